This is an optimization exercise on Yosys and OpenROAD, whose aim is small area, not a production implementation.
Function was checked by simulation only, so behaviour that the tests miss may differ from the original.
Order is by start time. A run may have started before the one above it ended, and the first run may already hold edits.
Not every run is shown, and edits may drop behaviour that the tests do not exercise.

File: flow/config.mk
export PLATFORM = sky130hd
export DESIGN_NAME = LCDI
export DESIGN_NICKNAME = LCDI
export VERILOG_FILES = /design/flow/design.v
export SDC_FILE = /design/flow/constraint.sdc
export NUM_CORES = 4
export LEC_CHECK = 0
export CAP_MARGIN = 20
export CORE_MARGIN = 2
export CORE_UTILIZATION = 40
export SLEW_MARGIN = 20
File: flow/constraint.sdc
create_clock -name core_clock -period 10.0 [get_ports {clk}]
set_input_delay 2.0000 -clock core_clock [delete_from_list [all_inputs] [get_ports {clk}]]
set_output_delay 2.0000 -clock core_clock [all_outputs]
set_load 0.01 [all_outputs]
File: flow/design.v
module W_VL1 (
    input  wire        clka,
    input  wire        ena,
    input  wire [6:0]  addra,
    output reg  [31:0] douta
);
reg [31:0] mem [0:80];
initial begin
    $readmemh("W_VL1.hex", mem);
end
always @(posedge clka) begin
    if (ena) begin
        douta <= mem[addra];
    end
end
endmodule
module W_VL2 (
    input  wire        clka,
    input  wire        ena,
    input  wire [6:0]  addra,
    output reg  [31:0] douta
);
reg [31:0] mem [0:80];
initial begin
    $readmemh("W_VL2.hex", mem);
end
always @(posedge clka) begin
    if (ena) begin
        douta <= mem[addra];
    end
end
endmodule
module W_VU1 (
    input  wire        clka,
    input  wire        ena,
    input  wire [6:0]  addra,
    output reg  [31:0] douta
);
reg [31:0] mem [0:80];
initial begin
    $readmemh("W_VU1.hex", mem);
end
always @(posedge clka) begin
    if (ena) begin
        douta <= mem[addra];
    end
end
endmodule
module W_VU2 (
    input  wire        clka,
    input  wire        ena,
    input  wire [6:0]  addra,
    output reg  [31:0] douta
);
reg [31:0] mem [0:80];
initial begin
    $readmemh("W_VU2.hex", mem);
end
always @(posedge clka) begin
    if (ena) begin
        douta <= mem[addra];
    end
end
endmodule
module W_HL1 (
    input  wire        clka,
    input  wire        ena,
    input  wire [6:0]  addra,
    output reg  [31:0] douta
);
reg [31:0] mem [0:80];
initial begin
    $readmemh("W_HL1.hex", mem);
end
always @(posedge clka) begin
    if (ena) begin
        douta <= mem[addra];
    end
end
endmodule
module W_HL2 (
    input  wire        clka,
    input  wire        ena,
    input  wire [6:0]  addra,
    output reg  [31:0] douta
);
reg [31:0] mem [0:80];
initial begin
    $readmemh("W_HL2.hex", mem);
end
always @(posedge clka) begin
    if (ena) begin
        douta <= mem[addra];
    end
end
endmodule
module W_HR1 (
    input  wire        clka,
    input  wire        ena,
    input  wire [6:0]  addra,
    output reg  [31:0] douta
);
reg [31:0] mem [0:80];
initial begin
    $readmemh("W_HR1.hex", mem);
end
always @(posedge clka) begin
    if (ena) begin
        douta <= mem[addra];
    end
end
endmodule
module W_HR2 (
    input  wire        clka,
    input  wire        ena,
    input  wire [6:0]  addra,
    output reg  [31:0] douta
);
reg [31:0] mem [0:80];
initial begin
    $readmemh("W_HR2.hex", mem);
end
always @(posedge clka) begin
    if (ena) begin
        douta <= mem[addra];
    end
end
endmodule
module LCDI_queue
(
    input wire clk,
    input wire rst_n,
    input wire [2:0] LCDI_state,
    input wire write_enable,
    input wire [8-1:0] data0_in,
    input wire [8-1:0] data1_in,
    input wire [8-1:0] data2_in,
    input wire [8-1:0] data3_in,
    output reg [8-1:0] index_data0_out,
    output reg [8-1:0] index_data1_out,
    output reg [8-1:0] index_data2_out,
    output reg [8-1:0] inter_data0_out,
    output reg [8-1:0] inter_data1_out,
    output reg [8-1:0] inter_data2_out
);
reg [1:0] col_index;
reg [8-1:0] tmp_data0_out;
reg [8-1:0] tmp_data1_out;
reg [8-1:0] tmp_data2_out;
reg [8-1:0] tmp_data3_out;
reg [8-1:0] tmp_data0_0, tmp_data0_1, tmp_data0_2, tmp_data0_3;
reg [8-1:0] tmp_data1_0, tmp_data1_1, tmp_data1_2, tmp_data1_3;
reg [8-1:0] tmp_data2_0, tmp_data2_1, tmp_data2_2, tmp_data2_3;
reg [8-1:0] tmp_data3_0, tmp_data3_1, tmp_data3_2, tmp_data3_3;
always @(posedge clk or negedge rst_n) begin
    if(~rst_n) begin
        col_index<=2'd0;
    end
    else begin
        if(write_enable) begin
            col_index<=col_index+2'd1;
        end
    end
end
always @(posedge clk or negedge rst_n) begin
    if(~rst_n) begin
        tmp_data0_0<=8'b0;tmp_data0_1<=8'b0;tmp_data0_2<=8'b0;tmp_data0_3<=8'b0;
        tmp_data1_0<=8'b0;tmp_data1_1<=8'b0;tmp_data1_2<=8'b0;tmp_data1_3<=8'b0;
        tmp_data2_0<=8'b0;tmp_data2_1<=8'b0;tmp_data2_2<=8'b0;tmp_data2_3<=8'b0;
        tmp_data3_0<=8'b0;tmp_data3_1<=8'b0;tmp_data3_2<=8'b0;tmp_data3_3<=8'b0;
    end
    else begin
        if(write_enable) begin
            case(col_index) 
            2'd0:begin
                tmp_data0_0<=data0_in;
                tmp_data1_0<=data1_in;
                tmp_data2_0<=data2_in;
                tmp_data3_0<=data3_in;
            end
            2'd1:begin
                tmp_data0_1<=data0_in;
                tmp_data1_1<=data1_in;
                tmp_data2_1<=data2_in;
                tmp_data3_1<=data3_in;
            end
            2'd2:begin
                tmp_data0_2<=data0_in;
                tmp_data1_2<=data1_in;
                tmp_data2_2<=data2_in;
                tmp_data3_2<=data3_in;
            end
            2'd3:begin
                tmp_data0_3<=data0_in;
                tmp_data1_3<=data1_in;
                tmp_data2_3<=data2_in;
                tmp_data3_3<=data3_in;
            end
            endcase
        end
    end
end
always @(*) begin
    case(LCDI_state)
    3'd1:begin
        tmp_data0_out=tmp_data0_0;
        tmp_data1_out=tmp_data0_1;
        tmp_data2_out=tmp_data0_2;
        tmp_data3_out=tmp_data0_3;
    end
    3'd2:begin
        tmp_data0_out=tmp_data1_0;
        tmp_data1_out=tmp_data1_1;
        tmp_data2_out=tmp_data1_2;
        tmp_data3_out=tmp_data1_3;
    end
    3'd3:begin
        tmp_data0_out=tmp_data2_0;
        tmp_data1_out=tmp_data2_1;
        tmp_data2_out=tmp_data2_2;
        tmp_data3_out=tmp_data2_3;
    end
    3'd4:begin
        tmp_data0_out=tmp_data3_0;
        tmp_data1_out=tmp_data3_1;
        tmp_data2_out=tmp_data3_2;
        tmp_data3_out=tmp_data3_3;
    end
    default:begin
        tmp_data0_out=8'b0;
        tmp_data1_out=8'b0;
        tmp_data2_out=8'b0;
        tmp_data3_out=8'b0;
    end
    endcase
end
always @(posedge clk or negedge rst_n) begin
    if(~rst_n) begin
        index_data0_out<=8'b0;
        index_data1_out<=8'b0;
        index_data2_out<=8'b0;
    end
    else begin
        case(col_index)
        2'd0:begin
            index_data0_out<=tmp_data1_out;
            index_data1_out<=tmp_data2_out;
            index_data2_out<=tmp_data3_out;
        end
        2'd1:begin
            index_data0_out<=tmp_data2_out;
            index_data1_out<=tmp_data3_out;
            index_data2_out<=tmp_data0_out;
        end
        2'd2:begin
            index_data0_out<=tmp_data3_out;
            index_data1_out<=tmp_data0_out;
            index_data2_out<=tmp_data1_out;
        end
        2'd3:begin
            index_data0_out<=tmp_data0_out;
            index_data1_out<=tmp_data1_out;
            index_data2_out<=tmp_data2_out;
        end
        endcase
    end
end
always @(posedge clk or negedge rst_n) begin
    if(~rst_n) begin
        inter_data0_out<=8'b0;
        inter_data1_out<=8'b0;
        inter_data2_out<=8'b0;
    end
    else begin
        case(col_index)
        2'd0:begin
            inter_data0_out<=tmp_data0_out;
            inter_data1_out<=tmp_data1_out;
            inter_data2_out<=tmp_data2_out;
        end
        2'd1:begin
            inter_data0_out<=tmp_data1_out;
            inter_data1_out<=tmp_data2_out;
            inter_data2_out<=tmp_data3_out;
        end
        2'd2:begin
            inter_data0_out<=tmp_data2_out;
            inter_data1_out<=tmp_data3_out;
            inter_data2_out<=tmp_data0_out;
        end
        2'd3:begin
            inter_data0_out<=tmp_data3_out;
            inter_data1_out<=tmp_data0_out;
            inter_data2_out<=tmp_data1_out;
        end
        endcase
    end
end
endmodule
module index1
(
    input wire clk,
    input wire rst_n,
    input wire [2:0] LCDI_state,
    input wire [8-1:0] data0_in,
    input wire [8-1:0] data1_in,
    input wire [8-1:0] data2_in,
    output reg [8-1:0] data0_out,
    output reg [8-1:0] data1_out,
    output reg [8-1:0] data2_out,
    output reg [6:0] index
);
reg [3:0] G0;
reg [3:0] G1;
always @(posedge clk or negedge rst_n) begin
    if(~rst_n) begin
        data0_out<=8'b0;
        data1_out<=8'b0;
        data2_out<=8'b0;
    end
    else begin
        if(LCDI_state==3'd6) begin
            data0_out<=data0_in;
            data1_out<=data1_in;
            data2_out<=data2_in;
        end
    end
end
always @(posedge clk or negedge rst_n) begin
    if(~rst_n) begin
        G0<=4'b0;
        G1<=4'b0;
    end 
    else begin
        G0<=classify(data0_in-data1_in);
        G1<=classify(data2_in-data1_in);
    end
end
always @(posedge clk or negedge rst_n) begin
    if(~rst_n) begin
        index<=7'b0;
    end
    else begin
        if(LCDI_state==3'd6) begin
            index<=G0+G1*9; 
        end
    end
end
function [3:0] classify 
(
input [8:0] G
);
    casex(G)
    9'b01??????? : begin classify=4'd0;end    
    9'b001?????? : begin classify=4'd0;end    
    9'b00011???? : begin classify=4'd0;end    
    9'b00010???? : begin classify=4'd1;end    
    9'b00001???? : begin classify=4'd2;end    
    9'b0000001?? : begin classify=4'd3;end    
    9'b000001??? : begin classify=4'd3;end    
    9'b0000000?? : begin classify=4'd4;end    
    9'b1111111?? : begin classify=4'd4;end    
    9'b11111???? : begin classify=4'd5;end    
    9'b1111????? : begin classify=4'd6;end    
    9'b11101???? : begin classify=4'd7;end    
    9'b111?????? : begin classify=4'd8;end    
    9'b11??????? : begin classify=4'd8;end    
    9'b1???????? : begin classify=4'd8;end    
    endcase
endfunction
endmodule
module inter1
(
    input wire clk,
    input wire rst_n,
    input wire [2:0] LCDI_state,
    input wire [6:0] index,
    input wire [8-1:0] data0_in,
    input wire [8-1:0] data1_in,
    input wire [8-1:0] data2_in,
    output reg write_enable,
    output reg [8-1:0] data0_out,
    output reg [8-1:0] data1_out,
    output reg [8-1:0] data2_out,
    output reg [8-1:0] data3_out
);
reg signed [9:0] coeff0_0, coeff0_1, coeff0_2;
reg signed [9:0] coeff1_0, coeff1_1, coeff1_2;
reg signed [16:0] tmp_result0_0, tmp_result0_1, tmp_result0_2;
reg signed [16:0] tmp_result1_0, tmp_result1_1, tmp_result1_2;
wire signed [18:0] tmp_add_result0 ,tmp_add_result1;
reg [7:0] add_result0,add_result1;
wire [31:0] W_VU1_data;
wire [31:0] W_VU2_data;
wire [31:0] W_VL1_data;
wire [31:0] W_VL2_data;
always @(*) begin
    case(LCDI_state)
    3'd2:begin
        coeff0_0=W_VU1_data[29:20]; coeff0_1=W_VU1_data[19:10]; coeff0_2=W_VU1_data[9:0];
        coeff1_0=W_VU2_data[29:20]; coeff1_1=W_VU2_data[19:10]; coeff1_2=W_VU2_data[9:0];
    end
    3'd3:begin 
        coeff0_0=W_VL1_data[29:20]; coeff0_1=W_VL1_data[19:10]; coeff0_2=W_VL1_data[9:0];
        coeff1_0=W_VL2_data[29:20]; coeff1_1=W_VL2_data[19:10]; coeff1_2=W_VL2_data[9:0];
    end
    default:begin
        coeff0_0=10'b0; coeff0_1=10'b0; coeff0_2=10'b0; 
        coeff1_0=10'b0; coeff1_1=10'b0; coeff1_2=10'b0; 
    end
    endcase
end
always @(posedge clk or negedge rst_n) begin
    if(~rst_n) begin
        tmp_result0_0<=17'b0; tmp_result0_1<=17'b0; tmp_result0_2<=17'b0;
        tmp_result1_0<=17'b0; tmp_result1_1<=17'b0; tmp_result1_2<=17'b0;
    end
    else begin
        tmp_result0_0<=$signed({1'b0,data0_in})*coeff0_0;
        tmp_result0_1<=$signed({1'b0,data1_in})*coeff0_1;
        tmp_result0_2<=$signed({1'b0,data2_in})*coeff0_2;
        tmp_result1_0<=$signed({1'b0,data0_in})*coeff1_0;
        tmp_result1_1<=$signed({1'b0,data1_in})*coeff1_1;
        tmp_result1_2<=$signed({1'b0,data2_in})*coeff1_2;
    end
end
assign tmp_add_result0=tmp_result0_0+tmp_result0_1+tmp_result0_2;
assign tmp_add_result1=tmp_result1_0+tmp_result1_1+tmp_result1_2;
assign add_result0=anti_flow(tmp_add_result0);
assign add_result1=anti_flow(tmp_add_result1);
always @(posedge clk or negedge rst_n) begin
    if(~rst_n) begin
        data0_out<=8'b0;
        data1_out<=8'b0;
        data2_out<=8'b0;
        data3_out<=8'b0;
    end
    else begin
        case(LCDI_state)
        3'd3:begin
            data0_out<=add_result0;
            data1_out<=add_result1;
        end
        3'd4:begin
            data2_out<=add_result0;
            data3_out<=add_result1;
        end
        endcase
    end
end
always @(posedge clk or negedge rst_n) begin
    if(~rst_n) begin
        write_enable<=1'b0;
    end
    else begin
        if(LCDI_state==3'd4) begin
            write_enable<=1'b1;
        end
        else begin
            write_enable<=1'b0;
        end
    end
end
W_VL1 W_VL1_inst
(
    .clka(clk),
    .ena(1'b1),
    .addra(index),
    .douta(W_VL1_data)
);
W_VL2 W_VL2_inst
(
    .clka(clk),
    .ena(1'b1),
    .addra(index),
    .douta(W_VL2_data)
);
W_VU1 W_VU1_inst
(
    .clka(clk),
    .ena(1'b1),
    .addra(index),
    .douta(W_VU1_data)
);
W_VU2 W_VU2_inst
(
    .clka(clk),
    .ena(1'b1),
    .addra(index),
    .douta(W_VU2_data)
);
function [7:0] anti_flow(input [18:0] data_in);
    if(data_in[18]==1'b1) begin
        anti_flow=8'b0;
    end
    else if(data_in[17:16]!=2'b0) begin
        anti_flow=8'hff;
    end
    else if(data0_in[7]==1'b1) begin
        anti_flow=data_in[15:8]+8'b1;
    end
    else begin
        anti_flow=data_in[15:8];
    end
endfunction
endmodule
module index2
(
    input wire clk,
    input wire rst_n,
    input wire [2:0] LCDI_state,
    input wire [8-1:0] data0_in,
    input wire [8-1:0] data1_in,
    input wire [8-1:0] data2_in,
    output reg [6:0] index0,
    output reg [6:0] index1,
    output reg [6:0] index2,
    output reg [6:0] index3
);
reg [3:0] G0;
reg [3:0] G1;
wire [6:0] index;
always @(posedge clk or negedge rst_n) begin
    if(~rst_n) begin
        G0<=4'b0;
        G1<=4'b0;
    end
    else begin
        G0<=classify(data0_in-data1_in);
        G1<=classify(data2_in-data1_in);
    end
end
assign index=G0+G1*9;
always @(posedge clk or negedge rst_n) begin
    if(~rst_n) begin
        index0<=7'b0;
        index1<=7'b0;
        index2<=7'b0;
        index3<=7'b0;
    end
    else begin
        case(LCDI_state)
        3'd3:index0<=index;
        3'd4:index1<=index;
        3'd5:index2<=index;
        3'd6:index3<=index;
        endcase
    end
end
function [3:0] classify 
(
input [8:0] G
);
    casex(G)
    9'b01??????? : begin classify=4'd0;end    
    9'b001?????? : begin classify=4'd0;end    
    9'b00011???? : begin classify=4'd0;end    
    9'b00010???? : begin classify=4'd1;end    
    9'b00001???? : begin classify=4'd2;end    
    9'b0000001?? : begin classify=4'd3;end    
    9'b000001??? : begin classify=4'd3;end    
    9'b0000000?? : begin classify=4'd4;end    
    9'b1111111?? : begin classify=4'd4;end    
    9'b11111???? : begin classify=4'd5;end    
    9'b1111????? : begin classify=4'd6;end    
    9'b11101???? : begin classify=4'd7;end    
    9'b111?????? : begin classify=4'd8;end    
    9'b11??????? : begin classify=4'd8;end    
    9'b1???????? : begin classify=4'd8;end    
    endcase
endfunction
endmodule
module inter2
(
    input wire clk,
    input wire rst_n,
    input wire [2:0] LCDI_state,
    input wire  [6:0] index0,
    input wire  [6:0] index1,
    input wire  [6:0] index2,
    input wire  [6:0] index3,
    input wire [8-1:0] data0_in,
    input wire [8-1:0] data1_in,
    input wire [8-1:0] data2_in,
    output reg [8-1:0] data0_out,
    output reg [8-1:0] data1_out,
    output reg [8-1:0] data2_out,
    output reg [8-1:0] data3_out
);
reg [6:0] index;
wire [31:0] W_HL1_data;
wire [31:0] W_HL2_data;
wire [31:0] W_HR1_data;
wire [31:0] W_HR2_data;
wire signed [9:0] coeff0_0, coeff0_1, coeff0_2;
wire signed [9:0] coeff1_0, coeff1_1, coeff1_2;
wire signed [9:0] coeff2_0, coeff2_1, coeff2_2;
wire signed [9:0] coeff3_0, coeff3_1, coeff3_2;
reg signed [16:0] tmp_result0_0, tmp_result0_1, tmp_result0_2;
reg signed [16:0] tmp_result1_0, tmp_result1_1, tmp_result1_2;
reg signed [16:0] tmp_result2_0, tmp_result2_1, tmp_result2_2;
reg signed [16:0] tmp_result3_0, tmp_result3_1, tmp_result3_2;
wire signed [18:0] tmp_add_result0, tmp_add_result1, tmp_add_result2, tmp_add_result3;
wire [7:0] add_result0,add_result1,add_result2,add_result3;
always @(posedge clk or negedge rst_n) begin
    if(~rst_n) begin
        index<=7'b0;
    end
    else begin
        case(LCDI_state)
        3'd6:index<=index0;
        3'd1:index<=index1;
        3'd2:index<=index2;
        3'd3:index<=index3;
        endcase
    end
end
assign coeff0_0=W_HL1_data[29:20];
assign coeff0_1=W_HL1_data[19:10];
assign coeff0_2=W_HL1_data[9 :0 ];
assign coeff1_0=W_HL2_data[29:20];
assign coeff1_1=W_HL2_data[19:10];
assign coeff1_2=W_HL2_data[9 :0 ];
assign coeff2_0=W_HR1_data[29:20];
assign coeff2_1=W_HR1_data[19:10];
assign coeff2_2=W_HR1_data[9 :0 ];
assign coeff3_0=W_HR2_data[29:20];
assign coeff3_1=W_HR2_data[19:10];
assign coeff3_2=W_HR2_data[9 :0 ];
always @(posedge clk or negedge rst_n) begin
    if(~rst_n) begin
        tmp_result0_0<=17'd0; tmp_result0_1<=17'd0; tmp_result0_2<=17'd0;
        tmp_result1_0<=17'd0; tmp_result1_1<=17'd0; tmp_result1_2<=17'd0;
        tmp_result2_0<=17'd0; tmp_result2_1<=17'd0; tmp_result2_2<=17'd0;
        tmp_result3_0<=17'd0; tmp_result3_1<=17'd0; tmp_result3_2<=17'd0;
    end
    else begin
        tmp_result0_0 <= coeff0_0 * $signed({1'b0,data0_in}); 
        tmp_result0_1 <= coeff0_1 * $signed({1'b0,data1_in}); 
        tmp_result0_2 <= coeff0_2 * $signed({1'b0,data2_in});
        tmp_result1_0 <= coeff1_0 * $signed({1'b0,data0_in}); 
        tmp_result1_1 <= coeff1_1 * $signed({1'b0,data1_in}); 
        tmp_result1_2 <= coeff1_2 * $signed({1'b0,data2_in});
        tmp_result2_0 <= coeff2_0 * $signed({1'b0,data0_in}); 
        tmp_result2_1 <= coeff2_1 * $signed({1'b0,data1_in}); 
        tmp_result2_2 <= coeff2_2 * $signed({1'b0,data2_in});
        tmp_result3_0 <= coeff3_0 * $signed({1'b0,data0_in}); 
        tmp_result3_1 <= coeff3_1 * $signed({1'b0,data1_in}); 
        tmp_result3_2 <= coeff3_2 * $signed({1'b0,data2_in});
    end
end
assign tmp_add_result0=tmp_result0_0+tmp_result0_1+tmp_result0_2;
assign tmp_add_result1=tmp_result1_0+tmp_result1_1+tmp_result1_2;
assign tmp_add_result2=tmp_result2_0+tmp_result2_1+tmp_result2_2;
assign tmp_add_result3=tmp_result3_0+tmp_result3_1+tmp_result3_2;
assign add_result0=anti_flow(tmp_add_result0);
assign add_result1=anti_flow(tmp_add_result1);
assign add_result2=anti_flow(tmp_add_result2);
assign add_result3=anti_flow(tmp_add_result3);
always @(posedge clk or negedge rst_n) begin
    if(~rst_n) begin
        data0_out<=8'b0;
        data1_out<=8'b0;
        data2_out<=8'b0;
        data3_out<=8'b0;
    end
    else begin
        data0_out<=add_result0;
        data1_out<=add_result1;
        data2_out<=add_result2;
        data3_out<=add_result3;
    end
end
function [7:0] anti_flow(input [18:0] data_in);
    if(data_in[18]==1'b1) begin
        anti_flow=8'b0;
    end
    else if(data_in[17:16]!=2'b0) begin
        anti_flow=8'hff;
    end
    else if(data0_in[7]==1'b1) begin
        anti_flow=data_in[15:8]+8'b1;
    end
    else begin
        anti_flow=data_in[15:8];
    end
endfunction
W_HL1 W_HL1_inst
(
    .clka(clk),
    .ena(1'b1),
    .addra(index),
    .douta(W_HL1_data)
);
W_HL2 W_HL2_inst
(
    .clka(clk),
    .ena(1'b1),
    .addra(index),
    .douta(W_HL2_data)
);
W_HR1 W_HR1_inst
(
    .clka(clk),
    .ena(1'b1),
    .addra(index),
    .douta(W_HR1_data)
);
W_HR2 W_HR2_inst
(
    .clka(clk),
    .ena(1'b1),
    .addra(index),
    .douta(W_HR2_data)
);
endmodule
module LCDI 
(
    input wire clk,
    input wire rst_n,
    input wire [8-1:0] data0_in,     
    input wire [8-1:0] data1_in,     
    input wire [8-1:0] data2_in,     
    output wire [8-1:0] data0_out,
    output wire [8-1:0] data1_out,
    output wire [8-1:0] data2_out,
    output wire [8-1:0] data3_out,
    input wire frame_start,
    output reg frame_end,
    output reg line_end,
    output reg data_out_valid,   
    output reg data_in_valid,    
    input wire data_in_ready     
);
reg [2:0] LCDI_state;
reg [2:0] next_state;
reg [9:0] col_count;
reg [9:0] row_count;
always @(posedge clk or negedge rst_n) begin
    if(~rst_n) begin
        LCDI_state<=3'd0;
    end
    else begin
        LCDI_state<=next_state;
    end
end
always @(*) begin
    case(LCDI_state)
    3'd0:begin
        if(frame_start) begin
            next_state=3'd1;        
        end
        else begin
            next_state=3'd0;        
        end
    end
    3'd1:next_state=3'd2;
    3'd2:next_state=3'd3;
    3'd3:next_state=3'd4;
    3'd4:next_state=3'd5;
    3'd5:next_state=3'd6;
    3'd6:begin
        if(col_count==10'd962&&row_count==10'd540) begin
            next_state=3'd0;
        end
        else begin
            next_state=3'd1;
        end
    end
    default:next_state=3'd0;
    endcase
end
always @(posedge clk or negedge rst_n) begin
    if(~rst_n) begin
        col_count<=-10'd3;   
    end
    else begin
        if(LCDI_state==3'd6) begin
            if(col_count<10'd963) begin
                col_count<=col_count+10'd1;
            end
            else begin
                col_count<=10'd1;
            end
        end
        else if(LCDI_state==3'd0) begin
            col_count<=-10'd3;
        end
    end
end
always @(posedge clk or negedge rst_n) begin
    if(~rst_n) begin
        row_count<=10'd0;
    end
    else begin
        if(LCDI_state==3'd6) begin
            if(col_count==10'd962) begin
                row_count<=row_count+10'd1;
            end
        end
        else if(LCDI_state==3'd0) begin
            row_count<=10'd0;
        end
    end
end
always @(posedge clk or negedge rst_n) begin
    if(~rst_n) begin
        line_end<=1'b0;
    end
    else begin
        if(LCDI_state==3'd6) begin
            if(row_count!=10'd0&&col_count==10'd962) begin
                line_end<=1'b1;
            end
            else begin
                line_end<=1'b0;
            end
        end
        else begin
            line_end<=1'b0;
        end
    end
end
always @(posedge clk or negedge rst_n) begin
    if(~rst_n) begin
        frame_end<=1'b0;
    end
    else begin
        if(LCDI_state==3'd6) begin
            if(col_count==10'd962&&row_count==10'd540) begin
                frame_end<=1'b1;
            end
        end
        else begin
            frame_end<=1'b0;
        end
    end
end
always @(posedge clk or negedge rst_n) begin
    if(~rst_n) begin
        data_out_valid<=1'b0;
    end
    else begin
        if((LCDI_state==3'd6||LCDI_state==3'd5||
        LCDI_state==3'd4||LCDI_state==3'd3)
        &&row_count!=10'd0&&col_count>10'd2&&col_count!=10'd963) begin
            data_out_valid<=1'b1;
        end
        else begin
            data_out_valid<=1'b0;
        end
    end
end
always @(posedge clk or negedge rst_n) begin
    if(~rst_n) begin
        data_in_valid<=1'b0;
    end
    else begin
        if(LCDI_state==3'd6&&(row_count!=10'd540||col_count<10'd960)) begin
            data_in_valid<=1'b1;
        end
        else begin
            data_in_valid<=1'b0;
        end
    end
end
wire queue_write_enalbe;
wire [8-1:0] queue_in_data0;
wire [8-1:0] queue_in_data1;
wire [8-1:0] queue_in_data2;
wire [8-1:0] queue_in_data3;
wire [8-1:0] queue_out_index_data0;
wire [8-1:0] queue_out_index_data1;
wire [8-1:0] queue_out_index_data2;
wire [8-1:0] queue_out_inter_data0;
wire [8-1:0] queue_out_inter_data1;
wire [8-1:0] queue_out_inter_data2;
wire [8-1:0] index1_data0_out;
wire [8-1:0] index1_data1_out;
wire [8-1:0] index1_data2_out;
wire [6:0] index1_index;
wire [6:0] index2_index0;
wire [6:0] index2_index1;
wire [6:0] index2_index2;
wire [6:0] index2_index3;
LCDI_queue LCDI_queue_inst
(
    .clk(clk),
    .rst_n(rst_n),
    .LCDI_state(LCDI_state),
    .write_enable(queue_write_enalbe),
    .data0_in(queue_in_data0),
    .data1_in(queue_in_data1),
    .data2_in(queue_in_data2),
    .data3_in(queue_in_data3),
    .index_data0_out(queue_out_index_data0),
    .index_data1_out(queue_out_index_data1),
    .index_data2_out(queue_out_index_data2),
    .inter_data0_out(queue_out_inter_data0),
    .inter_data1_out(queue_out_inter_data1),
    .inter_data2_out(queue_out_inter_data2)
);
index1 index1_inst
(
    .clk(clk),
    .rst_n(rst_n),
    .LCDI_state(LCDI_state),
    .data0_in(data0_in),
    .data1_in(data1_in),
    .data2_in(data2_in),
    .data0_out(index1_data0_out),
    .data1_out(index1_data1_out),
    .data2_out(index1_data2_out),
    .index(index1_index)
);
inter1 inter1_inst
(
    .clk(clk),
    .rst_n(rst_n),
    .LCDI_state(LCDI_state),
    .index(index1_index),
    .data0_in(index1_data0_out),
    .data1_in(index1_data1_out),
    .data2_in(index1_data2_out),
    .write_enable(queue_write_enalbe),
    .data0_out(queue_in_data0),
    .data1_out(queue_in_data1),
    .data2_out(queue_in_data2),
    .data3_out(queue_in_data3)
);
index2 index2_inst
(
    .clk(clk),
    .rst_n(rst_n),
    .LCDI_state(LCDI_state),
    .data0_in(queue_out_index_data0),
    .data1_in(queue_out_index_data1),
    .data2_in(queue_out_index_data2),
    .index0(index2_index0),
    .index1(index2_index1),
    .index2(index2_index2),
    .index3(index2_index3)
);
inter2 inter2_ins
(
    .clk(clk),
    .rst_n(rst_n),
    .LCDI_state(LCDI_state),
    .index0(index2_index0),
    .index1(index2_index1),
    .index2(index2_index2),
    .index3(index2_index3),
    .data0_in(queue_out_inter_data0),
    .data1_in(queue_out_inter_data1),
    .data2_in(queue_out_inter_data2),
    .data0_out(data0_out),
    .data1_out(data1_out),
    .data2_out(data2_out),
    .data3_out(data3_out)
);
endmodule
File: flow/W_HL1.hex
041433c7
0303e7e0
037347ef
02631801
05824c03
0b212bfe
0be167f2
0ed173e3
116133e5
0264efc5
05b38fc3
043387dc
03532bf8
05627fff
08f1e3f5
09722be5
0ce1f3da
0d9207d4
0174d7d8
03742fcb
05436fd1
03a35fec
05f28ff9
083247ec
0852bbd6
0a92c3c5
0d72b7b9
0044380e
018433ec
0263c7ed
04239fd7
04c317ee
05c317e0
071333ca
087383b0
09c3eb95
00663b88
01254faa
01e507a5
02d433c8
048383d7
03e3f7c4
04a3ebbd
04945ba4
06949f83
01b78f02
02f5bb60
03e4cb8c
0473efbc
0692d3e3
05f357cc
06a2cfec
0892bfde
08f27ff3
0465eb18
05549372
05e3eb9b
061387b6
06430bda
0503cfb8
07833bbe
09b2a7d6
0b52c7c0
0763cf61
06e3df76
07935398
0812fbaf
0762afe1
04b407a3
05d3d7a1
0a233f94
0c52d3a3
08e1c465
08e2c79b
094273bd
09625bc4
08327be1
039407b6
04042f9c
06f3bf98
0f934f33
File: flow/W_HL2.hex
3fc3b002
01136ff7
00239ffe
3f43d802
02033402
07024bfa
06b2ffe6
0883c7c4
256657d6
0003ebf7
006433e6
00c3ebef
3fc403f9
01d36bfe
044333ef
0323f3d9
04043bc9
3ec5e79c
3fd42bf3
3ff443ee
002477e0
00043fee
02139bf6
0293cbe6
01c45bd3
0124dbc1
3e95b3a8
3fb44bf1
3fa473eb
3fe473e6
3fe4abd9
00e40fee
00d44be1
00c493d2
0044ffc0
3ef58fab
3fb43bf7
3fa473ed
3fc48be3
000483e1
005473df
0024b7d1
3fe4c7d0
3f54f3ca
3e3533c3
3f24e3dd
3f1543c3
3f5533c0
3fe4cfce
00b447e4
0034abd3
00c46fd9
00845fe3
00445fe6
3e1613a3
3e85cfa5
3f6553b3
0054c7c5
00e453dc
3f94dbcd
0074cbc1
018483cb
005477db
3db6ef4e
3ea6177c
000543a0
01249fbb
020407dc
00b4c7b6
0024f7b2
00e5139e
0214a3b7
3e95d3cd
3fd5c769
0124eb97
024443b9
0313dbd0
0044b3c5
3ff4e7b9
3f9503ba
0394afa5
File: flow/W_HR1.hex
3f839009
3fe3cbff
3f0433fe
3ee45bfb
3fb41ffd
3e04dbf1
3aa603e0
35e727cf
3d25f7e2
3fb36c0d
3e543c04
3ec43801
3ec46bfb
3ea477fa
3c253ff2
3a95c3e9
37562bea
37059c01
3fd39806
3f03e40b
3df47c01
3e9463fe
3e248ffc
3bd537f5
3b753bf7
3a452c01
38c4e815
0023fbed
3fa3fbfd
3f242fff
3e147401
3e147c00
3d04c3fe
3c54d002
3be49c10
3ae44029
0003182b
3fc37c1c
3f63a01e
3ee40c0e
3df46c05
3e445007
3de44410
3e04081e
3d23c036
3f82686b
3ee34441
3e53cc29
3e04480f
3cb4d7ff
3d14a804
3cb4e7f6
3bc4d402
3b84ebfc
3e72dc74
3dc3bc3e
3d54481f
3d14940c
3d04b801
3d647c0b
3c44c805
3b24f402
3ad4c411
3cc3d464
3cb43c3a
3c14c816
3bf4f807
3c74fff5
3d946c0e
3cf4900d
3ad4d813
3a24dc19
3a667b49
3a756812
3a65aff0
3ac58bef
3c253be2
3e746bfe
3d347414
3c74a40a
3974c831
File: flow/W_HR2.hex
3cd48430
3c84c02b
3de4c016
3fd48c04
39164401
2f97c018
3295a848
32b3ac8a
0cc27064
3e039c3c
3bb3f454
3cd42436
3ec42c19
3a55780f
3625c02d
38843459
37a3b873
3c827c90
3f134036
3de37844
3ce38851
3e93b42e
39f51c1e
38b4d83c
3a03cc60
39b3447a
3b42b089
00136019
3f832834
3ef34c3b
3df3444f
3ca41c30
3bc3f844
3b538862
3b22f480
3c624c97
00125c58
3ff29c4f
3f929c5b
3f02f850
3d837849
3df2f863
3dd30463
3e52a474
3e326c84
3fd138b0
3f51cc95
3eb25480
3de3205b
3c040c3d
3c937459
3b83ec47
3ac40c42
3b542c2f
3f3130cd
3e71f4a5
3d82988c
3c933c70
3bd3e04c
3e32f069
3ba34479
3973e85f
3983f456
3e317cea
3dd1d8d0
3c62b0ac
3af3808a
3a244851
3d62c493
3d42ac9a
3a12e0b9
3773b08d
3e220081
3ce210ea
3b42fcbc
3993e093
38a4706e
3e02d486
3f126c96
3d229ca5
338338f7
File: flow/W_VL1.hex
3f839009
3fe3cbff
3f0433fe
3ee45bfb
3fb41ffd
3e04dbf1
3aa603e0
35e727cf
3d25f7e2
3fb36c0d
3e543c04
3ec43801
3ec46bfb
3ea477fa
3c253ff2
3a95c3e9
37562bea
37059c01
3fd39806
3f03e40b
3df47c01
3e9463fe
3e248ffc
3bd537f5
3b753bf7
3a452c01
38c4e815
0023fbed
3fa3fbfd
3f242fff
3e147401
3e147c00
3d04c3fe
3c54d002
3be49c10
3ae44029
0003182b
3fc37c1c
3f63a01e
3ee40c0e
3df46c05
3e445007
3de44410
3e04081e
3d23c036
3f82686b
3ee34441
3e53cc29
3e04480f
3cb4d7ff
3d14a804
3cb4e7f6
3bc4d402
3b84ebfc
3e72dc74
3dc3bc3e
3d54481f
3d14940c
3d04b801
3d647c0b
3c44c805
3b24f402
3ad4c411
3cc3d464
3cb43c3a
3c14c816
3bf4f807
3c74fff5
3d946c0e
3cf4900d
3ad4d813
3a24dc19
3a667b49
3a756812
3a65aff0
3ac58bef
3c253be2
3e746bfe
3d347414
3c74a40a
3974c831
File: flow/W_VL2.hex
3cd48430
3c84c02b
3de4c016
3fd48c04
39164401
2f97c018
3295a848
32b3ac8a
0cc27064
3e039c3c
3bb3f454
3cd42436
3ec42c19
3a55780f
3625c02d
38843459
37a3b873
3c827c90
3f134036
3de37844
3ce38851
3e93b42e
39f51c1e
38b4d83c
3a03cc60
39b3447a
3b42b089
00136019
3f832834
3ef34c3b
3df3444f
3ca41c30
3bc3f844
3b538862
3b22f480
3c624c97
00125c58
3ff29c4f
3f929c5b
3f02f850
3d837849
3df2f863
3dd30463
3e52a474
3e326c84
3fd138b0
3f51cc95
3eb25480
3de3205b
3c040c3d
3c937459
3b83ec47
3ac40c42
3b542c2f
3f3130cd
3e71f4a5
3d82988c
3c933c70
3bd3e04c
3e32f069
3ba34479
3973e85f
3983f456
3e317cea
3dd1d8d0
3c62b0ac
3af3808a
3a244851
3d62c493
3d42ac9a
3a12e0b9
3773b08d
3e220081
3ce210ea
3b42fcbc
3993e093
38a4706e
3e02d486
3f126c96
3d229ca5
338338f7
File: flow/W_VU1.hex
041433c7
0303e7e0
037347ef
02631801
05824c03
0b212bfe
0be167f2
0ed173e3
116133e5
0264efc5
05b38fc3
043387dc
03532bf8
05627fff
08f1e3f5
09722be5
0ce1f3da
0d9207d4
0174d7d8
03742fcb
05436fd1
03a35fec
05f28ff9
083247ec
0852bbd6
0a92c3c5
0d72b7b9
0044380e
018433ec
0263c7ed
04239fd7
04c317ee
05c317e0
071333ca
087383b0
09c3eb95
00663b88
01254faa
01e507a5
02d433c8
048383d7
03e3f7c4
04a3ebbd
04945ba4
06949f83
01b78f02
02f5bb60
03e4cb8c
0473efbc
0692d3e3
05f357cc
06a2cfec
0892bfde
08f27ff3
0465eb18
05549372
05e3eb9b
061387b6
06430bda
0503cfb8
07833bbe
09b2a7d6
0b52c7c0
0763cf61
06e3df76
07935398
0812fbaf
0762afe1
04b407a3
05d3d7a1
0a233f94
0c52d3a3
08e1c465
08e2c79b
094273bd
09625bc4
08327be1
039407b6
04042f9c
06f3bf98
0f934f33
File: flow/W_VU2.hex
3fc3b002
01136ff7
00239ffe
3f43d802
02033402
07024bfa
06b2ffe6
0883c7c4
256657d6
0003ebf7
006433e6
00c3ebef
3fc403f9
01d36bfe
044333ef
0323f3d9
04043bc9
3ec5e79c
3fd42bf3
3ff443ee
002477e0
00043fee
02139bf6
0293cbe6
01c45bd3
0124dbc1
3e95b3a8
3fb44bf1
3fa473eb
3fe473e6
3fe4abd9
00e40fee
00d44be1
00c493d2
0044ffc0
3ef58fab
3fb43bf7
3fa473ed
3fc48be3
000483e1
005473df
0024b7d1
3fe4c7d0
3f54f3ca
3e3533c3
3f24e3dd
3f1543c3
3f5533c0
3fe4cfce
00b447e4
0034abd3
00c46fd9
00845fe3
00445fe6
3e1613a3
3e85cfa5
3f6553b3
0054c7c5
00e453dc
3f94dbcd
0074cbc1
018483cb
005477db
3db6ef4e
3ea6177c
000543a0
01249fbb
020407dc
00b4c7b6
0024f7b2
00e5139e
0214a3b7
3e95d3cd
3fd5c769
0124eb97
024443b9
0313dbd0
0044b3c5
3ff4e7b9
3f9503ba
0394afa5
File: flow/run.sh
#!/bin/bash
# synth_recipe.tcl (not shown) runs the flow's synth.tcl, then flattens the netlist and writes it again
# the make line also repeats each setting of config.mk as NAME=value (left out here)
make -C /OpenROAD-flow-scripts/flow DESIGN_CONFIG=/design/flow/config.mk WORK_HOME=/design/flow/orfs CLKGATE_MAP_FILE= SYNTH_SCRIPT=/design/flow/synth_recipe.tcl finish
==> results.cfg, run 1 <==
[synthesis]
synth_cells = 11400
syn_avg_cell_area_um2 = 8.52
yosys_warnings = 16
synth_nets = 13400
synthArstFlopShare = 0.747
netlist_area_um2 = 97400
synth_cell_type_count = 104
seq_area_frac_synth = 0.210
synth-main-ff-cell = dfrtp_1
synth_edf_count = 0
ys_ff_latch = 860

[sta]
period_minus_slack_ns = 7.05
worstMarginPinSlew_ns = 1.26
slew_headroom = 0.146
skew_ns = 0.0532
clock.fmax_mhz = 142
post-route-period-util = 0.705
rsz0062_at_grt = false
tns_ns = 0
setup_viol = 0
hold_viol = 0
slew_viol_final = 0

[place]
postPlaceCellArea_um2 = 102000
portBuffers = 62
hpwl_mm = 337
gp_congestion = 1.06
placedCellCount = 14400

[worst_setup_path]
r2r_slack_ns = 2.95
required_ns = 10.65
crit_fanout = 37
r2r_start = LCDI_state[0]$_DFF_PN0_
cp.arrival_ns = 7.70
cp-start-kind = flop
critical_path_class = reg -> reg
crit_start = LCDI_state[0]$_DFF_PN0_
rr_worst_depth = 22
endpoint_kind = flop
r2r_end = inter1_inst.tmp_result0_0[16]$_DFF_PN0_

[drt]
drtIter0Drc = 8214
drc_errors = 0
drt-pass1-iter-count = 9
vias_per_cell = 5.90
drt-total-wl_mm = 444
vias = 86300
post_drt_wl_per_cell_um = 30.4
ant_nets = 0

[floorplanning]
dieArea_um2 = 247000
core-area_um2 = 243000
die_x_um = 497
ioPinCount = 64
core.rowCount = 181
initial_core_util = 0.401
die_h_um = 497

[clocking]
cts.htree.levels = 3
cts_buffers = 109
ctsResizeCount = 0
clock-sinks = 860
cts-root-buf = clkbuf_16
cts_tree = yes
clk_latency_ns = 0.81
cts_hold_buf = 0
postCtsSetupRepairBufs = 0
clk_pin_slew_ns = 0.06
clockBufferDepth = 3

[global_route]
gr-total-overflow = 0
antenna_found_initial = 62
grt_pass1_vias = 88400
grt_max_degree = 138
grt_first_pass_wirelength_mm = 637
grt.total_usage = 0.355

[run_status]
outcome = timing/DRC/antenna clean

[run]
cap_violations = 0

[finish]
instances_no_fill = 14600
drive_above_1_share = 0.0642
final_common_cell = inv_1
area_growth_pct = 8.89
layout_common_cells = inv_1, nand2_1, ha_1
fin_util = 0.437
final_cell_area_um2 = 106000
fill_cells = 24100
num-nets-final = 13200

[min_path]
hp-start = index2_inst.index1[0]$_DFFE_PN0P_
holdPathStages = 2
min_to = index2_inst.index1[0]$_DFFE_PN0P_
min_path_type = reg -> reg
-- critical path, stage by stage (launching register included) --
cell	delay [ns]
dfrtp_1	0.93
and3_4	0.67
buf_4	0.47
a22o_1	0.52
nand2_1	0.14
fa_1	0.56
inv_1	0.06
fa_1	0.50
inv_1	0.06
fa_1	0.50
fa_1	0.50
inv_1	0.04
ha_1	0.29
inv_1	0.08
nor2_1	0.05
nor2_1	0.15
o21bai_1	0.08
a21oi_1	0.25
o21bai_1	0.11
a21oi_1	0.22
o21ai_0	0.16
o41a_1	0.34
xnor2_1	0.13
-- metrics by stage --
step / setup WS, ns / hold WS (ns)
2_1_floorplan: 4.11 / 0.437
3_3_place_gp: 3.05 / 0.449
3_5_place_dp: 2.98 / 0.454
4_1_cts: 2.93 / 0.469
5_1_grt: 2.41 / 0.509
6_report: 2.95 / 0.466
-- layout make-up --
type	instances	area (um^2)	share of cell area
multi-input cells	8448	69100	0.652
flip-flops and latches	860	20500	0.193
inverters	1555	5840	0.0551
well taps	3202	4010	0.0378
clock buffers	155	3120	0.0295
repair buffers	318	2640	0.0248
clock inverters	52	756	0.00712
diodes	34	85.1	0.000802
-- cell usage after synthesis, drive strengths merged, types with 50 or more instances --
| library cell | n | area share |
|---|---|---|
| buf | 93 | 0.0037 |
| o311ai | 56 | 0.0052 |
| nor2b | 210 | 0.013 |
| xnor2 | 333 | 0.030 |
| fa | 942 | 0.19 |
| nand3 | 141 | 0.0073 |
| o21ai | 648 | 0.033 |
| a22o | 68 | 0.0061 |
| nor2 | 708 | 0.027 |
| mux2 | 145 | 0.017 |
| inv | 1551 | 0.060 |
| o21bai | 60 | 0.0046 |
| xor2 | 95 | 0.0086 |
| nand2b | 79 | 0.0051 |
| a211oi | 80 | 0.0062 |
| a21oi | 710 | 0.037 |
| o211ai | 63 | 0.0049 |
| a31oi | 122 | 0.0081 |
| o22ai | 71 | 0.0046 |
| nor3 | 209 | 0.011 |
| dfxtp | 218 | 0.045 |
| a21o | 64 | 0.0049 |
| a21boi | 53 | 0.0041 |
| dfrtp | 633 | 0.16 |
| and2 | 690 | 0.044 |
| nand2 | 1239 | 0.048 |
| or3 | 50 | 0.0033 |
| ha | 972 | 0.12 |
| clkbuf | 477 | 0.018 |
-- flip-flops by register name (all words and copies together), names as in the netlist, 27 cells and up --
signal / flops
inter1_inst.W_VL2_inst.douta: 27
inter2_ins.W_HL2_inst.douta: 28
inter2_ins.W_HR2_inst.douta: 27
inter1_inst.W_VL1_inst.douta: 27
inter1_inst.W_VU1_inst.douta: 27
inter1_inst.W_VU2_inst.douta: 28
inter2_ins.W_HL1_inst.douta: 27
inter2_ins.W_HR1_inst.douta: 27
-- metal layers --
layer / wire [um] / vias up / global-route usage
met3: 35800 / 1096 / 0.0741
met1: 179000 / 43600 / 0.449
met4: 34900 / 26 / 0.237
met5: 184 / - / 0
li1: - / 37800 / -
met2: 195000 / 3800 / 0.548
-- cells by family after synthesis --
| kind of cell | synth area share |
|---|---|
| simple gates | 0.172 |
| compound gates | 0.159 |
| buf+inv | 0.0820 |
| fa+ha+maj | 0.319 |
| flops | 0.210 |
| xor+xnor | 0.0388 |
| mux | 0.0192 |
-- worst max path at each step --
stage	end	cells past startpoint
after global routing	inter1_inst.tmp_result0_0[16]$_DFF_PN0_	22
final	inter1_inst.tmp_result0_0[16]$_DFF_PN0_	22
after detailed placement	inter1_inst.tmp_result1_0[16]$_DFF_PN0_	22
after global placement	inter1_inst.tmp_result0_0[16]$_DFF_PN0_	22
after CTS	inter1_inst.tmp_result1_0[16]$_DFF_PN0_	22
after floorplan	inter1_inst.tmp_result1_1[16]$_DFF_PN0_	24
Power of run 1 is not shown: default switching activity piles up to over one toggle a cycle in this logic, so the estimate is an artifact.
--- run 2: outline of the changes from run 1 ---
flow/design.v: 961 -> 3557 lines; modules unchanged: 0
  lcdi_coef: new, 106 lines, not shown
  lcdi_laneA: new, 802 lines, not shown
  lcdi_laneB: new, 828 lines, shown in part
  lcdi_laneC: new, 797 lines, not shown
  lcdi_laneD: new, 802 lines, not shown
  lcdi_fa: new, 4 lines
  lcdi_ha: new, 4 lines
  LCDI: edited, 245 -> 214 lines
  removed: W_VL1, W_VL2, W_VU1, W_VU2, W_HL1, W_HL2, W_HR1, W_HR2, LCDI_queue, index1, inter1, index2, inter2
==> module lcdi_laneB as of run 2, first 64 of 828 lines <==
module lcdi_laneB (
    input  wire [7:0] p0, p1, p2,
    input  wire [9:0] c0,
    input  wire [8:0] c1,
    input  wire [8:0] c2,
    input  wire f1,
    input  wire rb,
    output wire [7:0] o
);
wire n1 = ~(p1[0] & c1[0]);
wire n2 = ~(p1[0] & c1[1]);
wire n3 = ~(p1[0] & c1[2]);
wire n4 = ~(p1[0] & c1[3]);
wire n5 = ~(p1[0] & c1[4]);
wire n6 = ~(p1[0] & c1[5]);
wire n7 = ~(p1[0] & c1[6]);
wire n8 = ~(p1[0] & c1[7]);
wire n9 = ~(p1[0] & c1[8]);
wire n10 = ~(p1[1] & c1[0]);
wire n11 = ~(p1[1] & c1[1]);
wire n12 = ~(p1[1] & c1[2]);
wire n13 = ~(p1[1] & c1[3]);
wire n14 = ~(p1[1] & c1[4]);
wire n15 = ~(p1[1] & c1[5]);
wire n16 = ~(p1[1] & c1[6]);
wire n17 = ~(p1[1] & c1[7]);
wire n18 = ~(p1[1] & c1[8]);
wire n19 = ~(p1[2] & c1[0]);
wire n20 = ~(p1[2] & c1[1]);
wire n21 = ~(p1[2] & c1[2]);
wire n22 = ~(p1[2] & c1[3]);
wire n23 = ~(p1[2] & c1[4]);
wire n24 = ~(p1[2] & c1[5]);
wire n25 = ~(p1[2] & c1[6]);
wire n26 = ~(p1[2] & c1[7]);
wire n27 = ~(p1[2] & c1[8]);
wire n28 = ~(p1[3] & c1[0]);
wire n29 = ~(p1[3] & c1[1]);
wire n30 = ~(p1[3] & c1[2]);
wire n31 = ~(p1[3] & c1[3]);
wire n32 = ~(p1[3] & c1[4]);
wire n33 = ~(p1[3] & c1[5]);
wire n34 = ~(p1[3] & c1[6]);
wire n35 = ~(p1[3] & c1[7]);
wire n36 = ~(p1[3] & c1[8]);
wire n37 = ~(p1[4] & c1[0]);
wire n38 = ~(p1[4] & c1[1]);
wire n39 = ~(p1[4] & c1[2]);
wire n40 = ~(p1[4] & c1[3]);
wire n41 = ~(p1[4] & c1[4]);
wire n42 = ~(p1[4] & c1[5]);
wire n43 = ~(p1[4] & c1[6]);
wire n44 = ~(p1[4] & c1[7]);
wire n45 = ~(p1[4] & c1[8]);
wire n46 = ~(p1[5] & c1[0]);
wire n47 = ~(p1[5] & c1[1]);
wire n48 = ~(p1[5] & c1[2]);
wire n49 = ~(p1[5] & c1[3]);
wire n50 = ~(p1[5] & c1[4]);
wire n51 = ~(p1[5] & c1[5]);
wire n52 = ~(p1[5] & c1[6]);
wire n53 = ~(p1[5] & c1[7]);
wire n54 = ~(p1[5] & c1[8]);
wire n55 = ~(p1[6] & c1[0]);
==> module lcdi_fa as of run 2 <==
module lcdi_fa (input wire a, b, c, output wire s, co);
assign s = a ^ b ^ c;
assign co = (a & b) | (a & c) | (b & c);
endmodule
==> module lcdi_ha as of run 2 <==
module lcdi_ha (input wire a, b, output wire s, co);
assign s = a ^ b;
assign co = a & b;
endmodule
==> module LCDI as of run 2 <==
module LCDI 
(
    input wire clk,
    input wire rst_n,
    input wire [8-1:0] data0_in,
    input wire [8-1:0] data1_in,
    input wire [8-1:0] data2_in,
    output wire [8-1:0] data0_out,
    output wire [8-1:0] data1_out,
    output wire [8-1:0] data2_out,
    output wire [8-1:0] data3_out,
    input wire frame_start,
    output reg frame_end,
    output reg line_end,
    output reg data_out_valid,
    output reg data_in_valid,
    input wire data_in_ready
);
reg [2:0] LCDI_state;
reg [2:0] next_state;
reg [9:0] col_count;
reg [9:0] row_count;
always @(posedge clk or negedge rst_n) begin
    if(~rst_n) LCDI_state<=3'd0;
    else LCDI_state<=next_state;
end
always @(*) begin
    case(LCDI_state)
    3'd0:   next_state = frame_start ? 3'd1 : 3'd0;
    3'd1: next_state=3'd2;
    3'd2: next_state=3'd3;
    3'd3: next_state=3'd4;
    3'd4: next_state=3'd5;
    3'd5: next_state=3'd6;
    3'd6: next_state = (col_count==10'd962&&row_count==10'd540) ? 3'd0 : 3'd1;
    default:next_state=3'd0;
    endcase
end
always @(posedge clk or negedge rst_n) begin
    if(~rst_n) begin
        col_count<=-10'd3;
    end
    else begin
        if(LCDI_state==3'd6) begin
            if(col_count<10'd963) col_count<=col_count+10'd1;
            else col_count<=10'd1;
        end
        else if(LCDI_state==3'd0) begin
            col_count<=-10'd3;
        end
    end
end
always @(posedge clk or negedge rst_n) begin
    if(~rst_n) begin
        row_count<=10'd0;
    end
    else begin
        if(LCDI_state==3'd6) begin
            if(col_count==10'd962) row_count<=row_count+10'd1;
        end
        else if(LCDI_state==3'd0) begin
            row_count<=10'd0;
        end
    end
end
always @(posedge clk or negedge rst_n) begin
    if(~rst_n) line_end<=1'b0;
    else line_end <= (LCDI_state==3'd6) && row_count!=10'd0 && col_count==10'd962;
end
always @(posedge clk or negedge rst_n) begin
    if(~rst_n) begin
        frame_end<=1'b0;
    end
    else begin
        if(LCDI_state==3'd6) begin
            if(col_count==10'd962&&row_count==10'd540) frame_end<=1'b1;
        end
        else begin
            frame_end<=1'b0;
        end
    end
end
always @(posedge clk or negedge rst_n) begin
    if(~rst_n) data_out_valid<=1'b0;
    else data_out_valid <= (LCDI_state==3'd6||LCDI_state==3'd5||
        LCDI_state==3'd4||LCDI_state==3'd3)
        &&row_count!=10'd0&&col_count>10'd2&&col_count!=10'd963;
end
always @(posedge clk or negedge rst_n) begin
    if(~rst_n) data_in_valid<=1'b0;
    else data_in_valid <= LCDI_state==3'd6&&(row_count!=10'd540||col_count<10'd960);
end
wire st1 = (LCDI_state==3'd1);
reg [23:0] rw1, rw2;
always @(posedge clk) begin
    if (st1) begin
        rw1 <= {data2_in, data1_in, data0_in};
        rw2 <= rw1;
    end
end
reg [31:0] wl, wc, wr;
wire [31:0] eng_out;
always @(posedge clk) begin
    if (st1) begin
        wl <= wc;
        wc <= wr;
        wr <= eng_out;
    end
end
function [7:0] row8(input [31:0] v, input [1:0] r);
    row8 = v[8*r +: 8];
endfunction
reg [7:0] s1p0, s1p1, s1p2;
reg s1rb;
always @(*) begin
    case (LCDI_state)
    3'd2: begin s1p0=wl[7:0];   s1p1=wc[7:0];   s1p2=wr[7:0];   s1rb=wl[15]; end
    3'd3: begin s1p0=wl[15:8];  s1p1=wc[15:8];  s1p2=wr[15:8];  s1rb=wl[23]; end
    3'd4: begin s1p0=wl[23:16]; s1p1=wc[23:16]; s1p2=wr[23:16]; s1rb=wl[31]; end
    3'd5: begin s1p0=wl[31:24]; s1p1=wc[31:24]; s1p2=wr[31:24]; s1rb=1'b0;   end
    default:      begin s1p0=rw2[7:0];  s1p1=rw2[15:8]; s1p2=rw2[23:16]; s1rb=rw2[7]; end
    endcase
end
wire [3:0] g0 = classify({1'b0,s1p0} - {1'b0,s1p1});
wire [3:0] g1 = classify({1'b0,s1p2} - {1'b0,s1p1});
reg [7:0] q0, q1, q2;
reg qrb;
always @(posedge clk) begin
    q0 <= s1p0;
    q1 <= s1p1;
    q2 <= s1p2;
    qrb <= s1rb;
end
wire [8:0] cA0;
reg  [8:0] rcA0;
wire [8:0] cA1;
reg  [8:0] rcA1;
wire [8:0] cA2;
reg  [8:0] rcA2;
wire [9:0] cB0;
reg  [9:0] rcB0;
wire [8:0] cB1;
reg  [8:0] rcB1;
wire [8:0] cB2;
reg  [8:0] rcB2;
wire [8:0] cC0;
reg  [8:0] rcC0;
wire [8:0] cC1;
reg  [8:0] rcC1;
wire [8:0] cC2;
reg  [8:0] rcC2;
wire [9:0] cD0;
reg  [9:0] rcD0;
wire [8:0] cD1;
reg  [8:0] rcD1;
wire [7:0] cD2;
reg  [7:0] rcD2;
wire f0;
reg  rf0;
wire f1;
reg  rf1;
wire f2;
reg  rf2;
lcdi_coef coef_inst (.g0(g0), .g1(g1), .cA0(cA0), .cA1(cA1), .cA2(cA2), .cB0(cB0), .cB1(cB1), .cB2(cB2), .cC0(cC0), .cC1(cC1), .cC2(cC2), .cD0(cD0), .cD1(cD1), .cD2(cD2), .f0(f0), .f1(f1), .f2(f2));
always @(posedge clk) begin
    rcA0 <= cA0;
    rcA1 <= cA1;
    rcA2 <= cA2;
    rcB0 <= cB0;
    rcB1 <= cB1;
    rcB2 <= cB2;
    rcC0 <= cC0;
    rcC1 <= cC1;
    rcC2 <= cC2;
    rcD0 <= cD0;
    rcD1 <= cD1;
    rcD2 <= cD2;
    rf0 <= f0;
    rf1 <= f1;
    rf2 <= f2;
end
lcdi_laneA laneA (.p0(q0), .p1(q1), .p2(q2), .c0(rcA0), .c1(rcA1), .c2(rcA2), .f0(rf0), .rb(qrb), .o(eng_out[7:0]));
lcdi_laneB laneB (.p0(q0), .p1(q1), .p2(q2), .c0(rcB0), .c1(rcB1), .c2(rcB2), .f1(rf1), .rb(qrb), .o(eng_out[15:8]));
lcdi_laneC laneC (.p0(q0), .p1(q1), .p2(q2), .c0(rcC0), .c1(rcC1), .c2(rcC2), .rb(qrb), .o(eng_out[23:16]));
lcdi_laneD laneD (.p0(q0), .p1(q1), .p2(q2), .c0(rcD0), .c1(rcD1), .c2(rcD2), .f2(rf2), .rb(qrb), .o(eng_out[31:24]));
reg [31:0] dout;
always @(posedge clk or negedge rst_n) begin
    if (~rst_n) dout <= 32'b0;
    else if (LCDI_state==3'd3 || LCDI_state==3'd4 ||
             LCDI_state==3'd5 || LCDI_state==3'd6)
        dout <= eng_out;
end
assign data0_out = dout[7:0];
assign data1_out = dout[15:8];
assign data2_out = dout[23:16];
assign data3_out = dout[31:24];
function [3:0] classify(input [8:0] G);
    casex(G)
    9'b01??????? : classify=4'd0;
    9'b001?????? : classify=4'd0;
    9'b00011???? : classify=4'd0;
    9'b00010???? : classify=4'd1;
    9'b00001???? : classify=4'd2;
    9'b0000001?? : classify=4'd3;
    9'b000001??? : classify=4'd3;
    9'b0000000?? : classify=4'd4;
    9'b1111111?? : classify=4'd4;
    9'b11111???? : classify=4'd5;
    9'b1111????? : classify=4'd6;
    9'b11101???? : classify=4'd7;
    default      : classify=4'd8;
    endcase
endfunction
endmodule
removed: flow/W_HL1.hex
removed: flow/W_HL2.hex
removed: flow/W_HR1.hex
removed: flow/W_HR2.hex
removed: flow/W_VL1.hex
removed: flow/W_VL2.hex
removed: flow/W_VU1.hex
removed: flow/W_VU2.hex
--- a/flow/config.mk
+++ b/flow/config.mk
@@ -9,3 +9,5 @@
 export CORE_MARGIN = 2
 export CORE_UTILIZATION = 40
 export SLEW_MARGIN = 20
+export SYNTH_HIERARCHICAL = 1
+export SYNTH_MEMORY_MAX_BITS = 65536
==> run 2 against run 1 <==
Sequential share of layout area fell by 2.0 points; still clean on timing, DRC and antenna; final cell count fell by 57%; die area fell by 53%; critical path depth rose by 6; first-iteration DRC count fell by 21%; hold slack got worse by 0.051 ns; critical endpoint is now dout[6]$_DFFE_PN0P_; final area fell by 53%; area after synthesis fell by 53%; global-route usage rose by 3.1 points; via count fell by 51%.
==> results.cfg, run 2 <==
[worst_setup_path]
critPathBufInv = 1
slowest_stage = dfxtp_1
endpoint_kind = flop
required_ns = 10.54
cp-start-kind = flop
critical_path.top_delay_family = adder cells
cp.arrival_ns = 9.99
max_stage_delay_ns = 0.63
crit_fanout = 11
cpMostUsedCell = fa_1
critical_path_class = reg -> reg

[drt]
vias = 42700
drt-total-wl_mm = 228
drt-pass1-iter-count = 7
vias_per_cell = 6.73
drtIter0Drc = 6467
ant_nets = 0
drc_errors = 0
post_drt_wl_per_cell_um = 35.9

[synthesis]
synth_area_leaders = fa_1, edfxtp_1, nand2_1
netlist_area_um2 = 45900
synth-main-ff-cell = edfxtp_1
synth_common_cells = nand2_1, fa_1, o21ai_0
seq_area_frac_synth = 0.187
synth_nets = 5870
syn_avg_cell_area_um2 = 9.26
synth_cell_type_count = 119
synth.most_common_cell = nand2_1
ys_ff_latch = 340
synthArstFlopShare = 0.174
yosys_warnings = 8
synth_edf_count = 144
synth_area_leader_cell = fa_1
netlist.area_leader.share = 0.343
synth_cells = 4954

[sta]
worstMarginPinSlew_ns = 1.25
slew_viol_final = 0
clock.fmax_mhz = 106
skew_ns = 0.0552
rsz0062_at_grt = false
setup_viol = 0
period_minus_slack_ns = 9.45
hold_viol = 0
hold-worst-slack_ns = 0.415
slew_headroom = 0.164
tns_ns = 0
post-route-period-util = 0.945
setup_ws_ns = 0.545

[floorplanning]
dieArea_um2 = 117000
ioPinCount = 64
core-area_um2 = 114000
core.rowCount = 124
die_h_um = 343
die_x_um = 343
initial_core_util = 0.402

[global_route]
grt_max_degree = 91
antenna_found_initial = 29
grt_pass1_vias = 42100
gr-total-overflow = 0
grt_first_pass_wirelength_mm = 321
grt.total_usage = 0.386

[clocking]
postCtsSetupRepairBufs = 0
cts_buffers = 42
cts.htree.levels = 2
ctsResizeCount = 0
cts_hold_buf = 0
cts-root-buf = clkbuf_16
clockBufferDepth = 3
cts_tree = yes
clk_pin_slew_ns = 0.06
clock-sinks = 340
clk_latency_ns = 0.62

[finish]
final_common_cell = nand2_1
layout_common_cells = nand2_1, fa_1, o21ai_0
area_growth_pct = 8.02
drive_above_1_share = 0.0997
num-nets-final = 5707
final_cell_area_um2 = 49500

[place]
postPlaceCellArea_um2 = 47900
hpwl_mm = 167
portBuffers = 62
gp_congestion = 1.18
post-place-ws_ns = 0.359

[run_status]
outcome = timing/DRC/antenna clean

[min_path]
min_path_type = reg -> reg

[run]
cap_violations = 0
==> run 2: metal layers <==
layer	up-vias	wire length (um)	global-route usage	share of wire
li1	16700	-	-	-
met4	24	18000	0.233	0.079
met3	901	31900	0.157	0.14
met2	3378	91900	0.537	0.40
met5	-	171	0	0.00075
met1	21700	85900	0.501	0.38
==> run 2: path summary, 6_finish.rpt <==
kind,startpoint,to,slack [ns],cells after the start
hold / removal,rw1[0]$_DFFE_PP_,rw2[0]$_DFFE_PP_,0.41,0
setup / recovery,q1[1]$_DFF_P_,dout[6]$_DFFE_PN0P_,0.55,28
hold reg to reg,rw1[0]$_DFFE_PP_,rw2[0]$_DFFE_PP_,0.41,0
setup reg to reg,q1[1]$_DFF_P_,dout[6]$_DFFE_PN0P_,0.55,28
min in group asynchronous,rst_n,LCDI_state[2]$_DFF_PN0_,1.57,2
max in group asynchronous,rst_n,dout[12]$_DFFE_PN0P_,7.82,2
==> run 2: area by class of cell <==
type	count	area [um^2]
Fill cell	11100	64500
Timing Repair Buffer	260	2190
Multi-Input combinational cell	4036	34900
Tap cell	1512	1890
Antenna cell	14	35.0
Inverter	111	418
Clock buffer	55	1190
Sequential cell	340	8570
Clock inverter	23	355
==> run 2: per-stage QoR <==
step                       util  cells
after floorplan               -   4954
after global placement    0.420   6257
after detailed placement  0.420   6258
after CTS                 0.434   6336
after global routing      0.434   6338
final                     0.434   6351
==> run 2: per-module statistics from Yosys (local to each module, per instance) <==
module / cells inside / copies in the design / flip-flops and latches
lcdi_ha: 1 / 8 / 0
lcdi_coef: 1751 / 1 / 0
lcdi_fa: 1 / 773 / 0
LCDI: 833 / 1 / 340
lcdi_laneC: 389 / 1 / 0
lcdi_laneB: 399 / 1 / 0
lcdi_laneD: 391 / 1 / 0
lcdi_laneA: 410 / 1 / 0
==> run 2: cell families (layout without fill, tap and decap cells) <==
family | after synthesis | count (layout) | share of synthesized area
adder cells (fa/ha/maj) | 899 | 899 | 0.373
AND/OR/NAND/NOR | 1839 | 1839 | 0.181
flip-flops | 340 | 340 | 0.187
AO/OA/AOI/OAI | 1149 | 1149 | 0.170
other | 0 | 14 | 0
XOR/XNOR | 39 | 39 | 0.00778
buffers and inverters | 578 | 449 | 0.0565
multiplexers | 110 | 110 | 0.0254
Power of run 2 is left out for the same reason.
==> inputs of run 3 (changes only) <==
--- a/flow/design.v
+++ b/flow/design.v
@@ -1,108 +1,153 @@
 module lcdi_coef (
     input  wire [3:0] g0,
     input  wire [3:0] g1,
-    output reg  [8:0] cA0,
-    output reg  [8:0] cA1,
-    output reg  [8:0] cA2,
-    output reg  [9:0] cB0,
-    output reg  [8:0] cB1,
-    output reg  [8:0] cB2,
-    output reg  [8:0] cC0,
-    output reg  [8:0] cC1,
-    output reg  [8:0] cC2,
-    output reg  [9:0] cD0,
-    output reg  [8:0] cD1,
-    output reg  [7:0] cD2,
-    output reg  f0,
-    output reg  f1,
-    output reg  f2
+    output wire [8:0] cA0,
+    output wire [8:0] cA1,
+    output wire [8:0] cA2,
+    output wire [9:0] cB0,
+    output wire [8:0] cB1,
+    output wire [8:0] cB2,
+    output wire [8:0] cC0,
+    output wire [8:0] cC1,
+    output wire [8:0] cC2,
+    output wire [9:0] cD0,
+    output wire [8:0] cD1,
+    output wire [7:0] cD2,
+    output wire f0,
+    output wire f1,
+    output wire f2
 );
-always @(*) begin
-    case ({g1, g0})
-    8'h00: begin cA0 = 9'd65; cA1 = 9'd268; cA2 = 9'd455; cB0 = 10'd1020; cB1 = 9'd236; cB2 = 9'd2; cC0 = 9'd504; cC1 = 9'd228; cC2 = 9'd9; cD0 = 10'd973; cD1 = 9'd289; cD2 = 8'd48; f0 = 1'b0; f1 = 1'b0; f2 = 1'b0; end
-    8'h01: begin cA0 = 9'd48; cA1 = 9'd249; cA2 = 9'd480; cB0 = 10'd17; cB1 = 9'd219; cB2 = 9'd503; cC0 = 9'd510; cC1 = 9'd242; cC2 = 9'd511; cD0 = 10'd968; cD1 = 9'd304; cD2 = 8'd43; f0 = 1'b0; f1 = 1'b0; f2 = 1'b0; end
-    8'h02: begin cA0 = 9'd55; cA1 = 9'd209; cA2 = 9'd495; cB0 = 10'd2; cB1 = 9'd231; cB2 = 9'd510; cC0 = 9'd496; cC1 = 9'd268; cC2 = 9'd510; cD0 = 10'd990; cD1 = 9'd304; cD2 = 8'd22; f0 = 1'b0; f1 = 1'b0; f2 = 1'b0; end
-    8'h03: begin cA0 = 9'd38; cA1 = 9'd198; cA2 = 9'd1; cB0 = 10'd1012; cB1 = 9'd246; cB2 = 9'd2; cC0 = 9'd494; cC1 = 9'd278; cC2 = 9'd507; cD0 = 10'd1021; cD1 = 9'd291; cD2 = 8'd4; f0 = 1'b0; f1 = 1'b0; f2 = 1'b0; end
-    8'h04: begin cA0 = 9'd88; cA1 = 9'd147; cA2 = 9'd3; cB0 = 10'd32; cB1 = 9'd205; cB2 = 9'd2; cC0 = 9'd507; cC1 = 9'd263; cC2 = 9'd509; cD0 = 10'd913; cD1 = 9'd401; cD2 = 8'd1; f0 = 1'b0; f1 = 1'b0; f2 = 1'b0; end
-    8'h05: begin cA0 = 9'd178; cA1 = 9'd74; cA2 = 9'd510; cB0 = 10'd112; cB1 = 9'd146; cB2 = 9'd506; cC0 = 9'd480; cC1 = 9'd310; cC2 = 9'd497; cD0 = 10'd761; cD1 = 9'd496; cD2 = 8'd24; f0 = 1'b0; f1 = 1'b0; f2 = 1'b1; end
-    8'h06: begin cA0 = 9'd190; cA1 = 9'd89; cA2 = 9'd498; cB0 = 10'd107; cB1 = 9'd191; cB2 = 9'd486; cC0 = 9'd426; cC1 = 9'd384; cC2 = 9'd480; cD0 = 10'd809; cD1 = 9'd362; cD2 = 8'd72; f0 = 1'b0; f1 = 1'b0; f2 = 1'b0; end
-    8'h07: begin cA0 = 9'd237; cA1 = 9'd92; cA2 = 9'd483; cB0 = 10'd136; cB1 = 9'd241; cB2 = 9'd452; cC0 = 9'd350; cC1 = 9'd457; cC2 = 9'd463; cD0 = 10'd811; cD1 = 9'd235; cD2 = 8'd138; f0 = 1'b0; f1 = 1'b0; f2 = 1'b0; end
-    8'h08: begin cA0 = 9'd278; cA1 = 9'd76; cA2 = 9'd485; cB0 = 10'd598; cB1 = 9'd405; cB2 = 9'd470; cC0 = 9'd466; cC1 = 9'd381; cC2 = 9'd482; cD0 = 10'd204; cD1 = 9'd156; cD2 = 8'd100; f0 = 1'b1; f1 = 1'b1; f2 = 1'b0; end
-    8'h10: begin cA0 = 9'd38; cA1 = 9'd315; cA2 = 9'd453; cB0 = 10'd0; cB1 = 9'd250; cB2 = 9'd503; cC0 = 9'd507; cC1 = 9'd219; cC2 = 9'd13; cD0 = 10'd992; cD1 = 9'd231; cD2 = 8'd60; f0 = 1'b0; f1 = 1'b0; f2 = 1'b0; end
-    8'h11: begin cA0 = 9'd91; cA1 = 9'd227; cA2 = 9'd451; cB0 = 10'd6; cB1 = 9'd268; cB2 = 9'd486; cC0 = 9'd485; cC1 = 9'd271; cC2 = 9'd4; cD0 = 10'd955; cD1 = 9'd253; cD2 = 8'd84; f0 = 1'b0; f1 = 1'b0; f2 = 1'b0; end
-    8'h12: begin cA0 = 9'd67; cA1 = 9'd225; cA2 = 9'd476; cB0 = 10'd12; cB1 = 9'd250; cB2 = 9'd495; cC0 = 9'd492; cC1 = 9'd270; cC2 = 9'd1; cD0 = 10'd973; cD1 = 9'd265; cD2 = 8'd54; f0 = 1'b0; f1 = 1'b0; f2 = 1'b0; end
-    8'h13: begin cA0 = 9'd53; cA1 = 9'd202; cA2 = 9'd504; cB0 = 10'd1020; cB1 = 9'd256; cB2 = 9'd505; cC0 = 9'd492; cC1 = 9'd282; cC2 = 9'd507; cD0 = 10'd1004; cD1 = 9'd267; cD2 = 8'd25; f0 = 1'b0; f1 = 1'b0; f2 = 1'b0; end
-    8'h14: begin cA0 = 9'd86; cA1 = 9'd159; cA2 = 9'd511; cB0 = 10'd29; cB1 = 9'd218; cB2 = 9'd510; cC0 = 9'd490; cC1 = 9'd285; cC2 = 9'd506; cD0 = 10'd933; cD1 = 9'd350; cD2 = 8'd15; f0 = 1'b0; f1 = 1'b0; f2 = 1'b0; end
-    8'h15: begin cA0 = 9'd143; cA1 = 9'd120; cA2 = 9'd501; cB0 = 10'd68; cB1 = 9'd204; cB2 = 9'd495; cC0 = 9'd450; cC1 = 9'd335; cC2 = 9'd498; cD0 = 10'd866; cD1 = 9'd368; cD2 = 8'd45; f0 = 1'b0; f1 = 1'b0; f2 = 1'b0; end
-    8'h16: begin cA0 = 9'd151; cA1 = 9'd138; cA2 = 9'd485; cB0 = 10'd50; cB1 = 9'd252; cB2 = 9'd473; cC0 = 9'd425; cC1 = 9'd368; cC2 = 9'd489; cD0 = 10'd904; cD1 = 9'd269; cD2 = 8'd89; f0 = 1'b0; f1 = 1'b0; f2 = 1'b0; end
-    8'h17: begin cA0 = 9'd206; cA1 = 9'd124; cA2 = 9'd474; cB0 = 10'd64; cB1 = 9'd270; cB2 = 9'd457; cC0 = 9'd373; cC1 = 9'd394; cC2 = 9'd490; cD0 = 10'd890; cD1 = 9'd238; cD2 = 8'd115; f0 = 1'b0; f1 = 1'b0; f2 = 1'b0; end
-    8'h18: begin cA0 = 9'd217; cA1 = 9'd129; cA2 = 9'd468; cB0 = 10'd1004; cB1 = 9'd377; cB2 = 9'd412; cC0 = 9'd368; cC1 = 9'd359; cC2 = 9'd1; cD0 = 10'd968; cD1 = 9'd159; cD2 = 8'd144; f0 = 1'b0; f1 = 1'b0; f2 = 1'b0; end
-    8'h20: begin cA0 = 9'd23; cA1 = 9'd309; cA2 = 9'd472; cB0 = 10'd1021; cB1 = 9'd266; cB2 = 9'd499; cC0 = 9'd509; cC1 = 9'd230; cC2 = 9'd6; cD0 = 10'd1009; cD1 = 9'd208; cD2 = 8'd54; f0 = 1'b0; f1 = 1'b0; f2 = 1'b0; end
-    8'h21: begin cA0 = 9'd55; cA1 = 9'd267; cA2 = 9'd459; cB0 = 10'd1023; cB1 = 9'd272; cB2 = 9'd494; cC0 = 9'd496; cC1 = 9'd249; cC2 = 9'd11; cD0 = 10'd990; cD1 = 9'd222; cD2 = 8'd68; f0 = 1'b0; f1 = 1'b0; f2 = 1'b0; end
-    8'h22: begin cA0 = 9'd84; cA1 = 9'd219; cA2 = 9'd465; cB0 = 10'd2; cB1 = 9'd285; cB2 = 9'd480; cC0 = 9'd479; cC1 = 9'd287; cC2 = 9'd1; cD0 = 10'd974; cD1 = 9'd226; cD2 = 8'd81; f0 = 1'b0; f1 = 1'b0; f2 = 1'b0; end
-    8'h23: begin cA0 = 9'd58; cA1 = 9'd215; cA2 = 9'd492; cB0 = 10'd0; cB1 = 9'd271; cB2 = 9'd494; cC0 = 9'd489; cC1 = 9'd280; cC2 = 9'd510; cD0 = 10'd1001; cD1 = 9'd237; cD2 = 8'd46; f0 = 1'b0; f1 = 1'b0; f2 = 1'b0; end
-    8'h24: begin cA0 = 9'd95; cA1 = 9'd163; cA2 = 9'd505; cB0 = 10'd33; cB1 = 9'd230; cB2 = 9'd502; cC0 = 9'd482; cC1 = 9'd291; cC2 = 9'd508; cD0 = 10'd927; cD1 = 9'd327; cD2 = 8'd30; f0 = 1'b0; f1 = 1'b0; f2 = 1'b0; end
-    8'h25: begin cA0 = 9'd131; cA1 = 9'd145; cA2 = 9'd492; cB0 = 10'd41; cB1 = 9'd242; cB2 = 9'd486; cC0 = 9'd445; cC1 = 9'd333; cC2 = 9'd501; cD0 = 10'd907; cD1 = 9'd310; cD2 = 8'd60; f0 = 1'b0; f1 = 1'b0; f2 = 1'b0; end
-    8'h26: begin cA0 = 9'd133; cA1 = 9'd174; cA2 = 9'd470; cB0 = 10'd28; cB1 = 9'd278; cB2 = 9'd467; cC0 = 9'd439; cC1 = 9'd334; cC2 = 9'd503; cD0 = 10'd928; cD1 = 9'd243; cD2 = 8'd96; f0 = 1'b0; f1 = 1'b0; f2 = 1'b0; end
-    8'h27: begin cA0 = 9'd169; cA1 = 9'd176; cA2 = 9'd453; cB0 = 10'd18; cB1 = 9'd310; cB2 = 9'd449; cC0 = 9'd420; cC1 = 9'd331; cC2 = 9'd1; cD0 = 10'd923; cD1 = 9'd209; cD2 = 8'd122; f0 = 1'b0; f1 = 1'b0; f2 = 1'b0; end
-    8'h28: begin cA0 = 9'd215; cA1 = 9'd173; cA2 = 9'd441; cB0 = 10'd1001; cB1 = 9'd364; cB2 = 9'd424; cC0 = 9'd396; cC1 = 9'd314; cC2 = 9'd21; cD0 = 10'd948; cD1 = 9'd172; cD2 = 8'd137; f0 = 1'b0; f1 = 1'b0; f2 = 1'b0; end
-    8'h30: begin cA0 = 9'd4; cA1 = 9'd270; cA2 = 9'd14; cB0 = 10'd1019; cB1 = 9'd274; cB2 = 9'd497; cC0 = 9'd2; cC1 = 9'd254; cC2 = 9'd493; cD0 = 10'd1; cD1 = 9'd216; cD2 = 8'd25; f0 = 1'b0; f1 = 1'b0; f2 = 1'b0; end
-    8'h31: begin cA0 = 9'd24; cA1 = 9'd268; cA2 = 9'd492; cB0 = 10'd1018; cB1 = 9'd284; cB2 = 9'd491; cC0 = 9'd506; cC1 = 9'd254; cC2 = 9'd509; cD0 = 10'd1016; cD1 = 9'd202; cD2 = 8'd52; f0 = 1'b0; f1 = 1'b0; f2 = 1'b0; end
-    8'h32: begin cA0 = 9'd38; cA1 = 9'd241; cA2 = 9'd493; cB0 = 10'd1022; cB1 = 9'd284; cB2 = 9'd486; cC0 = 9'd498; cC1 = 9'd267; cC2 = 9'd511; cD0 = 10'd1007; cD1 = 9'd211; cD2 = 8'd59; f0 = 1'b0; f1 = 1'b0; f2 = 1'b0; end
-    8'h33: begin cA0 = 9'd66; cA1 = 9'd231; cA2 = 9'd471; cB0 = 10'd1022; cB1 = 9'd298; cB2 = 9'd473; cC0 = 9'd481; cC1 = 9'd285; cC2 = 9'd1; cD0 = 10'd991; cD1 = 9'd209; cD2 = 8'd79; f0 = 1'b0; f1 = 1'b0; f2 = 1'b0; end
-    8'h34: begin cA0 = 9'd76; cA1 = 9'd197; cA2 = 9'd494; cB0 = 10'd14; cB1 = 9'd259; cB2 = 9'd494; cC0 = 9'd481; cC1 = 9'd287; cC2 = 9'd0; cD0 = 10'd970; cD1 = 9'd263; cD2 = 8'd48; f0 = 1'b0; f1 = 1'b0; f2 = 1'b0; end
-    8'h35: begin cA0 = 9'd92; cA1 = 9'd197; cA2 = 9'd480; cB0 = 10'd13; cB1 = 9'd274; cB2 = 9'd481; cC0 = 9'd464; cC1 = 9'd304; cC2 = 9'd510; cD0 = 10'd956; cD1 = 9'd254; cD2 = 8'd68; f0 = 1'b0; f1 = 1'b0; f2 = 1'b0; end
-    8'h36: begin cA0 = 9'd113; cA1 = 9'd204; cA2 = 9'd458; cB0 = 10'd12; cB1 = 9'd292; cB2 = 9'd466; cC0 = 9'd453; cC1 = 9'd308; cC2 = 9'd2; cD0 = 10'd949; cD1 = 9'd226; cD2 = 8'd98; f0 = 1'b0; f1 = 1'b0; f2 = 1'b0; end
-    8'h37: begin cA0 = 9'd135; cA1 = 9'd224; cA2 = 9'd432; cB0 = 10'd4; cB1 = 9'd319; cB2 = 9'd448; cC0 = 9'd446; cC1 = 9'd295; cC2 = 9'd16; cD0 = 10'd946; cD1 = 9'd189; cD2 = 8'd128; f0 = 1'b0; f1 = 1'b0; f2 = 1'b0; end
-    8'h38: begin cA0 = 9'd156; cA1 = 9'd250; cA2 = 9'd405; cB0 = 10'd1007; cB1 = 9'd355; cB2 = 9'd427; cC0 = 9'd430; cC1 = 9'd272; cC2 = 9'd41; cD0 = 10'd966; cD1 = 9'd147; cD2 = 8'd151; f0 = 1'b0; f1 = 1'b0; f2 = 1'b0; end
-    8'h40: begin cA0 = 9'd6; cA1 = 9'd398; cA2 = 9'd392; cB0 = 10'd1019; cB1 = 9'd270; cB2 = 9'd503; cC0 = 9'd0; cC1 = 9'd198; cC2 = 9'd43; cD0 = 10'd1; cD1 = 9'd151; cD2 = 8'd88; f0 = 1'b0; f1 = 1'b0; f2 = 1'b0; end
-    8'h41: begin cA0 = 9'd18; cA1 = 9'd339; cA2 = 9'd426; cB0 = 10'd1018; cB1 = 9'd284; cB2 = 9'd493; cC0 = 9'd508; cC1 = 9'd223; cC2 = 9'd28; cD0 = 10'd1023; cD1 = 9'd167; cD2 = 8'd79; f0 = 1'b0; f1 = 1'b0; f2 = 1'b0; end
-    8'h42: begin cA0 = 9'd30; cA1 = 9'd321; cA2 = 9'd421; cB0 = 10'd1020; cB1 = 9'd290; cB2 = 9'd483; cC0 = 9'd502; cC1 = 9'd232; cC2 = 9'd30; cD0 = 10'd1017; cD1 = 9'd167; cD2 = 8'd91; f0 = 1'b0; f1 = 1'b0; f2 = 1'b0; end
-    8'h43: begin cA0 = 9'd45; cA1 = 9'd268; cA2 = 9'd456; cB0 = 10'd0; cB1 = 9'd288; cB2 = 9'd481; cC0 = 9'd494; cC1 = 9'd259; cC2 = 9'd14; cD0 = 10'd1008; cD1 = 9'd190; cD2 = 8'd80; f0 = 1'b0; f1 = 1'b0; f2 = 1'b0; end
-    8'h44: begin cA0 = 9'd72; cA1 = 9'd224; cA2 = 9'd471; cB0 = 10'd5; cB1 = 9'd284; cB2 = 9'd479; cC0 = 9'd479; cC1 = 9'd283; cC2 = 9'd5; cD0 = 10'd984; cD1 = 9'd222; cD2 = 8'd73; f0 = 1'b0; f1 = 1'b0; f2 = 1'b0; end
-    8'h45: begin cA0 = 9'd62; cA1 = 9'd253; cA2 = 9'd452; cB0 = 10'd2; cB1 = 9'd301; cB2 = 9'd465; cC0 = 9'd484; cC1 = 9'd276; cC2 = 9'd7; cD0 = 10'd991; cD1 = 9'd190; cD2 = 8'd99; f0 = 1'b0; f1 = 1'b0; f2 = 1'b0; end
-    8'h46: begin cA0 = 9'd74; cA1 = 9'd250; cA2 = 9'd445; cB0 = 10'd1022; cB1 = 9'd305; cB2 = 9'd464; cC0 = 9'd478; cC1 = 9'd273; cC2 = 9'd16; cD0 = 10'd989; cD1 = 9'd193; cD2 = 8'd99; f0 = 1'b0; f1 = 1'b0; f2 = 1'b0; end
-    8'h47: begin cA0 = 9'd73; cA1 = 9'd278; cA2 = 9'd420; cB0 = 10'd1013; cB1 = 9'd316; cB2 = 9'd458; cC0 = 9'd480; cC1 = 9'd258; cC2 = 9'd30; cD0 = 10'd997; cD1 = 9'd169; cD2 = 8'd116; f0 = 1'b0; f1 = 1'b0; f2 = 1'b0; end
-    8'h48: begin cA0 = 9'd105; cA1 = 9'd295; cA2 = 9'd387; cB0 = 10'd995; cB1 = 9'd332; cB2 = 9'd451; cC0 = 9'd466; cC1 = 9'd240; cC2 = 9'd54; cD0 = 10'd995; cD1 = 9'd155; cD2 = 8'd132; f0 = 1'b0; f1 = 1'b0; f2 = 1'b0; end
-    8'h50: begin cA0 = 9'd27; cA1 = 9'd483; cA2 = 9'd258; cB0 = 10'd1010; cB1 = 9'd312; cB2 = 9'd477; cC0 = 9'd504; cC1 = 9'd154; cC2 = 9'd107; cD0 = 10'd1021; cD1 = 9'd78; cD2 = 8'd176; f0 = 1'b0; f1 = 1'b0; f2 = 1'b0; end
-    8'h51: begin cA0 = 9'd47; cA1 = 9'd366; cA2 = 9'd352; cB0 = 10'd1009; cB1 = 9'd336; cB2 = 9'd451; cC0 = 9'd494; cC1 = 9'd209; cC2 = 9'd65; cD0 = 10'd1013; cD1 = 9'd115; cD2 = 8'd149; f0 = 1'b0; f1 = 1'b0; f2 = 1'b0; end
-    8'h52: begin cA0 = 9'd62; cA1 = 9'd306; cA2 = 9'd396; cB0 = 10'd1013; cB1 = 9'd332; cB2 = 9'd448; cC0 = 9'd485; cC1 = 9'd243; cC2 = 9'd41; cD0 = 10'd1003; cD1 = 9'd149; cD2 = 8'd128; f0 = 1'b0; f1 = 1'b0; f2 = 1'b0; end
-    8'h53: begin cA0 = 9'd71; cA1 = 9'd251; cA2 = 9'd444; cB0 = 10'd1022; cB1 = 9'd307; cB2 = 9'd462; cC0 = 9'd480; cC1 = 9'd274; cC2 = 9'd15; cD0 = 10'd990; cD1 = 9'd200; cD2 = 8'd91; f0 = 1'b0; f1 = 1'b0; f2 = 1'b0; end
-    8'h54: begin cA0 = 9'd105; cA1 = 9'd180; cA2 = 9'd483; cB0 = 10'd11; cB1 = 9'd273; cB2 = 9'd484; cC0 = 9'd459; cC1 = 9'd309; cC2 = 9'd511; cD0 = 10'd960; cD1 = 9'd259; cD2 = 8'd61; f0 = 1'b0; f1 = 1'b0; f2 = 1'b0; end
-    8'h55: begin cA0 = 9'd95; cA1 = 9'd213; cA2 = 9'd460; cB0 = 10'd3; cB1 = 9'd298; cB2 = 9'd467; cC0 = 9'd465; cC1 = 9'd298; cC2 = 9'd4; cD0 = 10'd969; cD1 = 9'd221; cD2 = 8'd89; f0 = 1'b0; f1 = 1'b0; f2 = 1'b0; end
-    8'h56: begin cA0 = 9'd106; cA1 = 9'd179; cA2 = 9'd492; cB0 = 10'd12; cB1 = 9'd283; cB2 = 9'd473; cC0 = 9'd459; cC1 = 9'd313; cC2 = 9'd502; cD0 = 10'd952; cD1 = 9'd251; cD2 = 8'd71; f0 = 1'b0; f1 = 1'b0; f2 = 1'b0; end
-    8'h57: begin cA0 = 9'd137; cA1 = 9'd175; cA2 = 9'd478; cB0 = 10'd8; cB1 = 9'd279; cB2 = 9'd483; cC0 = 9'd444; cC1 = 9'd309; cC2 = 9'd2; cD0 = 10'd940; cD1 = 9'd259; cD2 = 8'd66; f0 = 1'b0; f1 = 1'b0; f2 = 1'b0; end
-    8'h58: begin cA0 = 9'd143; cA1 = 9'd159; cA2 = 9'd499; cB0 = 10'd4; cB1 = 9'd279; cB2 = 9'd486; cC0 = 9'd440; cC1 = 9'd314; cC2 = 9'd508; cD0 = 10'd949; cD1 = 9'd267; cD2 = 8'd47; f0 = 1'b0; f1 = 1'b0; f2 = 1'b0; end
-    8'h60: begin cA0 = 9'd70; cA1 = 9'd378; cA2 = 9'd280; cB0 = 10'd993; cB1 = 9'd388; cB2 = 9'd419; cC0 = 9'd487; cC1 = 9'd183; cC2 = 9'd116; cD0 = 10'd1011; cD1 = 9'd76; cD2 = 8'd205; f0 = 1'b0; f1 = 1'b0; f2 = 1'b0; end
-    8'h61: begin cA0 = 9'd85; cA1 = 9'd292; cA2 = 9'd370; cB0 = 10'd1000; cB1 = 9'd371; cB2 = 9'd421; cC0 = 9'd476; cC1 = 9'd239; cC2 = 9'd62; cD0 = 10'd999; cD1 = 9'd125; cD2 = 8'd165; f0 = 1'b0; f1 = 1'b0; f2 = 1'b0; end
-    8'h62: begin cA0 = 9'd94; cA1 = 9'd250; cA2 = 9'd411; cB0 = 10'd1014; cB1 = 9'd340; cB2 = 9'd435; cC0 = 9'd469; cC1 = 9'd274; cC2 = 9'd31; cD0 = 10'd984; cD1 = 9'd166; cD2 = 8'd140; f0 = 1'b0; f1 = 1'b0; f2 = 1'b0; end
-    8'h63: begin cA0 = 9'd97; cA1 = 9'd225; cA2 = 9'd438; cB0 = 10'd5; cB1 = 9'd305; cB2 = 9'd453; cC0 = 9'd465; cC1 = 9'd293; cC2 = 9'd12; cD0 = 10'd969; cD1 = 9'd207; cD2 = 8'd112; f0 = 1'b0; f1 = 1'b0; f2 = 1'b0; end
-    8'h64: begin cA0 = 9'd100; cA1 = 9'd194; cA2 = 9'd474; cB0 = 10'd14; cB1 = 9'd276; cB2 = 9'd476; cC0 = 9'd464; cC1 = 9'd302; cC2 = 9'd1; cD0 = 10'd957; cD1 = 9'd248; cD2 = 8'd76; f0 = 1'b0; f1 = 1'b0; f2 = 1'b0; end
-    8'h65: begin cA0 = 9'd80; cA1 = 9'd243; cA2 = 9'd440; cB0 = 10'd1017; cB1 = 9'd310; cB2 = 9'd461; cC0 = 9'd470; cC1 = 9'd287; cC2 = 9'd11; cD0 = 10'd995; cD1 = 9'd188; cD2 = 8'd105; f0 = 1'b0; f1 = 1'b0; f2 = 1'b0; end
-    8'h66: begin cA0 = 9'd120; cA1 = 9'd206; cA2 = 9'd446; cB0 = 10'd7; cB1 = 9'd306; cB2 = 9'd449; cC0 = 9'd452; cC1 = 9'd306; cC2 = 9'd5; cD0 = 10'd954; cD1 = 9'd209; cD2 = 8'd121; f0 = 1'b0; f1 = 1'b0; f2 = 1'b0; end
-    8'h67: begin cA0 = 9'd155; cA1 = 9'd169; cA2 = 9'd470; cB0 = 10'd24; cB1 = 9'd288; cB2 = 9'd459; cC0 = 9'd434; cC1 = 9'd317; cC2 = 9'd2; cD0 = 10'd919; cD1 = 9'd250; cD2 = 8'd95; f0 = 1'b0; f1 = 1'b0; f2 = 1'b0; end
-    8'h68: begin cA0 = 9'd181; cA1 = 9'd177; cA2 = 9'd448; cB0 = 10'd5; cB1 = 9'd285; cB2 = 9'd475; cC0 = 9'd429; cC1 = 9'd305; cC2 = 9'd17; cD0 = 10'd920; cD1 = 9'd253; cD2 = 8'd86; f0 = 1'b0; f1 = 1'b0; f2 = 1'b0; end
-    8'h70: begin cA0 = 9'd118; cA1 = 9'd243; cA2 = 9'd353; cB0 = 10'd987; cB1 = 9'd443; cB2 = 9'd334; cC0 = 9'd460; cC1 = 9'd245; cC2 = 9'd100; cD0 = 10'd995; cD1 = 9'd95; cD2 = 8'd234; f0 = 1'b0; f1 = 1'b0; f2 = 1'b0; end
-    8'h71: begin cA0 = 9'd110; cA1 = 9'd247; cA2 = 9'd374; cB0 = 10'd1002; cB1 = 9'd389; cB2 = 9'd380; cC0 = 9'd459; cC1 = 9'd271; cC2 = 9'd58; cD0 = 10'd989; cD1 = 9'd118; cD2 = 8'd208; f0 = 1'b0; f1 = 1'b0; f2 = 1'b0; end
-    8'h72: begin cA0 = 9'd121; cA1 = 9'd212; cA2 = 9'd408; cB0 = 10'd0; cB1 = 9'd336; cB2 = 9'd416; cC0 = 9'd449; cC1 = 9'd306; cC2 = 9'd22; cD0 = 10'd966; cD1 = 9'd172; cD2 = 8'd172; f0 = 1'b0; f1 = 1'b0; f2 = 1'b0; end
-    8'h73: begin cA0 = 9'd129; cA1 = 9'd190; cA2 = 9'd431; cB0 = 10'd18; cB1 = 9'd295; cB2 = 9'd443; cC0 = 9'd447; cC1 = 9'd318; cC2 = 9'd7; cD0 = 10'd943; cD1 = 9'd224; cD2 = 8'd138; f0 = 1'b0; f1 = 1'b0; f2 = 1'b0; end
-    8'h74: begin cA0 = 9'd118; cA1 = 9'd171; cA2 = 9'd481; cB0 = 10'd32; cB1 = 9'd257; cB2 = 9'd476; cC0 = 9'd455; cC1 = 9'd319; cC2 = 9'd501; cD0 = 10'd930; cD1 = 9'd274; cD2 = 8'd81; f0 = 1'b0; f1 = 1'b0; f2 = 1'b0; end
-    8'h75: begin cA0 = 9'd75; cA1 = 9'd257; cA2 = 9'd419; cB0 = 10'd11; cB1 = 9'd305; cB2 = 9'd438; cC0 = 9'd473; cC1 = 9'd283; cC2 = 9'd14; cD0 = 10'd982; cD1 = 9'd177; cD2 = 8'd147; f0 = 1'b0; f1 = 1'b0; f2 = 1'b0; end
-    8'h76: begin cA0 = 9'd93; cA1 = 9'd245; cA2 = 9'd417; cB0 = 10'd2; cB1 = 9'd317; cB2 = 9'd434; cC0 = 9'd463; cC1 = 9'd292; cC2 = 9'd13; cD0 = 10'd980; cD1 = 9'd171; cD2 = 8'd154; f0 = 1'b0; f1 = 1'b0; f2 = 1'b0; end
-    8'h77: begin cA0 = 9'd162; cA1 = 9'd207; cA2 = 9'd404; cB0 = 10'd14; cB1 = 9'd324; cB2 = 9'd414; cC0 = 9'd429; cC1 = 9'd310; cC2 = 9'd19; cD0 = 10'd929; cD1 = 9'd184; cD2 = 8'd185; f0 = 1'b0; f1 = 1'b0; f2 = 1'b0; end
-    8'h78: begin cA0 = 9'd197; cA1 = 9'd180; cA2 = 9'd419; cB0 = 10'd33; cB1 = 9'd296; cB2 = 9'd439; cC0 = 9'd418; cC1 = 9'd311; cC2 = 9'd25; cD0 = 10'd887; cD1 = 9'd236; cD2 = 8'd141; f0 = 1'b0; f1 = 1'b0; f2 = 1'b0; end
-    8'h80: begin cA0 = 9'd142; cA1 = 9'd113; cA2 = 9'd101; cB0 = 10'd1001; cB1 = 9'd372; cB2 = 9'd461; cC0 = 9'd422; cC1 = 9'd414; cC2 = 9'd329; cD0 = 10'd994; cD1 = 9'd128; cD2 = 8'd129; f0 = 1'b0; f1 = 1'b0; f2 = 1'b0; end
-    8'h81: begin cA0 = 9'd142; cA1 = 9'd177; cA2 = 9'd411; cB0 = 10'd1021; cB1 = 9'd369; cB2 = 9'd361; cC0 = 9'd423; cC1 = 9'd346; cC2 = 9'd18; cD0 = 10'd974; cD1 = 9'd132; cD2 = 8'd234; f0 = 1'b0; f1 = 1'b0; f2 = 1'b0; end
-    8'h82: begin cA0 = 9'd148; cA1 = 9'd156; cA2 = 9'd445; cB0 = 10'd18; cB1 = 9'd314; cB2 = 9'd407; cC0 = 9'd422; cC1 = 9'd363; cC2 = 9'd496; cD0 = 10'd948; cD1 = 9'd191; cD2 = 8'd188; f0 = 1'b0; f1 = 1'b0; f2 = 1'b0; end
-    8'h83: begin cA0 = 9'd150; cA1 = 9'd150; cA2 = 9'd452; cB0 = 10'd36; cB1 = 9'd272; cB2 = 9'd441; cC0 = 9'd428; cC1 = 9'd354; cC2 = 9'd495; cD0 = 10'd921; cD1 = 9'd248; cD2 = 8'd147; f0 = 1'b0; f1 = 1'b0; f2 = 1'b0; end
-    8'h84: begin cA0 = 9'd131; cA1 = 9'd158; cA2 = 9'd481; cB0 = 10'd49; cB1 = 9'd246; cB2 = 9'd464; cC0 = 9'd450; cC1 = 9'd334; cC2 = 9'd482; cD0 = 10'd906; cD1 = 9'd284; cD2 = 8'd110; f0 = 1'b0; f1 = 1'b0; f2 = 1'b0; end
-    8'h85: begin cA0 = 9'd57; cA1 = 9'd257; cA2 = 9'd438; cB0 = 10'd4; cB1 = 9'd300; cB2 = 9'd453; cC0 = 9'd487; cC1 = 9'd282; cC2 = 9'd510; cD0 = 10'd992; cD1 = 9'd181; cD2 = 8'd134; f0 = 1'b0; f1 = 1'b0; f2 = 1'b0; end
-    8'h86: begin cA0 = 9'd64; cA1 = 9'd267; cA2 = 9'd412; cB0 = 10'd1023; cB1 = 9'd313; cB2 = 9'd441; cC0 = 9'd467; cC1 = 9'd285; cC2 = 9'd20; cD0 = 10'd1009; cD1 = 9'd155; cD2 = 8'd150; f0 = 1'b0; f1 = 1'b0; f2 = 1'b0; end
-    8'h87: begin cA0 = 9'd111; cA1 = 9'd239; cA2 = 9'd408; cB0 = 10'd1017; cB1 = 9'd320; cB2 = 9'd442; cC0 = 9'd455; cC1 = 9'd297; cC2 = 9'd10; cD0 = 10'd978; cD1 = 9'd167; cD2 = 8'd165; f0 = 1'b0; f1 = 1'b0; f2 = 1'b0; end
-    8'h88: begin cA0 = 9'd249; cA1 = 9'd211; cA2 = 9'd307; cB0 = 10'd57; cB1 = 9'd299; cB2 = 9'd421; cC0 = 9'd407; cC1 = 9'd306; cC2 = 9'd49; cD0 = 10'd824; cD1 = 9'd206; cD2 = 8'd247; f0 = 1'b0; f1 = 1'b0; f2 = 1'b0; end
-    default: begin cA0 = 9'd0; cA1 = 9'd0; cA2 = 9'd0; cB0 = 10'd0; cB1 = 9'd0; cB2 = 9'd0; cC0 = 9'd0; cC1 = 9'd0; cC2 = 9'd0; cD0 = 10'd0; cD1 = 9'd0; cD2 = 8'd0; f0 = 1'b0; f1 = 1'b0; f2 = 1'b0; end
-    endcase
-end
+wire [8:0] a, b;
+assign a[0] = ~g0[3] & (g0[2:0] == 3'd0);
+assign b[0] = ~g1[3] & (g1[2:0] == 3'd0);
+assign a[1] = ~g0[3] & (g0[2:0] == 3'd1);
+assign b[1] = ~g1[3] & (g1[2:0] == 3'd1);
+assign a[2] = ~g0[3] & (g0[2:0] == 3'd2);
+assign b[2] = ~g1[3] & (g1[2:0] == 3'd2);
+assign a[3] = ~g0[3] & (g0[2:0] == 3'd3);
+assign b[3] = ~g1[3] & (g1[2:0] == 3'd3);
+assign a[4] = ~g0[3] & (g0[2:0] == 3'd4);
+assign b[4] = ~g1[3] & (g1[2:0] == 3'd4);
+assign a[5] = ~g0[3] & (g0[2:0] == 3'd5);
+assign b[5] = ~g1[3] & (g1[2:0] == 3'd5);
+assign a[6] = ~g0[3] & (g0[2:0] == 3'd6);
+assign b[6] = ~g1[3] & (g1[2:0] == 3'd6);
+assign a[7] = ~g0[3] & (g0[2:0] == 3'd7);
+assign b[7] = ~g1[3] & (g1[2:0] == 3'd7);
+assign a[8] = g0[3];
+assign b[8] = g1[3];
+assign cA0[0] = (a[0] & (b[0] | b[2] | b[5])) | (a[1] & (b[1] | b[2] | b[5] | b[6])) | (a[2] & (b[0] | b[1] | b[7])) | (a[3] & (b[1] | b[4] | b[5] | b[6] | b[7])) | (a[4] & (b[2] | b[5] | b[8])) | (a[5] & (b[1] | b[2] | b[5] | b[7] | b[8])) | (a[6] & (b[1] | b[2] | b[3] | b[7])) | (a[7] & (b[0] | b[2] | b[3] | b[4] | b[5] | b[6] | b[8])) | (a[8] & (b[1] | b[2] | b[4] | b[5] | b[6] | b[7] | b[8]));
+assign cA0[1] = (a[0] & (b[1] | b[2] | b[4] | b[5] | b[6] | b[7] | b[8])) | (a[1] & (b[1] | b[2] | b[4] | b[5] | b[7] | b[8])) | (a[2] & (b[0] | b[1] | b[3] | b[4] | b[5] | b[6])) | (a[3] & (b[0] | b[2] | b[3] | b[5] | b[8])) | (a[4] & (b[1] | b[2] | b[7] | b[8])) | (a[5] & (b[0] | b[1] | b[2] | b[4] | b[5] | b[7])) | (a[6] & (b[0] | b[1] | b[4] | b[5])) | (a[7] & (b[1] | b[3] | b[6] | b[7] | b[8])) | (a[8] & (b[0] | b[2] | b[5]));
+assign cA0[2] = (a[0] & (b[1] | b[2] | b[3] | b[4] | b[6] | b[7] | b[8])) | (a[1] & (b[2] | b[5] | b[6] | b[7] | b[8])) | (a[2] & (b[0] | b[2] | b[3] | b[4] | b[5] | b[6] | b[8])) | (a[3] & (b[0] | b[1] | b[4] | b[5] | b[8])) | (a[4] & (b[1] | b[2] | b[3] | b[6] | b[7])) | (a[5] & (b[1] | b[3] | b[4] | b[5])) | (a[6] & (b[0] | b[1] | b[2] | b[7])) | (a[7] & (b[0] | b[1] | b[3] | b[8])) | (a[8] & (b[0] | b[2] | b[3] | b[5] | b[6] | b[7]));
+assign cA0[3] = (a[0] & (b[5] | b[8])) | (a[1] & (b[1] | b[3] | b[5] | b[7] | b[8])) | (a[2] & (b[4] | b[5] | b[6] | b[7])) | (a[3] & (b[2] | b[4])) | (a[4] & (b[0] | b[2] | b[3] | b[4] | b[5])) | (a[5] & (b[1] | b[3] | b[4] | b[5] | b[7] | b[8])) | (a[6] & (b[0] | b[4] | b[5] | b[6] | b[7])) | (a[7] & (b[0] | b[1] | b[2] | b[4] | b[5] | b[6] | b[8])) | (a[8] & (b[1] | b[3] | b[4] | b[5] | b[8]));
+assign cA0[4] = (a[0] & (b[2] | b[5] | b[7])) | (a[1] & (b[0] | b[1] | b[2] | b[3] | b[4] | b[6])) | (a[2] & (b[0] | b[2] | b[4] | b[5] | b[6] | b[7] | b[8])) | (a[3] & (b[1] | b[2] | b[8])) | (a[4] & (b[0] | b[1] | b[2] | b[7])) | (a[5] & (b[0] | b[3] | b[4] | b[5] | b[6] | b[8])) | (a[6] & (b[0] | b[1] | b[3] | b[6] | b[7])) | (a[7] & (b[6])) | (a[8] & (b[0] | b[1] | b[2] | b[3] | b[6] | b[8]));
+assign cA0[5] = (a[0] & (b[1] | b[7])) | (a[1] & (b[0] | b[2] | b[5] | b[7])) | (a[2] & (b[0] | b[3] | b[5] | b[7])) | (a[3] & (b[0] | b[1] | b[2] | b[4] | b[6])) | (a[4] & (b[5] | b[6] | b[7])) | (a[5] & (b[0] | b[4] | b[8])) | (a[6] & (b[0] | b[3] | b[5] | b[6])) | (a[7] & (b[0] | b[2] | b[7] | b[8])) | (a[8] & (b[4] | b[6] | b[8]));
+assign cA0[6] = (a[0] & (b[0] | b[6] | b[7])) | (a[1] & (b[1] | b[6] | b[7])) | (a[2] & (b[1] | b[2] | b[6] | b[7])) | (a[3] & (b[3] | b[5] | b[6])) | (a[4] & (b[0] | b[1] | b[2] | b[3] | b[4] | b[5] | b[6] | b[7])) | (a[5] & (b[3] | b[5] | b[6] | b[7])) | (a[6] & (b[3] | b[4] | b[5] | b[6] | b[7] | b[8])) | (a[7] & (b[0] | b[1] | b[4] | b[8])) | (a[8] & (b[1] | b[2] | b[4] | b[7] | b[8]));
+assign cA0[7] = (a[0] & (b[8])) | (a[1] & (b[8])) | (a[2] & (b[8])) | (a[3] & (b[7] | b[8])) | (a[4] & (b[8])) | (a[5] & (b[0] | b[1] | b[2])) | (a[6] & (b[0] | b[1] | b[2])) | (a[7] & (b[0] | b[1] | b[2] | b[3] | b[5] | b[6] | b[7])) | (a[8] & (b[1] | b[2] | b[3] | b[5] | b[6] | b[7] | b[8]));
+assign cA0[8] = (a[8] & (b[0]));
+assign cA1[0] = (a[0] & (b[1] | b[2] | b[5] | b[7] | b[8])) | (a[1] & (b[0] | b[1] | b[2] | b[4] | b[7] | b[8])) | (a[2] & (b[0] | b[1] | b[2] | b[3] | b[4])) | (a[3] & (b[2] | b[3] | b[5] | b[6])) | (a[4] & (b[0] | b[1] | b[2] | b[3] | b[7])) | (a[5] & (b[2] | b[3] | b[4] | b[5] | b[6] | b[7] | b[8])) | (a[6] & (b[0] | b[5] | b[7] | b[8])) | (a[7] & (b[5] | b[6] | b[7] | b[8])) | (a[8] & (b[1] | b[2] | b[4] | b[5] | b[6] | b[8]));
+assign cA1[1] = (a[0] & (b[1] | b[3] | b[4] | b[5] | b[6] | b[7])) | (a[1] & (b[1] | b[2] | b[4] | b[5] | b[7])) | (a[2] & (b[2] | b[5] | b[6])) | (a[3] & (b[0] | b[1] | b[2] | b[3] | b[5] | b[7] | b[8])) | (a[4] & (b[0] | b[1] | b[2] | b[6] | b[7] | b[8])) | (a[5] & (b[0] | b[6])) | (a[6] & (b[1] | b[2] | b[4] | b[5] | b[6] | b[8])) | (a[7] & (b[4] | b[5] | b[7] | b[8])) | (a[8] & (b[3] | b[4] | b[5] | b[8]));
+assign cA1[2] = (a[0] & (b[0] | b[2] | b[3] | b[4])) | (a[1] & (b[3] | b[5] | b[6] | b[7])) | (a[2] & (b[7] | b[8])) | (a[3] & (b[0] | b[2] | b[3] | b[4] | b[7] | b[8])) | (a[4] & (b[1] | b[3] | b[5] | b[8])) | (a[5] & (b[3] | b[4] | b[5])) | (a[6] & (b[2] | b[3] | b[6] | b[7])) | (a[7] & (b[0] | b[1] | b[4] | b[5] | b[7] | b[8])) | (a[8] & (b[0] | b[2] | b[4] | b[5] | b[7]));
+assign cA1[3] = (a[0] & (b[0] | b[1] | b[3] | b[4] | b[6])) | (a[1] & (b[0] | b[2] | b[3] | b[5])) | (a[2] & (b[2] | b[6] | b[8])) | (a[3] & (b[1] | b[4] | b[5] | b[7])) | (a[4] & (b[1] | b[7] | b[8])) | (a[5] & (b[0] | b[1] | b[4])) | (a[6] & (b[0] | b[1] | b[2] | b[3] | b[4] | b[6] | b[8])) | (a[7] & (b[0] | b[1] | b[5] | b[6] | b[7] | b[8])) | (a[8] & (b[0] | b[2] | b[3] | b[5]));
+assign cA1[4] = (a[0] & (b[1] | b[2] | b[6] | b[7] | b[8])) | (a[1] & (b[0] | b[4] | b[7] | b[8])) | (a[2] & (b[0] | b[2] | b[3] | b[5] | b[6] | b[7] | b[8])) | (a[3] & (b[2] | b[5] | b[7] | b[8])) | (a[4] & (b[0] | b[1] | b[5] | b[8])) | (a[5] & (b[1] | b[2] | b[4] | b[5] | b[6])) | (a[6] & (b[0] | b[4] | b[5] | b[7])) | (a[7] & (b[0] | b[1] | b[2] | b[4])) | (a[8] & (b[3] | b[5] | b[6] | b[7] | b[8]));
+assign cA1[5] = (a[0] & (b[1] | b[2] | b[5] | b[6] | b[7] | b[8])) | (a[1] & (b[0] | b[1] | b[5] | b[6] | b[7] | b[8])) | (a[2] & (b[1] | b[3] | b[5] | b[6])) | (a[3] & (b[3] | b[5] | b[6] | b[7])) | (a[4] & (b[2] | b[4] | b[5] | b[7])) | (a[5] & (b[1] | b[4] | b[6])) | (a[6] & (b[2] | b[4] | b[5] | b[7])) | (a[7] & (b[1] | b[2] | b[3] | b[5] | b[6] | b[8])) | (a[8] & (b[2] | b[3] | b[4] | b[6] | b[7]));
+assign cA1[6] = (a[0] & (b[5] | b[6] | b[7] | b[8])) | (a[1] & (b[0] | b[1] | b[4] | b[5] | b[7])) | (a[2] & (b[0] | b[1] | b[2] | b[3] | b[4] | b[6] | b[7])) | (a[3] & (b[0] | b[1] | b[2] | b[3] | b[5] | b[6])) | (a[4] & (b[3] | b[4] | b[6])) | (a[5] & (b[0] | b[1] | b[3] | b[4] | b[5] | b[6])) | (a[6] & (b[0] | b[3] | b[4] | b[6] | b[7])) | (a[7] & (b[0] | b[1] | b[3] | b[7] | b[8])) | (a[8] & (b[0] | b[3] | b[8]));
+assign cA1[7] = (a[0] & (b[4] | b[5] | b[7])) | (a[1] & (b[0] | b[1] | b[7] | b[8])) | (a[2] & (b[0] | b[1] | b[2] | b[3] | b[6] | b[7] | b[8])) | (a[3] & (b[0] | b[1] | b[2] | b[3] | b[5] | b[6] | b[7] | b[8])) | a[4] | (a[5] & (b[2] | b[3] | b[4] | b[5] | b[6])) | (a[6] & (b[1] | b[2] | b[3] | b[4] | b[5] | b[6] | b[7])) | (a[7] & (b[2] | b[3] | b[5] | b[6] | b[7] | b[8])) | (a[8] & (b[1] | b[2] | b[3] | b[5] | b[6] | b[7] | b[8]));
+assign cA1[8] = (a[0] & (b[0] | b[1] | b[2] | b[3] | b[4] | b[5] | b[6])) | (a[1] & (b[2] | b[3] | b[4] | b[5] | b[6])) | (a[2] & (b[4] | b[5])) | (a[3] & (b[4])) | (a[5] & (b[7] | b[8])) | (a[6] & (b[8])) | (a[7] & (b[4])) | (a[8] & (b[4]));
+assign cA2[0] = (a[0] & (b[0] | b[1] | b[7] | b[8])) | (a[1] & (b[1] | b[2] | b[8])) | (a[2] & (b[0] | b[2] | b[3] | b[4] | b[6] | b[8])) | (a[3] & (b[0] | b[3] | b[7])) | (a[4] & (b[0] | b[1] | b[2] | b[4] | b[5] | b[7] | b[8])) | (a[5] & (b[1] | b[7])) | (a[6] & (b[1] | b[4] | b[7])) | (a[7] & (b[0] | b[2])) | (a[8] & (b[0] | b[2] | b[3] | b[4] | b[5] | b[7] | b[8]));
+assign cA2[1] = (a[0] & (b[0] | b[3] | b[5])) | (a[1] & (b[1] | b[2] | b[4] | b[6] | b[7] | b[8])) | (a[2] & (b[0] | b[6])) | (a[3] & (b[3] | b[6] | b[7])) | (a[4] & (b[0] | b[1] | b[3] | b[4] | b[5] | b[6])) | (a[5] & (b[0] | b[7] | b[8])) | (a[6] & (b[0] | b[2] | b[3] | b[6])) | (a[7] & (b[0] | b[1] | b[5] | b[6])) | (a[8] & (b[4] | b[5] | b[7] | b[8]));
+assign cA2[2] = (a[0] & (b[0] | b[1] | b[3] | b[8])) | (a[1] & (b[3] | b[7])) | (a[2] & (b[0] | b[1] | b[3] | b[4] | b[5] | b[8])) | (a[3] & (b[2] | b[3] | b[5] | b[6] | b[7] | b[8])) | (a[4] & (b[1] | b[3] | b[4])) | (a[5] & (b[0] | b[1] | b[2] | b[4] | b[5] | b[8])) | (a[6] & (b[1] | b[2] | b[4] | b[5] | b[6] | b[8])) | (a[7] & (b[2] | b[4] | b[5] | b[6] | b[7])) | (a[8] & (b[0] | b[1] | b[3]));
+assign cA2[3] = (a[0] & (b[2] | b[3] | b[4] | b[6])) | (a[1] & (b[2] | b[3] | b[4] | b[8])) | (a[2] & (b[0] | b[1] | b[3] | b[5] | b[6] | b[7] | b[8])) | (a[3] & (b[1] | b[2] | b[4] | b[5] | b[7])) | (a[4] & (b[1] | b[2] | b[3] | b[6])) | (a[5] & (b[0] | b[2] | b[5] | b[6])) | (a[6] & (b[3] | b[4] | b[5] | b[6] | b[8])) | (a[7] & (b[1] | b[5] | b[8])) | (a[8] & (b[2]));
+assign cA2[4] = (a[0] & (b[2] | b[6])) | (a[1] & (b[6] | b[7] | b[8])) | (a[2] & (b[1] | b[2] | b[6] | b[7] | b[8])) | (a[3] & (b[1] | b[3] | b[5] | b[6])) | (a[4] & (b[1] | b[2] | b[4] | b[6])) | (a[5] & (b[0] | b[1] | b[6] | b[8])) | (a[6] & (b[0] | b[2] | b[4] | b[6] | b[8])) | (a[7] & (b[1] | b[3] | b[5] | b[6] | b[7] | b[8])) | (a[8] & (b[1] | b[2] | b[3] | b[5] | b[8]));
+assign cA2[5] = (a[0] & (b[7] | b[8])) | (a[1] & (b[0] | b[3] | b[4] | b[5] | b[6] | b[7])) | (a[2] & (b[0] | b[3] | b[4] | b[8])) | (a[3] & (b[1] | b[2] | b[5] | b[6] | b[7])) | (a[4] & (b[1] | b[2] | b[3] | b[5] | b[7] | b[8])) | (a[5] & (b[0] | b[1] | b[2] | b[3] | b[6] | b[7] | b[8])) | (a[6] & (b[0] | b[1] | b[4] | b[5] | b[6] | b[7])) | (a[7] & (b[0] | b[3] | b[4])) | (a[8] & (b[0] | b[2] | b[5] | b[7] | b[8]));
+assign cA2[6] = (a[0] & (b[0] | b[1] | b[2] | b[7] | b[8])) | (a[1] & (b[0] | b[1] | b[2] | b[3] | b[5] | b[6] | b[7])) | (a[2] & (b[0] | b[1] | b[2] | b[3])) | (a[3] & (b[1] | b[2] | b[3] | b[4] | b[8])) | (a[4] & (b[1] | b[2] | b[3] | b[4] | b[5] | b[6] | b[7] | b[8])) | (a[5] & (b[0] | b[1] | b[2] | b[3] | b[4] | b[5])) | (a[6] & (b[0] | b[1] | b[2] | b[3] | b[5])) | (a[7] & (b[0] | b[1] | b[2] | b[5] | b[6])) | (a[8] & (b[0] | b[1] | b[5] | b[6]));
+assign cA2[7] = (a[0] & (b[0] | b[1] | b[2] | b[4])) | (a[1] & (b[0] | b[1] | b[2] | b[3] | b[4] | b[8])) | a[2] | (a[3] & (b[1] | b[2] | b[3] | b[4] | b[5] | b[6] | b[7] | b[8])) | (a[4] & (b[1] | b[2] | b[3] | b[4] | b[5] | b[6] | b[7] | b[8])) | a[5] | a[6] | a[7] | (a[8] & (b[0] | b[1] | b[2] | b[3] | b[4] | b[5] | b[6] | b[7]));
+assign cA2[8] = (a[0] & (b[0] | b[1] | b[2] | b[4] | b[5] | b[6] | b[7])) | a[1] | a[2] | (a[3] & (b[1] | b[2] | b[3] | b[4] | b[5] | b[6] | b[7] | b[8])) | (a[4] & (b[1] | b[2] | b[3] | b[4] | b[5] | b[6] | b[7] | b[8])) | a[5] | a[6] | a[7] | a[8];
+assign cB0[0] = (a[0] & (b[2] | b[3] | b[4] | b[6] | b[7] | b[8])) | (a[1] & (b[0] | b[2] | b[5] | b[8])) | (a[2] & (b[5])) | (a[3] & (b[6])) | (a[4] & (b[1] | b[2] | b[4] | b[5] | b[8])) | (a[5] & (b[2] | b[3] | b[5] | b[6] | b[7])) | (a[6] & (b[0] | b[6] | b[8])) | (a[7] & (b[4] | b[8])) | (a[8] & (b[2] | b[3] | b[4] | b[6] | b[7] | b[8]));
+assign cB0[1] = (a[0] & (b[3] | b[4] | b[5] | b[7])) | (a[1] & (b[1] | b[2] | b[3] | b[4] | b[7])) | (a[2] & (b[0] | b[2] | b[3] | b[6] | b[8])) | (a[3] & (b[3] | b[5] | b[7])) | (a[4] & (b[3] | b[5] | b[6])) | (a[5] & (b[4] | b[5] | b[7])) | (a[6] & (b[0] | b[1] | b[4] | b[6] | b[7] | b[8])) | (a[7] & (b[2] | b[7])) | (a[8] & (b[0] | b[3] | b[4]));
+assign cB0[2] = (a[0] & (b[0] | b[2])) | (a[1] & (b[1] | b[2] | b[8])) | (a[2] & (b[1] | b[3] | b[4] | b[5] | b[6])) | (a[3] & (b[0] | b[1] | b[3] | b[5] | b[6] | b[8])) | (a[4] & (b[1] | b[3] | b[4] | b[6])) | (a[5] & (b[1] | b[3] | b[8])) | (a[6] & (b[2] | b[3] | b[4] | b[5] | b[6] | b[8])) | (a[7] & (b[3] | b[4] | b[7])) | (a[8] & (b[0] | b[1] | b[3] | b[5] | b[6]));
+assign cB0[3] = (a[0] & (b[0] | b[2] | b[3] | b[4] | b[7] | b[8])) | (a[1] & (b[2] | b[3] | b[4] | b[6] | b[7] | b[8])) | (a[2] & (b[1] | b[3] | b[4])) | (a[3] & (b[1] | b[3] | b[5])) | (a[4] & (b[1] | b[3] | b[5] | b[6])) | (a[5] & (b[2] | b[3] | b[6] | b[7])) | (a[6] & (b[0] | b[2] | b[3] | b[4] | b[5] | b[8])) | (a[7] & (b[0] | b[5] | b[6] | b[7] | b[8])) | (a[8] & (b[1] | b[2] | b[3] | b[8]));
+assign cB0[4] = (a[0] & (b[0] | b[2] | b[3] | b[4] | b[5] | b[7])) | (a[1] & (b[0] | b[2] | b[3] | b[4] | b[5] | b[8])) | (a[2] & (b[3] | b[4] | b[5] | b[6] | b[8])) | (a[3] & (b[0] | b[1] | b[3] | b[5] | b[7])) | (a[4] & (b[1] | b[8])) | (a[5] & (b[0] | b[6])) | (a[6] & (b[1] | b[2] | b[4] | b[8])) | (a[7] & (b[2] | b[4] | b[6] | b[8])) | (a[8] & (b[0] | b[8]));
+assign cB0[5] = (a[0] & (b[0] | b[2] | b[3] | b[4] | b[5] | b[6] | b[8])) | (a[1] & (b[2] | b[3] | b[4] | b[5] | b[6] | b[7] | b[8])) | (a[2] & (b[3] | b[4] | b[5] | b[6])) | (a[3] & (b[0] | b[1] | b[3] | b[5] | b[8])) | (a[4] & (b[0] | b[2] | b[7] | b[8])) | (a[5] & (b[0] | b[2] | b[6])) | (a[6] & (b[0] | b[1] | b[4] | b[8])) | (a[7] & (b[4] | b[8])) | (a[8] & (b[1] | b[2] | b[3] | b[4] | b[7] | b[8]));
+assign cB0[6] = (a[0] & (b[0] | b[2] | b[3] | b[4] | b[5] | b[6] | b[7] | b[8])) | (a[1] & (b[2] | b[3] | b[4] | b[5] | b[6] | b[7] | b[8])) | (a[2] & (b[3] | b[4] | b[5] | b[6])) | (a[3] & (b[0] | b[1] | b[3] | b[5])) | (a[5] & (b[0] | b[1] | b[6])) | (a[6] & (b[0] | b[4] | b[8])) | (a[7] & (b[1] | b[4] | b[8])) | (a[8] & (b[0] | b[1] | b[2] | b[3] | b[4]));
+assign cB0[7] = (a[0] & (b[0] | b[2] | b[3] | b[4] | b[5] | b[6] | b[7] | b[8])) | (a[1] & (b[2] | b[3] | b[4] | b[5] | b[6] | b[7] | b[8])) | (a[2] & (b[3] | b[4] | b[5] | b[6])) | (a[3] & (b[0] | b[1] | b[3] | b[5])) | (a[5] & (b[6])) | (a[6] & (b[4] | b[8])) | (a[7] & (b[0] | b[4] | b[8])) | (a[8] & (b[1] | b[2] | b[3] | b[4]));
+assign cB0[8] = (a[0] & (b[0] | b[2] | b[3] | b[4] | b[5] | b[6] | b[7] | b[8])) | (a[1] & (b[2] | b[3] | b[4] | b[5] | b[6] | b[7] | b[8])) | (a[2] & (b[3] | b[4] | b[5] | b[6])) | (a[3] & (b[0] | b[1] | b[3] | b[5])) | (a[5] & (b[6])) | (a[6] & (b[4] | b[8])) | (a[7] & (b[4] | b[8])) | (a[8] & (b[1] | b[2] | b[3] | b[4]));
+assign cB0[9] = (a[0] & (b[0] | b[2] | b[3] | b[4] | b[5] | b[6] | b[7] | b[8])) | (a[1] & (b[2] | b[3] | b[4] | b[5] | b[6] | b[7] | b[8])) | (a[2] & (b[3] | b[4] | b[5] | b[6])) | (a[3] & (b[0] | b[1] | b[3] | b[5])) | (a[5] & (b[6])) | (a[6] & (b[4] | b[8])) | (a[7] & (b[4] | b[8])) | (a[8] & (b[0] | b[1] | b[2] | b[3] | b[4]));
+assign cB1[0] = (a[0] & (b[7])) | (a[1] & (b[0] | b[6] | b[7] | b[8])) | (a[2] & (b[0] | b[2])) | (a[3] & (b[2] | b[5] | b[6] | b[7])) | (a[4] & (b[0] | b[3] | b[5] | b[7])) | (a[5] & (b[4] | b[7])) | (a[6] & (b[0] | b[4] | b[5] | b[7] | b[8])) | (a[7] & (b[0] | b[3] | b[5])) | (a[8] & (b[0] | b[1] | b[3] | b[5] | b[6] | b[8]));
+assign cB1[1] = (a[0] & (b[1] | b[2] | b[3] | b[4] | b[7])) | (a[1] & (b[0] | b[6])) | (a[2] & (b[0] | b[1] | b[4] | b[8])) | (a[3] & (b[0] | b[2] | b[3] | b[5] | b[7])) | (a[4] & (b[1] | b[2] | b[3] | b[8])) | (a[5] & (b[0] | b[2] | b[3] | b[5] | b[6])) | (a[6] & (b[0] | b[2] | b[5] | b[6])) | (a[7] & (b[1] | b[2] | b[3] | b[5])) | (a[8] & (b[3] | b[5] | b[8]));
+assign cB1[2] = (a[0] & (b[0] | b[4] | b[6] | b[8])) | (a[1] & (b[1] | b[3] | b[4] | b[7])) | (a[2] & (b[0] | b[2] | b[3] | b[5] | b[6])) | (a[3] & (b[0] | b[2] | b[7])) | (a[4] & (b[0] | b[2] | b[4] | b[6] | b[8])) | (a[5] & (b[1] | b[4] | b[6] | b[8])) | (a[6] & (b[0] | b[1] | b[2] | b[3] | b[7])) | (a[7] & (b[1] | b[2] | b[3] | b[4] | b[5] | b[7])) | (a[8] & (b[0] | b[2] | b[4] | b[5] | b[6]));
+assign cB1[3] = (a[0] & (b[0] | b[1] | b[2] | b[4] | b[5] | b[7])) | (a[1] & (b[0] | b[1] | b[3] | b[4])) | (a[2] & (b[1] | b[2] | b[3] | b[5] | b[8])) | (a[3] & (b[2] | b[3])) | (a[4] & (b[0] | b[1] | b[4])) | (a[5] & (b[1] | b[4] | b[5] | b[8])) | (a[6] & (b[0] | b[1] | b[5] | b[7] | b[8])) | (a[7] & (b[1] | b[3] | b[4])) | (a[8] & (b[1] | b[2] | b[4] | b[6] | b[7] | b[8]));
+assign cB1[4] = (a[0] & (b[1] | b[3] | b[5] | b[7] | b[8])) | (a[1] & (b[0] | b[2] | b[3] | b[4] | b[5] | b[6] | b[8])) | (a[2] & (b[1] | b[2] | b[3] | b[6] | b[7] | b[8])) | (a[3] & (b[0] | b[5] | b[6] | b[8])) | (a[4] & (b[1] | b[4] | b[5] | b[6] | b[8])) | (a[5] & (b[0] | b[2] | b[3] | b[6] | b[7])) | (a[6] & (b[0] | b[1] | b[2] | b[4] | b[5] | b[6] | b[7] | b[8])) | (a[7] & (b[0] | b[2] | b[3] | b[4] | b[5])) | (a[8] & (b[0] | b[1] | b[5] | b[6]));
+assign cB1[5] = (a[0] & (b[0] | b[1] | b[5] | b[7] | b[8])) | (a[1] & (b[6] | b[8])) | (a[2] & (b[0] | b[1] | b[4] | b[8])) | (a[3] & (b[0] | b[3] | b[4] | b[5] | b[6] | b[7])) | (a[4] & (b[2] | b[8])) | (a[5] & (b[2] | b[4] | b[5] | b[6] | b[7] | b[8])) | (a[6] & (b[0] | b[1] | b[3] | b[4] | b[6] | b[7] | b[8])) | (a[7] & (b[0] | b[2] | b[3] | b[4] | b[6])) | (a[8] & (b[1] | b[2] | b[3] | b[7] | b[8]));
+assign cB1[6] = (a[0] & (b[0] | b[1] | b[8])) | (a[1] & (b[0] | b[5] | b[6] | b[8])) | (a[2] & (b[0] | b[1] | b[5] | b[6] | b[7])) | (a[3] & (b[0])) | (a[4] & (b[0] | b[1] | b[2] | b[8])) | (a[5] & (b[1] | b[2])) | (a[6] & (b[1])) | (a[7] & (b[0] | b[7] | b[8])) | (a[8] & (b[1] | b[2] | b[3] | b[4]));
+assign cB1[7] = (a[0] & (b[0] | b[1] | b[6] | b[7])) | (a[1] & (b[0] | b[7])) | (a[2] & (b[0] | b[1])) | (a[3] & (b[0])) | (a[4] & (b[0] | b[1] | b[2] | b[8])) | (a[5] & (b[0] | b[1] | b[2])) | (a[6] & (b[0] | b[1])) | (a[7] & (b[0])) | (a[8] & (b[0]));
+assign cB1[8] = (a[0] & (b[2] | b[3] | b[4] | b[5] | b[6] | b[7] | b[8])) | (a[1] & (b[1] | b[2] | b[3] | b[4] | b[5] | b[6] | b[7] | b[8])) | (a[2] & (b[2] | b[3] | b[4] | b[5] | b[6] | b[7] | b[8])) | (a[3] & (b[1] | b[2] | b[3] | b[4] | b[5] | b[6] | b[7] | b[8])) | (a[4] & (b[3] | b[4] | b[5] | b[6] | b[7])) | (a[5] & (b[3] | b[4] | b[5] | b[6] | b[7] | b[8])) | (a[6] & (b[2] | b[3] | b[4] | b[5] | b[6] | b[7] | b[8])) | (a[7] & (b[1] | b[2] | b[3] | b[4] | b[5] | b[6] | b[7] | b[8])) | a[8];
+assign cB2[0] = (a[0] & (b[1] | b[2] | b[3] | b[4] | b[5] | b[6] | b[8])) | (a[1] & (b[0] | b[3] | b[4] | b[5] | b[6] | b[8])) | (a[2] & (b[1] | b[4] | b[6] | b[8])) | (a[3] & (b[1] | b[3] | b[4] | b[6] | b[7] | b[8])) | (a[4] & (b[4])) | (a[5] & (b[1] | b[3] | b[4] | b[5] | b[6] | b[8])) | (a[6] & (b[1] | b[2] | b[5] | b[6] | b[8])) | (a[7] & (b[1] | b[2] | b[5] | b[6])) | (a[8] & (b[3] | b[4] | b[6] | b[7] | b[8]));
+assign cB2[1] = (a[0] & (b[0] | b[1] | b[2] | b[4] | b[6] | b[7])) | (a[1] & (b[0] | b[1] | b[2] | b[3] | b[5])) | (a[2] & (b[0] | b[1] | b[3] | b[4] | b[6] | b[8])) | (a[3] & (b[0] | b[2] | b[5] | b[7])) | (a[4] & (b[0] | b[1] | b[2] | b[3] | b[4])) | (a[5] & (b[0] | b[1] | b[2] | b[5] | b[7])) | (a[6] & (b[0] | b[2] | b[3] | b[7])) | (a[7] & (b[4] | b[5] | b[6] | b[7] | b[8])) | (a[8] & (b[0] | b[3] | b[4] | b[5] | b[6] | b[7]));
+assign cB2[2] = (a[0] & (b[1] | b[4] | b[5] | b[7] | b[8])) | (a[1] & (b[0] | b[1] | b[2] | b[4] | b[6] | b[7])) | (a[2] & (b[0] | b[1] | b[3] | b[8])) | (a[3] & (b[2] | b[5] | b[6])) | (a[4] & (b[1] | b[2] | b[3] | b[4] | b[5] | b[6] | b[7])) | (a[5] & (b[1] | b[2] | b[6] | b[7] | b[8])) | (a[6] & (b[0])) | (a[7] & (b[0] | b[7])) | (a[8] & (b[0] | b[1] | b[5] | b[7] | b[8]));
+assign cB2[3] = (a[0] & (b[5] | b[7] | b[8])) | (a[1] & (b[2] | b[3] | b[4] | b[7] | b[8])) | (a[2] & (b[0] | b[1])) | (a[3] & (b[1] | b[2] | b[3] | b[5] | b[7] | b[8])) | (a[4] & (b[1] | b[3] | b[4] | b[6] | b[7])) | (a[5] & (b[0] | b[1] | b[6])) | (a[6] & (b[1] | b[5] | b[8])) | (a[7] & (b[1] | b[4] | b[6] | b[7] | b[8])) | (a[8] & (b[1] | b[2] | b[3] | b[6]));
+assign cB2[4] = (a[0] & (b[1] | b[2] | b[3] | b[4] | b[5])) | (a[1] & (b[0] | b[7])) | (a[2] & (b[0] | b[6] | b[8])) | (a[3] & (b[1] | b[3] | b[7] | b[8])) | (a[4] & (b[1] | b[2] | b[4] | b[6] | b[7] | b[8])) | (a[5] & (b[0] | b[4] | b[5] | b[7])) | (a[6] & (b[1] | b[2] | b[3] | b[4] | b[5] | b[7] | b[8])) | (a[7] & (b[7] | b[8])) | (a[8] & (b[0] | b[1] | b[6] | b[7]));
+assign cB2[5] = (a[0] & (b[1] | b[2] | b[3] | b[4] | b[6])) | (a[1] & (b[0] | b[1] | b[2] | b[3] | b[4] | b[6] | b[7] | b[8])) | (a[2] & (b[0] | b[1] | b[2] | b[3] | b[4] | b[6] | b[7])) | (a[3] & (b[1] | b[2] | b[4] | b[7] | b[8])) | (a[4] & (b[1] | b[2] | b[3] | b[5])) | (a[5] & (b[0] | b[1] | b[2] | b[3] | b[7])) | (a[6] & (b[0] | b[7] | b[8])) | (a[7] & (b[5] | b[8])) | (a[8] & (b[2] | b[3] | b[5] | b[7] | b[8]));
+assign cB2[6] = (a[0] & (b[1] | b[2] | b[3] | b[4] | b[5] | b[7] | b[8])) | (a[1] & (b[0] | b[1] | b[2] | b[3] | b[4] | b[5] | b[7] | b[8])) | (a[2] & (b[0] | b[1] | b[2] | b[3] | b[4] | b[5])) | (a[3] & (b[1] | b[2] | b[3] | b[4] | b[5] | b[6])) | (a[4] & (b[1] | b[2] | b[3] | b[4] | b[5] | b[6] | b[7] | b[8])) | (a[5] & (b[0] | b[1] | b[2] | b[3] | b[4] | b[5] | b[6] | b[8])) | (a[6] & (b[0] | b[1] | b[2] | b[3] | b[4] | b[5] | b[6])) | (a[7] & (b[0] | b[1] | b[2] | b[3] | b[4] | b[5] | b[6])) | (a[8] & (b[0] | b[4] | b[5] | b[6]));
+assign cB2[7] = (a[0] & (b[1] | b[2] | b[3] | b[4] | b[5] | b[6] | b[8])) | (a[1] & (b[0] | b[1] | b[2] | b[3] | b[4] | b[5] | b[6])) | a[2] | (a[3] & (b[1] | b[2] | b[3] | b[4] | b[5] | b[6] | b[7] | b[8])) | (a[4] & (b[1] | b[2] | b[3] | b[4] | b[5] | b[6] | b[7] | b[8])) | a[5] | a[6] | a[7] | a[8];
+assign cB2[8] = (a[0] & (b[1] | b[2] | b[3] | b[4] | b[5] | b[6] | b[7] | b[8])) | a[1] | a[2] | (a[3] & (b[1] | b[2] | b[3] | b[4] | b[5] | b[6] | b[7] | b[8])) | (a[4] & (b[1] | b[2] | b[3] | b[4] | b[5] | b[6] | b[7] | b[8])) | a[5] | a[6] | a[7] | a[8];
+assign cC0[0] = (a[0] & (b[1] | b[2] | b[6])) | (a[1] & (b[1] | b[7] | b[8])) | (a[2] & (b[2] | b[5] | b[6] | b[7])) | (a[3] & (b[2] | b[3] | b[6] | b[7])) | (a[4] & (b[0] | b[3] | b[4] | b[5] | b[7])) | (a[5] & (b[2] | b[5] | b[7] | b[8])) | (a[6] & (b[1] | b[2] | b[3] | b[5] | b[7] | b[8])) | (a[7] & (b[1] | b[7] | b[8])) | (a[8] & (b[6] | b[8]));
+assign cC0[1] = (a[0] & (b[1] | b[3] | b[6] | b[8])) | (a[1] & (b[0] | b[3] | b[5] | b[7] | b[8])) | (a[2] & (b[2] | b[3] | b[4] | b[8])) | (a[3] & (b[0] | b[4] | b[7])) | (a[4] & (b[0] | b[1] | b[2] | b[4] | b[5] | b[7] | b[8])) | (a[5] & (b[1] | b[6] | b[8])) | (a[6] & (b[0] | b[2] | b[4] | b[5] | b[7] | b[8])) | (a[7] & (b[0] | b[3] | b[6] | b[8])) | (a[8] & (b[0] | b[3] | b[4] | b[7] | b[8]));
+assign cC0[2] = (a[0] & (b[2] | b[6] | b[7] | b[8])) | (a[1] & (b[0] | b[1] | b[4] | b[5] | b[6] | b[8])) | (a[2] & (b[1] | b[2] | b[4] | b[5] | b[6] | b[8])) | (a[3] & (b[0] | b[1] | b[4] | b[7] | b[8])) | (a[4] & (b[4] | b[7])) | (a[5] & (b[2] | b[4] | b[6] | b[8])) | (a[6] & (b[2] | b[3] | b[4] | b[6] | b[7])) | (a[7] & (b[0] | b[1] | b[2] | b[3] | b[5] | b[7] | b[8])) | (a[8] & (b[2] | b[3] | b[6] | b[8]));
+assign cC0[3] = (a[0] & (b[0] | b[1] | b[2] | b[5] | b[7])) | (a[1] & (b[0] | b[3] | b[4] | b[5] | b[6] | b[7])) | (a[2] & (b[1] | b[2])) | (a[3] & (b[0] | b[1] | b[2] | b[4] | b[7] | b[8])) | (a[4] & (b[0] | b[1] | b[4] | b[5])) | (a[5] & (b[2] | b[7])) | (a[6] & (b[0] | b[1] | b[4] | b[5] | b[7])) | (a[7] & (b[0] | b[3] | b[5] | b[7])) | (a[8] & (b[2] | b[3] | b[5] | b[6]));
+assign cC0[4] = (a[0] & (b[0] | b[1] | b[2] | b[5])) | (a[1] & (b[0] | b[2] | b[3] | b[4] | b[6])) | (a[2] & (b[0] | b[2] | b[3] | b[4] | b[6])) | (a[3] & (b[6] | b[7])) | (a[4] & (b[0] | b[4] | b[6])) | (a[5] & (b[2] | b[3] | b[5] | b[6] | b[7])) | (a[6] & (b[2] | b[4] | b[8])) | (a[7] & (b[0] | b[1] | b[3] | b[5] | b[6])) | (a[8] & (b[0] | b[1] | b[4] | b[5] | b[8]));
+assign cC0[5] = (a[0] & (b[0] | b[1] | b[2] | b[5] | b[6] | b[8])) | (a[1] & (b[0] | b[1] | b[2] | b[3] | b[4] | b[5] | b[8])) | (a[2] & (b[0] | b[1] | b[3] | b[4] | b[5] | b[8])) | (a[3] & (b[0] | b[1] | b[2] | b[3] | b[4] | b[5] | b[7] | b[8])) | (a[4] & (b[0] | b[1] | b[2] | b[3])) | (a[5] & (b[0] | b[2] | b[4] | b[8])) | (a[6] & (b[0] | b[1] | b[2])) | (a[7] & (b[1] | b[2] | b[3] | b[4] | b[5] | b[6] | b[7])) | (a[8] & (b[1] | b[3] | b[5] | b[6] | b[7]));
+assign cC0[6] = (a[0] & (b[0] | b[1] | b[2] | b[5] | b[6] | b[7])) | (a[1] & (b[0] | b[1] | b[2] | b[3] | b[4] | b[5] | b[6] | b[7])) | (a[2] & (b[0] | b[1] | b[2] | b[3] | b[4] | b[5] | b[6] | b[7])) | (a[3] & (b[0] | b[1] | b[2] | b[3] | b[4] | b[5] | b[6])) | a[4] | (a[5] & (b[0] | b[1] | b[3] | b[4] | b[5] | b[6] | b[7] | b[8])) | (a[6] & (b[3] | b[4] | b[5] | b[6] | b[7] | b[8])) | (a[7] & (b[0] | b[1] | b[4] | b[8])) | (a[8] & (b[0] | b[1] | b[4]));
+assign cC0[7] = (a[0] & (b[0] | b[1] | b[2] | b[5] | b[6] | b[7] | b[8])) | a[1] | a[2] | a[3] | a[4] | a[5] | a[6] | (a[7] & (b[2] | b[3] | b[4] | b[5] | b[6] | b[7] | b[8])) | (a[8] & (b[0] | b[2] | b[3] | b[4] | b[5] | b[6] | b[7] | b[8]));
+assign cC0[8] = (a[0] & (b[0] | b[1] | b[2] | b[5] | b[6] | b[7] | b[8])) | a[1] | a[2] | a[3] | a[4] | a[5] | a[6] | a[7] | a[8];
+assign cC1[0] = (a[0] & (b[1] | b[6] | b[7])) | (a[1] & (b[1] | b[2] | b[4] | b[5] | b[6] | b[7])) | (a[2] & (b[2] | b[3] | b[5] | b[8])) | (a[3] & (b[3] | b[4] | b[6])) | (a[4] & (b[0] | b[1] | b[2] | b[3] | b[4] | b[5] | b[7])) | (a[5] & (b[1] | b[2] | b[6] | b[7])) | (a[6] & (b[4] | b[5] | b[8])) | (a[7] & (b[0] | b[2] | b[3] | b[5] | b[6] | b[8])) | (a[8] & (b[0] | b[1] | b[6] | b[7]));
+assign cC1[1] = (a[0] & (b[1] | b[2] | b[3] | b[4] | b[5] | b[6] | b[8])) | (a[1] & (b[0] | b[1] | b[3] | b[4] | b[6] | b[7] | b[8])) | (a[2] & (b[1] | b[2] | b[3] | b[5] | b[6] | b[7] | b[8])) | (a[3] & (b[0] | b[1] | b[4] | b[5] | b[7] | b[8])) | (a[4] & (b[0] | b[2] | b[3] | b[4] | b[6] | b[7] | b[8])) | (a[5] & (b[0] | b[1] | b[5] | b[6] | b[7] | b[8])) | (a[6] & (b[2] | b[6])) | (a[7] & (b[1] | b[2] | b[3] | b[4] | b[7])) | (a[8] & (b[1] | b[2] | b[5] | b[7] | b[8]));
+assign cC1[2] = (a[0] & (b[0] | b[2] | b[3] | b[4] | b[6] | b[7] | b[8])) | (a[1] & (b[1] | b[3] | b[4] | b[6] | b[7])) | (a[2] & (b[0] | b[1] | b[2])) | (a[3] & (b[0] | b[3] | b[6] | b[7])) | (a[4] & (b[0] | b[1] | b[3] | b[5] | b[6] | b[7] | b[8])) | (a[5] & (b[0] | b[1] | b[2] | b[4] | b[6])) | (a[6] & (b[2] | b[3] | b[7] | b[8])) | (a[7] & (b[3] | b[5] | b[6] | b[7])) | (a[8] & (b[0] | b[1] | b[7]));
+assign cC1[3] = (a[0] & (b[1] | b[3] | b[5] | b[8])) | (a[1] & (b[1] | b[2] | b[3] | b[4] | b[6] | b[7] | b[8])) | (a[2] & (b[0] | b[1] | b[2] | b[3] | b[4] | b[8])) | (a[3] & (b[1] | b[2] | b[3] | b[7])) | (a[4] & (b[1] | b[3] | b[4] | b[6] | b[7] | b[8])) | (a[5] & (b[1] | b[2] | b[5] | b[6] | b[7] | b[8])) | (a[6] & (b[2] | b[5] | b[8])) | (a[7] & (b[0] | b[1] | b[2] | b[6] | b[8])) | (a[8] & (b[0] | b[2] | b[5]));
+assign cC1[4] = (a[0] & (b[1] | b[3] | b[5] | b[6] | b[7] | b[8])) | (a[1] & (b[0] | b[2] | b[3] | b[4] | b[5] | b[8])) | (a[2] & (b[2] | b[5] | b[6] | b[7])) | (a[3] & (b[0] | b[1] | b[2] | b[3] | b[5] | b[7])) | (a[4] & (b[1] | b[3] | b[4] | b[5] | b[7])) | (a[5] & (b[0] | b[3] | b[4] | b[6] | b[7] | b[8])) | (a[6] & (b[1] | b[3] | b[4] | b[5] | b[6] | b[8])) | (a[7] & (b[5] | b[6] | b[7])) | (a[8] & (b[0] | b[2] | b[3] | b[4] | b[5] | b[6] | b[7] | b[8]));
+assign cC1[5] = (a[0] & (b[0] | b[2] | b[3] | b[6] | b[7])) | (a[1] & (b[0] | b[2] | b[3] | b[6])) | (a[2] & (b[4] | b[5] | b[7] | b[8])) | (a[3] & (b[6] | b[7] | b[8])) | (a[4] & (b[2] | b[5] | b[6] | b[7])) | (a[5] & (b[0] | b[3] | b[5])) | (a[6] & (b[1] | b[3] | b[5] | b[6] | b[7])) | (a[7] & (b[3] | b[5] | b[6] | b[7] | b[8])) | (a[8] & (b[0] | b[1] | b[2] | b[4] | b[5] | b[6] | b[7] | b[8]));
+assign cC1[6] = (a[0] & (b[0] | b[1] | b[2] | b[3] | b[4] | b[7])) | (a[1] & (b[0] | b[2] | b[3] | b[4] | b[5] | b[6] | b[8])) | (a[2] & (b[4] | b[5] | b[8])) | (a[3] & (b[8])) | (a[4] & (b[8])) | (a[5] & (b[1] | b[2])) | (a[6] & (b[1] | b[2])) | (a[7] & (b[0] | b[2])) | (a[8] & (b[0] | b[1] | b[4]));
+assign cC1[7] = a[0] | (a[1] & (b[0] | b[2] | b[3] | b[4] | b[5] | b[6])) | (a[2] & (b[4] | b[5])) | (a[6] & (b[0])) | (a[7] & (b[0] | b[1])) | (a[8] & (b[4]));
+assign cC1[8] = (a[0] & (b[8])) | (a[1] & (b[1] | b[7] | b[8])) | (a[2] & (b[0] | b[1] | b[2] | b[3] | b[6] | b[7] | b[8])) | a[3] | a[4] | a[5] | a[6] | a[7] | (a[8] & (b[0] | b[1] | b[2] | b[3] | b[5] | b[6] | b[7] | b[8]));
+assign cC2[0] = (a[0] & (b[0] | b[1] | b[3] | b[4] | b[5] | b[8])) | (a[1] & (b[0] | b[2] | b[3] | b[5])) | (a[2] & (b[1] | b[2] | b[3] | b[5] | b[6])) | (a[3] & (b[0] | b[1] | b[3] | b[5] | b[7] | b[8])) | (a[4] & (b[0] | b[4] | b[5] | b[6] | b[7])) | (a[5] & (b[0] | b[2] | b[4] | b[6])) | (a[6] & (b[1] | b[2] | b[6] | b[7])) | (a[7] & (b[0] | b[2] | b[7])) | (a[8] & (b[1] | b[2] | b[3] | b[6] | b[7] | b[8]));
+assign cC2[1] = (a[0] & (b[2] | b[4] | b[5])) | (a[1] & (b[0] | b[2] | b[6] | b[7] | b[8])) | (a[2] & (b[0] | b[3] | b[4] | b[6] | b[7])) | (a[3] & (b[0] | b[1] | b[2] | b[4] | b[5] | b[7] | b[8])) | (a[4] & (b[1] | b[5] | b[8])) | (a[5] & (b[1] | b[3] | b[4] | b[6] | b[7] | b[8])) | (a[6] & (b[2] | b[3] | b[5])) | (a[7] & (b[0] | b[1] | b[4] | b[5] | b[6] | b[7] | b[8])) | (a[8] & (b[0] | b[4]));
+assign cC2[2] = (a[0] & (b[1] | b[2] | b[3] | b[6] | b[7])) | (a[1] & (b[0] | b[1] | b[3] | b[4] | b[6])) | (a[2] & (b[0] | b[3] | b[4] | b[6] | b[7])) | (a[3] & (b[2] | b[4] | b[5] | b[6] | b[7] | b[8])) | (a[4] & (b[0] | b[2] | b[4] | b[5] | b[7])) | (a[5] & (b[2] | b[3] | b[4] | b[5] | b[7] | b[8])) | (a[6] & (b[2] | b[5] | b[6] | b[7] | b[8])) | (a[7] & (b[0] | b[4])) | (a[8] & (b[2] | b[4] | b[5]));
+assign cC2[3] = (a[0] & (b[0] | b[1] | b[3] | b[4] | b[5] | b[8])) | (a[1] & (b[0] | b[2] | b[3] | b[4] | b[6] | b[7])) | (a[2] & (b[0] | b[3] | b[4] | b[5] | b[6])) | (a[3] & (b[0] | b[1] | b[2] | b[4] | b[5] | b[6] | b[8])) | (a[4] & (b[0] | b[1] | b[2] | b[5])) | (a[5] & (b[3] | b[6] | b[7] | b[8])) | (a[6] & (b[1] | b[7])) | (a[7] & (b[0] | b[1] | b[4] | b[8])) | (a[8] & (b[3] | b[5] | b[7]));
+assign cC2[4] = (a[0] & (b[6])) | (a[1] & (b[0] | b[3] | b[4] | b[6] | b[7] | b[8])) | (a[2] & (b[0] | b[3] | b[4] | b[6] | b[7] | b[8])) | (a[3] & (b[0] | b[1] | b[2])) | (a[4] & (b[0] | b[1] | b[2] | b[5] | b[7])) | (a[5] & (b[0] | b[1] | b[2] | b[3] | b[8])) | (a[6] & (b[2] | b[4] | b[5] | b[8])) | (a[7] & (b[3] | b[4] | b[7])) | (a[8] & (b[2] | b[4] | b[5] | b[6] | b[7] | b[8]));
+assign cC2[5] = (a[0] & (b[3] | b[4] | b[5] | b[6] | b[7])) | (a[1] & (b[0] | b[3] | b[6] | b[7])) | (a[2] & (b[0] | b[3] | b[5] | b[8])) | (a[3] & (b[0] | b[1] | b[2] | b[8])) | (a[4] & (b[0] | b[1] | b[2] | b[5] | b[7] | b[8])) | (a[5] & (b[0] | b[1] | b[2] | b[3] | b[8])) | (a[6] & (b[0] | b[1] | b[2] | b[5])) | (a[7] & (b[1])) | (a[8] & (b[0] | b[3] | b[4] | b[5] | b[8]));
+assign cC2[6] = (a[0] & (b[3] | b[5] | b[6] | b[7] | b[8])) | (a[1] & (b[0] | b[3] | b[5])) | (a[2] & (b[0] | b[3] | b[8])) | (a[3] & (b[0] | b[1] | b[2] | b[8])) | (a[4] & (b[0] | b[1] | b[2] | b[5] | b[7] | b[8])) | (a[5] & (b[0] | b[1] | b[2] | b[3] | b[8])) | (a[6] & (b[0] | b[1] | b[2] | b[5])) | (a[7] & (b[0] | b[1])) | (a[8] & (b[0] | b[5]));
+assign cC2[7] = (a[0] & (b[3])) | (a[1] & (b[0] | b[3])) | (a[2] & (b[0] | b[3] | b[8])) | (a[3] & (b[0] | b[1] | b[2] | b[8])) | (a[4] & (b[0] | b[1] | b[2] | b[5] | b[7] | b[8])) | (a[5] & (b[0] | b[1] | b[2] | b[3] | b[8])) | (a[6] & (b[0] | b[1] | b[2] | b[5])) | (a[7] & (b[0] | b[1])) | (a[8] & (b[0] | b[5]));
+assign cC2[8] = (a[0] & (b[3] | b[8])) | (a[1] & (b[0] | b[3])) | (a[2] & (b[0] | b[3] | b[8])) | (a[3] & (b[0] | b[1] | b[2] | b[8])) | (a[4] & (b[0] | b[1] | b[2] | b[5] | b[7] | b[8])) | (a[5] & (b[0] | b[1] | b[2] | b[3] | b[8])) | (a[6] & (b[0] | b[1] | b[2] | b[5])) | (a[7] & (b[0] | b[1])) | (a[8] & (b[0] | b[5]));
+assign cD0[0] = (a[0] & (b[0] | b[2] | b[3] | b[4] | b[5] | b[6] | b[7])) | (a[1] & (b[1] | b[4] | b[5] | b[6] | b[7])) | (a[2] & (b[1] | b[3] | b[4] | b[5])) | (a[3] & (b[0] | b[2] | b[3] | b[6] | b[7] | b[8])) | (a[4] & (b[0] | b[1] | b[2] | b[6])) | (a[5] & (b[0] | b[2] | b[4] | b[5] | b[6])) | (a[6] & (b[0] | b[3] | b[4] | b[8])) | (a[7] & (b[0] | b[2] | b[4] | b[6] | b[7])) | (a[8] & (b[4] | b[5] | b[7]));
+assign cD0[1] = (a[0] & (b[6] | b[7] | b[8])) | (a[1] & (b[1] | b[2] | b[4] | b[6] | b[8])) | (a[2] & (b[0] | b[2] | b[3] | b[5] | b[7])) | (a[3] & (b[3] | b[5] | b[7])) | (a[4] & (b[2] | b[3] | b[7] | b[8])) | (a[5] & (b[1] | b[2] | b[4] | b[6] | b[7])) | (a[6] & (b[6])) | (a[7] & (b[0] | b[1] | b[2] | b[3] | b[6] | b[8])) | (a[8] & (b[3] | b[4] | b[7]));
+assign cD0[2] = (a[0] & (b[0] | b[5])) | (a[1] & (b[2] | b[4] | b[5] | b[6] | b[7] | b[8])) | (a[2] & (b[0] | b[1] | b[2] | b[3] | b[7] | b[8])) | (a[3] & (b[0] | b[1] | b[3] | b[5] | b[7])) | (a[4] & (b[1] | b[2] | b[6])) | (a[5] & (b[3] | b[4] | b[7])) | (a[6] & (b[3] | b[4] | b[7])) | (a[7] & (b[4] | b[5] | b[6])) | (a[8] & (b[0] | b[2] | b[3] | b[5] | b[7]));
+assign cD0[3] = (a[0] & (b[0] | b[5])) | (a[1] & (b[0] | b[1] | b[2] | b[3] | b[4] | b[7] | b[8])) | (a[2] & (b[0] | b[1] | b[2] | b[3] | b[4] | b[5] | b[6])) | (a[3] & (b[0] | b[1] | b[2] | b[3] | b[5] | b[6] | b[7] | b[8])) | (a[4] & (b[2] | b[3] | b[4] | b[6] | b[8])) | (a[5] & (b[0] | b[2] | b[3] | b[4] | b[5])) | (a[6] & (b[0] | b[1] | b[4] | b[5] | b[6])) | (a[7] & (b[0] | b[1] | b[2] | b[5])) | (a[8] & (b[0] | b[1] | b[6] | b[8]));
+assign cD0[4] = (a[0] & (b[2] | b[5] | b[6])) | (a[1] & (b[1] | b[2] | b[3] | b[4] | b[5] | b[7])) | (a[2] & (b[0] | b[4] | b[6] | b[8])) | (a[3] & (b[0] | b[3] | b[4] | b[5] | b[8])) | (a[4] & (b[0] | b[2] | b[4] | b[6])) | (a[5] & (b[0] | b[3] | b[4] | b[7])) | (a[6] & (b[3] | b[4] | b[5] | b[6] | b[7] | b[8])) | (a[7] & (b[1] | b[2] | b[3] | b[6] | b[8])) | (a[8] & (b[2] | b[5] | b[6] | b[7] | b[8]));
+assign cD0[5] = (a[0] & (b[1] | b[2] | b[5] | b[6] | b[7] | b[8])) | (a[1] & (b[1] | b[3] | b[4] | b[5] | b[6])) | (a[2] & (b[3] | b[4] | b[5] | b[8])) | (a[3] & (b[0] | b[1] | b[2] | b[4] | b[7])) | (a[4] & (b[1] | b[6] | b[7])) | (a[5] & (b[0] | b[1] | b[3] | b[6] | b[8])) | (a[6] & (b[0] | b[2] | b[3] | b[5] | b[6] | b[8])) | (a[7] & (b[0] | b[1] | b[3] | b[4] | b[5] | b[7])) | (a[8] & (b[2] | b[4] | b[5] | b[7] | b[8]));
+assign cD0[6] = (a[0] & (b[0] | b[1] | b[2] | b[5] | b[6] | b[7] | b[8])) | (a[1] & (b[0] | b[2] | b[3] | b[4] | b[5] | b[6] | b[7] | b[8])) | (a[2] & (b[0] | b[1] | b[2] | b[3] | b[4] | b[5] | b[6] | b[7])) | (a[3] & (b[0] | b[1] | b[2] | b[3] | b[4] | b[5] | b[6])) | (a[4] & (b[3] | b[4] | b[5])) | (a[5] & (b[0] | b[1] | b[4] | b[5] | b[6] | b[7] | b[8])) | (a[6] & (b[4] | b[7] | b[8])) | (a[7] & (b[1] | b[4] | b[8])) | (a[8] & (b[0] | b[1] | b[3] | b[4] | b[7]));
+assign cD0[7] = (a[0] & (b[0] | b[1] | b[2] | b[5] | b[6] | b[7] | b[8])) | a[1] | a[2] | a[3] | a[4] | (a[5] & (b[0] | b[2] | b[3] | b[4] | b[5] | b[6] | b[7] | b[8])) | (a[6] & (b[1] | b[2] | b[3] | b[4] | b[5] | b[6] | b[7] | b[8])) | (a[7] & (b[2] | b[3] | b[4] | b[5] | b[6] | b[7] | b[8])) | (a[8] & (b[0] | b[1] | b[2] | b[3] | b[4] | b[5] | b[6]));
+assign cD0[8] = (a[0] & (b[0] | b[1] | b[2] | b[5] | b[6] | b[7] | b[8])) | a[1] | a[2] | a[3] | a[4] | (a[5] & (b[1] | b[2] | b[3] | b[4] | b[5] | b[6] | b[7] | b[8])) | a[6] | a[7] | (a[8] & (b[1] | b[2] | b[3] | b[4] | b[5] | b[6] | b[7] | b[8]));
+assign cD0[9] = (a[0] & (b[0] | b[1] | b[2] | b[5] | b[6] | b[7] | b[8])) | a[1] | a[2] | a[3] | a[4] | a[5] | a[6] | a[7] | (a[8] & (b[1] | b[2] | b[3] | b[4] | b[5] | b[6] | b[7] | b[8]));
+assign cD1[0] = (a[0] & (b[0] | b[1] | b[4] | b[7])) | (a[1] & (b[1] | b[4] | b[5] | b[6])) | (a[2] & (b[1] | b[3] | b[4] | b[5] | b[8])) | (a[3] & (b[0] | b[1] | b[2] | b[3] | b[6])) | (a[4] & (b[0] | b[2] | b[3] | b[5])) | (a[5] & (b[5] | b[7] | b[8])) | (a[6] & (b[1] | b[2] | b[4] | b[5] | b[6] | b[7] | b[8])) | (a[7] & (b[0] | b[2] | b[3] | b[4] | b[5] | b[8])) | (a[8] & (b[1] | b[3] | b[4] | b[5] | b[6]));
+assign cD1[1] = (a[0] & (b[1] | b[4] | b[5] | b[7])) | (a[1] & (b[2] | b[3] | b[4] | b[5] | b[7])) | (a[2] & (b[2] | b[3] | b[4] | b[6] | b[8])) | (a[3] & (b[0] | b[1] | b[4] | b[6])) | (a[4] & (b[1] | b[2] | b[3] | b[4] | b[5] | b[7])) | (a[5] & (b[2] | b[3] | b[4])) | (a[6] & (b[0] | b[2] | b[3] | b[5] | b[7] | b[8])) | (a[7] & (b[0] | b[1] | b[5] | b[6] | b[8])) | (a[8] & (b[1] | b[3] | b[4] | b[5] | b[8]));
+assign cD1[2] = (a[0] & (b[1] | b[4] | b[5] | b[6] | b[7])) | (a[1] & (b[1] | b[2] | b[4] | b[6] | b[7] | b[8])) | (a[2] & (b[4] | b[5] | b[6] | b[7] | b[8])) | (a[3] & (b[2] | b[4] | b[6])) | (a[4] & (b[1] | b[2] | b[3] | b[4] | b[8])) | (a[5] & (b[2] | b[3] | b[4] | b[5] | b[6] | b[8])) | (a[6] & (b[1])) | (a[7] & (b[1] | b[3] | b[8])) | (a[8] & (b[0] | b[1] | b[2] | b[6] | b[7] | b[8]));
+assign cD1[3] = (a[0] & (b[3] | b[5] | b[6] | b[7])) | (a[1] & (b[1] | b[2] | b[3] | b[6])) | (a[2] & (b[1] | b[7] | b[8])) | (a[3] & (b[1] | b[2] | b[4] | b[5] | b[6] | b[8])) | (a[4] & (b[1] | b[4] | b[6] | b[8])) | (a[5] & (b[3] | b[4] | b[5] | b[6])) | (a[6] & (b[0] | b[1] | b[5] | b[7] | b[8])) | (a[7] & (b[0] | b[1] | b[3] | b[4] | b[6] | b[7])) | (a[8] & (b[0] | b[1] | b[2] | b[4] | b[5] | b[6] | b[7] | b[8]));
+assign cD1[4] = (a[0] & (b[2] | b[3] | b[4] | b[7])) | (a[1] & (b[0] | b[1] | b[2] | b[5] | b[6] | b[7])) | (a[2] & (b[0] | b[3] | b[5] | b[8])) | (a[3] & (b[3] | b[4] | b[8])) | (a[4] & (b[0] | b[1] | b[4] | b[6] | b[7] | b[8])) | a[5] | (a[6] & (b[2] | b[5] | b[6] | b[8])) | (a[7] & (b[2] | b[3] | b[6] | b[7])) | (a[8] & (b[0] | b[1] | b[3] | b[4] | b[6]));
+assign cD1[5] = (a[0] & (b[0] | b[1])) | (a[1] & (b[0] | b[1] | b[4] | b[5] | b[6] | b[7])) | (a[2] & (b[0] | b[2] | b[4] | b[6] | b[7] | b[8])) | (a[3] & (b[0] | b[2] | b[4] | b[7] | b[8])) | (a[4] & (b[6])) | (a[5] & (b[0] | b[1] | b[2] | b[3] | b[4] | b[6] | b[7] | b[8])) | (a[6] & (b[0] | b[2] | b[3] | b[5] | b[7])) | (a[7] & (b[0] | b[1] | b[3] | b[4] | b[6] | b[7] | b[8])) | (a[8] & (b[2] | b[6] | b[7]));
+assign cD1[6] = (a[0] & (b[1] | b[2] | b[3] | b[5] | b[6] | b[7])) | (a[1] & (b[1] | b[2] | b[3] | b[5] | b[6] | b[7])) | (a[2] & (b[2] | b[3])) | (a[3] & (b[2] | b[3] | b[5] | b[6] | b[7] | b[8])) | (a[4] & (b[1] | b[2] | b[4] | b[6])) | (a[5] & (b[0] | b[1] | b[3] | b[5])) | (a[6] & (b[0] | b[2] | b[3] | b[4] | b[5] | b[6])) | (a[7] & (b[0] | b[1] | b[2] | b[6])) | (a[8] & (b[6] | b[7] | b[8]));
+assign cD1[7] = (a[0] & (b[1] | b[2] | b[3] | b[4] | b[8])) | (a[1] & (b[1] | b[2] | b[3] | b[4] | b[8])) | (a[2] & (b[2] | b[3] | b[4] | b[5] | b[6] | b[7] | b[8])) | (a[3] & (b[2] | b[3] | b[4] | b[5] | b[6] | b[7] | b[8])) | (a[4] & (b[0] | b[4] | b[6])) | (a[5] & (b[0] | b[3] | b[4] | b[5] | b[6] | b[7] | b[8])) | (a[6] & (b[2] | b[3] | b[4] | b[5] | b[6] | b[7] | b[8])) | (a[7] & (b[0] | b[1] | b[2] | b[3] | b[4] | b[6] | b[7] | b[8])) | (a[8] & (b[0] | b[1] | b[2] | b[3] | b[4] | b[6] | b[7] | b[8]));
+assign cD1[8] = (a[0] & (b[0])) | (a[1] & (b[0])) | (a[2] & (b[0] | b[1])) | (a[3] & (b[0] | b[1])) | (a[4] & (b[0] | b[1] | b[2] | b[3] | b[5] | b[7] | b[8])) | (a[5] & (b[0] | b[1] | b[2])) | (a[6] & (b[0] | b[1])) | (a[7] & (b[5])) | (a[8] & (b[5]));
+assign cD2[0] = (a[0] & (b[3] | b[6] | b[8])) | (a[1] & (b[0] | b[4] | b[5] | b[6])) | (a[2] & (b[2] | b[3] | b[4])) | (a[3] & (b[1] | b[3] | b[5] | b[8])) | (a[4] & (b[0] | b[1] | b[4] | b[5] | b[7])) | (a[5] & (b[1] | b[4] | b[5] | b[6] | b[7])) | (a[6] & (b[1] | b[4] | b[5] | b[6])) | (a[7] & (b[1] | b[6] | b[7] | b[8])) | (a[8] & (b[2] | b[3] | b[5] | b[7] | b[8]));
+assign cD2[1] = (a[0] & (b[2] | b[7])) | (a[1] & (b[0] | b[4] | b[8])) | (a[2] & (b[0] | b[1] | b[3] | b[4])) | (a[3] & (b[2] | b[3] | b[5] | b[7] | b[8])) | (a[4] & (b[1] | b[2] | b[8])) | (a[5] & (b[4] | b[7] | b[8])) | (a[6] & (b[3] | b[4] | b[5] | b[7] | b[8])) | (a[7] & (b[0] | b[1] | b[2] | b[5] | b[6])) | (a[8] & (b[3] | b[5] | b[6] | b[8]));
+assign cD2[2] = (a[0] & (b[1] | b[2] | b[6])) | (a[1] & (b[1] | b[2] | b[3] | b[4] | b[5] | b[6])) | (a[2] & (b[0] | b[1] | b[6] | b[7] | b[8])) | (a[3] & (b[0] | b[2] | b[3])) | (a[4] & (b[1] | b[2] | b[5] | b[6] | b[8])) | (a[5] & (b[1] | b[2] | b[3] | b[8])) | (a[6] & (b[5] | b[8])) | (a[7] & (b[4] | b[6] | b[8])) | (a[8] & (b[0] | b[3] | b[4] | b[5] | b[6] | b[7] | b[8]));
+assign cD2[3] = (a[0] & (b[1] | b[3] | b[4] | b[6] | b[7])) | (a[1] & (b[0] | b[4] | b[8])) | (a[2] & (b[3] | b[4] | b[6] | b[7] | b[8])) | (a[3] & (b[1] | b[2] | b[3] | b[5] | b[7])) | (a[4] & (b[1] | b[2] | b[4] | b[5] | b[6] | b[8])) | (a[5] & (b[0] | b[1] | b[2] | b[5] | b[6])) | (a[6] & (b[0] | b[1] | b[6] | b[7])) | (a[7] & (b[0] | b[2] | b[6] | b[7])) | (a[8] & (b[2] | b[5] | b[7]));
+assign cD2[4] = (a[0] & (b[0] | b[1] | b[2] | b[3] | b[4] | b[5])) | (a[1] & (b[1] | b[3] | b[5] | b[7])) | (a[2] & (b[0] | b[1] | b[2] | b[3] | b[4] | b[8])) | (a[3] & (b[1] | b[4] | b[5] | b[6] | b[8])) | (a[4] & (b[2] | b[3] | b[5] | b[7])) | (a[5] & (b[0] | b[2] | b[5] | b[7])) | (a[6] & (b[1] | b[6] | b[7] | b[8])) | (a[7] & (b[1] | b[2] | b[4] | b[6] | b[7])) | (a[8] & (b[1] | b[3] | b[6] | b[8]));
+assign cD2[5] = (a[0] & (b[0] | b[1] | b[2] | b[5] | b[7])) | (a[1] & (b[0] | b[3] | b[6] | b[8])) | (a[2] & (b[1] | b[3] | b[7] | b[8])) | (a[3] & (b[2] | b[6])) | (a[4] & (b[3] | b[5] | b[8])) | (a[5] & (b[1] | b[2] | b[4] | b[6])) | (a[6] & (b[2] | b[3] | b[4] | b[6])) | (a[7] & (b[1] | b[2] | b[4] | b[7] | b[8])) | (a[8] & (b[0] | b[5] | b[8]));
+assign cD2[6] = (a[0] & (b[4] | b[6] | b[7])) | (a[1] & (b[1] | b[2] | b[4] | b[7] | b[8])) | (a[2] & (b[2] | b[4])) | (a[3] & (b[3] | b[4] | b[5] | b[6])) | (a[4] & (b[4] | b[6] | b[7] | b[8])) | (a[5] & (b[3] | b[4] | b[5] | b[6])) | (a[6] & (b[0] | b[1] | b[2] | b[3] | b[4] | b[5] | b[6])) | (a[7] & (b[1] | b[2] | b[4] | b[5] | b[6])) | (a[8] & (b[0] | b[6] | b[8]));
+assign cD2[7] = (a[0] & (b[5] | b[6] | b[7] | b[8])) | (a[1] & (b[5] | b[6] | b[7] | b[8])) | (a[2] & (b[5] | b[6] | b[7] | b[8])) | (a[3] & (b[7] | b[8])) | (a[5] & (b[7] | b[8])) | (a[6] & (b[7] | b[8])) | (a[7] & (b[0] | b[3] | b[7] | b[8])) | (a[8] & (b[1] | b[2] | b[3] | b[4] | b[7] | b[8]));
+assign f0 = (a[8] & (b[0]));
+assign f1 = (a[8] & (b[0]));
+assign f2 = (a[5] & (b[0]));
 endmodule
 module lcdi_laneA (
     input  wire [7:0] p0, p1, p2,
--- a/flow/config.mk
+++ b/flow/config.mk
@@ -5,6 +5,7 @@
 export SDC_FILE = /design/flow/constraint.sdc
 export NUM_CORES = 4
 export LEC_CHECK = 0
+export ABC_AREA = 1
 export CAP_MARGIN = 20
 export CORE_MARGIN = 2
 export CORE_UTILIZATION = 40
==> run 3 against run 2 <==
Still clean on timing, DRC and antenna; via count fell by 14%; final cell count up 0.87%; critical path depth up 5; hold slack worse by 0.0089 ns; area after synthesis shrank 6.5%; core utilization is 0.17 points lower; final area fell by 6.9%; maximum frequency grew 12%; wire length decreased by 17%; critical endpoint is now dout[7]$_DFFE_PN0P_.
==> results.cfg, run 3 <==
[clocking]
cts_hold_buf = 0
clockBufferDepth = 3
cts.htree.levels = 2
clk_latency_ns = 0.65
cts-root-buf = clkbuf_16
cts_tree = yes
postCtsSetupRepairBufs = 0
ctsResizeCount = 0
clk_pin_slew_ns = 0.06
cts_buffers = 42
clock-sinks = 340

[finish]
drive_above_1_share = 0.0990
layout_common_cells = nand2_1, fa_1, nor2_1
area_growth_pct = 7.61
instances_no_fill = 6406
final_common_cell = nand2_1
num-nets-final = 5858

[drt]
ant_nets = 0
post_drt_wl_per_cell_um = 29.6
drc_errors = 0
drt-total-wl_mm = 190
drt-pass1-iter-count = 8
vias_per_cell = 5.73
drtIter0Drc = 4012
vias = 36700

[global_route]
gr-total-overflow = 0
grt.total_usage = 0.350
grt_first_pass_wirelength_mm = 276
antenna_found_initial = 12
grt_pass1_vias = 38100
grt_max_degree = 60

[worst_setup_path]
cp.arrival_ns = 8.95
cp-start-kind = flop
critPathBufInv = 5
required_ns = 10.51
critical_path_class = reg -> reg
critical_path.top_delay_family = adder cells
endpoint_kind = flop
crit_fanout = 20
cpMostUsedCell = fa_1
slowest_stage = dfxtp_2
max_stage_delay_ns = 0.85

[synthesis]
netlist.area_leader.share = 0.367
ys_ff_latch = 340
synth-main-ff-cell = edfxtp_1
synth.most_common_cell = nand2_1
synth_area_leader_cell = fa_1
yosys_warnings = 7
netlist_area_um2 = 42900
synth_nets = 5972
synth_cells = 5081
synth_cell_type_count = 67
seq_area_frac_synth = 0.200
synthArstFlopShare = 0.174
synth_area_leaders = fa_1, nand2_1, edfxtp_1
synth_edf_count = 144
synth_common_cells = nand2_1, fa_1, nor2_1
syn_avg_cell_area_um2 = 8.44

[sta]
slew_viol_final = 0
setup_viol = 0
clock.fmax_mhz = 118
worstMarginPinSlew_ns = 1.17
post-route-period-util = 0.845
hold_viol = 0
period_minus_slack_ns = 8.45
setup_ws_ns = 1.55
skew_ns = 0.0418
slew_headroom = 0.216
rsz0062_at_grt = false
tns_ns = 0

[place]
post-place-ws_ns = 1.57
gp_congestion = 1.08
placedCellCount = 6325
portBuffers = 62
hpwl_mm = 147

[floorplanning]
dieArea_um2 = 110000
die_x_um = 331
ioPinCount = 64
core-area_um2 = 107000
die_h_um = 331
core.rowCount = 120
initial_core_util = 0.402

[run]
cap_violations = 0

[min_path]
min_path_type = reg -> reg

[run_status]
outcome = timing/DRC/antenna clean
==> run 3: per-layer routing <==
| layer | GRT usage | up-vias | routed length [um] |
|---|---|---|---|
| li1 | - | 15600 | - |
| met4 | 0.154 | 14 | 9880 |
| met1 | 0.482 | 18800 | 79200 |
| met3 | 0.0762 | 398 | 17400 |
| met2 | 0.531 | 1899 | 83200 |
| met5 | 0 | - | 108 |
==> run 3: per-module statistics from Yosys (local to each module, per instance) <==
module      area (um^2)  cells inside
lcdi_ha            12.5             1
lcdi_laneC         2140           462
lcdi_laneD         2070           434
lcdi_fa            20.0             1
lcdi_laneB         2150           449
lcdi_coef          6920          1566
LCDI              11800           910
lcdi_laneA         2230           479
==> run 3: through the flow <==
stage / hold slack, ns / area (um^2) / util
global placement: 0.403 / 44700 / 0.419
detailed placement: 0.405 / 44700 / 0.419
finish: 0.406 / 46100 / 0.433
CTS: 0.405 / 46100 / 0.432
floorplan: 0.400 / 42900 / -
global route: 0.413 / 46100 / 0.433
==> run 3: worst paths after layout <==
kind,from,to,slack [ns],cells after the start
setup / recovery,q1[1]$_DFF_P_,dout[7]$_DFFE_PN0P_,1.55,33
hold reg to reg,rw1[13]$_DFFE_PN_,rw2[13]$_DFFE_PN_,0.41,0
min in group asynchronous,rst_n,dout[15]$_DFFE_PN0P_,1.53,2
max in group asynchronous,rst_n,dout[31]$_DFFE_PN0P_,7.87,2
setup reg to reg,q1[1]$_DFF_P_,dout[7]$_DFFE_PN0P_,1.55,33
hold / removal,rw1[13]$_DFFE_PN_,rw2[13]$_DFFE_PN_,0.41,0
==> run 3: worst register-to-register path: cells and delay by family (launching register included) <==
family / cells / cell delay, ns
adder cells (fa/ha/maj): 11 / 5.11
AND/OR/NAND/NOR: 16 / 1.39
flip-flops: 1 / 0.85
buffers and inverters: 5 / 0.71
multiplexers: 1 / 0.26
==> run 3: cell type report <==
cell class	instances	area, um^2
clock buffers	54	1150
flip-flops and latches	340	8580
inverters	382	1450
clock inverters	23	284
diodes	3	7.51
fillers	10700	60500
multi-input cells	4036	31500
repair buffers	165	1420
well taps	1403	1760
==> run 3: logic make-up (layout without fill, tap and decap cells) <==
logic type / Yosys count / after routing / share of synthesized area
mux: 32 / 32 / 0.00841
compound gates: 358 / 358 / 0.0507
buf+inv: 705 / 624 / 0.0674
fa+ha+maj: 863 / 863 / 0.389
simple gates: 2768 / 2768 / 0.280
flops: 340 / 340 / 0.200
xor+xnor: 15 / 15 / 0.00412
other cells: 0 / 3 / 0
Power of run 3 is not shown: the default activity estimate is doubtful for this run.
==> run 4: too many edits to list; what changed since run 3 <==
flow/design.v: 3602 -> 2870 lines; modules unchanged: 2
  lcdi_laneA: edited, 802 -> 623 lines, not shown
  lcdi_laneB: edited, 828 -> 649 lines, not shown
  lcdi_laneC: edited, 797 -> 619 lines, not shown
  lcdi_laneD: edited, 802 -> 623 lines, not shown
  LCDI: edited, 214 -> 348 lines, shown in part
  removed: lcdi_coef
==> module LCDI, changes in run 4, first 37 of 167 lines <==
@@ -124,8 +124,12 @@
 wire [3:0] g0 = classify({1'b0,s1p0} - {1'b0,s1p1});
 wire [3:0] g1 = classify({1'b0,s1p2} - {1'b0,s1p1});
 reg [7:0] q0, q1, q2;
+reg [9:0] t0, t1, t2;    
 reg qrb;
 always @(posedge clk) begin
+    t0 <= {2'b0, s1p0} + {1'b0, s1p0, 1'b0};
+    t1 <= {2'b0, s1p1} + {1'b0, s1p1, 1'b0};
+    t2 <= {2'b0, s1p2} + {1'b0, s1p2, 1'b0};
     q0 <= s1p0;
     q1 <= s1p1;
     q2 <= s1p2;
@@ -161,7 +165,137 @@
 reg  rf1;
 wire f2;
 reg  rf2;
-lcdi_coef coef_inst (.g0(g0), .g1(g1), .cA0(cA0), .cA1(cA1), .cA2(cA2), .cB0(cB0), .cB1(cB1), .cB2(cB2), .cC0(cC0), .cC1(cC1), .cC2(cC2), .cD0(cD0), .cD1(cD1), .cD2(cD2), .f0(f0), .f1(f1), .f2(f2));
+wire [8:0] a, b;
+assign a[0] = ~g0[3] & (g0[2:0] == 3'd0);
+assign b[0] = ~g1[3] & (g1[2:0] == 3'd0);
+assign a[1] = ~g0[3] & (g0[2:0] == 3'd1);
+assign b[1] = ~g1[3] & (g1[2:0] == 3'd1);
+assign a[2] = ~g0[3] & (g0[2:0] == 3'd2);
+assign b[2] = ~g1[3] & (g1[2:0] == 3'd2);
+assign a[3] = ~g0[3] & (g0[2:0] == 3'd3);
+assign b[3] = ~g1[3] & (g1[2:0] == 3'd3);
+assign a[4] = ~g0[3] & (g0[2:0] == 3'd4);
+assign b[4] = ~g1[3] & (g1[2:0] == 3'd4);
+assign a[5] = ~g0[3] & (g0[2:0] == 3'd5);
+assign b[5] = ~g1[3] & (g1[2:0] == 3'd5);
+assign a[6] = ~g0[3] & (g0[2:0] == 3'd6);
+assign b[6] = ~g1[3] & (g1[2:0] == 3'd6);
+assign a[7] = ~g0[3] & (g0[2:0] == 3'd7);
+assign b[7] = ~g1[3] & (g1[2:0] == 3'd7);
+assign a[8] = g0[3];
+assign b[8] = g1[3];
==> run 4 against run 3 <==
Critical path depth is the same; synthesized cell count grew 2.4%; critical endpoint is now dout[13]$_DFFE_PN0P_; hold slack improved by 0.0095 ns; final area down 3.3%.
==> results.cfg, run 4 <==
[run_status]
outcome = timing/DRC/antenna clean

[sta]
rsz0062_at_grt = false
clock.fmax_mhz = 120
skew_ns = 0.0635
tns_ns = 0
period_minus_slack_ns = 8.30
post-route-period-util = 0.830
slew_headroom = 0.165
hold_viol = 0
slew_viol_final = 0
worstMarginPinSlew_ns = 1.25
setup_viol = 0

[clocking]
cts_buffers = 42
cts.htree.levels = 2
cts-root-buf = clkbuf_16
postCtsSetupRepairBufs = 0
clockBufferDepth = 3
clk_latency_ns = 0.61
cts_hold_buf = 0
clock-sinks = 365
cts_tree = yes
clk_pin_slew_ns = 0.06
ctsResizeCount = 0

[global_route]
grt.total_usage = 0.389
grt_first_pass_wirelength_mm = 288
antenna_found_initial = 23
grt_max_degree = 85
gr-total-overflow = 0
grt_pass1_vias = 39700

[synthesis]
synth_edf_count = 144
yosys_warnings = 7
synth_cells = 5205
seq_area_frac_synth = 0.223
synth_cell_type_count = 71
netlist.area_leader.share = 0.245
syn_avg_cell_area_um2 = 7.81
synth_common_cells = nand2_1, inv_1, fa_1
synth-main-ff-cell = dfxtp_1
synthArstFlopShare = 0.162
ys_ff_latch = 365
synth_area_leader_cell = fa_1
netlist_area_um2 = 40700
synth.most_common_cell = nand2_1
synth_nets = 5843
synth_area_leaders = fa_1, edfxtp_1, nand2_1

[drt]
drtIter0Drc = 5757
drt-pass1-iter-count = 7
drc_errors = 0
vias = 41000
post_drt_wl_per_cell_um = 30.8
vias_per_cell = 6.18
drt-total-wl_mm = 205
ant_nets = 0

[floorplanning]
ioPinCount = 64
core.rowCount = 116
die_x_um = 323
die_h_um = 323
initial_core_util = 0.405
dieArea_um2 = 104000
core-area_um2 = 100000

[finish]
layout_common_cells = nand2_1, inv_1, fa_1
drive_above_1_share = 0.0820
num-nets-final = 5883
final_common_cell = nand2_1
area_growth_pct = 9.74
fill_cells = 10300

[worst_setup_path]
cp-start-kind = flop
cp.arrival_ns = 8.80
slowest_stage = dfxtp_1
cpMostUsedCell = fa_1
required_ns = 10.49
setup.worst_path.end = dout[13]$_DFFE_PN0P_
crit_start = q1[2]$_DFF_P_
max_stage_delay_ns = 1.15
endpoint_kind = flop
rr_worst_depth = 33
r2r_end = dout[13]$_DFFE_PN0P_
critical_path_class = reg -> reg
r2r_slack_ns = 1.70
crit_fanout = 13
r2r_start = q1[2]$_DFF_P_

[place]
gp_congestion = 1.07
portBuffers = 62
hpwl_mm = 158

[run]
cap_violations = 0

[min_path]
min_path_type = reg -> reg
## run 4: cell count changes after synthesis, sizes merged, moves of 97 or more
| cell | change |
|---|---|
| a21oi | +342 |
| inv | +369 |
| nand2 | -687 |
| o22ai | +362 |
| clkbuf | -97 |
| fa | -288 |
## run 4: per-module statistics from Yosys (local to each module, per instance)
module	cells	cell area, um^2
lcdi_laneA	550	2900
lcdi_laneB	537	2780
lcdi_ha	1	12.5
lcdi_fa	1	20.0
LCDI	2549	19800
lcdi_laneC	543	2750
lcdi_laneD	536	2720
## run 4: logic make-up (layout without fill, tap and decap cells)
| logic type | after synthesis | in the layout | synth area share |
|---|---|---|---|
| mux | 32 | 32 | 0.00886 |
| simple gates | 2094 | 2094 | 0.228 |
| fa+ha+maj | 610 | 610 | 0.279 |
| compound gates | 1139 | 1139 | 0.164 |
| flops | 365 | 365 | 0.223 |
| other cells | 0 | 7 | 0 |
| buf+inv | 925 | 999 | 0.0882 |
| xor+xnor | 40 | 40 | 0.00862 |
## run 4: how the worst min path moves through the flow
| stage | end | start | cells after the start | slack (ns) |
|---|---|---|---|---|
| 5_1_grt | rw2[8]$_DFFE_PN_ | rw1[8]$_DFFE_PN_ | 0 | 0.42 |
| 4_1_cts | rw2[13]$_DFFE_PN_ | rw1[13]$_DFFE_PN_ | 0 | 0.42 |
| 3_5_place_dp | rw2[17]$_DFFE_PN_ | rw1[17]$_DFFE_PN_ | 0 | 0.40 |
| 2_1_floorplan | rw2[0]$_DFFE_PN_ | rw1[0]$_DFFE_PN_ | 0 | 0.40 |
| 3_3_place_gp | rw2[19]$_DFFE_PN_ | rw1[19]$_DFFE_PN_ | 0 | 0.40 |
| 6_report | rw2[13]$_DFFE_PN_ | rw1[13]$_DFFE_PN_ | 0 | 0.42 |
## run 4: through the flow
step | instances | worst slack, ns | hold slack (ns) | utilization | area (um^2)
after global routing | 6638 | 1.34 | 0.421 | 0.444 | 44600
after floorplan | 5205 | 2.70 | 0.400 | - | 40700
after CTS | 6636 | 1.78 | 0.417 | 0.444 | 44600
final | 6643 | 1.70 | 0.415 | 0.444 | 44600
after detailed placement | 6558 | 1.82 | 0.405 | 0.429 | 43100
after global placement | 6558 | 1.77 | 0.403 | 0.429 | 43100
## run 4: area by class of cell
cell class	count	area [um^2]	area share
antenna	7	17.5	0.000393
clock buffer	48	1090	0.0245
clock inverter	30	435	0.00976
inverter	762	2880	0.0645
multi-input combinational	3915	28100	0.630
sequential	365	9050	0.203
tap	1357	1700	0.0381
timing repair buffer	159	1340	0.0301
## run 4: worst max-delay path: cells and delay by family, from the launching register on
kind	cells	cell delay, ns
adder cells (fa/ha/maj)	10	4.25
AND/OR/NAND/NOR	15	1.76
flip-flops	1	1.15
buffers and inverters	5	0.40
AO/OA/AOI/OAI	2	0.34
multiplexers	1	0.28
## run 4: layer usage
| metal | routed length, um | vias up | track usage |
|---|---|---|---|
| met5 | 172 | - | 0 |
| met1 | 81800 | 20200 | 0.520 |
| met2 | 83700 | 2776 | 0.554 |
| met4 | 14000 | 28 | 0.219 |
| met3 | 25100 | 654 | 0.125 |
| li1 | - | 17400 | - |
Power of run 4 is not shown: the default activity estimate is doubtful for this run.
==> inputs of run 5 (changes only) <==
==> flow/flow/run.sh (new file) <==
#!/bin/bash
# Layout flow: the standard flow (standard.sh, all steps), with one change:
# the ABC script used for the area-oriented technology mapping in synthesis
# (ABC_AREA 1) is flow/abc_area.script instead of ORFS's abc_area.script.
# Everything else, including the registers synthesis makes, is unchanged.
set -e
rm -rf scripts_abc
cp -r "$FLOW_HOME/scripts" scripts_abc
cp flow/abc_area.script scripts_abc/abc_area.script
export SCRIPTS_DIR="$PWD/scripts_abc"
bash standard.sh > standard_flow.log 2>&1
==> flow/flow/abc_area.script (new file) <==
strash
&get -n
&st
&synch2
&nf -R 1000
&put
==> flow/standard.sh (new file) <==
#!/bin/bash
# synth_recipe.tcl (not shown) runs the flow's synth.tcl, then flattens the netlist and writes it again
# the make line also repeats each setting of config.mk as NAME=value (left out here)
make -C /OpenROAD-flow-scripts/flow DESIGN_CONFIG=/design/flow/config.mk WORK_HOME=/design/flow/orfs CLKGATE_MAP_FILE= SYNTH_SCRIPT=/design/flow/synth_recipe.tcl "${@:-finish}"
removed: flow/run.sh
==> run 5 against run 4 <==
Die area is 8.8% lower; synthesized cell count is 28% lower; maximum frequency is 9.5% lower; non-clock buffer count is 145 higher; final area is 4.7% lower; critical endpoint is now rcA0[1]$_DFF_P_; clock-buffer cell count is 9 higher; highest routed layer unchanged.
==> results.cfg, run 5 <==
[clocking]
ctsResizeCount = 0
cts-root-buf = clkbuf_16
cts_buffers = 41
cts.htree.levels = 2
clock-sinks = 365
clk_pin_slew_ns = 0.06
cts_tree = yes
clockBufferDepth = 3
postCtsSetupRepairBufs = 0
cts_hold_buf = 0
clk_latency_ns = 0.61

[sta]
post-route-period-util = 0.918
period_minus_slack_ns = 9.18
slew_viol_final = 0
rsz0062_at_grt = false
hold_viol = 0
hold-worst-slack_ns = 0.389
setup_viol = 0
tns_ns = 0
clock.fmax_mhz = 109
slew_headroom = 0.147
skew_ns = 0.0391
worstMarginPinSlew_ns = 1.27

[global_route]
grt_max_degree = 86
antenna_found_initial = 10
grt_pass1_vias = 35600
met2_usage = 0.512
top_usage_layer = met2
grt.total_usage = 0.352
gr-total-overflow = 0
grt_first_pass_wirelength_mm = 246
grt_util_met3 = 0.114
grtUsageMet1 = 0.469

[synthesis]
synth_cells = 3757
synthArstFlopShare = 0.162
yosys_warnings = 7
synth.most_common_cell = a21oi_1
netlist.area_leader.share = 0.269
synth_area_leader_cell = fa_1
syn_avg_cell_area_um2 = 9.86
seq_area_frac_synth = 0.244
synth_common_cells = a21oi_1, fa_1, nand2_1
ys_ff_latch = 365
synth_edf_count = 144
synth_nets = 4395
netlist_area_um2 = 37000
synth-main-ff-cell = dfxtp_1
synth_cell_type_count = 60
synth_area_leaders = fa_1, edfxtp_1, dfxtp_1

[drt]
post_drt_wl_per_cell_um = 31.8
drtIter0Drc = 5677
drc_errors = 0
drt-total-wl_mm = 170
vias_per_cell = 6.85
drt-pass1-iter-count = 11
ant_nets = 0
vias = 36400

[finish]
area_growth_pct = 14.8
fin_util = 0.464
final_common_cell = a21oi_1
drive_above_1_share = 0.0830
num-nets-final = 4742
layout_common_cells = a21oi_1, fa_1, nand2_1

[worst_setup_path]
r2r_start = LCDI_state[2]$_DFF_PN0_
slowest_stage = nor2_1
crit_fanout = 13
cp.arrival_ns = 9.59
r2r_end = rcA0[1]$_DFF_P_
required_ns = 10.42
r2r_slack_ns = 0.82
cp-start-kind = flop
critical_path_class = reg -> reg
endpoint_kind = flop
max_stage_delay_ns = 0.96
rr_worst_depth = 28
crit_start = LCDI_state[2]$_DFF_PN0_
cpMostUsedCell = nand2_1

[floorplanning]
core-area_um2 = 91700
initial_core_util = 0.404
core.rowCount = 111
dieArea_um2 = 95100
die_x_um = 308
ioPinCount = 64
die_h_um = 308

[place]
gp_congestion = 1.10
portBuffers = 62
hpwl_mm = 127

[min_path]
hp-start = rw1[22]$_DFFE_PN_
min_to = rw2[22]$_DFFE_PN_
holdPathStages = 0
min_path_type = reg -> reg

[run_status]
outcome = timing/DRC/antenna clean

[run]
cap_violations = 0
## run 5: cell count changes after synthesis, moves of 107 or more
cell / before / now
a22o_1: 13 / 337
clkbuf_1: 107 / 0
inv_1: 715 / 0
nand2_1: 1150 / 388
nand3_1: 269 / 66
o22ai_1: 387 / 32
## run 5: kinds of logic (layout without fill, tap and decap cells)
logic type                 count (synthesis)  after routing  share of synthesized area
AOI/OAI and AO/OA                       1501           1501                      0.276
and+or+nand+nor                         1051           1051                      0.130
adders and majority gates                623            623                      0.310
DFF                                      365            365                      0.244
buffers and inverters                    109            486                     0.0110
xor gates and xnor gates                  74             74                     0.0175
muxes                                     34             34                     0.0103
other                                      0              3                          0
## run 5: area by class of cell
class	count	area, um^2
fillers	8796	49100
multi-input cells	3283	27700
flip-flops and latches	365	9060
repair buffers	304	2510
well taps	1186	1480
clock buffers	57	1150
inverters	109	409
clock inverters	16	156
diodes	3	7.51
## run 5: metrics by stage
step / setup WS (ns) / area (um^2) / std cells
final: 0.823 / 42500 / 5323
after global routing: 0.696 / 42500 / 5320
after CTS: 1.46 / 42500 / 5319
after detailed placement: 1.51 / 41200 / 5246
after global placement: 1.58 / 41200 / 5246
after floorplan: 0.205 / 37100 / 3757
## run 5: layer usage
layer / up-vias / routed length [um]
li1: 15000 / -
met1: 17900 / 65900
met2: 2816 / 70700
met3: 723 / 21800
met4: 16 / 10900
met5: - / 155
## run 5: worst max-delay path, delay by kind of cell (launching register included)
kind / cells / cell delay, ns
AND/OR/NAND/NOR: 17 / 5.41
AO/OA/AOI/OAI: 6 / 1.96
buffers and inverters: 3 / 0.65
flip-flops: 1 / 0.46
adder cells (fa/ha/maj): 1 / 0.32
XOR/XNOR: 1 / 0.17
## run 5: worst max-delay path by stage
stage	end	slack, ns	cells after the start
after detailed placement	dout[9]$_DFFE_PN0P_	1.51	27
after global routing	rcA1[3]$_DFF_P_	0.70	28
final	rcA0[1]$_DFF_P_	0.82	28
after CTS	dout[9]$_DFFE_PN0P_	1.46	27
after floorplan	rcC2[6]$_DFF_P_	0.20	22
after global placement	rcB2[5]$_DFF_P_	1.58	28
## run 5: modules after synthesis, one instance, submodules excluded
module,copies in the design,cell area [um^2],flip-flops and latches
LCDI,1,17500,365
lcdi_laneB,1,2530,0
lcdi_laneD,1,2480,0
lcdi_laneA,1,2430,0
lcdi_laneC,1,2390,0
lcdi_fa,481,20.0,0
lcdi_ha,9,12.5,0
Power of run 5 is not shown: the default activity estimate is doubtful for this run.
==> inputs of run 6 (changes only) <==
==> flow/run.sh (new file) <==
#!/bin/bash
# synth_recipe.tcl (not shown) runs the flow's synth.tcl, then flattens the netlist and writes it again
# the make line also repeats each setting of config.mk as NAME=value (left out here)
make -C /OpenROAD-flow-scripts/flow DESIGN_CONFIG=/design/flow/config.mk WORK_HOME=/design/flow/orfs CLKGATE_MAP_FILE= SYNTH_SCRIPT=/design/flow/synth_recipe.tcl finish
--- a/flow/config.mk
+++ b/flow/config.mk
@@ -9,6 +9,8 @@
 export CAP_MARGIN = 20
 export CORE_MARGIN = 2
 export CORE_UTILIZATION = 40
+export CTS_BUF_LIST = sky130_fd_sc_hd__clkbuf_8
+export CTS_CLUSTER_SIZE = 24
 export SLEW_MARGIN = 20
 export SYNTH_HIERARCHICAL = 1
 export SYNTH_MEMORY_MAX_BITS = 65536
removed: flow/flow/run.sh
removed: flow/flow/abc_area.script
removed: flow/standard.sh
==> run 6 against run 5 <==
Register-to-register slack improved by 0.85 ns; maximum frequency rose by 10%; critical path depth rose by 5; sequential cell count did not move; first-iteration DRC count rose by 4.8%; synthesized cell count rose by 39%; final cell count rose by 25%; die area rose by 9.6%; global-route usage rose by 3.6 points; clock skew fell by 0.0072 ns; non-clock buffer count fell by 145; worst setup slack improved by 0.85 ns.
==> results.cfg, run 6 <==
[worst_setup_path]
endpoint_kind = flop
r2r_slack_ns = 1.67
critical_path_class = reg -> reg
r2r_end = dout[13]$_DFFE_PN0P_
cp.arrival_ns = 8.93
slowest_stage = dfxtp_1
rr_worst_depth = 33
crit_start = q1[2]$_DFF_P_
cp-start-kind = flop
required_ns = 10.60
r2r_start = q1[2]$_DFF_P_
max_stage_delay_ns = 1.18
cpMostUsedCell = fa_1
crit_fanout = 13

[global_route]
grt.total_usage = 0.388
grt_pass1_vias = 39700
grt_max_degree = 85
grt_first_pass_wirelength_mm = 287
gr-total-overflow = 0
antenna_found_initial = 22

[drt]
drt-pass1-iter-count = 7
drc_errors = 0
drt-total-wl_mm = 204
vias_per_cell = 6.11
post_drt_wl_per_cell_um = 30.5
ant_nets = 0
vias = 40800
drtIter0Drc = 5952

[clocking]
clock-sinks = 365
cts_tree = yes
cts.htree.levels = 2
ctsResizeCount = 0
clk_latency_ns = 0.73
cts-root-buf = clkbuf_8
cts_hold_buf = 0
cts_buffers = 60
clockBufferDepth = 3
postCtsSetupRepairBufs = 0
clk_pin_slew_ns = 0.07

[synthesis]
synth_nets = 5843
synth_compound_area_frac = 0.164
synth_common_cells = nand2_1, inv_1, fa_1
synth_mux_area_frac = 0.00886
yosys_warnings = 7
synth_xor_area_frac = 0.00862
synth_cells = 5205
netlist_area_um2 = 40700
synth_area_leader_cell = fa_1
synth_edf_count = 144
synth-simple-area-share = 0.228
synth_top_family_by_area = adder cells
synthArstFlopShare = 0.162
synthAdderAreaFrac = 0.279
syn_avg_cell_area_um2 = 7.81
seq_area_frac_synth = 0.223
synth_area_leaders = fa_1, edfxtp_1, nand2_1
ys_ff_latch = 365
synth.most_common_cell = nand2_1
synth_cell_type_count = 71
synth-main-ff-cell = dfxtp_1
netlist.area_leader.share = 0.245

[sta]
period_minus_slack_ns = 8.33
slew_viol_final = 0
clock.fmax_mhz = 120
tns_ns = 0
setup_ws_ns = 1.67
worstMarginPinSlew_ns = 1.29
rsz0062_at_grt = false
hold_viol = 0
post-route-period-util = 0.833
setup_viol = 0
slew_headroom = 0.140
skew_ns = 0.0319

[place]
post-place-ws_ns = 1.82
hpwl_mm = 158
portBuffers = 62
gp_congestion = 1.07

[finish]
final_common_cell = nand2_1
drive_above_1_share = 0.0845
layout_common_cells = nand2_1, inv_1, fa_1
fill_cells = 10400
fin_util = 0.442
num-nets-final = 5901
area_growth_pct = 9.11

[floorplanning]
core.rowCount = 116
core-area_um2 = 100000
die_x_um = 323
initial_core_util = 0.405
die_h_um = 323
dieArea_um2 = 104000
ioPinCount = 64

[min_path]
holdPathStages = 0
min_to = rw2[0]$_DFFE_PN_
hp-start = rw1[0]$_DFFE_PN_
min_path_type = reg -> reg

[run]
cap_violations = 0

[run_status]
outcome = timing/DRC/antenna clean
==> run 6: cell types whose count changed in the layout (fill, tap and decap cells not counted), moves of 96 or more <==
| cell | previous run | this run |
|---|---|---|
| nand3_1 | 64 | 269 |
| nand2_1 | 387 | 1147 |
| o22ai_1 | 32 | 387 |
| inv_1 | 0 | 731 |
| buf_4 | 235 | 97 |
| nor2b_1 | 97 | 1 |
| and2_0 | 103 | 0 |
| a22o_1 | 337 | 13 |
==> run 6: per-stage QoR <==
| step | cells | cell area, um^2 | hold WS [ns] |
|---|---|---|---|
| floorplan | 5205 | 40700 | 0.400 |
| global placement | 6558 | 43100 | 0.403 |
| detailed placement | 6558 | 43100 | 0.405 |
| CTS | 6670 | 44300 | 0.419 |
| global route | 6672 | 44400 | 0.423 |
| finish | 6677 | 44400 | 0.417 |
==> run 6: final cells by class <==
| class | count | area, um^2 | share of cell area |
|---|---|---|---|
| clock buffer | 71 | 977 | 0.0220 |
| sequential | 365 | 9050 | 0.204 |
| tap | 1357 | 1700 | 0.0383 |
| timing repair buffer | 159 | 1340 | 0.0303 |
| multi-input combinational | 3915 | 28100 | 0.633 |
| inverter | 762 | 2880 | 0.0649 |
| clock inverter | 41 | 298 | 0.00671 |
| antenna | 7 | 17.5 | 0.000395 |
==> run 6: worst max-delay path by stage <==
stage	slack, ns	end
after detailed placement	1.82	dout[13]$_DFFE_PN0P_
final	1.67	dout[13]$_DFFE_PN0P_
after CTS	1.79	dout[8]$_DFFE_PN0P_
after global routing	1.33	dout[2]$_DFFE_PN0P_
after global placement	1.77	dout[6]$_DFFE_PN0P_
after floorplan	2.70	rw1[0]$_DFFE_PN_
==> run 6: cells by family (layout without fill, tap and decap cells) <==
| group | Yosys count | in the layout |
|---|---|---|
| fa+ha+maj | 610 | 610 |
| compound gates | 1139 | 1139 |
| flops | 365 | 365 |
| mux | 32 | 32 |
| buf+inv | 925 | 1033 |
| simple gates | 2094 | 2094 |
| xor+xnor | 40 | 40 |
| other cells | 0 | 7 |
==> run 6: layer usage <==
layer / track usage / up-vias / part of all wire
met3: 0.118 / 682 / 0.12
li1: - / 17500 / -
met4: 0.226 / 22 / 0.072
met1: 0.522 / 19900 / 0.40
met5: 0 / - / 0.00089
met2: 0.550 / 2699 / 0.40
==> run 6: per-module statistics from Yosys, one instance, submodules excluded <==
| module | flops+latches | cells inside | cell area (um^2) | copies in the design |
|---|---|---|---|---|
| lcdi_laneB | 0 | 537 | 2780 | 1 |
| lcdi_laneA | 0 | 550 | 2900 | 1 |
| lcdi_laneC | 0 | 543 | 2750 | 1 |
| lcdi_fa | 0 | 1 | 20.0 | 481 |
| lcdi_laneD | 0 | 536 | 2720 | 1 |
| LCDI | 365 | 2549 | 19800 | 1 |
| lcdi_ha | 0 | 1 | 12.5 | 9 |
==> run 6: critical path: cells and delay by family, from the launching register on <==
kind	cells	cell delay [ns]
AO/OA/AOI/OAI	2	0.34
adder cells (fa/ha/maj)	10	4.25
buffers and inverters	5	0.40
flip-flops	1	1.18
multiplexers	1	0.28
AND/OR/NAND/NOR	15	1.77
Power of run 6 is not shown: the default activity estimate is doubtful for this run.
--- run 7: outline of the changes from run 6 ---
flow/design.v: 2870 -> 2822 lines; modules unchanged: 2
  lcdi_laneA: edited, 623 -> 609 lines, not shown
  lcdi_laneB: edited, 649 -> 635 lines, shown in part
  lcdi_laneC: edited, 619 -> 606 lines, not shown
  lcdi_laneD: edited, 623 -> 609 lines, not shown
  lcdi_sel: new, 5 lines
  LCDI: edited, 348 -> 350 lines
==> module lcdi_laneB as of run 7, first 39 of 635 lines <==
module lcdi_laneB (
    input  wire [7:0] p0, p1, p2,
    input  wire [9:0] qp0, qp1, qp2,
    input  wire [9:0] c0,
    input  wire [8:0] c1,
    input  wire [8:0] c2,
    input  wire f1,
    input  wire rb,
    output wire [7:0] o
);
wire n1a, n1b, n1c;
lcdi_sel u1 (.a(c1[0]), .b(c1[1]), .s1(n1a), .s2(n1b), .s3(n1c));
wire n2 = ~(c1[0] & p1[0]);
wire n3 = ~((n1a & p1[1]) | (n1b & p1[0]) | (n1c & qp1[1]));
wire n4 = ~((n1a & p1[2]) | (n1b & p1[1]) | (n1c & qp1[2]));
wire n5 = ~((n1a & p1[3]) | (n1b & p1[2]) | (n1c & qp1[3]));
wire n6 = ~((n1a & p1[4]) | (n1b & p1[3]) | (n1c & qp1[4]));
wire n7 = ~((n1a & p1[5]) | (n1b & p1[4]) | (n1c & qp1[5]));
wire n8 = ~((n1a & p1[6]) | (n1b & p1[5]) | (n1c & qp1[6]));
wire n9 = ~((n1a & p1[7]) | (n1b & p1[6]) | (n1c & qp1[7]));
wire n10 = ~((n1b & p1[7]) | (n1c & qp1[8]));
wire n11 = ~(n1c & qp1[9]);
wire n12a, n12b, n12c;
lcdi_sel u12 (.a(c1[2]), .b(c1[3]), .s1(n12a), .s2(n12b), .s3(n12c));
wire n13 = ~(c1[2] & p1[0]);
wire n14 = ~((n12a & p1[1]) | (n12b & p1[0]) | (n12c & qp1[1]));
wire n15 = ~((n12a & p1[2]) | (n12b & p1[1]) | (n12c & qp1[2]));
wire n16 = ~((n12a & p1[3]) | (n12b & p1[2]) | (n12c & qp1[3]));
wire n17 = ~((n12a & p1[4]) | (n12b & p1[3]) | (n12c & qp1[4]));
wire n18 = ~((n12a & p1[5]) | (n12b & p1[4]) | (n12c & qp1[5]));
wire n19 = ~((n12a & p1[6]) | (n12b & p1[5]) | (n12c & qp1[6]));
wire n20 = ~((n12a & p1[7]) | (n12b & p1[6]) | (n12c & qp1[7]));
wire n21 = ~((n12b & p1[7]) | (n12c & qp1[8]));
wire n22 = ~(n12c & qp1[9]);
wire n23a, n23b, n23c;
lcdi_sel u23 (.a(c1[4]), .b(c1[5]), .s1(n23a), .s2(n23b), .s3(n23c));
wire n24 = ~(c1[4] & p1[0]);
wire n25 = ~((n23a & p1[1]) | (n23b & p1[0]) | (n23c & qp1[1]));
wire n26 = ~((n23a & p1[2]) | (n23b & p1[1]) | (n23c & qp1[2]));
==> module lcdi_sel as of run 7 <==
module lcdi_sel (input wire a, b, output wire s1, s2, s3);
assign s1 = a & ~b;
assign s2 = ~a & b;
assign s3 = a & b;
endmodule
==> module LCDI, changes in run 7 <==
@@ -110,17 +110,21 @@
 function [7:0] row8(input [31:0] v, input [1:0] r);
     row8 = v[8*r +: 8];
 endfunction
-reg [7:0] s1p0, s1p1, s1p2;
-reg s1rb;
-always @(*) begin
-    case (LCDI_state)
-    3'd2: begin s1p0=wl[7:0];   s1p1=wc[7:0];   s1p2=wr[7:0];   s1rb=wl[15]; end
-    3'd3: begin s1p0=wl[15:8];  s1p1=wc[15:8];  s1p2=wr[15:8];  s1rb=wl[23]; end
-    3'd4: begin s1p0=wl[23:16]; s1p1=wc[23:16]; s1p2=wr[23:16]; s1rb=wl[31]; end
-    3'd5: begin s1p0=wl[31:24]; s1p1=wc[31:24]; s1p2=wr[31:24]; s1rb=1'b0;   end
-    default:      begin s1p0=rw2[7:0];  s1p1=rw2[15:8]; s1p2=rw2[23:16]; s1rb=rw2[7]; end
-    endcase
+reg [3:0] srow;     
+always @(posedge clk) begin
+    srow[0] <= (next_state == 3'd2);
+    srow[1] <= (next_state == 3'd3);
+    srow[2] <= (next_state == 3'd4);
+    srow[3] <= (next_state == 3'd5);
 end
+wire sraw = ~|srow;
+wire [7:0] s1p0 = ({8{srow[0]}} & wl[7:0])   | ({8{srow[1]}} & wl[15:8])  |
+                  ({8{srow[2]}} & wl[23:16]) | ({8{srow[3]}} & wl[31:24]) | ({8{sraw}} & rw2[7:0]);
+wire [7:0] s1p1 = ({8{srow[0]}} & wc[7:0])   | ({8{srow[1]}} & wc[15:8])  |
+                  ({8{srow[2]}} & wc[23:16]) | ({8{srow[3]}} & wc[31:24]) | ({8{sraw}} & rw2[15:8]);
+wire [7:0] s1p2 = ({8{srow[0]}} & wr[7:0])   | ({8{srow[1]}} & wr[15:8])  |
+                  ({8{srow[2]}} & wr[23:16]) | ({8{srow[3]}} & wr[31:24]) | ({8{sraw}} & rw2[23:16]);
+wire s1rb = (srow[0] & wl[15]) | (srow[1] & wl[23]) | (srow[2] & wl[31]) | (sraw & rw2[7]);
 wire [3:0] g0 = classify({1'b0,s1p0} - {1'b0,s1p1});
 wire [3:0] g1 = classify({1'b0,s1p2} - {1'b0,s1p1});
 reg [7:0] q0, q1, q2;
@@ -320,9 +324,7 @@
 reg [31:0] dout;
 always @(posedge clk or negedge rst_n) begin
     if (~rst_n) dout <= 32'b0;
-    else if (LCDI_state==3'd3 || LCDI_state==3'd4 ||
-             LCDI_state==3'd5 || LCDI_state==3'd6)
-        dout <= eng_out;
+    else dout <= (LCDI_state == 3'd0) ? 32'b0 : eng_out;
 end
 assign data0_out = dout[7:0];
 assign data1_out = dout[15:8];
removed: flow/run.sh
==> flow/flow/run.sh (new file) <==
#!/bin/bash
# Layout flow: the standard flow (standard.sh, all steps), with one change:
# the ABC script used for the area-oriented technology mapping in synthesis
# (ABC_AREA 1) is flow/abc_area.script instead of ORFS's abc_area.script.
# Everything else, including the registers synthesis makes, is unchanged.
set -e
rm -rf scripts_abc
cp -r "$FLOW_HOME/scripts" scripts_abc
cp flow/abc_area.script scripts_abc/abc_area.script
export SCRIPTS_DIR="$PWD/scripts_abc"
bash standard.sh > standard_flow.log 2>&1
==> flow/flow/abc_area.script (new file) <==
strash
dc2
dc2
&get -n
&st
&synch2
&nf -R 1000
&put
==> flow/standard.sh (new file) <==
#!/bin/bash
# synth_recipe.tcl (not shown) runs the flow's synth.tcl, then flattens the netlist and writes it again
# the make line also repeats each setting of config.mk as NAME=value (left out here)
make -C /OpenROAD-flow-scripts/flow DESIGN_CONFIG=/design/flow/config.mk WORK_HOME=/design/flow/orfs CLKGATE_MAP_FILE= SYNTH_SCRIPT=/design/flow/synth_recipe.tcl "${@:-finish}"
--- a/flow/config.mk
+++ b/flow/config.mk
@@ -11,6 +11,7 @@
 export CORE_UTILIZATION = 40
 export CTS_BUF_LIST = sky130_fd_sc_hd__clkbuf_8
 export CTS_CLUSTER_SIZE = 24
+export GPL_TIMING_DRIVEN = 0
 export SLEW_MARGIN = 20
 export SYNTH_HIERARCHICAL = 1
 export SYNTH_MEMORY_MAX_BITS = 65536
==> run 7 against run 6 <==
Now fails the layout checks on negative setup slack; maximum frequency shrank 18%; wire length is 11% lower; global-route usage increased by 0.82 points; clock-buffer cell count fell by 3; sequential share of layout area rose by 2.2 points; critical endpoint is now rcA0[3]$_DFF_P_.
==> results.cfg, run 7 <==
[place]
placedCellCount = 4742
hpwl_mm = 134
gp_congestion = 1.12
portBuffers = 62
post-place-ws_ns = -1.90

[clocking]
clock-sinks = 369
cts.htree.levels = 2
clk_pin_slew_ns = 0.06
clk_latency_ns = 0.71
clockBufferDepth = 3
cts_buffers = 61
cts-root-buf = clkbuf_8
cts_tree = yes

[global_route]
gr-total-overflow = 0
grt_max_degree = 45
antenna_found_initial = 13
grt.total_usage = 0.396
grt_first_pass_wirelength_mm = 258
grt_pass1_vias = 34700

[sta]
setup_ws_ns = -0.104
skew_ns = 0.0377
setup_viol = 1
clock.fmax_mhz = 99.0
slew_headroom = 0.122
post-route-period-util = 1.01
period_minus_slack_ns = 10.10
hold_viol = 0
slew_viol_final = 0
worstMarginPinSlew_ns = 1.32

[worst_setup_path]
rr_worst_depth = 32
max_stage_delay_ns = 0.61
cp-start-kind = flop
cp.arrival_ns = 10.52
required_ns = 10.41
crit_cells = 32
crit_fanout = 26
slowest_stage = nand2_1
critical_path_class = reg -> reg
critical_path.top_delay_family = simple AND/OR/NAND/NOR gates
endpoint_kind = flop
critPathBufInv = 4

[finish]
layout_common_cells = fa_1, nand2_1, a222oi_1
final_common_cell = fa_1
instances_no_fill = 4867
num-nets-final = 4276
ff_latch_area_um2 = 9200
area_growth_pct = 14.7
fin_util = 0.462
fill_cells = 8400
drive_above_1_share = 0.0820
multi_input_area_um2 = 26300

[drt]
post_drt_wl_per_cell_um = 37.5
vias = 35500
drt-total-wl_mm = 182
drc_errors = 0
drtIter0Drc = 8445
vias_per_cell = 7.30
drt-pass1-iter-count = 15
ant_nets = 0

[synthesis]
seq_area_frac_synth = 0.258
synth_edf_count = 144
yosys_warnings = 7
syn_avg_cell_area_um2 = 10.3
synth_cells = 3445
synth_nets = 4078
synth-main-ff-cell = dfxtp_1
ys_ff_latch = 369
synth_cell_type_count = 63
synthArstFlopShare = 0.160
netlist_area_um2 = 35500
synth.most_common_cell = fa_1
synth_common_cells = fa_1, nand2_1, a222oi_1
netlist.area_leader.share = 0.282
synth_area_leader_cell = fa_1
synth_area_leaders = fa_1, edfxtp_1, a222oi_1

[floorplanning]
initial_core_util = 0.402
dieArea_um2 = 91000
ioPinCount = 64
core-area_um2 = 88100
core.rowCount = 109
die_h_um = 302
die_x_um = 302

[min_path]
holdPathStages = 0
min_path_type = reg -> reg

[run]
cap_violations = 0

[run_status]
outcome = complete, but fails checks
failed_checks = negative setup slack
## run 7: cell count changes in the layout (fill, tap and decap cells not counted), moves of 177 or more
cell | before | now
inv_1 | 731 | 12
nand2_1 | 1147 | 429
o22ai_1 | 387 | 42
a222oi_1 | 0 | 341
a21oi_1 | 430 | 184
nand3_1 | 269 | 92
## run 7: worst paths after layout
kind                                 endpoint               from  slack, ns
min                         rw2[10]$_DFFE_PP_  rw1[10]$_DFFE_PP_       0.42
max in group asynchronous  dout[15]$_DFF_PN0_              rst_n       8.22
min in group asynchronous  line_end$_DFF_PN0_              rst_n       1.23
max                           rcA0[3]$_DFF_P_    srow[2]$_DFF_P_      -0.10
min reg2reg                 rw2[10]$_DFFE_PP_  rw1[10]$_DFFE_PP_       0.42
max reg2reg                   rcA0[3]$_DFF_P_    srow[2]$_DFF_P_      -0.10
## run 7: repair_timing
item                                    CTS  global route
hold buffers                              0             0
pin swaps                                 0             1
setup buffers                             0             3
gates resized for setup                  15            14
endpoints found under the setup margin  104            59
cloned                                    0             0
## run 7: logic make-up after synthesis
group / after synthesis / synth area share
mux: 1 / 0.000282
compound gates: 1062 / 0.232
fa+ha+maj: 607 / 0.320
flops: 369 / 0.258
xor+xnor: 69 / 0.0170
simple gates: 1214 / 0.161
buf+inv: 123 / 0.0130
## run 7: per-module statistics from Yosys, one instance, submodules excluded
module,copies in the design,flops+latches
LCDI,1,369
lcdi_fa,484,0
lcdi_ha,5,0
lcdi_laneA,1,0
lcdi_laneB,1,0
lcdi_laneC,1,0
lcdi_laneD,1,0
lcdi_sel,48,0
## run 7: area by class of cell
class | count | area share
clock buffers | 68 | 0.0230
multi-input cells | 2953 | 0.646
diodes | 7 | 0.000431
repair buffers | 135 | 0.0490
inverters | 123 | 0.0114
clock inverters | 47 | 0.00849
well taps | 1165 | 0.0358
flip-flops and latches | 369 | 0.226
## run 7: per-stage QoR
step	area (um^2)	setup TNS (ns)	hold WS, ns
2_1_floorplan	35500	0	0.400
3_5_place_dp	39200	-95.18	0.407
6_report	40700	-0.104	0.419
3_3_place_gp	37500	-836.05	0.404
4_1_cts	40600	0	0.416
5_1_grt	40700	-0.00161	0.424
## run 7: per-layer routing
layer	part of all wire	vias up	track usage
met3	0.14	858	0.153
li1	-	14000	-
met4	0.077	10	0.234
met5	0.00033	-	0
met2	0.40	3154	0.556
met1	0.38	17500	0.517
Power of run 7 is left out: the tool's default activity adds up to more than one toggle a clock period on the data nets, which glitch-free logic cannot reach.
==> run 8: too many edits to list; what changed since run 7 <==
flow/design.v: 2822 -> 2865 lines; modules unchanged: 3
  lcdi_laneA: edited, 609 -> 621 lines, not shown
  lcdi_laneB: edited, 635 -> 647 lines, shown in part
  lcdi_laneC: edited, 606 -> 618 lines, not shown
  lcdi_laneD: edited, 609 -> 621 lines, not shown
  removed: lcdi_sel
==> module lcdi_laneB as of run 8, first 44 of 647 lines <==
module lcdi_laneB (
    input  wire [7:0] p0, p1, p2,
    input  wire [9:0] qp0, qp1, qp2,
    input  wire [9:0] c0,
    input  wire [8:0] c1,
    input  wire [8:0] c2,
    input  wire f1,
    input  wire rb,
    output wire [7:0] o
);
wire n1 = c1[0] & ~c1[1];
wire n2 = ~c1[0] & c1[1];
wire n3 = c1[0] & c1[1];
wire n4 = ~(c1[0] & p1[0]);
wire n5 = ~((n1 & p1[1]) | (n2 & p1[0]) | (n3 & qp1[1]));
wire n6 = ~((n1 & p1[2]) | (n2 & p1[1]) | (n3 & qp1[2]));
wire n7 = ~((n1 & p1[3]) | (n2 & p1[2]) | (n3 & qp1[3]));
wire n8 = ~((n1 & p1[4]) | (n2 & p1[3]) | (n3 & qp1[4]));
wire n9 = ~((n1 & p1[5]) | (n2 & p1[4]) | (n3 & qp1[5]));
wire n10 = ~((n1 & p1[6]) | (n2 & p1[5]) | (n3 & qp1[6]));
wire n11 = ~((n1 & p1[7]) | (n2 & p1[6]) | (n3 & qp1[7]));
wire n12 = ~((n2 & p1[7]) | (n3 & qp1[8]));
wire n13 = ~(n3 & qp1[9]);
wire n14 = c1[2] & ~c1[3];
wire n15 = ~c1[2] & c1[3];
wire n16 = c1[2] & c1[3];
wire n17 = ~(c1[2] & p1[0]);
wire n18 = ~((n14 & p1[1]) | (n15 & p1[0]) | (n16 & qp1[1]));
wire n19 = ~((n14 & p1[2]) | (n15 & p1[1]) | (n16 & qp1[2]));
wire n20 = ~((n14 & p1[3]) | (n15 & p1[2]) | (n16 & qp1[3]));
wire n21 = ~((n14 & p1[4]) | (n15 & p1[3]) | (n16 & qp1[4]));
wire n22 = ~((n14 & p1[5]) | (n15 & p1[4]) | (n16 & qp1[5]));
wire n23 = ~((n14 & p1[6]) | (n15 & p1[5]) | (n16 & qp1[6]));
wire n24 = ~((n14 & p1[7]) | (n15 & p1[6]) | (n16 & qp1[7]));
wire n25 = ~((n15 & p1[7]) | (n16 & qp1[8]));
wire n26 = ~(n16 & qp1[9]);
wire n27 = c1[4] & ~c1[5];
wire n28 = ~c1[4] & c1[5];
wire n29 = c1[4] & c1[5];
wire n30 = ~(c1[4] & p1[0]);
wire n31 = ~((n27 & p1[1]) | (n28 & p1[0]) | (n29 & qp1[1]));
wire n32 = ~((n27 & p1[2]) | (n28 & p1[1]) | (n29 & qp1[2]));
wire n33 = ~((n27 & p1[3]) | (n28 & p1[2]) | (n29 & qp1[3]));
wire n34 = ~((n27 & p1[4]) | (n28 & p1[3]) | (n29 & qp1[4]));
==> flow/flow/abc_area.script (replaced) <==
strash
&get -n
&st
&synch2
&nf -R 1000
&put
--- a/flow/config.mk
+++ b/flow/config.mk
@@ -11,7 +11,6 @@
 export CORE_UTILIZATION = 40
 export CTS_BUF_LIST = sky130_fd_sc_hd__clkbuf_8
 export CTS_CLUSTER_SIZE = 24
-export GPL_TIMING_DRIVEN = 0
 export SLEW_MARGIN = 20
 export SYNTH_HIERARCHICAL = 1
 export SYNTH_MEMORY_MAX_BITS = 65536
==> run 8 against run 7 <==
Critical path type unchanged; final cell count grew 12%; maximum frequency grew 13%; worst setup slack gained 1.2 ns; register-to-register slack gained 1.2 ns; the run now finishes clean; global-route usage shrank 0.46 points; sequential share of layout area shrank 1.2 points.
==> results.cfg, run 8 <==
[sta]
tns_ns = 0
hold_viol = 0
slew_viol_final = 0
post-route-period-util = 0.893
rsz0062_at_grt = false
hold-worst-slack_ns = 0.418
worstMarginPinSlew_ns = 1.28
setup_ws_ns = 1.07
setup_viol = 0
period_minus_slack_ns = 8.93
slew_headroom = 0.136
clock.fmax_mhz = 112
skew_ns = 0.0780

[synthesis]
ys_ff_latch = 369
synth-main-ff-cell = dfxtp_1
synth_cells = 3779
synth.most_common_cell = a21oi_1
synth_nets = 4412
seq_area_frac_synth = 0.248
synth_common_cells = a21oi_1, fa_1, nand2_1
yosys_warnings = 7
synth_area_leader_cell = fa_1
synth_area_leaders = fa_1, edfxtp_1, dfxtp_1
netlist.area_leader.share = 0.271
syn_avg_cell_area_um2 = 9.77
synthArstFlopShare = 0.160
netlist_area_um2 = 36900
synth_cell_type_count = 63
synth_edf_count = 144

[worst_setup_path]
crit_fanout = 14
max_stage_delay_ns = 0.74
endpoint_kind = flop
critical_path_class = reg -> reg
slowest_stage = dfxtp_1
cp.arrival_ns = 9.46
cp-start-kind = flop
cpMostUsedCell = fa_1
required_ns = 10.53

[global_route]
grt.total_usage = 0.392
gr-total-overflow = 0
grt_pass1_vias = 35500
antenna_found_initial = 9
grt_max_degree = 82
grt_first_pass_wirelength_mm = 267

[clocking]
cts_tree = yes
cts_hold_buf = 0
cts-root-buf = clkbuf_8
ctsResizeCount = 0
clk_pin_slew_ns = 0.08
clockBufferDepth = 3
cts.htree.levels = 2
cts_buffers = 60
postCtsSetupRepairBufs = 0
clock-sinks = 369
clk_latency_ns = 0.75

[floorplanning]
initial_core_util = 0.403
die_x_um = 308
ioPinCount = 64
dieArea_um2 = 94700
core.rowCount = 111
die_h_um = 308
core-area_um2 = 91500

[min_path]
min_path_type = reg -> reg

[place]
gp_congestion = 1.09
placedCellCount = 5309
portBuffers = 62
hpwl_mm = 141
post-place-ws_ns = 1.14

[drt]
vias = 36800
drt-total-wl_mm = 186
ant_nets = 0
drtIter0Drc = 5848
drc_errors = 0
drt-pass1-iter-count = 9
post_drt_wl_per_cell_um = 34.3
vias_per_cell = 6.79

[finish]
drive_above_1_share = 0.0944
final_common_cell = a21oi_1
num-nets-final = 4818
layout_common_cells = a21oi_1, fa_1, nand2_1
instances_no_fill = 5428
area_growth_pct = 15.4

[run]
cap_violations = 0

[run_status]
outcome = timing/DRC/antenna clean
==> run 8: cell types whose count changed after synthesis, sizes merged, moves of 14 or more <==
| cell | change |
|---|---|
| o221ai | +30 |
| a22o | +333 |
| a21oi | +348 |
| nand4 | -21 |
| a22oi | -44 |
| o2111ai | -14 |
| a222oi | -300 |
| nor3 | -14 |
| nor2b | +33 |
| and2 | -34 |
| o21ai | +25 |
| clkinv | -18 |
==> run 8: layout make-up <==
class,instances,area (um^2)
repair buffers,344,2820
inverters,105,394
diodes,6,15.0
well taps,1186,1480
fillers,8843,48900
flip-flops and latches,369,9140
clock buffers,65,895
clock inverters,48,328
multi-input cells,3305,27500
==> run 8: kinds of logic (layout without fill, tap and decap cells) <==
kind of cell,Yosys count,after routing,share of synthesized area
buffers and inverters,105,562,0.0107
and+or+nand+nor,1156,1156,0.145
xor gates and xnor gates,69,69,0.0164
DFF,369,369,0.248
adders and majority gates,611,611,0.308
other,0,6,0
muxes,5,5,0.00139
AOI/OAI and AO/OA,1464,1464,0.270
==> run 8: final timing paths <==
path | end | cells past startpoint | startpoint | slack [ns]
min in group asynchronous | dout[7]$_DFF_PN0_ | 2 | rst_n | 1.44
worst min register to register | rw2[19]$_DFFE_PP_ | 0 | rw1[19]$_DFFE_PP_ | 0.42
max in group asynchronous | dout[31]$_DFF_PN0_ | 2 | rst_n | 7.95
worst max-delay path | dout[24]$_DFF_PN0_ | 33 | t0[0]$_DFF_P_ | 1.07
worst max register to register | dout[24]$_DFF_PN0_ | 33 | t0[0]$_DFF_P_ | 1.07
worst min-delay path | rw2[19]$_DFFE_PP_ | 0 | rw1[19]$_DFFE_PP_ | 0.42
==> run 8: Yosys stat by module, one instance, submodules excluded <==
module	times used	area (um^2)
LCDI	1	17300
lcdi_laneB	1	2620
lcdi_laneD	1	2490
lcdi_laneC	1	2410
lcdi_laneA	1	2340
lcdi_fa	484	20.0
lcdi_ha	5	12.5
==> run 8: critical path: cells and delay by family, from the launching register on <==
kind | cells | cell delay (ns)
flops | 1 | 0.74
compound gates | 10 | 1.84
mux | 1 | 0.18
simple gates | 10 | 1.67
fa+ha+maj | 9 | 3.60
buf+inv | 3 | 0.64
==> run 8: per-stage QoR <==
stage | instance area (um^2) | utilization
after floorplan | 36900 | -
after global placement | 41400 | 0.452
after detailed placement | 41400 | 0.452
after CTS | 42600 | 0.465
after global routing | 42600 | 0.465
final | 42600 | 0.466
==> run 8: per-layer routing <==
| metal | part of all wire | track usage | vias up |
|---|---|---|---|
| met5 | 0.00020 | 0 | - |
| met4 | 0.082 | 0.255 | 6 |
| met3 | 0.10 | 0.0887 | 640 |
| met2 | 0.43 | 0.586 | 2612 |
| met1 | 0.39 | 0.510 | 18400 |
| li1 | - | - | 15200 |
Power of run 8 is not shown: the default activity estimate is doubtful for this run.
==> inputs of run 9 (changes only) <==
--- a/flow/config.mk
+++ b/flow/config.mk
@@ -6,11 +6,11 @@
 export NUM_CORES = 4
 export LEC_CHECK = 0
 export ABC_AREA = 1
-export CAP_MARGIN = 20
+export CAP_MARGIN = 10
 export CORE_MARGIN = 2
 export CORE_UTILIZATION = 40
 export CTS_BUF_LIST = sky130_fd_sc_hd__clkbuf_8
 export CTS_CLUSTER_SIZE = 24
-export SLEW_MARGIN = 20
+export SLEW_MARGIN = 10
 export SYNTH_HIERARCHICAL = 1
 export SYNTH_MEMORY_MAX_BITS = 65536
==> run 9 against run 8 <==
Final cell count is 0.28% higher; global-route usage hardly changed; clock-buffer cell count is 10 higher; hold slack worse by 0.0048 ns; area after synthesis stayed put; critical path depth is 4 lower; register-to-register slack worse by 0.03 ns; wire length is 0.11% lower; sequential cell count stayed put; via count is 0.36% higher; highest routed layer unchanged.
==> results.cfg, run 9 <==
[run_status]
outcome = timing/DRC/antenna clean

[run]
cap_violations = 0

[floorplanning]
initial_core_util = 0.403
ioPinCount = 64
core.rowCount = 111
dieArea_um2 = 94700
die_x_um = 308
die_h_um = 308
core-area_um2 = 91500

[place]
post-place-ws_ns = 1.07
gp_congestion = 1.09
hpwl_mm = 141
portBuffers = 62

[synthesis]
ys_ff_latch = 369
synth_cell_type_count = 63
synth_cells = 3779
synth_area_leaders = fa_1, edfxtp_1, dfxtp_1
seq_area_frac_synth = 0.248
netlist_area_um2 = 36900
synth_area_leader_cell = fa_1
synth-main-ff-cell = dfxtp_1
synth.most_common_cell = a21oi_1
synthArstFlopShare = 0.160
netlist.area_leader.share = 0.271
synth_nets = 4412
syn_avg_cell_area_um2 = 9.77
yosys_warnings = 7
synth_common_cells = a21oi_1, fa_1, nand2_1
synth_edf_count = 144

[worst_setup_path]
required_ns = 10.40
slowest_stage = fa_1
critical_path.top_delay_family = adder cells
cpMostUsedCell = fa_1
cp-start-kind = flop
endpoint_kind = flop
critical_path_class = reg -> reg
critPathBufInv = 2
cp.arrival_ns = 9.35
crit_fanout = 8
max_stage_delay_ns = 0.57

[sta]
setup_viol = 0
clock.fmax_mhz = 112
skew_ns = 0.0733
setup_ws_ns = 1.04
hold-worst-slack_ns = 0.413
hold_viol = 0
period_minus_slack_ns = 8.96
worstMarginPinSlew_ns = 1.26
slew_headroom = 0.150
slew_viol_final = 0
post-route-period-util = 0.896
tns_ns = 0
rsz0062_at_grt = false

[finish]
layout_common_cells = a21oi_1, fa_1, nand2_1
drive_above_1_share = 0.0984
fill_cells = 8882
final_common_cell = a21oi_1
area_growth_pct = 16.0
num-nets-final = 4827

[drt]
drtIter0Drc = 5748
vias_per_cell = 6.79
vias = 37000
drt-total-wl_mm = 186
drt-pass1-iter-count = 10
drc_errors = 0
post_drt_wl_per_cell_um = 34.2
ant_nets = 0

[clocking]
cts_tree = yes
cts_buffers = 68
cts.htree.levels = 3
cts-root-buf = clkbuf_8
clk_pin_slew_ns = 0.06
ctsResizeCount = 0
clk_latency_ns = 0.71
clock-sinks = 369
postCtsSetupRepairBufs = 0
clockBufferDepth = 3
cts_hold_buf = 0

[global_route]
grt_max_degree = 82
grt_pass1_vias = 35500
grt_first_pass_wirelength_mm = 266
gr-total-overflow = 0
grt.total_usage = 0.392
antenna_found_initial = 15

[min_path]
min_path_type = reg -> reg
run 9: area by class of cell:
type / instances / area [um^2] / area share
multi-input combinational: 3305 / 27500 / 0.643
clock buffer: 75 / 1030 / 0.0241
sequential: 369 / 9140 / 0.213
antenna: 8 / 20.0 / 0.000468
timing repair buffer: 345 / 2830 / 0.0661
inverter: 105 / 394 / 0.00921
tap: 1186 / 1480 / 0.0347
clock inverter: 50 / 394 / 0.00921
run 9: final timing paths:
check	startpoint	end	slack (ns)	cells after the start
min	rw1[19]$_DFFE_PP_	rw2[19]$_DFFE_PP_	0.41	0
max	rcB0[0]$_DFF_P_	wr[12]$_DFFE_PP_	1.04	29
max reg2reg	rcB0[0]$_DFF_P_	wr[12]$_DFFE_PP_	1.04	29
max in group asynchronous	rst_n	dout[31]$_DFF_PN0_	7.90	2
min reg2reg	rw1[19]$_DFFE_PP_	rw2[19]$_DFFE_PP_	0.41	0
min in group asynchronous	rst_n	dout[7]$_DFF_PN0_	1.47	2
run 9: through the flow:
stage	std cells	util	area [um^2]
after detailed placement	5309	0.452	41400
after global placement	5309	0.452	41400
after CTS	5434	0.467	42800
final	5443	0.468	42800
after global routing	5438	0.468	42800
after floorplan	3779	-	36900
run 9: cell families (layout without fill, tap and decap cells):
kind of cell	count (synthesis)	count (layout)	share of synthesized area
AOI/OAI and AO/OA	1464	1464	0.270
DFF	369	369	0.248
buffers and inverters	105	575	0.0107
other	0	8	0
and+or+nand+nor	1156	1156	0.145
xor gates and xnor gates	69	69	0.0164
muxes	5	5	0.00139
adders and majority gates	611	611	0.308
run 9: layer usage:
| layer | global-route usage | vias to the layer above | routed length [um] |
|---|---|---|---|
| met2 | 0.581 | 2721 | 79400 |
| met3 | 0.0913 | 674 | 20200 |
| met1 | 0.509 | 18300 | 71000 |
| met4 | 0.263 | 12 | 15400 |
| li1 | - | 15200 | - |
| met5 | 0 | - | 72 |
run 9: modules after synthesis (local to each module, per instance):
| module | copies in the design | cell area, um^2 | cells |
|---|---|---|---|
| lcdi_laneC | 1 | 2410 | 365 |
| lcdi_laneD | 1 | 2490 | 385 |
| LCDI | 1 | 17300 | 1772 |
| lcdi_laneB | 1 | 2620 | 406 |
| lcdi_fa | 484 | 20.0 | 1 |
| lcdi_ha | 5 | 12.5 | 1 |
| lcdi_laneA | 1 | 2340 | 362 |
Power of run 9 is not shown: the default activity estimate is doubtful for this run.
==> inputs of run 10 (changes only) <==
--- a/flow/config.mk
+++ b/flow/config.mk
@@ -6,11 +6,11 @@
 export NUM_CORES = 4
 export LEC_CHECK = 0
 export ABC_AREA = 1
-export CAP_MARGIN = 10
+export CAP_MARGIN = 20
 export CORE_MARGIN = 2
-export CORE_UTILIZATION = 40
+export CORE_UTILIZATION = 55
 export CTS_BUF_LIST = sky130_fd_sc_hd__clkbuf_8
 export CTS_CLUSTER_SIZE = 24
-export SLEW_MARGIN = 10
+export SLEW_MARGIN = 20
 export SYNTH_HIERARCHICAL = 1
 export SYNTH_MEMORY_MAX_BITS = 65536
==> run 10 against run 9 <==
Clock skew down 0.031 ns; synthesized cell count unchanged; sequential cell count unchanged; critical path depth unchanged; first-iteration DRC count up 33%; register-to-register slack worse by 0.42 ns; area after synthesis unchanged; worst setup slack worse by 0.42 ns; critical path type unchanged; largest cell class unchanged; highest routed layer unchanged.
==> results.cfg, run 10 <==
[clocking]
clk_latency_ns = 0.68
postCtsSetupRepairBufs = 0
clockBufferDepth = 3
cts_hold_buf = 0
clk_pin_slew_ns = 0.06
cts_buffers = 66
cts-root-buf = clkbuf_8
clock-sinks = 369
cts_tree = yes
ctsResizeCount = 0
cts.htree.levels = 3

[place]
portBuffers = 62
hpwl_mm = 136
gp_congestion = 1.13

[global_route]
antenna_found_initial = 15
grt.total_usage = 0.533
grt_pass1_vias = 39200
grt_max_degree = 98
grt_first_pass_wirelength_mm = 269
gr-total-overflow = 0

[sta]
period_minus_slack_ns = 9.38
clock.fmax_mhz = 107
setup_viol = 0
tns_ns = 0
slew_viol_final = 0
post-route-period-util = 0.938
hold-worst-slack_ns = 0.417
hold_viol = 0
skew_ns = 0.0421
worstMarginPinSlew_ns = 1.30
rsz0062_at_grt = false
slew_headroom = 0.133

[min_path]
min_path_type = reg -> reg

[drt]
drt-met1-wl_mm = 60.7
drt-pass1-iter-count = 12
wl_met3_mm = 32.0
route.met2.wl_mm = 74.1
ant_nets = 0
post_drt_wl_per_cell_um = 37.4
vias_per_cell = 7.90
highest_layer = met5
drtIter0Drc = 7632
drc_errors = 0
drt-total-wl_mm = 189
vias = 39800

[synthesis]
synth_area_leaders = fa_1, edfxtp_1, dfxtp_1
synth_edf_count = 144
synth-main-ff-cell = dfxtp_1
synth.most_common_cell = a21oi_1
synthAdderAreaFrac = 0.308
seq_area_frac_synth = 0.248
yosys_warnings = 7
synth_cell_type_count = 63
netlist_area_um2 = 36900
netlist.area_leader.share = 0.271
synth_mux_area_frac = 0.00139
synth_top_family_by_area = adder cells
synth_xor_area_frac = 0.0164
synthArstFlopShare = 0.160
synth_common_cells = a21oi_1, fa_1, nand2_1
synth_area_leader_cell = fa_1
synth-simple-area-share = 0.145
ys_ff_latch = 369
syn_avg_cell_area_um2 = 9.77
synth_cells = 3779
synth_nets = 4412
synth_compound_area_frac = 0.270

[worst_setup_path]
max_stage_delay_ns = 0.87
required_ns = 10.56
cp.arrival_ns = 9.94
critical_path_class = reg -> reg
cpMostUsedCell = fa_1
slowest_stage = dfxtp_1
crit_fanout = 18
endpoint_kind = flop
cp-start-kind = flop

[run]
cap_violations = 0

[floorplanning]
ioPinCount = 64
die_h_um = 263
core-area_um2 = 66100
core.rowCount = 94
die_x_um = 263
dieArea_um2 = 69200
initial_core_util = 0.558

[finish]
ff_latch_area_um2 = 9140
fill_cells = 5175
multi_input_area_um2 = 27500
drive_above_1_share = 0.0836
area_growth_pct = 13.1
layout_common_cells = a21oi_1, fa_1, nand2_1
num-nets-final = 4758
final_common_cell = a21oi_1

[run_status]
outcome = timing/DRC/antenna clean
==> run 10: cell counts after synthesis <==
Identical to the previous run, type by type.
==> run 10: metal layers <==
metal,vias up,GRT usage
met4,20,0.439
li1,15000,-
met3,1476,0.266
met1,18900,0.617
met2,4361,0.741
met5,-,0.00208
==> run 10: metrics by stage <==
| step | setup slack [ns] | cells | utilization | instance area (um^2) |
|---|---|---|---|---|
| floorplan | 0.857 | 3779 | - | 36900 |
| global placement | 1.17 | 4920 | 0.611 | 40400 |
| detailed placement | 0.932 | 4920 | 0.611 | 40400 |
| CTS | 0.893 | 5037 | 0.631 | 41700 |
| global route | 0.243 | 5039 | 0.631 | 41700 |
| finish | 0.620 | 5043 | 0.631 | 41700 |
==> run 10: path summary, 6_finish.rpt <==
| kind | startpoint | to | slack (ns) | depth (start not counted) |
|---|---|---|---|---|
| min in group asynchronous | rst_n | dout[1]$_DFF_PN0_ | 1.47 | 2 |
| worst max register to register | q0[2]$_DFF_P_ | dout[10]$_DFF_PN0_ | 0.62 | 29 |
| max in group asynchronous | rst_n | col_count[1]$_DFFE_PN0P_ | 7.91 | 2 |
| worst min-delay path | rw1[1]$_DFFE_PP_ | rw2[1]$_DFFE_PP_ | 0.42 | 0 |
| worst min register to register | rw1[1]$_DFFE_PP_ | rw2[1]$_DFFE_PP_ | 0.42 | 0 |
| worst max-delay path | q0[2]$_DFF_P_ | dout[10]$_DFF_PN0_ | 0.62 | 29 |
==> run 10: kinds of logic after synthesis <==
logic type      Yosys count
compound gates         1464
simple gates           1156
fa+ha+maj               611
flops                   369
buf+inv                 105
xor+xnor                 69
mux                       5
==> run 10: critical path: cells and delay by family (launching register included) <==
kind	cells	cell delay, ns
fa+ha+maj	8	3.55
buf+inv	3	0.62
compound gates	7	1.75
simple gates	11	2.46
flops	1	0.87
==> run 10: modules after synthesis, one instance, submodules excluded <==
module / cells inside / flops+latches
lcdi_fa: 1 / 0
lcdi_ha: 1 / 0
lcdi_laneB: 406 / 0
lcdi_laneC: 365 / 0
lcdi_laneD: 385 / 0
lcdi_laneA: 362 / 0
LCDI: 1772 / 369
==> run 10: layout make-up <==
cell class	count	share of cell area
timing repair buffer	278	0.0543
tap	864	0.0259
clock inverter	40	0.00612
antenna	5	0.000300
clock buffer	77	0.0254
sequential	369	0.219
inverter	105	0.00945
multi-input combinational	3305	0.660
Power of run 10 is not shown: the default activity estimate is doubtful for this run.
==> inputs of run 11 (changes only) <==
--- a/flow/config.mk
+++ b/flow/config.mk
@@ -8,7 +8,7 @@
 export ABC_AREA = 1
 export CAP_MARGIN = 20
 export CORE_MARGIN = 2
-export CORE_UTILIZATION = 55
+export CORE_UTILIZATION = 70
 export CTS_BUF_LIST = sky130_fd_sc_hd__clkbuf_8
 export CTS_CLUSTER_SIZE = 24
 export SLEW_MARGIN = 20
==> run 11 against run 10 <==
Area after synthesis stayed put; the flow now stops in global routing (5_1_grt); synthesized cell count stayed put.
==> results.cfg, run 11 <==
[place]
hpwl_mm = 124
placedCellCount = 4694
portBuffers = 62
gp_congestion = 1.25
postPlaceCellArea_um2 = 39700

[synthesis]
synth_area_leader_cell = fa_1
synth_nets = 4412
synth_cell_type_count = 63
seq_area_frac_synth = 0.248
synth_area_leaders = fa_1, edfxtp_1, dfxtp_1
synth_cells = 3779
syn_avg_cell_area_um2 = 9.77
netlist.area_leader.share = 0.271
synth_edf_count = 144
netlist_area_um2 = 36900
yosys_warnings = 7
ys_ff_latch = 369
synth_common_cells = a21oi_1, fa_1, nand2_1
synth-main-ff-cell = dfxtp_1
synth.most_common_cell = a21oi_1
synthArstFlopShare = 0.160

[clocking]
cts_buffers = 58
cts.htree.levels = 2
cts_hold_buf = 0
clockBufferDepth = 3
clock-sinks = 369
postCtsSetupRepairBufs = 0
ctsResizeCount = 0
cts-root-buf = clkbuf_8

[floorplanning]
core.rowCount = 84
die_h_um = 234
ioPinCount = 64
die_x_um = 234
initial_core_util = 0.705

[global_route]
grt_max_degree = 96

[run_status]
toolErrorMsg = [ERROR GRT-0116] Global routing finished with congestion. Check the congestion regions in the DRC Viewer.
lastStage = global routing (5_1_grt)
outcome = did not finish
-- run 11: Yosys stat by module (local to each module, per instance) --
module / flops+latches / area [um^2] / cells / times used
lcdi_laneB: 0 / 2620 / 406 / 1
lcdi_laneD: 0 / 2490 / 385 / 1
lcdi_laneA: 0 / 2340 / 362 / 1
LCDI: 369 / 17300 / 1772 / 1
lcdi_ha: 0 / 12.5 / 1 / 5
lcdi_fa: 0 / 20.0 / 1 / 484
lcdi_laneC: 0 / 2410 / 365 / 1
-- run 11: metrics by stage --
stage / hold slack, ns / util / worst slack (ns)
after global placement: 0.408 / 0.759 / 1.33
after CTS: 0.427 / 0.783 / 0.0177
after floorplan: 0.400 / - / 0.857
after detailed placement: 0.407 / 0.759 / 0.567
-- run 11: worst min-delay path by stage --
stage | startpoint | endpoint | slack (ns) | depth (start not counted)
after floorplan | rw1[0]$_DFFE_PP_ | rw2[0]$_DFFE_PP_ | 0.40 | 0
after global placement | rw1[12]$_DFFE_PP_ | rw2[12]$_DFFE_PP_ | 0.41 | 0
after detailed placement | rw1[13]$_DFFE_PP_ | rw2[13]$_DFFE_PP_ | 0.41 | 0
after CTS | rw1[17]$_DFFE_PP_ | rw2[17]$_DFFE_PP_ | 0.43 | 0
-- run 11: cell families after synthesis --
logic type / after synthesis / synth area share
flops: 369 / 0.248
buf+inv: 105 / 0.0107
simple gates: 1156 / 0.145
compound gates: 1464 / 0.270
fa+ha+maj: 611 / 0.308
xor+xnor: 69 / 0.0164
mux: 5 / 0.00139

==> port drivers added, routing unchanged <==
How much do the figures lean on ideal ports? The routed layouts below were timed once more, with nothing changed but the port constraints. Step 1 sets driving cells, clkbuf_16 on the clock port and buf_2 on the other inputs (assumed; they add their load-dependent delay and slew). Step 2 moves the port delays by t, midway between the first and last clock arrival at a register: inputs arrive t later, outputs are due t later. That takes back most of the time a late clock gives input paths. a / b / c = ideal / step 1 / step 2; a / b = the first two.
run	shift t [ns]	slack for setup (ns)	worst hold slack (ns)	slew at the worst register clock pin (ns)	cell pins on the clock port's net
run 1	0.875	2.950 / 2.950 / 2.950	0.466 / 0.466 / 0.466	0.07 / 0.07	1
run 2	0.654	0.545 / 0.545 / 0.545	0.415 / 0.415 / 0.415	0.07 / 0.07	1
run 3	0.705	1.551 / 1.551 / 1.551	0.406 / 0.406 / 0.406	0.07 / 0.07	1
run 4	0.643	1.695 / 1.695 / 1.695	0.415 / 0.415 / 0.415	0.07 / 0.07	1
run 5	0.651	0.823 / 0.823 / 0.823	0.389 / 0.389 / 0.389	0.07 / 0.07	1
run 6	0.778	1.670 / 1.670 / 1.670	0.417 / 0.417 / 0.417	0.08 / 0.08	1
run 7	0.756	-0.104 / -0.104 / -0.104	0.419 / 0.419 / 0.419	0.09 / 0.09	1
run 8	0.772	1.067 / 1.067 / 1.067	0.418 / 0.418 / 0.418	0.08 / 0.08	1
run 9	0.738	1.042 / 1.042 / 1.042	0.413 / 0.413 / 0.413	0.07 / 0.07	1
run 10	0.724	0.620 / 0.620 / 0.620	0.417 / 0.417 / 0.417	0.10 / 0.10	1
